This is an optimization exercise on Yosys and OpenROAD, whose aim is small area, not a production implementation.
Where RTL was checked, it was by simulation tests only, not by an equivalence proof against the original.
Order is by start time. A run may have started before the one above it ended, and the first run may already hold edits.
Some runs may be left out. An edit can pass the tests and still lose a function that they never use.
The RTL of runs 5 and 6 was laid out without a check of its function.

### flow/config.mk
export PLATFORM = sky130hd
export DESIGN_NAME = Posit_div_N32_ES6_PIPE12
export DESIGN_NICKNAME = Posit_div_N32_ES6_PIPE12
export VERILOG_FILES = /design/flow/design.v
export SDC_FILE = /design/flow/constraint.sdc
export NUM_CORES = 4
export LEC_CHECK = 0
export CAP_MARGIN = 20
export CORE_MARGIN = 2
export CORE_UTILIZATION = 40
export SLEW_MARGIN = 20
### flow/constraint.sdc
create_clock -name core_clock -period 9.0 [get_ports {clk}]
set_input_delay 1.8000 -clock core_clock [delete_from_list [all_inputs] [get_ports {clk}]]
set_output_delay 1.8000 -clock core_clock [all_outputs]
set_load 0.01 [all_outputs]
### flow/design.v
`timescale 1ns / 1ps
module Posit_div_N32_ES6_PIPE12(clk, in1, in2, start, out, inf, zero, done);
function [31:0] log2;
input reg [31:0] value;
	begin
	value = value-1;
	for (log2=0; value>0; log2=log2+1)
        	value = value>>1;
      	end
endfunction
parameter N = 32;
parameter Bs = log2(N); 
parameter es = 6;
parameter M = N-es;
parameter NR_Iter = 2;
input clk;
input [N-1:0] in1, in2;
input start; 
output reg [N-1:0] out;
output reg inf, zero, done;
wire start0= start;
wire s1 = in1[N-1];
wire s2 = in2[N-1];
wire zero_tmp1 = |in1[N-2:0];
wire zero_tmp2 = |in2[N-2:0];
wire inf1 = in1[N-1] & (~zero_tmp1),
	inf2 = in2[N-1] & (~zero_tmp2);
wire zero1 = ~(in1[N-1] | zero_tmp1),
	zero2 = ~(in2[N-1] | zero_tmp2);
wire inf_t = inf1 | zero2,
	zero_t = zero1 | inf2;
wire rc1, rc2;
wire [Bs-1:0] regime1, regime2;
wire [es-1:0] e1, e2;
wire [M-1:0] mant1, mant2;
wire [N-1:0] xin1 = s1 ? -in1 : in1;
wire [N-1:0] xin2 = s2 ? -in2 : in2;
data_extract_N32_ES6 #(.N(N),.es(es)) uut_de1(.in(xin1), .rc(rc1), .regime(regime1), .exp(e1), .mant(mant1));
data_extract_N32_ES6 #(.N(N),.es(es)) uut_de2(.in(xin2), .rc(rc2), .regime(regime2), .exp(e2), .mant(mant2));
wire [M:0] m1 = {zero_tmp1,mant1}, 
	m2 = {zero_tmp2,mant2};
reg start_r00; 
reg s1_r00, s2_r00, inf_r00, zero_r00, rc1_r00, rc2_r00;
reg [Bs-1:0] regime1_r00, regime2_r00;
reg [es-1:0] e1_r00, e2_r00;
reg [M:0] m1_r00, m2_r00;
reg start_r0; 
reg s1_r0, s2_r0, inf_r0, zero_r0, rc1_r0, rc2_r0;
reg [Bs-1:0] regime1_r0, regime2_r0;
reg [es-1:0] e1_r0, e2_r0;
reg [M:0] m1_r0, m2_r0;
always @(posedge clk) begin
start_r0 <= start0; s1_r0 <= s1; s2_r0 <= s2; 
inf_r0 <= inf_t; zero_r0 <= zero_t; rc1_r0 <= rc1; rc2_r0 <= rc2;
regime1_r0 <= regime1; regime2_r0 <= regime2; 
e1_r0 <= e1; e2_r0 <= e2;
m1_r0 <= m1; m2_r0 <= m2;
end
wire [8:0] m2_inv0_tmp;
a1_inv_8bit9_lat0 i_uut (.clk(),.addr(m2_r0[M-1:M-8]),.dout(m2_inv0_tmp));
wire [2*M+1:0] m2_inv0_r0 = {1'b0, m2_inv0_tmp[8:0], {M-8{1'b0}} , {M{1'b0}}};
wire [2*M+1:0] m2_inv0_X_m2_r1;
wire [33:0] mult_P1;
mult_lat1#( .WIDTH(9) ) m24_1 (.clk(clk), .b({m2_inv0_r0[2*M:2*M-8]}), .a(m2_r0[M:2]), .product(mult_P1));
assign m2_inv0_X_m2_r1 = {mult_P1,14'b0,6'b0};
reg [M:0] two_m2_inv0_X_m2_r2, m2_r1, m2_r2;
reg[2*M+1:0] m2_inv0_r1, m2_inv0_r2;
always @(posedge clk)begin
two_m2_inv0_X_m2_r2 <= {1'b1,{M{1'b0}}} - {1'b0,m2_inv0_X_m2_r1[2*M+1:M+3],|m2_inv0_X_m2_r1[M+2:0]};
m2_inv0_r1 <= m2_inv0_r0; 
m2_inv0_r2 <= m2_inv0_r1;
m2_r1 <= m2_r0; 
m2_r2 <= m2_r1;
end
wire [2*M+1:0] m2_inv1_r3;
wire [33:0] mult_P3;
mult_lat1#( .WIDTH(9) ) m24_2 (.clk(clk), .b({m2_inv0_r2[2*M:2*M-8]}), .a({two_m2_inv0_X_m2_r2[M-1:2],|two_m2_inv0_X_m2_r2[1:0]}), .product(mult_P3));
assign m2_inv1_r3 = {mult_P3,14'b0,6'b0};
reg start_r1, start_r2, start_r3; 
reg s1_r1, s2_r1, inf_r1, zero_r1, rc1_r1, rc2_r1,
s1_r2, s2_r2, inf_r2, zero_r2, rc1_r2, rc2_r2,
s1_r3, s2_r3, inf_r3, zero_r3, rc1_r3, rc2_r3;
reg [Bs-1:0] regime1_r1, regime2_r1, regime1_r2, regime2_r2, regime1_r3, regime2_r3;
reg [es-1:0] e1_r1, e2_r1, e1_r2, e2_r2, e1_r3, e2_r3;
reg [M:0] m1_r1, m1_r2, m1_r3;
reg [M:0] m2_r3;
always @(posedge clk) begin
start_r1 <= start_r0; 
s1_r1 <= s1_r0; 
s2_r1 <= s2_r0; 
start_r2 <= start_r1; 
s1_r2 <= s1_r1; 
s2_r2 <= s2_r1; 
start_r3 <= start_r2; 
s1_r3 <= s1_r2; 
s2_r3 <= s2_r2; 
inf_r1 <= inf_r0; 
zero_r1 <= zero_r0; 
rc1_r1 <= rc1_r0; 
rc2_r1 <= rc2_r0;
inf_r2 <= inf_r1; 
zero_r2 <= zero_r1; 
rc1_r2 <= rc1_r1; 
rc2_r2 <= rc2_r1;
inf_r3 <= inf_r2; 
zero_r3 <= zero_r2; 
rc1_r3 <= rc1_r2; 
rc2_r3 <= rc2_r2;
regime1_r1 <= regime1_r0; 
regime2_r1 <= regime2_r0; 
regime1_r2 <= regime1_r1; 
regime2_r2 <= regime2_r1; 
regime1_r3 <= regime1_r2; 
regime2_r3 <= regime2_r2; 
e1_r1 <= e1_r0; 
e2_r1 <= e2_r0;
e1_r2 <= e1_r1; 
e2_r2 <= e2_r1;
e1_r3 <= e1_r2; 
e2_r3 <= e2_r2;
m1_r1 <= m1_r0; 
m1_r2 <= m1_r1; 
m1_r3 <= m1_r2;
m2_r3 <= m2_r2; 
end
wire [2*M+1:0] m2_inv1_X_m2_r4;
wire [41:0] mult_P4;
mult_lat1#( .WIDTH(17) ) m24_3 (.clk(clk), .b({m2_inv1_r3[2*M:2*M-2*8]}), .a(m2_r3[M:2]), .product(mult_P4));
assign m2_inv1_X_m2_r4 = {mult_P4,6'b0,6'b0};
reg [M:0] two_m2_inv1_X_m2_r5, m2_r4, m2_r5;
reg [2*M+1:0] m2_inv1_r4, m2_inv1_r5;
always @(posedge clk)begin
two_m2_inv1_X_m2_r5 <= {1'b1,{M{1'b0}}} - {1'b0,m2_inv1_X_m2_r4[2*M+1:M+3],|m2_inv1_X_m2_r4[M+2:0]};
m2_inv1_r4 <= m2_inv1_r3; m2_inv1_r5 <= m2_inv1_r4;
m2_r4 <= m2_r3; m2_r5 <= m2_r4;
end
wire [2*M+1:0] m2_inv2_r6;
wire [41:0] mult_P6;
mult_lat1#( .WIDTH(17) ) m24_4 (.clk(clk), .b({m2_inv1_r5[2*M:2*M-2*8]}), .a({two_m2_inv1_X_m2_r5[M-1:2],|two_m2_inv1_X_m2_r5[1:0]}), .product(mult_P6));
assign m2_inv2_r6 = {mult_P6,6'b0,6'b0};
reg start_r4, start_r5, start_r6; 
reg s1_r4, s2_r4, inf_r4, zero_r4, rc1_r4, rc2_r4,
s1_r5, s2_r5, inf_r5, zero_r5, rc1_r5, rc2_r5,
s1_r6, s2_r6, inf_r6, zero_r6, rc1_r6, rc2_r6;
reg [Bs-1:0] regime1_r4, regime2_r4, regime1_r5, regime2_r5, regime1_r6, regime2_r6;
reg [es-1:0] e1_r4, e2_r4, e1_r5, e2_r5, e1_r6, e2_r6;
reg [M:0] m1_r4, m1_r5, m1_r6;
reg [M:0] m2_r6;
always @(posedge clk) begin
start_r4 <= start_r3; 
s1_r4 <= s1_r3; 
s2_r4 <= s2_r3; 
start_r5 <= start_r4; 
s1_r5 <= s1_r4; 
s2_r5 <= s2_r4; 
start_r6 <= start_r5; 
s1_r6 <= s1_r5; 
s2_r6 <= s2_r5; 
inf_r4 <= inf_r3; 
zero_r4 <= zero_r3; 
rc1_r4 <= rc1_r3; 
rc2_r4 <= rc2_r3;
inf_r5 <= inf_r4; 
zero_r5 <= zero_r4; 
rc1_r5 <= rc1_r4; 
rc2_r5 <= rc2_r4;
inf_r6 <= inf_r5; 
zero_r6 <= zero_r5; 
rc1_r6 <= rc1_r5; 
rc2_r6 <= rc2_r5;
regime1_r4 <= regime1_r3; 
regime2_r4 <= regime2_r3; 
regime1_r5 <= regime1_r4; 
regime2_r5 <= regime2_r4; 
regime1_r6 <= regime1_r5; 
regime2_r6 <= regime2_r5; 
e1_r4 <= e1_r3; 
e2_r4 <= e2_r3;
e1_r5 <= e1_r4; 
e2_r5 <= e2_r4;
e1_r6 <= e1_r5; 
e2_r6 <= e2_r5;
m1_r4 <= m1_r3; 
m1_r5 <= m1_r4; 
m1_r6 <= m1_r5;
m2_r6 <= m2_r5;
end
wire [2*M+1:0] div_m;
wire [49:0] mult_P9;
mult_lat3 m24_5 (.clk(clk), .a(m1_r6[M:2]), .b({m2_inv2_r6[2*M:M+2]}), .product(mult_P9));
reg start_r7, start_r8, start_r9; 
reg s1_r7, s2_r7, inf_r7, zero_r7, rc1_r7, rc2_r7;
reg s1_r8, s2_r8, inf_r8, zero_r8, rc1_r8, rc2_r8;
reg s1_r9, s2_r9, inf_r9, zero_r9, rc1_r9, rc2_r9;
reg [Bs-1:0] regime1_r7, regime2_r7, regime1_r8, regime2_r8, regime1_r9, regime2_r9;
reg [es-1:0] e1_r7, e2_r7, e1_r8, e2_r8, e1_r9, e2_r9;
reg [M:0] m1_r7, m2_r7, m1_r8, m2_r8, m1_r9, m2_r9;
always @(posedge clk) begin
start_r7 <= start_r6; 
s1_r7 <= s1_r6; 
s2_r7 <= s2_r6; 
start_r8 <= start_r7; 
s1_r8 <= s1_r7; 
s2_r8 <= s2_r7; 
start_r9 <= start_r8; 
s1_r9 <= s1_r8; 
s2_r9 <= s2_r8; 
inf_r7 <= inf_r6;
zero_r7 <= zero_r6; 
rc1_r7 <= rc1_r6; 
rc2_r7 <= rc2_r6;
inf_r8 <= inf_r7; 
zero_r8 <= zero_r7; 
rc1_r8 <= rc1_r7; 
rc2_r8 <= rc2_r7;
inf_r9 <= inf_r8; 
zero_r9 <= zero_r8; 
rc1_r9 <= rc1_r8; 
rc2_r9 <= rc2_r8;
regime1_r7 <= regime1_r6; 
regime2_r7 <= regime2_r6; 
regime1_r8 <= regime1_r7; 
regime2_r8 <= regime2_r7; 
regime1_r9 <= regime1_r8; 
regime2_r9 <= regime2_r8; 
e1_r7 <= e1_r6; 
e2_r7 <= e2_r6; 
e1_r8 <= e1_r7; 
e2_r8 <= e2_r7; 
e1_r9 <= e1_r8; 
e2_r9 <= e2_r8;
m1_r7 <= m1_r6; 
m2_r7 <= m2_r6; 
m1_r8 <= m1_r7; 
m2_r8 <= m2_r7; 
m1_r9 <= m1_r8; 
m2_r9 <= m2_r8;
end
wire mant2_zero = ~|m2_r9[M-1:0];
assign div_m = mant2_zero ? {1'b0,m1_r9,{M{1'b0}}} : {mult_P9,4'b0};
wire div_m_udf = div_m[2*M+1];
wire [2*M+1:0] div_mN = ~div_m_udf ? div_m << 1'b1 : div_m;
wire div_s = s1_r9 ^ s2_r9;
wire [Bs+1:0] r1 = rc1_r9 ? {2'b0,regime1_r9} : -regime1_r9;
wire [Bs+1:0] r2 = rc2_r9 ? {2'b0,regime2_r9} : -regime2_r9;
wire [Bs+es+1:0] div_e = {r1, e1_r9} - {r2, e2_r9} - 1 + mant2_zero + div_m_udf;
wire [es+Bs:0] div_eN = div_e[es+Bs+1] ? -div_e : div_e;
wire [es-1:0] e_o = div_e[es-1:0];
wire [Bs:0] r_o = (~div_e[es+Bs+1] || (|div_e[es-1:0])) + div_eN[es+Bs:es];
wire [2*N-1+3:0]tmp_o = {{N{~div_e[es+Bs+1]}},div_e[es+Bs+1],e_o,div_mN[2*M:2*M-(N-es-1)+1], div_mN[2*M-(N-es-1):2*M-(N-es-1)-1],|div_mN[2*M-(N-es-1)-2:0] };	 
reg start_r10, div_s_r10, inf_r10, zero_r10;
reg [2*N-1+3:0] tmp_o_r10;
reg [Bs:0] r_o_r10;
reg [2*M+1:0] div_mN_r10;
always @(posedge clk) begin
start_r10 <= start_r9; div_s_r10 <= div_s; inf_r10 <= inf_r9; zero_r10 <= zero_r9;
r_o_r10 <= r_o;
tmp_o_r10 <= tmp_o;
div_mN_r10 <= div_mN;
end
wire [3*N-1+3:0] tmp1_o;
DSR_right_64_lat1 #(.N(3*N+3)) dsr2 (.clk(clk), .a({tmp_o,{N{1'b0}}}), .b(r_o[Bs] ? {Bs{1'b1}} : r_o), .c(tmp1_o));
wire L = tmp1_o[N+4], G = tmp1_o[N+3], R = tmp1_o[N+2], St = |tmp1_o[N+1:0],
     ulp = ((G & (R | St)) | (L & G & ~(R | St)));
wire [N-1:0] rnd_ulp = {{N-1{1'b0}},ulp};
wire [N-1:0] tmp1_o_rnd = (r_o_r10 < M-2) ? tmp1_o[2*N-1+3:N+3] + rnd_ulp : tmp1_o[2*N-1+3:N+3];	 
wire [N-1:0] tmp1_oN = div_s_r10 ? -tmp1_o_rnd : tmp1_o_rnd;
wire[N-1:0] out_tmp = inf_r10|zero_r10|(~div_mN_r10[2*M+1]) ? {inf_r10,{N-1{1'b0}}} : {div_s_r10, tmp1_oN[N-1:1]};
always @(posedge clk) begin
out <= out_tmp;
done <= start_r10;
inf <= inf_r10;
zero <= zero_r10;
end
endmodule
module data_extract_N32_ES6(in, rc, regime, exp, mant);
function [31:0] log2;
input reg [31:0] value;
	begin
	value = value-1;
	for (log2=0; value>0; log2=log2+1)
        	value = value>>1;
    end
endfunction
parameter N=32;
parameter Bs=log2(N);
parameter es = 6;
input [N-1:0] in;
output rc;
output [Bs-1:0] regime;
output [es-1:0] exp;
output [N-es-1:0] mant;
wire [N-1:0] xin = in;
assign rc = xin[N-2];
wire [N-1:0] xin_r = rc ? ~xin : xin;
wire [Bs-1:0] k;
LOD_32 uut_lod32_5 (.in({xin_r[N-2:0],rc^1'b0}), .out(k));
assign regime = rc ? k-1 : k;
wire [N-1:0] xin_tmp;
DSR_left_N_S #(.N(N), .S(Bs)) ls (.a({xin[N-3:0],2'b0}),.b(k),.c(xin_tmp));
assign exp= xin_tmp[N-1:N-es];
assign mant= xin_tmp[N-es-1:0];
endmodule
module DSR_left_N_S(a,b,c);
        parameter N=16;
        parameter S=4;
        input [N-1:0] a;
        input [S-1:0] b;
        output [N-1:0] c;
wire [N-1:0] tmp [S-1:0];
assign tmp[0]  = b[0] ? a << 7'd1  : a; 
genvar i;
generate
	for (i=1; i<S; i=i+1)begin:loop_blk
		assign tmp[i] = b[i] ? tmp[i-1] << 2**i : tmp[i-1];
	end
endgenerate
assign c = tmp[S-1];
endmodule
module DSR_right_64_lat1(clk,a,b,c);
        parameter N=32;
	input clk;
        input [N-1:0] a;
        input [5:0] b;
        output [N-1:0] c;
        wire [N-1:0] tmp32, tmp16, tmp8,  tmp4, tmp2, tmp1;
assign tmp32 = b[5] ? a >> 7'd32 : a;
assign tmp16 = b[4] ? tmp32 >> 7'd16 : tmp32;
assign tmp8  = b[3] ? tmp16 >> 7'd8  : tmp16;
reg[N-1:0] tmp8_r;
reg [5:0] b_r;
always @(posedge clk)begin
	tmp8_r <= tmp8;
	b_r <= b;
end
assign tmp4  = b_r[2] ? tmp8_r  >> 7'd4  : tmp8_r;
assign tmp2  = b_r[1] ? tmp4  >> 7'd2  : tmp4;
assign tmp1  = b_r[0] ? tmp2  >> 7'd1  : tmp2; 
assign c = tmp1;
endmodule
module LOD_32(in, out);
input [31:0] in;
output [4:0] out;
wire [3:0] out_l, out_h;
wire out_vl, out_vh;
LOD16_4 pl(.in(in[15:0]), .out(out_l), .out_v(out_vl));
LOD16_4 ph(.in(in[31:16]), .out(out_h), .out_v(out_vh));
assign out = out_vh ? {1'b0,out_h} : {out_vl,out_l};
endmodule
module LOD16_4(in, out, out_v);
input [15:0] in;
output [3:0] out;
output out_v;
wire [2:0] out_l, out_h;
wire out_vl, out_vh;
LOD8_3 pl(.in(in[7:0]), .out(out_l), .out_v(out_vl));
LOD8_3 ph(.in(in[15:8]), .out(out_h), .out_v(out_vh));
assign out = out_vh ? {1'b0,out_h} : {out_vl,out_l};
assign out_v = out_vl | out_vh;
endmodule
module LOD8_3(in, out, out_v);
input [7:0] in;
output [2:0] out;
output out_v;
wire [1:0] out_l, out_h;
wire out_vl, out_vh;
LOD4_2 pl(.in(in[3:0]), .out(out_l), .out_v(out_vl));
LOD4_2 ph(.in(in[7:4]), .out(out_h), .out_v(out_vh));
assign out = out_vh ? {1'b0,out_h} : {out_vl,out_l};
assign out_v = out_vl | out_vh;
endmodule
module LOD4_2(in, out, out_v);
input [3:0] in;
output [1:0] out;
output out_v;
wire out_l, out_h;
wire out_vl, out_vh;
LOD2_1 pl(.in(in[1:0]), .out(out_l), .out_v(out_vl));
LOD2_1 ph(.in(in[3:2]), .out(out_h), .out_v(out_vh));
assign out = out_vh ? {1'b0,out_h} : {out_vl,out_l};
assign out_v = out_vl | out_vh;
endmodule
module LOD2_1(in, out, out_v);
input [1:0] in;
output out;
output out_v;
assign out = ~in[1] & in[0];
assign out_v = |in;
endmodule
module a1_inv_8bit9_lat0 (clk, addr, dout);
  input clk;
  output reg [8 : 0] dout;
  input  [7 : 0] addr;
   reg [8:0] a1_inv_rom [(2**8-1):0];
always @(*) begin 
	case (addr) 
		8'd000	:       dout <= 9'h1ff;
		8'd001  :       dout <= 9'h1fe;
		8'd002  :       dout <= 9'h1fc;
        8'd003  :       dout <= 9'h1fa;
	    8'd004  :       dout <= 9'h1f8;
                8'd005  :       dout <= 9'h1f6;
                8'd006  :       dout <= 9'h1f4;
                8'd007  :       dout <= 9'h1f2;
                8'd008	:       dout <= 9'h1f0;
                8'd009  :       dout <= 9'h1ee;
                8'd010  :       dout <= 9'h1ec;
                8'd011  :       dout <= 9'h1ea;
                8'd012  :       dout <= 9'h1e9;
                8'd013  :       dout <= 9'h1e7;
                8'd014  :       dout <= 9'h1e5;
                8'd015  :       dout <= 9'h1e3;
                8'd016  :       dout <= 9'h1e1;
                8'd017  :       dout <= 9'h1e0;
                8'd018	:       dout <= 9'h1de;
                8'd019  :       dout <= 9'h1dc;
                8'd020  :       dout <= 9'h1da;
                8'd021  :       dout <= 9'h1d9;
                8'd022  :       dout <= 9'h1d7;
                8'd023  :       dout <= 9'h1d5;
                8'd024  :       dout <= 9'h1d4;
                8'd025  :       dout <= 9'h1d2;
                8'd026  :       dout <= 9'h1d0;
                8'd027  :       dout <= 9'h1cf;
                8'd028	:       dout <= 9'h1cd;
                8'd029  :       dout <= 9'h1cb;
                8'd030  :       dout <= 9'h1ca;
                8'd031  :       dout <= 9'h1c8;
                8'd032  :       dout <= 9'h1c7;
                8'd033  :       dout <= 9'h1c5;
                8'd034  :       dout <= 9'h1c3;
                8'd035  :       dout <= 9'h1c2;
                8'd036  :       dout <= 9'h1c0;
                8'd037  :       dout <= 9'h1bf;
                8'd038	:       dout <= 9'h1bd;
                8'd039  :       dout <= 9'h1bc;
                8'd040  :       dout <= 9'h1ba;
                8'd041  :       dout <= 9'h1b9;
                8'd042  :       dout <= 9'h1b7;
                8'd043  :       dout <= 9'h1b6;
                8'd044  :       dout <= 9'h1b4;
                8'd045  :       dout <= 9'h1b3;
                8'd046  :       dout <= 9'h1b2;
                8'd047  :       dout <= 9'h1b0;
                8'd048	:       dout <= 9'h1af;
                8'd049  :       dout <= 9'h1ad;
                8'd050  :       dout <= 9'h1ac;
                8'd051  :       dout <= 9'h1aa;
                8'd052  :       dout <= 9'h1a9;
                8'd053  :       dout <= 9'h1a8;
                8'd054  :       dout <= 9'h1a6;
                8'd055  :       dout <= 9'h1a5;
                8'd056  :       dout <= 9'h1a4;
                8'd057  :       dout <= 9'h1a2;
                8'd058	:       dout <= 9'h1a1;
                8'd059  :       dout <= 9'h1a0;
                8'd060  :       dout <= 9'h19e;
                8'd061  :       dout <= 9'h19d;
                8'd062  :       dout <= 9'h19c;
                8'd063  :       dout <= 9'h19a;
                8'd064  :       dout <= 9'h199;
                8'd065  :       dout <= 9'h198;
                8'd066  :       dout <= 9'h197;
                8'd067  :       dout <= 9'h195;
                8'd068	:       dout <= 9'h194;
                8'd069  :       dout <= 9'h193;
                8'd070  :       dout <= 9'h192;
                8'd071  :       dout <= 9'h190;
                8'd072  :       dout <= 9'h18f;
                8'd073  :       dout <= 9'h18e;
                8'd074  :       dout <= 9'h18d;
                8'd075  :       dout <= 9'h18b;
                8'd076  :       dout <= 9'h18a;
                8'd077  :       dout <= 9'h189;
                8'd078	:       dout <= 9'h188;
                8'd079  :       dout <= 9'h187;
                8'd080  :       dout <= 9'h186;
                8'd081  :       dout <= 9'h184;
                8'd082  :       dout <= 9'h183;
                8'd083  :       dout <= 9'h182;
                8'd084  :       dout <= 9'h181;
                8'd085  :       dout <= 9'h180;
                8'd086  :       dout <= 9'h17f;
                8'd087  :       dout <= 9'h17e;
                8'd088	:       dout <= 9'h17d;
                8'd089  :       dout <= 9'h17b;
                8'd090  :       dout <= 9'h17a;
                8'd091  :       dout <= 9'h179;
                8'd092  :       dout <= 9'h178;
                8'd093  :       dout <= 9'h177;
                8'd094  :       dout <= 9'h176;
                8'd095  :       dout <= 9'h175;
                8'd096  :       dout <= 9'h174;
                8'd097  :       dout <= 9'h173;
                8'd098	:       dout <= 9'h172;
                8'd099  :       dout <= 9'h171;
                8'd100  :       dout <= 9'h170;
                8'd101  :       dout <= 9'h16f;
                8'd102  :       dout <= 9'h16e;
                8'd103  :       dout <= 9'h16d;
                8'd104  :       dout <= 9'h16c;
                8'd105  :       dout <= 9'h16b;
                8'd106  :       dout <= 9'h16a;
                8'd107  :       dout <= 9'h169;
                8'd108	:       dout <= 9'h168;
                8'd109  :       dout <= 9'h167;
                8'd110  :       dout <= 9'h166;
                8'd111  :       dout <= 9'h165;
                8'd112  :       dout <= 9'h164;
                8'd113  :       dout <= 9'h163;
                8'd114  :       dout <= 9'h162;
                8'd115  :       dout <= 9'h161;
                8'd116  :       dout <= 9'h160;
                8'd117  :       dout <= 9'h15f;
                8'd118	:       dout <= 9'h15e;
                8'd119  :       dout <= 9'h15d;
                8'd120  :       dout <= 9'h15c;
                8'd121  :       dout <= 9'h15b;
                8'd122  :       dout <= 9'h15a;
                8'd123  :       dout <= 9'h159;
                8'd124  :       dout <= 9'h158;
                8'd125  :       dout <= 9'h158;
                8'd126  :       dout <= 9'h157;
                8'd127  :       dout <= 9'h156;
                8'd128	:       dout <= 9'h155;
                8'd129  :       dout <= 9'h154;
                8'd130  :       dout <= 9'h153;
                8'd131  :       dout <= 9'h152;
                8'd132  :       dout <= 9'h151;
                8'd133  :       dout <= 9'h150;
                8'd134  :       dout <= 9'h150;
                8'd135  :       dout <= 9'h14f;
                8'd136  :       dout <= 9'h14e;
                8'd137  :       dout <= 9'h14d;
                8'd138	:       dout <= 9'h14c;
                8'd139  :       dout <= 9'h14b;
                8'd140  :       dout <= 9'h14a;
                8'd141  :       dout <= 9'h14a;
                8'd142  :       dout <= 9'h149;
                8'd143  :       dout <= 9'h148;
                8'd144  :       dout <= 9'h147;
                8'd145  :       dout <= 9'h146;
                8'd146  :       dout <= 9'h146;
                8'd147  :       dout <= 9'h145;
                8'd148	:       dout <= 9'h144;
                8'd149  :       dout <= 9'h143;
                8'd150  :       dout <= 9'h142;
                8'd151  :       dout <= 9'h142;
                8'd152  :       dout <= 9'h141;
                8'd153  :       dout <= 9'h140;
                8'd154  :       dout <= 9'h13f;
                8'd155  :       dout <= 9'h13e;
                8'd156  :       dout <= 9'h13e;
                8'd157  :       dout <= 9'h13d;
                8'd158	:       dout <= 9'h13c;
                8'd159  :       dout <= 9'h13b;
                8'd160  :       dout <= 9'h13b;
                8'd161  :       dout <= 9'h13a;
                8'd162  :       dout <= 9'h139;
                8'd163  :       dout <= 9'h138;
                8'd164  :       dout <= 9'h138;
                8'd165  :       dout <= 9'h137;
                8'd166  :       dout <= 9'h136;
                8'd167  :       dout <= 9'h135;
                8'd168	:       dout <= 9'h135;
                8'd169  :       dout <= 9'h134;
                8'd170  :       dout <= 9'h133;
                8'd171  :       dout <= 9'h132;
                8'd172  :       dout <= 9'h132;
                8'd173  :       dout <= 9'h131;
                8'd174  :       dout <= 9'h130;
                8'd175  :       dout <= 9'h130;
                8'd176  :       dout <= 9'h12f;
                8'd177  :       dout <= 9'h12e;
                8'd178	:       dout <= 9'h12e;
                8'd179  :       dout <= 9'h12d;
                8'd180  :       dout <= 9'h12c;
                8'd181  :       dout <= 9'h12b;
                8'd182  :       dout <= 9'h12b;
                8'd183  :       dout <= 9'h12a;
                8'd184  :       dout <= 9'h129;
                8'd185  :       dout <= 9'h129;
                8'd186  :       dout <= 9'h128;
                8'd187  :       dout <= 9'h127;
                8'd188	:       dout <= 9'h127;
                8'd189  :       dout <= 9'h126;
                8'd190  :       dout <= 9'h125;
                8'd191  :       dout <= 9'h125;
                8'd192  :       dout <= 9'h124;
                8'd193  :       dout <= 9'h123;
                8'd194  :       dout <= 9'h123;
                8'd195  :       dout <= 9'h122;
                8'd196  :       dout <= 9'h121;
                8'd197  :       dout <= 9'h121;
                8'd198	:       dout <= 9'h120;
                8'd199  :       dout <= 9'h120;
                8'd200  :       dout <= 9'h11f;
                8'd201  :       dout <= 9'h11e;
                8'd202  :       dout <= 9'h11e;
                8'd203  :       dout <= 9'h11d;
                8'd204  :       dout <= 9'h11c;
                8'd205  :       dout <= 9'h11c;
                8'd206  :       dout <= 9'h11b;
                8'd207  :       dout <= 9'h11b;
                8'd208	:       dout <= 9'h11a;
                8'd209  :       dout <= 9'h119;
                8'd210  :       dout <= 9'h119;
                8'd211  :       dout <= 9'h118;
                8'd212  :       dout <= 9'h118;
                8'd213  :       dout <= 9'h117;
                8'd214  :       dout <= 9'h116;
                8'd215  :       dout <= 9'h116;
                8'd216  :       dout <= 9'h115;
                8'd217  :       dout <= 9'h115;
                8'd218	:       dout <= 9'h114;
                8'd219  :       dout <= 9'h113;
                8'd220  :       dout <= 9'h113;
                8'd221  :       dout <= 9'h112;
                8'd222  :       dout <= 9'h112;
                8'd223  :       dout <= 9'h111;
                8'd224  :       dout <= 9'h111;
                8'd225  :       dout <= 9'h110;
                8'd226  :       dout <= 9'h10f;
                8'd227  :       dout <= 9'h10f;
                8'd228	:       dout <= 9'h10e;
                8'd229  :       dout <= 9'h10e;
                8'd230  :       dout <= 9'h10d;
                8'd231  :       dout <= 9'h10d;
                8'd232  :       dout <= 9'h10c;
                8'd233  :       dout <= 9'h10c;
                8'd234  :       dout <= 9'h10b;
                8'd235  :       dout <= 9'h10a;
                8'd236  :       dout <= 9'h10a;
                8'd237  :       dout <= 9'h109;
                8'd238	:       dout <= 9'h109;
                8'd239  :       dout <= 9'h108;
                8'd240  :       dout <= 9'h108;
                8'd241  :       dout <= 9'h107;
                8'd242  :       dout <= 9'h107;
                8'd243  :       dout <= 9'h106;
                8'd244  :       dout <= 9'h106;
                8'd245  :       dout <= 9'h105;
                8'd246  :       dout <= 9'h105;
                8'd247  :       dout <= 9'h104;
                8'd248	:       dout <= 9'h104;
                8'd249  :       dout <= 9'h103;
                8'd250  :       dout <= 9'h103;
                8'd251  :       dout <= 9'h102;
                8'd252  :       dout <= 9'h102;
                8'd253  :       dout <= 9'h101;
                8'd254  :       dout <= 9'h101;
                8'd255  :       dout <= 9'h100;
		default : 	dout <= 9'h0;
	endcase
end
endmodule
module mult_lat1
#(
parameter WIDTH = 9
)
(
input clk,
input [25 - 1 : 0] a,
input [WIDTH - 1 : 0] b,
output [ 25 + WIDTH - 1 : 0] product
);
wire a_MSB = a[ 25 - 1 ];
wire[ 25 - 2 : 0 ] a_l = a[ 25 - 2 : 0 ];
wire [ 24 + WIDTH - 1 : 0 ] product_l;
wire [ WIDTH - 1 : 0 ] product_h;
wire [ 25 + WIDTH - 1 : 0 ] product_h_ls;
assign product_l = a_l * b;
assign product_h = a_MSB ? b : 0;
assign product_h_ls = { product_h, 24'd0 };
reg[25 + WIDTH - 1 : 0] product_reg;
always@( posedge clk ) begin
    product_reg <= { 1'b0, product_l} + product_h_ls;
end
assign product = product_reg;
endmodule
module mult_lat3
(
input clk,
input [25 - 1 : 0] a,
input [25 - 1 : 0] b,
output [ 25 + 25 - 1 : 0] product
);
wire[ 25 - 1 : 16 ] b_h = b[ 25 - 1 : 16 ];
wire[ 16 - 1 : 0 ] b_l = b[ 16 - 1 : 0 ];
wire[ 25 + 9 - 1 : 0 ] product_h;
wire[ 25 + 16 - 1 : 0 ] product_l;
mult_lat1 #( .WIDTH( 16 ) ) mult_25x16( .clk(clk), .a(a), .b(b_l), .product( product_l ) );
mult_lat1 #( .WIDTH( 9 ) ) mult_25x9( .clk(clk), .a(a), .b(b_h), .product( product_h ) );
wire [ 50 - 1 : 0 ] product_h_ls = { product_h, 16'd0 };
reg [ 50 - 1 : 0 ] product_reg;
reg [ 50 - 1 : 0 ] product_reg1;
always@( posedge clk ) begin
    product_reg <= product_h_ls + { 9'b0, product_l};
    product_reg1 <= product_reg;
end
assign product = product_reg1;
endmodule
### flow/run.sh
#!/bin/bash
# synth_recipe.tcl (not shown) runs the flow's synth.tcl, then flattens the netlist and writes it again
# the make line also repeats each setting of config.mk as NAME=value (left out here)
make -C /OpenROAD-flow-scripts/flow DESIGN_CONFIG=/design/flow/config.mk WORK_HOME=/design/flow/orfs CLKGATE_MAP_FILE= SYNTH_SCRIPT=/design/flow/synth_recipe.tcl finish
==> results.py, run 1 <==
metrics = {
    "final_layout": {
        "area_growth_pct": 10.4,
        "drive_gt1_share_pct": 6.05,
        "largest_register_ffs": 60,
        "nets": 13100,
    },
    "global_routing": {
        "antenna_found_initial": 9,
        "grt_max_degree": 54,
        "grt_overflow": 0,
        "track_usage_pct": 20.5,
        "grt_pass1_wl_um": 422000,
        "grt_pass1_vias": 76300,
    },
    "clock_tree": {
        "cts_root_buf": "clkbuf_16",
        "clk_path_buf_depth": 3,
        "cts_buffers": 139,
        "clk_pin_slew_ps": 70,
        "postCtsSetupBuffers": 0,
        "cts_resized": 0,
        "clock_sinks": 1293,
        "insertion_delay_ps": 830,
        "cts_hold_buf": 0,
        "htreeDepth": 4,
        "tritoncts": "done",
    },
    "synth": {
        "ys_seq_area_share_pct": 25.3,
        "syn-mean-instance-area_um2": 9.51,
        "synth_cell_types": 109,
        "syn_area_um2": 102000,
        "synth.top_cells.by_count": "2013 x inv_1, 1505 x fa_1, 1352 x nand2_1, 1293 x dfxtp_1, 833 x and2_1",
        "synth.largest_area_cell": "fa_1",
        "synth_top_area_share_pct": 29.4,
        "synthFlopType": "dfxtp_1",
        "yosys-top-cells-area": "fa_1 29%, dfxtp_1 25%, ha_1 8.3%",
        "yosysMostFrequentCell": "inv_1",
        "yosys_register_bits": 1293,
        "yosys_warnings": 8,
        "async_reset_ff_share_pct": 0,
        "syn_inst": 10800,
        "synth_edf_count": 0,
    },
    "sta": {
        "final.period_utilization_pct": 92.2,
        "setup_viol": 0,
        "tightest_slew_ps": 1140,
        "clock_skew_ps": 73.9,
        "min_period_ps": 8300,
        "fin_tns_setup_ps": 0,
        "slew_headroom_pct": 23.4,
        "rsz0062_at_grt": "false",
        "hold_violations": 0,
        "drv_slew": 0,
        "fmax_ghz": 0.120,
    },
    "detailed_routing": {
        "ant_nets": 0,
        "routedWlPerCell_um": 18.3,
        "initialDrtViolationCount": 4274,
        "drt-total-wl_um": 262000,
        "via_per_inst": 4.99,
        "vias": 71500,
        "drc": 0,
        "first_pass_iters": 6,
    },
    "run": {
        "drv_cap": 0,
    },
    "worst_setup_path": {
        "critPathMaxFanout": 10,
        "end_kind": "register",
        "crit_path_start_kind": "register",
        "reg2regPathDepth": 24,
        "arrival_ps": 9010,
        "critPathRequiredTime_ps": 9710,
        "ff2ff_setup_slack_ps": 700,
        "r2r-start": "m24_4.product_reg[19]",
        "reg2reg_to": "m24_5.mult_25x16.product_reg[40]",
        "path_class": "register to register",
    },
    "placement": {
        "dp_hpwl_um": 207000,
        "place.gp.congestion": 0.879,
        "port_buffers": 100,
    },
    "worst_hold_path": {
        "min_from": "m1_r5[20]",
        "hold_end": "m1_r6[20]",
        "whs_path_depth": 0,
        "hp-class": "register to register",
    },
    "floorplanning": {
        "start_util_pct": 40.3,
        "fp.dieH_um": 510,
        "rows": 185,
        "coreArea_um2": 254000,
        "die_w_um": 510,
        "fp.dieArea_um2": 260000,
        "ios": 101,
    },
    "outcome": {
        "status": "complete, no violations",
    },
}
==> routing by layer <==
metal  wire (um)  GRT usage (%)
met1      115000           27.2
met4        7730           6.29
met2      125000           34.5
met3       14500           3.05
met5          30              0
==> logic make-up after synthesis <==
group           after synthesis  synth area share [%]
buf+inv                    2433                  9.05
other cells                   1               0.00366
simple gates               3203                  15.1
mux                         268                  2.99
flops                      1293                  25.3
xor+xnor                    388                  3.32
fa+ha+maj                  2187                  37.7
compound gates             1000                  6.50
==> worst max-delay path, cell delays in order, from the launching register on <==
cell	delay, ps
dfxtp_1	750
nand2_1	150
fa_1	520
inv_1	60
fa_1	500
fa_1	510
inv_1	50
fa_1	550
fa_1	430
fa_1	500
inv_1	50
ha_1	220
o41ai_1	780
o211a_1	300
a211oi_1	100
a41o_1	270
o41ai_1	580
a2bb2oi_1	590
a21oi_1	230
a211o_1	340
nand2_1	130
o31a_1	180
o21ai_0	100
a21oi_1	190
xnor2_1	80
==> layout by cell type (no fill, tap or decap), types with 33 or more instances in the layout <==
cell type,n
mux2i_1,199
a211oi_1,48
nand2b_1,54
or3_1,62
and3_1,39
fa_1,1505
mux2_2,42
a21oi_1,284
nor2_1,399
clkdlybuf4s50_1,99
clkbuf_16,140
xnor2_1,258
nor2b_1,41
or2_2,33
o21a_1,34
nand3_1,105
buf_4,263
ha_1,681
nand2_1,1352
nor4_1,42
xor2_1,127
and2_1,832
a21o_1,47
nor3_1,147
o21ai_0,202
inv_1,2013
dfxtp_1,1290
==> worst max-delay path by stage <==
stage / from / end / slack (ps) / cells after the start
after global routing: m24_4.product_reg[19] / m24_5.mult_25x16.product_reg[40] / 260 / 28
final: m24_4.product_reg[19] / m24_5.mult_25x16.product_reg[40] / 700 / 24
after detailed placement: in2[1] / m24_1.b[1] / 260 / 26
after CTS: m24_4.product_reg[19] / m24_5.mult_25x16.product_reg[40] / 710 / 24
after floorplan: in2[0] / m24_1.b[1] / 1200 / 26
after global placement: in2[1] / m24_1.b[1] / 280 / 26
==> layout make-up <==
type	instances	area [um2]
clock inverter	68	1140
multi-input combinational	7048	67400
tap	3366	4210
inverter	2023	7600
antenna	3	7.51
fill	24200	141000
timing repair buffer	369	3090
sequential	1293	25900
clock buffer	182	3850
==> through the flow <==
step / util (%) / cell area, um2 / worst slack (ps) / hold slack [ps] / cells
6_report: 44.5 / 113000 / 700 / 293 / 14400
5_1_grt: 44.5 / 113000 / 255 / 309 / 14400
4_1_cts: 44.5 / 113000 / 710 / 292 / 14300
3_5_place_dp: 42.5 / 108000 / 263 / 312 / 14100
3_3_place_gp: 42.5 / 108000 / 280 / 310 / 14100
2_1_floorplan: - / 102000 / 1200 / 310 / 10800
Power of run 1 is not shown: default switching activity piles up to over one toggle a cycle in this logic, so the estimate is an artifact.
## Run 2: large edit since run 1, in outline
flow/design.v: 702 -> 3101 lines; modules unchanged: 0
  Posit_div_N32_ES6_PIPE12: edited, 274 -> 2818 lines, shown in part
  posit_dec: new, 17 lines
  recip_tab: new, 265 lines
  removed: data_extract_N32_ES6, DSR_left_N_S, DSR_right_64_lat1, LOD_32, LOD16_4, LOD8_3, LOD4_2, LOD2_1, a1_inv_8bit9_lat0, mult_lat1, mult_lat3
==> module Posit_div_N32_ES6_PIPE12, changes in run 2, first 58 of 3078 lines <==
@@ -1,274 +1,2818 @@
 module Posit_div_N32_ES6_PIPE12(clk, in1, in2, start, out, inf, zero, done);
-function [31:0] log2;
-input reg [31:0] value;
-	begin
-	value = value-1;
-	for (log2=0; value>0; log2=log2+1)
-        	value = value>>1;
-      	end
-endfunction
-parameter N = 32;
-parameter Bs = log2(N); 
-parameter es = 6;
-parameter M = N-es;
-parameter NR_Iter = 2;
 input clk;
-input [N-1:0] in1, in2;
-input start; 
-output reg [N-1:0] out;
-output reg inf, zero, done;
-wire start0= start;
-wire s1 = in1[N-1];
-wire s2 = in2[N-1];
-wire zero_tmp1 = |in1[N-2:0];
-wire zero_tmp2 = |in2[N-2:0];
-wire inf1 = in1[N-1] & (~zero_tmp1),
-	inf2 = in2[N-1] & (~zero_tmp2);
-wire zero1 = ~(in1[N-1] | zero_tmp1),
-	zero2 = ~(in2[N-1] | zero_tmp2);
-wire inf_t = inf1 | zero2,
-	zero_t = zero1 | inf2;
-wire rc1, rc2;
-wire [Bs-1:0] regime1, regime2;
-wire [es-1:0] e1, e2;
-wire [M-1:0] mant1, mant2;
-wire [N-1:0] xin1 = s1 ? -in1 : in1;
-wire [N-1:0] xin2 = s2 ? -in2 : in2;
-data_extract_N32_ES6 #(.N(N),.es(es)) uut_de1(.in(xin1), .rc(rc1), .regime(regime1), .exp(e1), .mant(mant1));
-data_extract_N32_ES6 #(.N(N),.es(es)) uut_de2(.in(xin2), .rc(rc2), .regime(regime2), .exp(e2), .mant(mant2));
-wire [M:0] m1 = {zero_tmp1,mant1}, 
-	m2 = {zero_tmp2,mant2};
-reg start_r00; 
-reg s1_r00, s2_r00, inf_r00, zero_r00, rc1_r00, rc2_r00;
-reg [Bs-1:0] regime1_r00, regime2_r00;
-reg [es-1:0] e1_r00, e2_r00;
-reg [M:0] m1_r00, m2_r00;
-reg start_r0; 
-reg s1_r0, s2_r0, inf_r0, zero_r0, rc1_r0, rc2_r0;
-reg [Bs-1:0] regime1_r0, regime2_r0;
-reg [es-1:0] e1_r0, e2_r0;
-reg [M:0] m1_r0, m2_r0;
+input [31:0] in1, in2;
+input start;
+output [31:0] out;
+output inf, zero, done;
+wire s1 = in1[31], s2 = in2[31];
+wire nz1 = |in1[30:0], nz2 = |in2[30:0];
+wire [0:0] vld = start;
==> module posit_dec as of run 2 <==
module posit_dec(input [31:0] x, output rc, output [4:0] k, output [5:0] e, output [25:0] mant);
wire [31:0] xin = x[31] ? -x : x;
assign rc = xin[30];
wire [31:0] xr = rc ? ~xin : xin;
wire [31:0] lz_in = {xr[30:0], rc};
reg [4:0] kk;
integer i;
always @(*) begin
  kk = 5'd0;
  for (i = 0; i < 32; i = i + 1)
    if (lz_in[i]) kk = 5'd31 - i[4:0];
end
assign k = kk;
wire [31:0] sh = {xin[29:0], 2'b0} << kk;
assign e = sh[31:26];
assign mant = sh[25:0];
endmodule
==> module recip_tab as of run 2 <==
module recip_tab (addr, dout);
  output reg [8 : 0] dout;
  input  [7 : 0] addr;
always @(*) begin 
	case (addr) 
		8'd000	:       dout <= 9'h1ff;
		8'd001  :       dout <= 9'h1fe;
		8'd002  :       dout <= 9'h1fc;
        8'd003  :       dout <= 9'h1fa;
	    8'd004  :       dout <= 9'h1f8;
                8'd005  :       dout <= 9'h1f6;
                8'd006  :       dout <= 9'h1f4;
                8'd007  :       dout <= 9'h1f2;
                8'd008	:       dout <= 9'h1f0;
                8'd009  :       dout <= 9'h1ee;
                8'd010  :       dout <= 9'h1ec;
                8'd011  :       dout <= 9'h1ea;
                8'd012  :       dout <= 9'h1e9;
                8'd013  :       dout <= 9'h1e7;
                8'd014  :       dout <= 9'h1e5;
                8'd015  :       dout <= 9'h1e3;
                8'd016  :       dout <= 9'h1e1;
                8'd017  :       dout <= 9'h1e0;
                8'd018	:       dout <= 9'h1de;
                8'd019  :       dout <= 9'h1dc;
                8'd020  :       dout <= 9'h1da;
                8'd021  :       dout <= 9'h1d9;
                8'd022  :       dout <= 9'h1d7;
                8'd023  :       dout <= 9'h1d5;
                8'd024  :       dout <= 9'h1d4;
                8'd025  :       dout <= 9'h1d2;
                8'd026  :       dout <= 9'h1d0;
                8'd027  :       dout <= 9'h1cf;
                8'd028	:       dout <= 9'h1cd;
                8'd029  :       dout <= 9'h1cb;
                8'd030  :       dout <= 9'h1ca;
                8'd031  :       dout <= 9'h1c8;
                8'd032  :       dout <= 9'h1c7;
                8'd033  :       dout <= 9'h1c5;
                8'd034  :       dout <= 9'h1c3;
                8'd035  :       dout <= 9'h1c2;
                8'd036  :       dout <= 9'h1c0;
                8'd037  :       dout <= 9'h1bf;
                8'd038	:       dout <= 9'h1bd;
                8'd039  :       dout <= 9'h1bc;
                8'd040  :       dout <= 9'h1ba;
                8'd041  :       dout <= 9'h1b9;
                8'd042  :       dout <= 9'h1b7;
                8'd043  :       dout <= 9'h1b6;
                8'd044  :       dout <= 9'h1b4;
                8'd045  :       dout <= 9'h1b3;
                8'd046  :       dout <= 9'h1b2;
                8'd047  :       dout <= 9'h1b0;
                8'd048	:       dout <= 9'h1af;
                8'd049  :       dout <= 9'h1ad;
                8'd050  :       dout <= 9'h1ac;
                8'd051  :       dout <= 9'h1aa;
                8'd052  :       dout <= 9'h1a9;
                8'd053  :       dout <= 9'h1a8;
                8'd054  :       dout <= 9'h1a6;
                8'd055  :       dout <= 9'h1a5;
                8'd056  :       dout <= 9'h1a4;
                8'd057  :       dout <= 9'h1a2;
                8'd058	:       dout <= 9'h1a1;
                8'd059  :       dout <= 9'h1a0;
                8'd060  :       dout <= 9'h19e;
                8'd061  :       dout <= 9'h19d;
                8'd062  :       dout <= 9'h19c;
                8'd063  :       dout <= 9'h19a;
                8'd064  :       dout <= 9'h199;
                8'd065  :       dout <= 9'h198;
                8'd066  :       dout <= 9'h197;
                8'd067  :       dout <= 9'h195;
                8'd068	:       dout <= 9'h194;
                8'd069  :       dout <= 9'h193;
                8'd070  :       dout <= 9'h192;
                8'd071  :       dout <= 9'h190;
                8'd072  :       dout <= 9'h18f;
                8'd073  :       dout <= 9'h18e;
                8'd074  :       dout <= 9'h18d;
                8'd075  :       dout <= 9'h18b;
                8'd076  :       dout <= 9'h18a;
                8'd077  :       dout <= 9'h189;
                8'd078	:       dout <= 9'h188;
                8'd079  :       dout <= 9'h187;
                8'd080  :       dout <= 9'h186;
                8'd081  :       dout <= 9'h184;
                8'd082  :       dout <= 9'h183;
                8'd083  :       dout <= 9'h182;
                8'd084  :       dout <= 9'h181;
                8'd085  :       dout <= 9'h180;
                8'd086  :       dout <= 9'h17f;
                8'd087  :       dout <= 9'h17e;
                8'd088	:       dout <= 9'h17d;
                8'd089  :       dout <= 9'h17b;
                8'd090  :       dout <= 9'h17a;
                8'd091  :       dout <= 9'h179;
                8'd092  :       dout <= 9'h178;
                8'd093  :       dout <= 9'h177;
                8'd094  :       dout <= 9'h176;
                8'd095  :       dout <= 9'h175;
                8'd096  :       dout <= 9'h174;
                8'd097  :       dout <= 9'h173;
                8'd098	:       dout <= 9'h172;
                8'd099  :       dout <= 9'h171;
                8'd100  :       dout <= 9'h170;
                8'd101  :       dout <= 9'h16f;
                8'd102  :       dout <= 9'h16e;
                8'd103  :       dout <= 9'h16d;
                8'd104  :       dout <= 9'h16c;
                8'd105  :       dout <= 9'h16b;
                8'd106  :       dout <= 9'h16a;
                8'd107  :       dout <= 9'h169;
                8'd108	:       dout <= 9'h168;
                8'd109  :       dout <= 9'h167;
                8'd110  :       dout <= 9'h166;
                8'd111  :       dout <= 9'h165;
                8'd112  :       dout <= 9'h164;
                8'd113  :       dout <= 9'h163;
                8'd114  :       dout <= 9'h162;
                8'd115  :       dout <= 9'h161;
                8'd116  :       dout <= 9'h160;
                8'd117  :       dout <= 9'h15f;
                8'd118	:       dout <= 9'h15e;
                8'd119  :       dout <= 9'h15d;
                8'd120  :       dout <= 9'h15c;
                8'd121  :       dout <= 9'h15b;
                8'd122  :       dout <= 9'h15a;
                8'd123  :       dout <= 9'h159;
                8'd124  :       dout <= 9'h158;
                8'd125  :       dout <= 9'h158;
                8'd126  :       dout <= 9'h157;
                8'd127  :       dout <= 9'h156;
                8'd128	:       dout <= 9'h155;
                8'd129  :       dout <= 9'h154;
                8'd130  :       dout <= 9'h153;
                8'd131  :       dout <= 9'h152;
                8'd132  :       dout <= 9'h151;
                8'd133  :       dout <= 9'h150;
                8'd134  :       dout <= 9'h150;
                8'd135  :       dout <= 9'h14f;
                8'd136  :       dout <= 9'h14e;
                8'd137  :       dout <= 9'h14d;
                8'd138	:       dout <= 9'h14c;
                8'd139  :       dout <= 9'h14b;
                8'd140  :       dout <= 9'h14a;
                8'd141  :       dout <= 9'h14a;
                8'd142  :       dout <= 9'h149;
                8'd143  :       dout <= 9'h148;
                8'd144  :       dout <= 9'h147;
                8'd145  :       dout <= 9'h146;
                8'd146  :       dout <= 9'h146;
                8'd147  :       dout <= 9'h145;
                8'd148	:       dout <= 9'h144;
                8'd149  :       dout <= 9'h143;
                8'd150  :       dout <= 9'h142;
                8'd151  :       dout <= 9'h142;
                8'd152  :       dout <= 9'h141;
                8'd153  :       dout <= 9'h140;
                8'd154  :       dout <= 9'h13f;
                8'd155  :       dout <= 9'h13e;
                8'd156  :       dout <= 9'h13e;
                8'd157  :       dout <= 9'h13d;
                8'd158	:       dout <= 9'h13c;
                8'd159  :       dout <= 9'h13b;
                8'd160  :       dout <= 9'h13b;
                8'd161  :       dout <= 9'h13a;
                8'd162  :       dout <= 9'h139;
                8'd163  :       dout <= 9'h138;
                8'd164  :       dout <= 9'h138;
                8'd165  :       dout <= 9'h137;
                8'd166  :       dout <= 9'h136;
                8'd167  :       dout <= 9'h135;
                8'd168	:       dout <= 9'h135;
                8'd169  :       dout <= 9'h134;
                8'd170  :       dout <= 9'h133;
                8'd171  :       dout <= 9'h132;
                8'd172  :       dout <= 9'h132;
                8'd173  :       dout <= 9'h131;
                8'd174  :       dout <= 9'h130;
                8'd175  :       dout <= 9'h130;
                8'd176  :       dout <= 9'h12f;
                8'd177  :       dout <= 9'h12e;
                8'd178	:       dout <= 9'h12e;
                8'd179  :       dout <= 9'h12d;
                8'd180  :       dout <= 9'h12c;
                8'd181  :       dout <= 9'h12b;
                8'd182  :       dout <= 9'h12b;
                8'd183  :       dout <= 9'h12a;
                8'd184  :       dout <= 9'h129;
                8'd185  :       dout <= 9'h129;
                8'd186  :       dout <= 9'h128;
                8'd187  :       dout <= 9'h127;
                8'd188	:       dout <= 9'h127;
                8'd189  :       dout <= 9'h126;
                8'd190  :       dout <= 9'h125;
                8'd191  :       dout <= 9'h125;
                8'd192  :       dout <= 9'h124;
                8'd193  :       dout <= 9'h123;
                8'd194  :       dout <= 9'h123;
                8'd195  :       dout <= 9'h122;
                8'd196  :       dout <= 9'h121;
                8'd197  :       dout <= 9'h121;
                8'd198	:       dout <= 9'h120;
                8'd199  :       dout <= 9'h120;
                8'd200  :       dout <= 9'h11f;
                8'd201  :       dout <= 9'h11e;
                8'd202  :       dout <= 9'h11e;
                8'd203  :       dout <= 9'h11d;
                8'd204  :       dout <= 9'h11c;
                8'd205  :       dout <= 9'h11c;
                8'd206  :       dout <= 9'h11b;
                8'd207  :       dout <= 9'h11b;
                8'd208	:       dout <= 9'h11a;
                8'd209  :       dout <= 9'h119;
                8'd210  :       dout <= 9'h119;
                8'd211  :       dout <= 9'h118;
                8'd212  :       dout <= 9'h118;
                8'd213  :       dout <= 9'h117;
                8'd214  :       dout <= 9'h116;
                8'd215  :       dout <= 9'h116;
                8'd216  :       dout <= 9'h115;
                8'd217  :       dout <= 9'h115;
                8'd218	:       dout <= 9'h114;
                8'd219  :       dout <= 9'h113;
                8'd220  :       dout <= 9'h113;
                8'd221  :       dout <= 9'h112;
                8'd222  :       dout <= 9'h112;
                8'd223  :       dout <= 9'h111;
                8'd224  :       dout <= 9'h111;
                8'd225  :       dout <= 9'h110;
                8'd226  :       dout <= 9'h10f;
                8'd227  :       dout <= 9'h10f;
                8'd228	:       dout <= 9'h10e;
                8'd229  :       dout <= 9'h10e;
                8'd230  :       dout <= 9'h10d;
                8'd231  :       dout <= 9'h10d;
                8'd232  :       dout <= 9'h10c;
                8'd233  :       dout <= 9'h10c;
                8'd234  :       dout <= 9'h10b;
                8'd235  :       dout <= 9'h10a;
                8'd236  :       dout <= 9'h10a;
                8'd237  :       dout <= 9'h109;
                8'd238	:       dout <= 9'h109;
                8'd239  :       dout <= 9'h108;
                8'd240  :       dout <= 9'h108;
                8'd241  :       dout <= 9'h107;
                8'd242  :       dout <= 9'h107;
                8'd243  :       dout <= 9'h106;
                8'd244  :       dout <= 9'h106;
                8'd245  :       dout <= 9'h105;
                8'd246  :       dout <= 9'h105;
                8'd247  :       dout <= 9'h104;
                8'd248	:       dout <= 9'h104;
                8'd249  :       dout <= 9'h103;
                8'd250  :       dout <= 9'h103;
                8'd251  :       dout <= 9'h102;
                8'd252  :       dout <= 9'h102;
                8'd253  :       dout <= 9'h101;
                8'd254  :       dout <= 9'h101;
                8'd255  :       dout <= 9'h100;
		default : 	dout <= 9'h0;
	endcase
end
endmodule
==> results.py, run 2 <==
metrics = {
    "detailed_routing": {
        "routedWlPerCell_um": 20.2,
        "vias": 52500,
        "drt-total-wl_um": 189000,
        "initialDrtViolationCount": 4253,
        "drc": 0,
        "first_pass_iters": 6,
        "via_per_inst": 5.63,
        "ant_nets": 0,
    },
    "worst_setup_path": {
        "path_class": "register to primary output",
        "worstPathCellList": "buf_6, mux2_2, and3_1, a31oi_1, nand2_1, o21ai_0, or2_2, or4b_2, nor4b_1, o21ai_0, a22o_1, ha_1, ha_1, nand2_1, or4_1, nor2_1, nand4_1, inv_1, and3_1, xnor2_1, nor2_1, clkdlybuf4s50_1",
        "cp_slowest_cell": "mux2_2",
        "critPathMaxFanout": 63,
        "critPathRequiredTime_ps": 7200,
        "r2r-start": "Rf_r5[3]",
        "end_kind": "primary output",
        "setup.worst_path.start": "pm_r6[28]",
        "crit_path_start_kind": "register",
        "critPathMaxStageDelay_ps": 840,
        "arrival_ps": 6660,
    },
    "synth": {
        "syn_inst": 7356,
        "yosys_warnings": 3,
        "synth.largest_area_cell": "fa_1",
        "synth_top_area_share_pct": 20.0,
        "synth_cell_types": 116,
        "synth.top_cells.by_count": "873 x inv_1, 663 x xnor2_1, 624 x fa_1, 574 x a22oi_1, 452 x dfxtp_1",
        "synth_edf_count": 0,
        "synthFlopType": "dfxtp_1",
        "yosys_register_bits": 452,
        "syn-mean-instance-area_um2": 8.49,
        "yosysMostFrequentCell": "inv_1",
        "async_reset_ff_share_pct": 0,
        "syn_area_um2": 62500,
        "yosys-top-cells-area": "fa_1 20%, dfxtp_1 14%, xnor2_1 9.3%",
        "ys_seq_area_share_pct": 14.5,
    },
    "sta": {
        "drv_slew": 0,
        "slew_headroom_pct": 22.0,
        "fmax_ghz": 0.118,
        "rsz0062_at_grt": "false",
        "min_period_ps": 8460,
        "setup_ws_ps": 544,
        "hold_violations": 0,
        "final.period_utilization_pct": 94.0,
        "clock_skew_ps": 48.2,
        "tightest_slew_ps": 1170,
        "fin_tns_setup_ps": 0,
        "setup_viol": 0,
    },
    "final_layout": {
        "fin_area_um2": 67700,
        "mostFrequentLayoutCells": "873 x inv_1, 663 x xnor2_1, 624 x fa_1",
        "nets": 8286,
        "diodes": 0,
        "largest-register": "pm_r6",
        "mostFrequentLayoutCell": "inv_1",
        "largest_register_ffs": 29,
        "area_growth_pct": 8.37,
        "drive_gt1_share_pct": 7.14,
        "nFillCells": 15400,
    },
    "floorplanning": {
        "rows": 145,
        "fp.dieArea_um2": 159000,
        "die_w_um": 399,
        "fp.dieH_um": 399,
        "coreArea_um2": 156000,
        "ios": 101,
        "start_util_pct": 40.1,
    },
    "clock_tree": {
        "clk_path_buf_depth": 3,
        "postCtsSetupBuffers": 0,
        "clk_pin_slew_ps": 70,
        "clock_sinks": 452,
        "tritoncts": "done",
        "htreeDepth": 2,
        "insertion_delay_ps": 640,
        "cts_buffers": 53,
        "cts_root_buf": "clkbuf_16",
    },
    "placement": {
        "place.gp.congestion": 0.913,
        "dp_hpwl_um": 146000,
        "dpl-instance-area_um2": 65900,
        "dp_slack_ps": -54.4,
        "port_buffers": 100,
    },
    "global_routing": {
        "antenna_found_initial": 1,
        "grt_pass1_wl_um": 302000,
        "grt_pass1_vias": 53000,
        "grt_max_degree": 64,
        "grt_overflow": 0,
        "track_usage_pct": 23.5,
    },
    "run": {
        "drv_cap": 0,
    },
    "worst_hold_path": {
        "min_from": "vld_r5",
        "hp-class": "register to register",
    },
    "outcome": {
        "status": "complete, no violations",
    },
}
-- run 2: cell count changes after synthesis, sizes merged, moves of 52 or more --
cell	change
a211oi	+52
a22oi	+558
and2	-785
buf	+77
dfxtp	-841
fa	-881
ha	-323
inv	-1131
nand2	-901
o21ai	+97
xnor2	+403
xor2	+190
-- run 2: path summary, 6_finish.rpt --
kind / endpoint / slack [ps] / cells after the start
setup reg to reg: pm_r6[28] / 580 / 33
hold / removal: vld_r6 / 310 / 0
setup / recovery: out[20] / 540 / 22
hold reg to reg: vld_r6 / 310 / 0
-- run 2: logic make-up (layout without fill, tap and decap cells) --
kind of cell | count (synthesis) | after routing | share of synthesized area (%)
XOR/XNOR | 981 | 981 | 13.8
AND/OR/NAND/NOR | 1426 | 1426 | 10.9
buffers and inverters | 1430 | 1352 | 8.83
other | 1 | 2 | 0.00600
flip-flops | 452 | 452 | 14.5
AO/OA/AOI/OAI | 1777 | 1777 | 19.7
multiplexers | 306 | 306 | 5.14
adder cells (fa/ha/maj) | 983 | 983 | 27.2
-- run 2: area by class of cell --
type | instances | area, um2 | area share (%)
multi-input combinational | 5475 | 47900 | 70.8
sequential | 452 | 9050 | 13.4
inverter | 902 | 3390 | 5.01
timing repair buffer | 354 | 2940 | 4.35
tap | 2058 | 2570 | 3.80
clock buffer | 57 | 1350 | 2.00
clock inverter | 39 | 433 | 0.640
-- run 2: metal layers --
metal / track usage (%) / vias up / wire length (um)
met5: 0 / - / 14
met4: 7.28 / 2 / 5710
met3: 2.33 / 280 / 10700
met2: 39.8 / 1749 / 89400
met1: 31.6 / 25800 / 83100
li1: - / 24700 / -
-- run 2: repair_timing --
item | CTS | global route
endpoints found under the setup margin | 0 | 12
hold buffers | 0 | 0
resized for setup | 0 | 2
-- run 2: critical path, delay by kind of cell, from the launching register on --
| family | cells | cell delay, ps |
|---|---|---|
| AND/OR/NAND/NOR | 11 | 2620 |
| buffers and inverters | 3 | 1110 |
| multiplexers | 1 | 840 |
| AO/OA/AOI/OAI | 4 | 580 |
| adder cells (fa/ha/maj) | 2 | 410 |
| flip-flops | 1 | 360 |
| XOR/XNOR | 1 | 120 |
-- run 2: stage by stage --
stage	hold WS (ps)	cells	utilization [%]
6_report	311	9337	43.5
2_1_floorplan	310	7357	-
3_3_place_gp	310	9241	42.3
3_5_place_dp	312	9241	42.3
5_1_grt	312	9337	43.5
4_1_cts	305	9337	43.5
Power of run 2 is left out for the same reason.
==> run 3, diff against run 2 <==
--- a/flow/config.mk
+++ b/flow/config.mk
@@ -5,7 +5,8 @@
 export SDC_FILE = /design/flow/constraint.sdc
 export NUM_CORES = 4
 export LEC_CHECK = 0
+export ABC_AREA = 1
 export CAP_MARGIN = 20
 export CORE_MARGIN = 2
-export CORE_UTILIZATION = 40
+export CORE_UTILIZATION = 50
 export SLEW_MARGIN = 20
==> results.py, run 3 <==
metrics = {
    "outcome": {
        "status": "complete, no violations",
    },
    "floorplanning": {
        "ios": 101,
        "fp.dieH_um": 350,
        "coreArea_um2": 119000,
        "rows": 127,
        "die_w_um": 350,
        "start_util_pct": 50.2,
        "fp.dieArea_um2": 123000,
    },
    "detailed_routing": {
        "routedWlPerCell_um": 19.1,
        "drt-total-wl_um": 180000,
        "via_per_inst": 5.52,
        "drc": 0,
        "vias": 52100,
        "initialDrtViolationCount": 4550,
        "ant_nets": 0,
        "first_pass_iters": 6,
    },
    "clock_tree": {
        "clk_path_buf_depth": 3,
        "htreeDepth": 2,
        "clock_sinks": 452,
        "cts_root_buf": "clkbuf_16",
        "cts_hold_buf": 0,
        "tritoncts": "done",
        "clk_pin_slew_ps": 80,
        "cts_buffers": 50,
        "insertion_delay_ps": 680,
    },
    "final_layout": {
        "nets": 8835,
        "diodes": 0,
        "mostFrequentLayoutCells": "1329 x inv_1, 1116 x nand2_1, 930 x xor2_1",
        "area_growth_pct": 7.50,
        "drive_gt1_share_pct": 5.76,
        "largest-register": "pm_r6",
        "mostFrequentLayoutCell": "inv_1",
        "largest_register_ffs": 29,
    },
    "synth": {
        "synthFlopType": "dfxtp_1",
        "yosysMostFrequentCell": "inv_1",
        "synth_edf_count": 0,
        "ys_seq_area_share_pct": 15.1,
        "synth_top_area_share_pct": 20.8,
        "synth.top_cells.by_count": "1331 x inv_1, 1116 x nand2_1, 930 x xor2_1, 634 x o22ai_1, 624 x fa_1",
        "syn-mean-instance-area_um2": 7.63,
        "syn_inst": 7855,
        "yosys_register_bits": 452,
        "synth.largest_area_cell": "fa_1",
        "yosys_warnings": 3,
        "yosys-top-cells-area": "fa_1 21%, dfxtp_1 15%, xor2_1 14%",
        "synth_cell_types": 67,
        "syn_area_um2": 59900,
        "async_reset_ff_share_pct": 0,
    },
    "sta": {
        "setup_viol": 0,
        "slew_headroom_pct": 33.9,
        "tightest_slew_ps": 989,
        "fmax_ghz": 0.123,
        "clock_skew_ps": 65.1,
        "hold_violations": 0,
        "setup_ws_ps": 878,
        "fin_tns_setup_ps": 0,
        "final.period_utilization_pct": 90.2,
        "rsz0062_at_grt": "false",
        "min_period_ps": 8120,
        "drv_slew": 0,
    },
    "placement": {
        "place.gp.congestion": 0.946,
        "dp_hpwl_um": 142000,
        "port_buffers": 100,
        "dp_slack_ps": 593,
    },
    "worst_setup_path": {
        "arrival_ps": 6320,
        "path_class": "register to primary output",
        "critPathMaxFanout": 35,
        "cp_top_family": "simple AND/OR/NAND/NOR gates",
        "critPathRequiredTime_ps": 7200,
        "critPathBufInv": 8,
        "cp_slowest_cell": "clkdlybuf4s50_1",
        "cp_common_cell": "nand2_1",
        "critPathMaxStageDelay_ps": 600,
        "end_kind": "primary output",
        "crit_cells": 36,
        "reg2regPathDepth": 36,
        "crit_path_start_kind": "register",
    },
    "global_routing": {
        "grt_pass1_wl_um": 288000,
        "grt_overflow": 0,
        "antenna_found_initial": 2,
        "grt_max_degree": 49,
        "grt_pass1_vias": 51500,
        "track_usage_pct": 29.6,
    },
    "run": {
        "drv_cap": 0,
    },
    "worst_hold_path": {
        "whs_path_depth": 0,
        "hp-class": "register to register",
    },
}
## run 3: changes by cell type in the layout (fill, tap and decap cells not counted), moves of 116 or more
cell	previous run	this run
xor2_1	318	930
mux2i_1	234	18
nand2_1	451	1116
xnor2_1	663	102
a22oi_1	574	2
o22ai_1	17	634
buf_4	250	134
inv_1	873	1329
nand3_1	115	276
o21ai_0	266	482
## run 3: final cells by class
class / count / area [um2]
repair inverters: 4 / 27.5
clock buffers: 64 / 1370
multi-input cells: 5626 / 44100
fillers: 11800 / 55100
clock inverters: 29 / 507
flip-flops and latches: 452 / 9050
repair buffers: 234 / 2010
well taps: 1612 / 2020
inverters: 1419 / 5340
## run 3: cell families after synthesis
family / Yosys count / synth area share [%]
and+or+nand+nor: 1996 / 14.3
buffers and inverters: 1778 / 11.4
AOI/OAI and AO/OA: 1585 / 15.2
xor gates and xnor gates: 1034 / 15.1
adders and majority gates: 982 / 28.3
DFF: 452 / 15.1
muxes: 27 / 0.470
other: 1 / 0.00626
## run 3: what timing repair did
action / in CTS / in global routing
endpoints found under the setup margin: 0 / 7
setup buffers: 0 / 1
gates resized for setup: 0 / 11
## run 3: worst paths after layout
path | endpoint | slack [ps] | startpoint
worst min register to register | m1_r4[24] | 310 | m1_r3[24]
worst max-delay path | out[25] | 880 | pm_r6[28]
worst min-delay path | m1_r4[24] | 310 | m1_r3[24]
worst max register to register | pm_r6[26] | 950 | Rf_r5[1]
## run 3: metrics by stage
stage	cells	instance area [um2]	utilization (%)	hold WS (ps)
2_1_floorplan	7856	59900	-	310
3_3_place_gp	9342	62500	52.3	311
3_5_place_dp	9342	62500	52.3	312
4_1_cts	9435	64400	53.9	308
5_1_grt	9440	64400	53.9	316
6_report	9440	64400	53.9	309
## run 3: per-layer routing
metal / GRT usage (%) / vias up / wire [um]
met3: 4.80 / 285 / 14200
met2: 47.4 / 2021 / 80300
li1: - / 25000 / -
met5: 0 / - / 0
met4: 8.93 / 0 / 5670
met1: 41.0 / 24800 / 80200
Power of run 3 is left out for the same reason.
==> run 4, diff against run 3 <==
--- a/flow/design.v
+++ b/flow/design.v
@@ -2835,267 +2835,269 @@
 assign mant = sh[25:0];
 endmodule
 module recip_tab (addr, dout);
-  output reg [8 : 0] dout;
-  input  [7 : 0] addr;
-always @(*) begin 
-	case (addr) 
-		8'd000	:       dout <= 9'h1ff;
-		8'd001  :       dout <= 9'h1fe;
-		8'd002  :       dout <= 9'h1fc;
-        8'd003  :       dout <= 9'h1fa;
-	    8'd004  :       dout <= 9'h1f8;
-                8'd005  :       dout <= 9'h1f6;
-                8'd006  :       dout <= 9'h1f4;
-                8'd007  :       dout <= 9'h1f2;
-                8'd008	:       dout <= 9'h1f0;
-                8'd009  :       dout <= 9'h1ee;
-                8'd010  :       dout <= 9'h1ec;
-                8'd011  :       dout <= 9'h1ea;
-                8'd012  :       dout <= 9'h1e9;
-                8'd013  :       dout <= 9'h1e7;
-                8'd014  :       dout <= 9'h1e5;
-                8'd015  :       dout <= 9'h1e3;
-                8'd016  :       dout <= 9'h1e1;
-                8'd017  :       dout <= 9'h1e0;
-                8'd018	:       dout <= 9'h1de;
-                8'd019  :       dout <= 9'h1dc;
-                8'd020  :       dout <= 9'h1da;
-                8'd021  :       dout <= 9'h1d9;
-                8'd022  :       dout <= 9'h1d7;
-                8'd023  :       dout <= 9'h1d5;
-                8'd024  :       dout <= 9'h1d4;
-                8'd025  :       dout <= 9'h1d2;
-                8'd026  :       dout <= 9'h1d0;
-                8'd027  :       dout <= 9'h1cf;
-                8'd028	:       dout <= 9'h1cd;
-                8'd029  :       dout <= 9'h1cb;
-                8'd030  :       dout <= 9'h1ca;
-                8'd031  :       dout <= 9'h1c8;
-                8'd032  :       dout <= 9'h1c7;
-                8'd033  :       dout <= 9'h1c5;
-                8'd034  :       dout <= 9'h1c3;
-                8'd035  :       dout <= 9'h1c2;
-                8'd036  :       dout <= 9'h1c0;
-                8'd037  :       dout <= 9'h1bf;
-                8'd038	:       dout <= 9'h1bd;
-                8'd039  :       dout <= 9'h1bc;
-                8'd040  :       dout <= 9'h1ba;
-                8'd041  :       dout <= 9'h1b9;
-                8'd042  :       dout <= 9'h1b7;
-                8'd043  :       dout <= 9'h1b6;
-                8'd044  :       dout <= 9'h1b4;
-                8'd045  :       dout <= 9'h1b3;
-                8'd046  :       dout <= 9'h1b2;
-                8'd047  :       dout <= 9'h1b0;
-                8'd048	:       dout <= 9'h1af;
-                8'd049  :       dout <= 9'h1ad;
-                8'd050  :       dout <= 9'h1ac;
-                8'd051  :       dout <= 9'h1aa;
-                8'd052  :       dout <= 9'h1a9;
-                8'd053  :       dout <= 9'h1a8;
-                8'd054  :       dout <= 9'h1a6;
-                8'd055  :       dout <= 9'h1a5;
-                8'd056  :       dout <= 9'h1a4;
-                8'd057  :       dout <= 9'h1a2;
-                8'd058	:       dout <= 9'h1a1;
-                8'd059  :       dout <= 9'h1a0;
-                8'd060  :       dout <= 9'h19e;
-                8'd061  :       dout <= 9'h19d;
-                8'd062  :       dout <= 9'h19c;
-                8'd063  :       dout <= 9'h19a;
-                8'd064  :       dout <= 9'h199;
-                8'd065  :       dout <= 9'h198;
-                8'd066  :       dout <= 9'h197;
-                8'd067  :       dout <= 9'h195;
-                8'd068	:       dout <= 9'h194;
-                8'd069  :       dout <= 9'h193;
-                8'd070  :       dout <= 9'h192;
-                8'd071  :       dout <= 9'h190;
-                8'd072  :       dout <= 9'h18f;
-                8'd073  :       dout <= 9'h18e;
-                8'd074  :       dout <= 9'h18d;
-                8'd075  :       dout <= 9'h18b;
-                8'd076  :       dout <= 9'h18a;
-                8'd077  :       dout <= 9'h189;
-                8'd078	:       dout <= 9'h188;
-                8'd079  :       dout <= 9'h187;
-                8'd080  :       dout <= 9'h186;
-                8'd081  :       dout <= 9'h184;
-                8'd082  :       dout <= 9'h183;
-                8'd083  :       dout <= 9'h182;
-                8'd084  :       dout <= 9'h181;
-                8'd085  :       dout <= 9'h180;
-                8'd086  :       dout <= 9'h17f;
-                8'd087  :       dout <= 9'h17e;
-                8'd088	:       dout <= 9'h17d;
-                8'd089  :       dout <= 9'h17b;
-                8'd090  :       dout <= 9'h17a;
-                8'd091  :       dout <= 9'h179;
-                8'd092  :       dout <= 9'h178;
-                8'd093  :       dout <= 9'h177;
-                8'd094  :       dout <= 9'h176;
-                8'd095  :       dout <= 9'h175;
-                8'd096  :       dout <= 9'h174;
-                8'd097  :       dout <= 9'h173;
-                8'd098	:       dout <= 9'h172;
-                8'd099  :       dout <= 9'h171;
-                8'd100  :       dout <= 9'h170;
-                8'd101  :       dout <= 9'h16f;
-                8'd102  :       dout <= 9'h16e;
-                8'd103  :       dout <= 9'h16d;
-                8'd104  :       dout <= 9'h16c;
-                8'd105  :       dout <= 9'h16b;
-                8'd106  :       dout <= 9'h16a;
-                8'd107  :       dout <= 9'h169;
-                8'd108	:       dout <= 9'h168;
-                8'd109  :       dout <= 9'h167;
-                8'd110  :       dout <= 9'h166;
-                8'd111  :       dout <= 9'h165;
-                8'd112  :       dout <= 9'h164;
-                8'd113  :       dout <= 9'h163;
-                8'd114  :       dout <= 9'h162;
-                8'd115  :       dout <= 9'h161;
-                8'd116  :       dout <= 9'h160;
-                8'd117  :       dout <= 9'h15f;
-                8'd118	:       dout <= 9'h15e;
-                8'd119  :       dout <= 9'h15d;
-                8'd120  :       dout <= 9'h15c;
-                8'd121  :       dout <= 9'h15b;
-                8'd122  :       dout <= 9'h15a;
-                8'd123  :       dout <= 9'h159;
-                8'd124  :       dout <= 9'h158;
-                8'd125  :       dout <= 9'h158;
-                8'd126  :       dout <= 9'h157;
-                8'd127  :       dout <= 9'h156;
-                8'd128	:       dout <= 9'h155;
-                8'd129  :       dout <= 9'h154;
-                8'd130  :       dout <= 9'h153;
-                8'd131  :       dout <= 9'h152;
-                8'd132  :       dout <= 9'h151;
-                8'd133  :       dout <= 9'h150;
-                8'd134  :       dout <= 9'h150;
-                8'd135  :       dout <= 9'h14f;
-                8'd136  :       dout <= 9'h14e;
-                8'd137  :       dout <= 9'h14d;
-                8'd138	:       dout <= 9'h14c;
-                8'd139  :       dout <= 9'h14b;
-                8'd140  :       dout <= 9'h14a;
-                8'd141  :       dout <= 9'h14a;
-                8'd142  :       dout <= 9'h149;
-                8'd143  :       dout <= 9'h148;
-                8'd144  :       dout <= 9'h147;
-                8'd145  :       dout <= 9'h146;
-                8'd146  :       dout <= 9'h146;
-                8'd147  :       dout <= 9'h145;
-                8'd148	:       dout <= 9'h144;
-                8'd149  :       dout <= 9'h143;
-                8'd150  :       dout <= 9'h142;
-                8'd151  :       dout <= 9'h142;
-                8'd152  :       dout <= 9'h141;
-                8'd153  :       dout <= 9'h140;
-                8'd154  :       dout <= 9'h13f;
-                8'd155  :       dout <= 9'h13e;
-                8'd156  :       dout <= 9'h13e;
-                8'd157  :       dout <= 9'h13d;
-                8'd158	:       dout <= 9'h13c;
-                8'd159  :       dout <= 9'h13b;
-                8'd160  :       dout <= 9'h13b;
-                8'd161  :       dout <= 9'h13a;
-                8'd162  :       dout <= 9'h139;
-                8'd163  :       dout <= 9'h138;
-                8'd164  :       dout <= 9'h138;
-                8'd165  :       dout <= 9'h137;
-                8'd166  :       dout <= 9'h136;
-                8'd167  :       dout <= 9'h135;
-                8'd168	:       dout <= 9'h135;
-                8'd169  :       dout <= 9'h134;
-                8'd170  :       dout <= 9'h133;
-                8'd171  :       dout <= 9'h132;
-                8'd172  :       dout <= 9'h132;
-                8'd173  :       dout <= 9'h131;
-                8'd174  :       dout <= 9'h130;
-                8'd175  :       dout <= 9'h130;
-                8'd176  :       dout <= 9'h12f;
-                8'd177  :       dout <= 9'h12e;
-                8'd178	:       dout <= 9'h12e;
-                8'd179  :       dout <= 9'h12d;
-                8'd180  :       dout <= 9'h12c;
-                8'd181  :       dout <= 9'h12b;
-                8'd182  :       dout <= 9'h12b;
-                8'd183  :       dout <= 9'h12a;
-                8'd184  :       dout <= 9'h129;
-                8'd185  :       dout <= 9'h129;
-                8'd186  :       dout <= 9'h128;
-                8'd187  :       dout <= 9'h127;
-                8'd188	:       dout <= 9'h127;
-                8'd189  :       dout <= 9'h126;
-                8'd190  :       dout <= 9'h125;
-                8'd191  :       dout <= 9'h125;
-                8'd192  :       dout <= 9'h124;
-                8'd193  :       dout <= 9'h123;
-                8'd194  :       dout <= 9'h123;
-                8'd195  :       dout <= 9'h122;
-                8'd196  :       dout <= 9'h121;
-                8'd197  :       dout <= 9'h121;
-                8'd198	:       dout <= 9'h120;
-                8'd199  :       dout <= 9'h120;
-                8'd200  :       dout <= 9'h11f;
-                8'd201  :       dout <= 9'h11e;
-                8'd202  :       dout <= 9'h11e;
-                8'd203  :       dout <= 9'h11d;
-                8'd204  :       dout <= 9'h11c;
-                8'd205  :       dout <= 9'h11c;
-                8'd206  :       dout <= 9'h11b;
-                8'd207  :       dout <= 9'h11b;
-                8'd208	:       dout <= 9'h11a;
-                8'd209  :       dout <= 9'h119;
-                8'd210  :       dout <= 9'h119;
-                8'd211  :       dout <= 9'h118;
-                8'd212  :       dout <= 9'h118;
-                8'd213  :       dout <= 9'h117;
-                8'd214  :       dout <= 9'h116;
-                8'd215  :       dout <= 9'h116;
-                8'd216  :       dout <= 9'h115;
-                8'd217  :       dout <= 9'h115;
-                8'd218	:       dout <= 9'h114;
-                8'd219  :       dout <= 9'h113;
-                8'd220  :       dout <= 9'h113;
-                8'd221  :       dout <= 9'h112;
-                8'd222  :       dout <= 9'h112;
-                8'd223  :       dout <= 9'h111;
-                8'd224  :       dout <= 9'h111;
-                8'd225  :       dout <= 9'h110;
-                8'd226  :       dout <= 9'h10f;
-                8'd227  :       dout <= 9'h10f;
-                8'd228	:       dout <= 9'h10e;
-                8'd229  :       dout <= 9'h10e;
-                8'd230  :       dout <= 9'h10d;
-                8'd231  :       dout <= 9'h10d;
-                8'd232  :       dout <= 9'h10c;
-                8'd233  :       dout <= 9'h10c;
-                8'd234  :       dout <= 9'h10b;
-                8'd235  :       dout <= 9'h10a;
-                8'd236  :       dout <= 9'h10a;
-                8'd237  :       dout <= 9'h109;
-                8'd238	:       dout <= 9'h109;
-                8'd239  :       dout <= 9'h108;
-                8'd240  :       dout <= 9'h108;
-                8'd241  :       dout <= 9'h107;
-                8'd242  :       dout <= 9'h107;
-                8'd243  :       dout <= 9'h106;
-                8'd244  :       dout <= 9'h106;
-                8'd245  :       dout <= 9'h105;
-                8'd246  :       dout <= 9'h105;
-                8'd247  :       dout <= 9'h104;
-                8'd248	:       dout <= 9'h104;
-                8'd249  :       dout <= 9'h103;
-                8'd250  :       dout <= 9'h103;
-                8'd251  :       dout <= 9'h102;
-                8'd252  :       dout <= 9'h102;
-                8'd253  :       dout <= 9'h101;
-                8'd254  :       dout <= 9'h101;
-                8'd255  :       dout <= 9'h100;
-		default : 	dout <= 9'h0;
-	endcase
+input [7:0] addr;
+output [8:0] dout;
+reg [5:0] c;
+always @(*) begin
+  case (addr)
+    8'd0: c = 6'd0;
+    8'd1: c = 6'd0;
+    8'd2: c = 6'd1;
+    8'd3: c = 6'd2;
+    8'd4: c = 6'd3;
+    8'd5: c = 6'd4;
+    8'd6: c = 6'd5;
+    8'd7: c = 6'd6;
+    8'd8: c = 6'd7;
+    8'd9: c = 6'd8;
+    8'd10: c = 6'd9;
+    8'd11: c = 6'd10;
+    8'd12: c = 6'd10;
+    8'd13: c = 6'd11;
+    8'd14: c = 6'd12;
+    8'd15: c = 6'd13;
+    8'd16: c = 6'd14;
+    8'd17: c = 6'd14;
+    8'd18: c = 6'd15;
+    8'd19: c = 6'd16;
+    8'd20: c = 6'd17;
+    8'd21: c = 6'd17;
+    8'd22: c = 6'd18;
+    8'd23: c = 6'd19;
+    8'd24: c = 6'd19;
+    8'd25: c = 6'd20;
+    8'd26: c = 6'd21;
+    8'd27: c = 6'd21;
+    8'd28: c = 6'd22;
+    8'd29: c = 6'd23;
+    8'd30: c = 6'd23;
+    8'd31: c = 6'd24;
+    8'd32: c = 6'd24;
+    8'd33: c = 6'd25;
+    8'd34: c = 6'd26;
+    8'd35: c = 6'd26;
+    8'd36: c = 6'd27;
+    8'd37: c = 6'd27;
+    8'd38: c = 6'd28;
+    8'd39: c = 6'd28;
+    8'd40: c = 6'd29;
+    8'd41: c = 6'd29;
+    8'd42: c = 6'd30;
+    8'd43: c = 6'd30;
+    8'd44: c = 6'd31;
+    8'd45: c = 6'd31;
+    8'd46: c = 6'd31;
+    8'd47: c = 6'd32;
+    8'd48: c = 6'd32;
+    8'd49: c = 6'd33;
+    8'd50: c = 6'd33;
+    8'd51: c = 6'd34;
+    8'd52: c = 6'd34;
+    8'd53: c = 6'd34;
+    8'd54: c = 6'd35;
+    8'd55: c = 6'd35;
+    8'd56: c = 6'd35;
+    8'd57: c = 6'd36;
+    8'd58: c = 6'd36;
+    8'd59: c = 6'd36;
+    8'd60: c = 6'd37;
+    8'd61: c = 6'd37;
+    8'd62: c = 6'd37;
+    8'd63: c = 6'd38;
+    8'd64: c = 6'd38;
+    8'd65: c = 6'd38;
+    8'd66: c = 6'd38;
+    8'd67: c = 6'd39;
+    8'd68: c = 6'd39;
+    8'd69: c = 6'd39;
+    8'd70: c = 6'd39;
+    8'd71: c = 6'd40;
+    8'd72: c = 6'd40;
+    8'd73: c = 6'd40;
+    8'd74: c = 6'd40;
+    8'd75: c = 6'd41;
+    8'd76: c = 6'd41;
+    8'd77: c = 6'd41;
+    8'd78: c = 6'd41;
+    8'd79: c = 6'd41;
+    8'd80: c = 6'd41;
+    8'd81: c = 6'd42;
+    8'd82: c = 6'd42;
+    8'd83: c = 6'd42;
+    8'd84: c = 6'd42;
+    8'd85: c = 6'd42;
+    8'd86: c = 6'd42;
+    8'd87: c = 6'd42;
+    8'd88: c = 6'd42;
+    8'd89: c = 6'd43;
+    8'd90: c = 6'd43;
+    8'd91: c = 6'd43;
+    8'd92: c = 6'd43;
+    8'd93: c = 6'd43;
+    8'd94: c = 6'd43;
+    8'd95: c = 6'd43;
+    8'd96: c = 6'd43;
+    8'd97: c = 6'd43;
+    8'd98: c = 6'd43;
+    8'd99: c = 6'd43;
+    8'd100: c = 6'd43;
+    8'd101: c = 6'd43;
+    8'd102: c = 6'd43;
+    8'd103: c = 6'd43;
+    8'd104: c = 6'd43;
+    8'd105: c = 6'd43;
+    8'd106: c = 6'd43;
+    8'd107: c = 6'd43;
+    8'd108: c = 6'd43;
+    8'd109: c = 6'd43;
+    8'd110: c = 6'd43;
+    8'd111: c = 6'd43;
+    8'd112: c = 6'd43;
+    8'd113: c = 6'd43;
+    8'd114: c = 6'd43;
+    8'd115: c = 6'd43;
+    8'd116: c = 6'd43;
+    8'd117: c = 6'd43;
+    8'd118: c = 6'd43;
+    8'd119: c = 6'd43;
+    8'd120: c = 6'd43;
+    8'd121: c = 6'd43;
+    8'd122: c = 6'd43;
+    8'd123: c = 6'd43;
+    8'd124: c = 6'd43;
+    8'd125: c = 6'd42;
+    8'd126: c = 6'd42;
+    8'd127: c = 6'd42;
+    8'd128: c = 6'd42;
+    8'd129: c = 6'd42;
+    8'd130: c = 6'd42;
+    8'd131: c = 6'd42;
+    8'd132: c = 6'd42;
+    8'd133: c = 6'd42;
+    8'd134: c = 6'd41;
+    8'd135: c = 6'd41;
+    8'd136: c = 6'd41;
+    8'd137: c = 6'd41;
+    8'd138: c = 6'd41;
+    8'd139: c = 6'd41;
+    8'd140: c = 6'd41;
+    8'd141: c = 6'd40;
+    8'd142: c = 6'd40;
+    8'd143: c = 6'd40;
+    8'd144: c = 6'd40;
+    8'd145: c = 6'd40;
+    8'd146: c = 6'd39;
+    8'd147: c = 6'd39;
+    8'd148: c = 6'd39;
+    8'd149: c = 6'd39;
+    8'd150: c = 6'd39;
+    8'd151: c = 6'd38;
+    8'd152: c = 6'd38;
+    8'd153: c = 6'd38;
+    8'd154: c = 6'd38;
+    8'd155: c = 6'd38;
+    8'd156: c = 6'd37;
+    8'd157: c = 6'd37;
+    8'd158: c = 6'd37;
+    8'd159: c = 6'd37;
+    8'd160: c = 6'd36;
+    8'd161: c = 6'd36;
+    8'd162: c = 6'd36;
+    8'd163: c = 6'd36;
+    8'd164: c = 6'd35;
+    8'd165: c = 6'd35;
+    8'd166: c = 6'd35;
+    8'd167: c = 6'd35;
+    8'd168: c = 6'd34;
+    8'd169: c = 6'd34;
+    8'd170: c = 6'd34;
+    8'd171: c = 6'd34;
+    8'd172: c = 6'd33;
+    8'd173: c = 6'd33;
+    8'd174: c = 6'd33;
+    8'd175: c = 6'd32;
+    8'd176: c = 6'd32;
+    8'd177: c = 6'd32;
+    8'd178: c = 6'd31;
+    8'd179: c = 6'd31;
+    8'd180: c = 6'd31;
+    8'd181: c = 6'd31;
+    8'd182: c = 6'd30;
+    8'd183: c = 6'd30;
+    8'd184: c = 6'd30;
+    8'd185: c = 6'd29;
+    8'd186: c = 6'd29;
+    8'd187: c = 6'd29;
+    8'd188: c = 6'd28;
+    8'd189: c = 6'd28;
+    8'd190: c = 6'd28;
+    8'd191: c = 6'd27;
+    8'd192: c = 6'd27;
+    8'd193: c = 6'd27;
+    8'd194: c = 6'd26;
+    8'd195: c = 6'd26;
+    8'd196: c = 6'd26;
+    8'd197: c = 6'd25;
+    8'd198: c = 6'd25;
+    8'd199: c = 6'd24;
+    8'd200: c = 6'd24;
+    8'd201: c = 6'd24;
+    8'd202: c = 6'd23;
+    8'd203: c = 6'd23;
+    8'd204: c = 6'd23;
+    8'd205: c = 6'd22;
+    8'd206: c = 6'd22;
+    8'd207: c = 6'd21;
+    8'd208: c = 6'd21;
+    8'd209: c = 6'd21;
+    8'd210: c = 6'd20;
+    8'd211: c = 6'd20;
+    8'd212: c = 6'd19;
+    8'd213: c = 6'd19;
+    8'd214: c = 6'd19;
+    8'd215: c = 6'd18;
+    8'd216: c = 6'd18;
+    8'd217: c = 6'd17;
+    8'd218: c = 6'd17;
+    8'd219: c = 6'd17;
+    8'd220: c = 6'd16;
+    8'd221: c = 6'd16;
+    8'd222: c = 6'd15;
+    8'd223: c = 6'd15;
+    8'd224: c = 6'd14;
+    8'd225: c = 6'd14;
+    8'd226: c = 6'd14;
+    8'd227: c = 6'd13;
+    8'd228: c = 6'd13;
+    8'd229: c = 6'd12;
+    8'd230: c = 6'd12;
+    8'd231: c = 6'd11;
+    8'd232: c = 6'd11;
+    8'd233: c = 6'd10;
+    8'd234: c = 6'd10;
+    8'd235: c = 6'd10;
+    8'd236: c = 6'd9;
+    8'd237: c = 6'd9;
+    8'd238: c = 6'd8;
+    8'd239: c = 6'd8;
+    8'd240: c = 6'd7;
+    8'd241: c = 6'd7;
+    8'd242: c = 6'd6;
+    8'd243: c = 6'd6;
+    8'd244: c = 6'd5;
+    8'd245: c = 6'd5;
+    8'd246: c = 6'd4;
+    8'd247: c = 6'd4;
+    8'd248: c = 6'd3;
+    8'd249: c = 6'd3;
+    8'd250: c = 6'd2;
+    8'd251: c = 6'd2;
+    8'd252: c = 6'd1;
+    8'd253: c = 6'd1;
+    8'd254: c = 6'd0;
+    8'd255: c = 6'd0;
+    default: c = 6'd0;
+  endcase
 end
+assign dout = 9'd511 - {1'b0, addr} - {3'b0, c};
 endmodule
==> flow/flow/run.sh (new file) <==
#!/bin/bash
# Standard ORFS layout, with one extra netlist pass between synthesis and floorplan:
# flow/polar.py flips the polarity of full-adder cells (FA(~a,~b,~c) = ~FA(a,b,c))
# where that removes inverters.  Registers and everything else are left as synthesized.
set -euo pipefail
WH=$(grep -o 'WORK_HOME=[^ ]*' standard.sh | head -1 | cut -d= -f2)
R=$WH/results/sky130hd/Posit_div_N32_ES6_PIPE12/base
bash standard.sh "$R/1_2_yosys.v" > synth_make.log 2>&1
cp "$R/1_2_yosys.v" "$R/1_2_yosys.std.v"
python3 flow/polar.py "$R/1_2_yosys.std.v" "$R/1_2_yosys.pol.v" > polar.log 2>&1
cp "$R/1_2_yosys.pol.v" "$R/1_2_yosys.v"
bash standard.sh > layout_make.log 2>&1
==> flow/flow/polar.py (new file) <==
#!/usr/bin/env python3
"""Remove inverters around sky130 full adders by flipping adder polarity.

A full adder is self-dual: FA(~a,~b,~c) = (~sum, ~cout).  For each fa cell we may
feed it the complements of its inputs and take the complements of its outputs;
this is done greedily whenever it reduces the number of inverters.
usage: polar.py in.v out.v
"""
import re, sys
from collections import defaultdict

src = open(sys.argv[1]).read()
cell_re = re.compile(r'^(\s*)(sky130_fd_sc_hd__\w+)\s+(\S+)\s*\((.*?)\);\s*$', re.S | re.M)
pin_re = re.compile(r'\.(\w+)\(\s*([^()]*?)\s*\)')

OUTPINS = {'X', 'Y', 'Q', 'Q_N', 'SUM', 'COUT', 'HI', 'LO'}
cells = {}      # name -> [type, {pin: net}]
order = []
pieces = []
pos = 0
for m in cell_re.finditer(src):
    pieces.append(src[pos:m.start()])
    pieces.append(('CELL', m.group(3)))
    pos = m.end()
    pins = dict(pin_re.findall(m.group(4)))
    cells[m.group(3)] = [m.group(2), pins]
    order.append(m.group(3))
pieces.append(src[pos:])
# nets used outside cells (assigns, ports) are external
ext = set()
for p in pieces:
    if isinstance(p, str):
        for line in p.split('\n'):
            l = line.strip()
            if l.startswith('assign') or l.startswith('output') or l.startswith('input'):
                for tok in re.findall(r'\\\S+|[A-Za-z_][\w$]*(?:\[\d+\])?', l):
                    ext.add(tok)
                    ext.add(re.sub(r'\[\d+\]$', '', tok))

def is_ext(net):
    return net in ext or re.sub(r'\[\d+\]$', '', net) in ext

driver = {}
loads = defaultdict(set)
def rebuild():
    driver.clear(); loads.clear()
    for c, (t, pins) in cells.items():
        for p, n in pins.items():
            if p in OUTPINS: driver[n] = (c, p)
            else: loads[n].add((c, p))
rebuild()

def is_inv(c): return cells[c][0].startswith('sky130_fd_sc_hd__inv_')
newid = [0]
newnets = []
def new_net():
    newid[0] += 1
    n = f"_pol{newid[0]}_"
    newnets.append(n)
    return n
def inv_of(net):
    """an existing inverter driven by net, if any"""
    for c, p in loads.get(net, ()):
        if is_inv(c): return c
    return None
def add_inv(a, y):
    newid[0] += 1
    c = f"_polinv{newid[0]}_"
    cells[c] = ['sky130_fd_sc_hd__inv_1', {'A': a, 'Y': y}]
    order.append(c)
    driver[y] = (c, 'Y'); loads[a].add((c, 'A'))
    return c
def del_cell(c):
    t, pins = cells.pop(c)
    for p, n in pins.items():
        if p in OUTPINS: driver.pop(n, None)
        else: loads[n].discard((c, p))
def connect(c, p, net):
    old = cells[c][1][p]
    if p in OUTPINS: driver.pop(old, None); driver[net] = (c, p)
    else: loads[old].discard((c, p)); loads[net].add((c, p))
    cells[c][1][p] = net

XSWAP = {'sky130_fd_sc_hd__xor2_1': 'sky130_fd_sc_hd__xnor2_1',
         'sky130_fd_sc_hd__xnor2_1': 'sky130_fd_sc_hd__xor2_1'}
def is_x(c): return cells[c][0] in XSWAP
def xswap(c):
    t, pins = cells[c]
    nt = XSWAP[t]
    cells[c][0] = nt
    if 'X' in pins: pins['Y'] = pins.pop('X'); driver[pins['Y']] = (c, 'Y')
    elif 'Y' in pins: pins['X'] = pins.pop('Y'); driver[pins['X']] = (c, 'X')
def free_compl_driver(n):
    """driver cell whose type can be swapped to complement net n for free"""
    d = driver.get(n)
    if d and is_x(d[0]) and len(loads[n]) == 1 and not is_ext(n): return d[0]
    return None

def gain(f):
    pins = cells[f][1]
    g = 0
    for p in ('A', 'B', 'CIN'):
        n = pins[p]
        d = driver.get(n)
        if d and is_inv(d[0]):
            # complement available for free; inverter removable if only load
            if len(loads[n]) == 1 and not is_ext(n): g += 1
        elif free_compl_driver(n):
            pass
        else:
            if inv_of(n) is None: g -= 1
    for p in ('SUM', 'COUT'):
        n = pins[p]
        ld = loads.get(n, set())
        invl = [c for c, q in ld if is_inv(c)]
        xl = [c for c, q in ld if is_x(c)]
        other = len(ld) - len(invl) - len(xl)
        g += len(invl)
        if other > 0 or is_ext(n): g -= 1
    return g

def flip(f):
    pins = cells[f][1]
    for p in ('A', 'B', 'CIN'):
        n = pins[p]
        d = driver.get(n)
        if d and is_inv(d[0]):
            src_net = cells[d[0]][1]['A']
            connect(f, p, src_net)
            if not loads[n] and not is_ext(n): del_cell(d[0])
        elif free_compl_driver(n):
            xswap(free_compl_driver(n))
        else:
            i = inv_of(n)
            if i is None:
                y = new_net(); add_inv(n, y)
            else:
                y = cells[i][1]['Y']
            connect(f, p, y)
    for p in ('SUM', 'COUT'):
        n = pins[p]
        phys = new_net()
        connect(f, p, phys)
        for c, q in list(loads.get(n, ())):
            if is_inv(c):
                y = cells[c][1]['Y']
                for c2, q2 in list(loads.get(y, ())):
                    connect(c2, q2, phys)
                if is_ext(y):
                    # keep a buffer-free path: y must still be driven -> keep inverter off phys? use buf
                    cells[c][1]['A'] = phys; loads[n].discard((c, 'A')); loads[phys].add((c, 'A'))
                    cells[c][0] = 'sky130_fd_sc_hd__buf_1'
                else:
                    del_cell(c)
            elif is_x(c):
                xswap(c)
                connect(c, q, phys)
        if loads.get(n) or is_ext(n):
            add_inv(phys, n)

fas = [c for c in order if cells[c][0].startswith('sky130_fd_sc_hd__fa_')]
ninv0 = sum(1 for c in cells if is_inv(c))
total = 0
for it in range(20):
    changed = 0
    for f in fas:
        if f in cells and gain(f) > 0:
            flip(f); changed += 1
    total += changed
    if not changed: break
# cleanup: absorb remaining inverters into xor/xnor cells
for c in list(cells):
    if c not in cells or not is_inv(c): continue
    a = cells[c][1]['A']; y = cells[c][1]['Y']
    if is_ext(y): continue
    d = free_compl_driver(a)
    if d:
        xswap(d)
        for c2, q2 in list(loads.get(y, ())): connect(c2, q2, a)
        del_cell(c); continue
    ld = list(loads.get(y, ()))
    if ld and all(is_x(c2) for c2, q2 in ld) and len(set(c2 for c2, q2 in ld)) == len(ld):
        for c2, q2 in ld:
            xswap(c2)
            connect(c2, q2, a)
        del_cell(c)
ninv1 = sum(1 for c in cells if is_inv(c))
sys.stderr.write(f"polar: flipped {total} adders, inverters {ninv0} -> {ninv1}\n")

# write out
out = []
first_cell = True
for p in pieces:
    if isinstance(p, str):
        out.append(p)
    else:
        c = p[1]
        if first_cell:
            first_cell = False
            out.append("".join(f"  wire {n};\n" for n in newnets))
            # new cells
            for c2 in order:
                if c2.startswith('_polinv') and c2 in cells:
                    t, pins = cells[c2]
                    out.append(f"  {t} {c2} (\n" + ",\n".join(f"    .{k}({v}{' ' if v.startswith(chr(92)) else ''})" for k, v in pins.items()) + "\n  );\n")
        if c in cells:
            t, pins = cells[c]
            out.append(f"  {t} {c} (\n" + ",\n".join(f"    .{k}({v}{' ' if v.startswith(chr(92)) else ''})" for k, v in pins.items()) + "\n  );")
        else:
            out.append("")
open(sys.argv[2], 'w').write("".join(out))
==> flow/standard.sh (new file) <==
#!/bin/bash
# synth_recipe.tcl (not shown) runs the flow's synth.tcl, then flattens the netlist and writes it again
# the make line also repeats each setting of config.mk as NAME=value (left out here)
make -C /OpenROAD-flow-scripts/flow DESIGN_CONFIG=/design/flow/config.mk WORK_HOME=/design/flow/orfs CLKGATE_MAP_FILE= SYNTH_SCRIPT=/design/flow/synth_recipe.tcl "${@:-finish}"
--- a/flow/config.mk
+++ b/flow/config.mk
@@ -8,5 +8,5 @@
 export ABC_AREA = 1
 export CAP_MARGIN = 20
 export CORE_MARGIN = 2
-export CORE_UTILIZATION = 50
+export CORE_UTILIZATION = 40
 export SLEW_MARGIN = 20
removed: flow/run.sh
==> results.py, run 4 <==
metrics = {
    "final_layout": {
        "mostFrequentLayoutCell": "nand2_1",
        "drive_gt1_share_pct": 6.52,
        "largest_register_ffs": 29,
        "nFillCells": 14300,
        "largest-register": "pm_r6",
        "utilization_pct": 43.9,
        "nets": 8162,
        "area_growth_pct": 8.73,
        "mostFrequentLayoutCells": "1082 x nand2_1, 698 x inv_1, 694 x xor2_1",
    },
    "worst_setup_path": {
        "critPathRequiredTime_ps": 7200,
        "path_class": "register to primary output",
        "cp_common_cell": "nor2_2",
        "arrival_ps": 6500,
        "critPathMaxStageDelay_ps": 540,
        "crit_path_start_kind": "register",
        "ff2ff_setup_slack_ps": 1080,
        "end_kind": "primary output",
        "cp_slowest_cell": "clkdlybuf4s50_1",
        "cp_top_family": "simple AND/OR/NAND/NOR gates",
        "critPathMaxFanout": 19,
        "critPathBufInv": 13,
    },
    "floorplanning": {
        "start_util_pct": 40.4,
        "ios": 101,
        "coreArea_um2": 142000,
        "fp.dieH_um": 383,
        "rows": 138,
        "fp.dieArea_um2": 146000,
        "die_w_um": 383,
    },
    "synth": {
        "syn_area_um2": 57300,
        "syn_inst": 7139,
        "syn-mean-instance-area_um2": 8.03,
        "yosys_warnings": 3,
    },
    "detailed_routing": {
        "highest_layer": "met4",
        "ant_nets": 0,
        "routedWlPerCell_um": 18.3,
        "vias": 48900,
        "drc": 0,
        "first_pass_iters": 6,
        "via_per_inst": 5.40,
        "wl_met1_um": 72800,
        "met2_length_um": 76800,
        "initialDrtViolationCount": 3819,
        "wl_met3_um": 10900,
        "drt-total-wl_um": 165000,
    },
    "clock_tree": {
        "cts_buffers": 52,
        "insertion_delay_ps": 640,
        "clock_sinks": 451,
        "htreeDepth": 2,
        "cts_hold_buf": 0,
        "clk_path_buf_depth": 3,
        "tritoncts": "done",
        "clk_pin_slew_ps": 70,
        "cts_root_buf": "clkbuf_16",
    },
    "global_routing": {
        "grt_pass1_vias": 48800,
        "grt_pass1_wl_um": 266000,
        "grt_overflow": 0,
        "antenna_found_initial": 3,
        "track_usage_pct": 22.2,
        "grt_max_degree": 46,
    },
    "placement": {
        "port_buffers": 100,
        "dp_hpwl_um": 130000,
        "place.gp.congestion": 0.941,
    },
    "sta": {
        "setup_viol": 0,
        "drv_slew": 0,
        "final.period_utilization_pct": 92.2,
        "fin_tns_setup_ps": 0,
        "fmax_ghz": 0.121,
        "slew_headroom_pct": 28.0,
        "hold_violations": 0,
        "clock_skew_ps": 31.8,
        "min_period_ps": 8300,
        "rsz0062_at_grt": "false",
        "tightest_slew_ps": 1080,
    },
    "run": {
        "drv_cap": 0,
    },
    "worst_hold_path": {
        "hp-class": "register to register",
    },
    "outcome": {
        "status": "complete, no violations",
    },
}
[run 4: repair_timing]
action / 4_1_cts / 5_1_grt
buffers inserted: 0 / 1
endpoints found under the setup margin: 0 / 5
resized for setup: 0 / 16
[run 4: final cells by class]
type	count	area, um2	share of cell area [%]
inverters	802	3040	4.88
well taps	1890	2360	3.79
clock buffers	59	1380	2.21
multi-input cells	5538	43800	70.3
clock inverters	39	518	0.831
diodes	2	5.00	0.00803
repair buffers	258	2190	3.52
flip-flops and latches	451	9030	14.5
repair inverters	2	11.3	0.0181
[run 4: worst reg2reg max path, delay by kind of cell (launching register included)]
family                   cells  cell delay (ps)
AO/OA/AOI/OAI                9             2170
XOR/XNOR                     1              210
adder cells (fa/ha/maj)      6             2800
AND/OR/NAND/NOR             15             1690
buffers and inverters        4              560
flip-flops                   1              380
[run 4: stage by stage]
stage / hold WS (ps) / cells / cell area, um2 / setup WS [ps]
floorplan: 310 / 7140 / 57300 / 2210
global placement: 309 / 8938 / 60400 / 1030
detailed placement: 312 / 8938 / 60400 / 984
CTS: 298 / 9036 / 62300 / 273
global route: 310 / 9039 / 62300 / 6.43
finish: 297 / 9041 / 62300 / 704
[run 4: path summary, 6_finish.rpt]
kind,cells past startpoint,to,from
setup / recovery,47,out[29],pm_r6[28]
setup reg to reg,35,pm_r6[27],Rf_r5[1]
hold reg to reg,0,m1_r3[14],m1_r2[14]
hold / removal,0,m1_r3[14],m1_r2[14]
[run 4: per-layer routing]
metal	vias to the layer above	track usage, %
met5	-	0
met4	0	6.69
met3	299	3.46
met2	1666	37.1
met1	23400	29.5
li1	23500	-
Power of run 4 is left out for the same reason.
==> run 5, diff against run 4 <==
--- a/flow/design.v
+++ b/flow/design.v
@@ -424,7 +424,146 @@
 wire L1_w375 = (L1_w323 & L1_w324) | (L1_w278 & (L1_w323 ^ L1_w324));
 wire [26:0] L1_a = {L1_w373, L1_w371, L1_w369, L1_w367, L1_w365, L1_w363, L1_w361, L1_w359, L1_w357, L1_w355, L1_w353, L1_w351, L1_w349, L1_w347, L1_w345, L1_w343, L1_w341, L1_w339, L1_w337, L1_w335, L1_w333, L1_w331, L1_w329, L1_w327, L1_w326, L1_w4, L1_w3};
 wire [26:0] L1_b = {L1_w374, L1_w372, L1_w370, L1_w368, L1_w366, L1_w364, L1_w362, L1_w360, L1_w358, L1_w356, L1_w354, L1_w352, L1_w350, L1_w348, L1_w346, L1_w344, L1_w342, L1_w340, L1_w338, L1_w336, L1_w334, L1_w332, L1_w330, L1_w328, 1'b0, 1'b0, L1_w0};
-wire [26:0] L1 = L1_a + L1_b;
+wire L1_w376 = L1_w3 & L1_w0;
+wire L1_w377 = L1_w3 ^ L1_w0;
+wire L1_w378 = L1_w327 & L1_w328;
+wire L1_w379 = L1_w327 ^ L1_w328;
+wire L1_w380 = L1_w329 & L1_w330;
+wire L1_w381 = L1_w329 ^ L1_w330;
+wire L1_w382 = L1_w331 & L1_w332;
+wire L1_w383 = L1_w331 ^ L1_w332;
+wire L1_w384 = L1_w333 & L1_w334;
+wire L1_w385 = L1_w333 ^ L1_w334;
+wire L1_w386 = L1_w335 & L1_w336;
+wire L1_w387 = L1_w335 ^ L1_w336;
+wire L1_w388 = L1_w337 & L1_w338;
+wire L1_w389 = L1_w337 ^ L1_w338;
+wire L1_w390 = L1_w339 & L1_w340;
+wire L1_w391 = L1_w339 ^ L1_w340;
+wire L1_w392 = L1_w341 & L1_w342;
+wire L1_w393 = L1_w341 ^ L1_w342;
+wire L1_w394 = L1_w343 & L1_w344;
+wire L1_w395 = L1_w343 ^ L1_w344;
+wire L1_w396 = L1_w345 & L1_w346;
+wire L1_w397 = L1_w345 ^ L1_w346;
+wire L1_w398 = L1_w347 & L1_w348;
+wire L1_w399 = L1_w347 ^ L1_w348;
+wire L1_w400 = L1_w349 & L1_w350;
+wire L1_w401 = L1_w349 ^ L1_w350;
+wire L1_w402 = L1_w351 & L1_w352;
+wire L1_w403 = L1_w351 ^ L1_w352;
+wire L1_w404 = L1_w353 & L1_w354;
+wire L1_w405 = L1_w353 ^ L1_w354;
+wire L1_w406 = L1_w355 & L1_w356;
+wire L1_w407 = L1_w355 ^ L1_w356;
+wire L1_w408 = L1_w357 & L1_w358;
+wire L1_w409 = L1_w357 ^ L1_w358;
+wire L1_w410 = L1_w359 & L1_w360;
+wire L1_w411 = L1_w359 ^ L1_w360;
+wire L1_w412 = L1_w361 & L1_w362;
+wire L1_w413 = L1_w361 ^ L1_w362;
+wire L1_w414 = L1_w363 & L1_w364;
+wire L1_w415 = L1_w363 ^ L1_w364;
+wire L1_w416 = L1_w365 & L1_w366;
+wire L1_w417 = L1_w365 ^ L1_w366;
+wire L1_w418 = L1_w367 & L1_w368;
+wire L1_w419 = L1_w367 ^ L1_w368;
+wire L1_w420 = L1_w369 & L1_w370;
+wire L1_w421 = L1_w369 ^ L1_w370;
+wire L1_w422 = L1_w371 & L1_w372;
+wire L1_w423 = L1_w371 ^ L1_w372;
+wire L1_w424 = L1_w373 & L1_w374;
+wire L1_w425 = L1_w373 ^ L1_w374;
+wire L1_w426 = L1_w4 & L1_w376;
+wire L1_w427 = L1_w4 & L1_w377;
+wire L1_w428 = L1_w379 & L1_w326;
+wire L1_w429 = L1_w382 | (L1_w383 & L1_w380);
+wire L1_w430 = L1_w383 & L1_w381;
+wire L1_w431 = L1_w386 | (L1_w387 & L1_w384);
+wire L1_w432 = L1_w387 & L1_w385;
+wire L1_w433 = L1_w390 | (L1_w391 & L1_w388);
+wire L1_w434 = L1_w391 & L1_w389;
+wire L1_w435 = L1_w394 | (L1_w395 & L1_w392);
+wire L1_w436 = L1_w395 & L1_w393;
+wire L1_w437 = L1_w398 | (L1_w399 & L1_w396);
+wire L1_w438 = L1_w399 & L1_w397;
+wire L1_w439 = L1_w402 | (L1_w403 & L1_w400);
+wire L1_w440 = L1_w403 & L1_w401;
+wire L1_w441 = L1_w406 | (L1_w407 & L1_w404);
+wire L1_w442 = L1_w407 & L1_w405;
+wire L1_w443 = L1_w410 | (L1_w411 & L1_w408);
+wire L1_w444 = L1_w411 & L1_w409;
+wire L1_w445 = L1_w414 | (L1_w415 & L1_w412);
+wire L1_w446 = L1_w415 & L1_w413;
+wire L1_w447 = L1_w418 | (L1_w419 & L1_w416);
+wire L1_w448 = L1_w419 & L1_w417;
+wire L1_w449 = L1_w422 | (L1_w423 & L1_w420);
+wire L1_w450 = L1_w423 & L1_w421;
+wire L1_w451 = L1_w378 | (L1_w428 & L1_w426);
+wire L1_w452 = L1_w428 & L1_w427;
+wire L1_w453 = L1_w431 | (L1_w432 & L1_w429);
+wire L1_w454 = L1_w432 & L1_w430;
+wire L1_w455 = L1_w435 | (L1_w436 & L1_w433);
+wire L1_w456 = L1_w436 & L1_w434;
+wire L1_w457 = L1_w439 | (L1_w440 & L1_w437);
+wire L1_w458 = L1_w440 & L1_w438;
+wire L1_w459 = L1_w443 | (L1_w444 & L1_w441);
+wire L1_w460 = L1_w444 & L1_w442;
+wire L1_w461 = L1_w447 | (L1_w448 & L1_w445);
+wire L1_w462 = L1_w448 & L1_w446;
+wire L1_w463 = L1_w453 | (L1_w454 & L1_w451);
+wire L1_w464 = L1_w454 & L1_w452;
+wire L1_w465 = L1_w457 | (L1_w458 & L1_w455);
+wire L1_w466 = L1_w458 & L1_w456;
+wire L1_w467 = L1_w461 | (L1_w462 & L1_w459);
+wire L1_w468 = L1_w462 & L1_w460;
+wire L1_w469 = L1_w465 | (L1_w466 & L1_w463);
+wire L1_w470 = L1_w466 & L1_w464;
+wire L1_w471 = L1_w467 | (L1_w468 & L1_w469);
+wire L1_w472 = L1_w468 & L1_w470;
+wire L1_w473 = L1_w455 | (L1_w456 & L1_w463);
+wire L1_w474 = L1_w456 & L1_w464;
+wire L1_w475 = L1_w459 | (L1_w460 & L1_w469);
+wire L1_w476 = L1_w460 & L1_w470;
+wire L1_w477 = L1_w429 | (L1_w430 & L1_w451);
+wire L1_w478 = L1_w430 & L1_w452;
+wire L1_w479 = L1_w433 | (L1_w434 & L1_w463);
+wire L1_w480 = L1_w434 & L1_w464;
+wire L1_w481 = L1_w437 | (L1_w438 & L1_w473);
+wire L1_w482 = L1_w438 & L1_w474;
+wire L1_w483 = L1_w441 | (L1_w442 & L1_w469);
+wire L1_w484 = L1_w442 & L1_w470;
+wire L1_w485 = L1_w445 | (L1_w446 & L1_w475);
+wire L1_w486 = L1_w446 & L1_w476;
+wire L1_w487 = L1_w449 | (L1_w450 & L1_w471);
+wire L1_w488 = L1_w450 & L1_w472;
+wire L1_w489 = L1_w326 & L1_w426;
+wire L1_w490 = L1_w326 & L1_w427;
+wire L1_w491 = L1_w380 | (L1_w381 & L1_w451);
+wire L1_w492 = L1_w381 & L1_w452;
+wire L1_w493 = L1_w384 | (L1_w385 & L1_w477);
+wire L1_w494 = L1_w385 & L1_w478;
+wire L1_w495 = L1_w388 | (L1_w389 & L1_w463);
+wire L1_w496 = L1_w389 & L1_w464;
+wire L1_w497 = L1_w392 | (L1_w393 & L1_w479);
+wire L1_w498 = L1_w393 & L1_w480;
+wire L1_w499 = L1_w396 | (L1_w397 & L1_w473);
+wire L1_w500 = L1_w397 & L1_w474;
+wire L1_w501 = L1_w400 | (L1_w401 & L1_w481);
+wire L1_w502 = L1_w401 & L1_w482;
+wire L1_w503 = L1_w404 | (L1_w405 & L1_w469);
+wire L1_w504 = L1_w405 & L1_w470;
+wire L1_w505 = L1_w408 | (L1_w409 & L1_w483);
+wire L1_w506 = L1_w409 & L1_w484;
+wire L1_w507 = L1_w412 | (L1_w413 & L1_w475);
+wire L1_w508 = L1_w413 & L1_w476;
+wire L1_w509 = L1_w416 | (L1_w417 & L1_w485);
+wire L1_w510 = L1_w417 & L1_w486;
+wire L1_w511 = L1_w420 | (L1_w421 & L1_w471);
+wire L1_w512 = L1_w421 & L1_w472;
+wire L1_w513 = L1_w424 | (L1_w425 & L1_w487);
+wire L1_w514 = L1_w425 & L1_w488;
+wire [26:0] L1 = {(L1_w425 ^ L1_w487), (L1_w423 ^ L1_w511), (L1_w421 ^ L1_w471), (L1_w419 ^ L1_w509), (L1_w417 ^ L1_w485), (L1_w415 ^ L1_w507), (L1_w413 ^ L1_w475), (L1_w411 ^ L1_w505), (L1_w409 ^ L1_w483), (L1_w407 ^ L1_w503), (L1_w405 ^ L1_w469), (L1_w403 ^ L1_w501), (L1_w401 ^ L1_w481), (L1_w399 ^ L1_w499), (L1_w397 ^ L1_w473), (L1_w395 ^ L1_w497), (L1_w393 ^ L1_w479), (L1_w391 ^ L1_w495), (L1_w389 ^ L1_w463), (L1_w387 ^ L1_w493), (L1_w385 ^ L1_w477), (L1_w383 ^ L1_w491), (L1_w381 ^ L1_w451), (L1_w379 ^ L1_w489), (L1_w326 ^ L1_w426), (L1_w4 ^ L1_w376), L1_w377};
 wire [17:0] ny1 = ~{L1[26:10], L1[9] | (|L1[8:0])};
 reg [0:0] vld_r2;
 reg [0:0] sgn_r2;
@@ -738,7 +877,182 @@
 wire P3_w287 = t_r2[7] & 1'b1;
 wire [31:0] P3_a = {P3_w285, P3_w283, P3_w281, P3_w279, P3_w277, P3_w275, P3_w273, P3_w271, P3_w269, P3_w267, P3_w265, P3_w263, P3_w261, P3_w259, P3_w257, P3_w255, P3_w253, P3_w251, P3_w249, P3_w247, P3_w245, P3_w243, P3_w241, P3_w239, P3_w237, P3_w235, P3_w233, P3_w231, P3_w229, P3_w227, P3_w225, P3_w224};
 wire [31:0] P3_b = {P3_w286, P3_w284, P3_w282, P3_w280, P3_w278, P3_w276, P3_w274, P3_w272, P3_w270, P3_w268, P3_w266, P3_w264, P3_w262, P3_w260, P3_w258, P3_w256, P3_w254, P3_w252, P3_w250, P3_w248, P3_w246, P3_w244, P3_w242, P3_w240, P3_w238, P3_w236, P3_w234, P3_w232, P3_w230, P3_w228, P3_w226, 1'b0};
-wire [31:0] P3 = P3_a + P3_b;
+wire P3_w288 = P3_w225 & P3_w226;
+wire P3_w289 = P3_w225 ^ P3_w226;
+wire P3_w290 = P3_w227 & P3_w228;
+wire P3_w291 = P3_w227 ^ P3_w228;
+wire P3_w292 = P3_w229 & P3_w230;
+wire P3_w293 = P3_w229 ^ P3_w230;
+wire P3_w294 = P3_w231 & P3_w232;
+wire P3_w295 = P3_w231 ^ P3_w232;
+wire P3_w296 = P3_w233 & P3_w234;
+wire P3_w297 = P3_w233 ^ P3_w234;
+wire P3_w298 = P3_w235 & P3_w236;
+wire P3_w299 = P3_w235 ^ P3_w236;
+wire P3_w300 = P3_w237 & P3_w238;
+wire P3_w301 = P3_w237 ^ P3_w238;
+wire P3_w302 = P3_w239 & P3_w240;
+wire P3_w303 = P3_w239 ^ P3_w240;
+wire P3_w304 = P3_w241 & P3_w242;
+wire P3_w305 = P3_w241 ^ P3_w242;
+wire P3_w306 = P3_w243 & P3_w244;
+wire P3_w307 = P3_w243 ^ P3_w244;
+wire P3_w308 = P3_w245 & P3_w246;
+wire P3_w309 = P3_w245 ^ P3_w246;
+wire P3_w310 = P3_w247 & P3_w248;
+wire P3_w311 = P3_w247 ^ P3_w248;
+wire P3_w312 = P3_w249 & P3_w250;
+wire P3_w313 = P3_w249 ^ P3_w250;
+wire P3_w314 = P3_w251 & P3_w252;
+wire P3_w315 = P3_w251 ^ P3_w252;
+wire P3_w316 = P3_w253 & P3_w254;
+wire P3_w317 = P3_w253 ^ P3_w254;
+wire P3_w318 = P3_w255 & P3_w256;
+wire P3_w319 = P3_w255 ^ P3_w256;
+wire P3_w320 = P3_w257 & P3_w258;
+wire P3_w321 = P3_w257 ^ P3_w258;
+wire P3_w322 = P3_w259 & P3_w260;
+wire P3_w323 = P3_w259 ^ P3_w260;
+wire P3_w324 = P3_w261 & P3_w262;
+wire P3_w325 = P3_w261 ^ P3_w262;
+wire P3_w326 = P3_w263 & P3_w264;
+wire P3_w327 = P3_w263 ^ P3_w264;
+wire P3_w328 = P3_w265 & P3_w266;
+wire P3_w329 = P3_w265 ^ P3_w266;
+wire P3_w330 = P3_w267 & P3_w268;
+wire P3_w331 = P3_w267 ^ P3_w268;
+wire P3_w332 = P3_w269 & P3_w270;
+wire P3_w333 = P3_w269 ^ P3_w270;
+wire P3_w334 = P3_w271 & P3_w272;
+wire P3_w335 = P3_w271 ^ P3_w272;
+wire P3_w336 = P3_w273 & P3_w274;
+wire P3_w337 = P3_w273 ^ P3_w274;
+wire P3_w338 = P3_w275 & P3_w276;
+wire P3_w339 = P3_w275 ^ P3_w276;
+wire P3_w340 = P3_w277 & P3_w278;
+wire P3_w341 = P3_w277 ^ P3_w278;
+wire P3_w342 = P3_w279 & P3_w280;
+wire P3_w343 = P3_w279 ^ P3_w280;
+wire P3_w344 = P3_w281 & P3_w282;
+wire P3_w345 = P3_w281 ^ P3_w282;
+wire P3_w346 = P3_w283 & P3_w284;
+wire P3_w347 = P3_w283 ^ P3_w284;
+wire P3_w348 = P3_w285 & P3_w286;
+wire P3_w349 = P3_w285 ^ P3_w286;
+wire P3_w350 = P3_w289 & P3_w224;
+wire P3_w351 = P3_w292 | (P3_w293 & P3_w290);
+wire P3_w352 = P3_w293 & P3_w291;
+wire P3_w353 = P3_w296 | (P3_w297 & P3_w294);
+wire P3_w354 = P3_w297 & P3_w295;
+wire P3_w355 = P3_w300 | (P3_w301 & P3_w298);
+wire P3_w356 = P3_w301 & P3_w299;
+wire P3_w357 = P3_w304 | (P3_w305 & P3_w302);
+wire P3_w358 = P3_w305 & P3_w303;
+wire P3_w359 = P3_w308 | (P3_w309 & P3_w306);
+wire P3_w360 = P3_w309 & P3_w307;
+wire P3_w361 = P3_w312 | (P3_w313 & P3_w310);
+wire P3_w362 = P3_w313 & P3_w311;
+wire P3_w363 = P3_w316 | (P3_w317 & P3_w314);
+wire P3_w364 = P3_w317 & P3_w315;
+wire P3_w365 = P3_w320 | (P3_w321 & P3_w318);
+wire P3_w366 = P3_w321 & P3_w319;
+wire P3_w367 = P3_w324 | (P3_w325 & P3_w322);
+wire P3_w368 = P3_w325 & P3_w323;
+wire P3_w369 = P3_w328 | (P3_w329 & P3_w326);
+wire P3_w370 = P3_w329 & P3_w327;
+wire P3_w371 = P3_w332 | (P3_w333 & P3_w330);
+wire P3_w372 = P3_w333 & P3_w331;
+wire P3_w373 = P3_w336 | (P3_w337 & P3_w334);
+wire P3_w374 = P3_w337 & P3_w335;
+wire P3_w375 = P3_w340 | (P3_w341 & P3_w338);
+wire P3_w376 = P3_w341 & P3_w339;
+wire P3_w377 = P3_w344 | (P3_w345 & P3_w342);
+wire P3_w378 = P3_w345 & P3_w343;
+wire P3_w379 = P3_w348 | (P3_w349 & P3_w346);
+wire P3_w380 = P3_w349 & P3_w347;
+wire P3_w381 = P3_w351 | (P3_w352 & P3_w288);
+wire P3_w382 = P3_w352 & P3_w350;
+wire P3_w383 = P3_w355 | (P3_w356 & P3_w353);
+wire P3_w384 = P3_w356 & P3_w354;
+wire P3_w385 = P3_w359 | (P3_w360 & P3_w357);
+wire P3_w386 = P3_w360 & P3_w358;
+wire P3_w387 = P3_w363 | (P3_w364 & P3_w361);
+wire P3_w388 = P3_w364 & P3_w362;
+wire P3_w389 = P3_w367 | (P3_w368 & P3_w365);
+wire P3_w390 = P3_w368 & P3_w366;
+wire P3_w391 = P3_w371 | (P3_w372 & P3_w369);
+wire P3_w392 = P3_w372 & P3_w370;
+wire P3_w393 = P3_w375 | (P3_w376 & P3_w373);
+wire P3_w394 = P3_w376 & P3_w374;
+wire P3_w395 = P3_w379 | (P3_w380 & P3_w377);
+wire P3_w396 = P3_w380 & P3_w378;
+wire P3_w397 = P3_w383 | (P3_w384 & P3_w381);
+wire P3_w398 = P3_w384 & P3_w382;
+wire P3_w399 = P3_w387 | (P3_w388 & P3_w385);
+wire P3_w400 = P3_w388 & P3_w386;
+wire P3_w401 = P3_w391 | (P3_w392 & P3_w389);
+wire P3_w402 = P3_w392 & P3_w390;
+wire P3_w403 = P3_w395 | (P3_w396 & P3_w393);
+wire P3_w404 = P3_w396 & P3_w394;
+wire P3_w405 = P3_w399 | (P3_w400 & P3_w397);
+wire P3_w406 = P3_w400 & P3_w398;
+wire P3_w407 = P3_w403 | (P3_w404 & P3_w401);
+wire P3_w408 = P3_w404 & P3_w402;
+wire P3_w409 = P3_w407 | (P3_w408 & P3_w405);
+wire P3_w410 = P3_w408 & P3_w406;
+wire P3_w411 = P3_w401 | (P3_w402 & P3_w405);
+wire P3_w412 = P3_w402 & P3_w406;
+wire P3_w413 = P3_w385 | (P3_w386 & P3_w397);
+wire P3_w414 = P3_w386 & P3_w398;
+wire P3_w415 = P3_w389 | (P3_w390 & P3_w405);
+wire P3_w416 = P3_w390 & P3_w406;
+wire P3_w417 = P3_w393 | (P3_w394 & P3_w411);
+wire P3_w418 = P3_w394 & P3_w412;
+wire P3_w419 = P3_w353 | (P3_w354 & P3_w381);
+wire P3_w420 = P3_w354 & P3_w382;
+wire P3_w421 = P3_w357 | (P3_w358 & P3_w397);
+wire P3_w422 = P3_w358 & P3_w398;
+wire P3_w423 = P3_w361 | (P3_w362 & P3_w413);
+wire P3_w424 = P3_w362 & P3_w414;
+wire P3_w425 = P3_w365 | (P3_w366 & P3_w405);
+wire P3_w426 = P3_w366 & P3_w406;
+wire P3_w427 = P3_w369 | (P3_w370 & P3_w415);
+wire P3_w428 = P3_w370 & P3_w416;
+wire P3_w429 = P3_w373 | (P3_w374 & P3_w411);
+wire P3_w430 = P3_w374 & P3_w412;
+wire P3_w431 = P3_w377 | (P3_w378 & P3_w417);
+wire P3_w432 = P3_w378 & P3_w418;
+wire P3_w433 = P3_w290 | (P3_w291 & P3_w288);
+wire P3_w434 = P3_w291 & P3_w350;
+wire P3_w435 = P3_w294 | (P3_w295 & P3_w381);
+wire P3_w436 = P3_w295 & P3_w382;
+wire P3_w437 = P3_w298 | (P3_w299 & P3_w419);
+wire P3_w438 = P3_w299 & P3_w420;
+wire P3_w439 = P3_w302 | (P3_w303 & P3_w397);
+wire P3_w440 = P3_w303 & P3_w398;
+wire P3_w441 = P3_w306 | (P3_w307 & P3_w421);
+wire P3_w442 = P3_w307 & P3_w422;
+wire P3_w443 = P3_w310 | (P3_w311 & P3_w413);
+wire P3_w444 = P3_w311 & P3_w414;
+wire P3_w445 = P3_w314 | (P3_w315 & P3_w423);
+wire P3_w446 = P3_w315 & P3_w424;
+wire P3_w447 = P3_w318 | (P3_w319 & P3_w405);
+wire P3_w448 = P3_w319 & P3_w406;
+wire P3_w449 = P3_w322 | (P3_w323 & P3_w425);
+wire P3_w450 = P3_w323 & P3_w426;
+wire P3_w451 = P3_w326 | (P3_w327 & P3_w415);
+wire P3_w452 = P3_w327 & P3_w416;
+wire P3_w453 = P3_w330 | (P3_w331 & P3_w427);
+wire P3_w454 = P3_w331 & P3_w428;
+wire P3_w455 = P3_w334 | (P3_w335 & P3_w411);
+wire P3_w456 = P3_w335 & P3_w412;
+wire P3_w457 = P3_w338 | (P3_w339 & P3_w429);
+wire P3_w458 = P3_w339 & P3_w430;
+wire P3_w459 = P3_w342 | (P3_w343 & P3_w417);
+wire P3_w460 = P3_w343 & P3_w418;
+wire P3_w461 = P3_w346 | (P3_w347 & P3_w431);
+wire P3_w462 = P3_w347 & P3_w432;
+wire [31:0] P3 = {(P3_w349 ^ P3_w461), (P3_w347 ^ P3_w431), (P3_w345 ^ P3_w459), (P3_w343 ^ P3_w417), (P3_w341 ^ P3_w457), (P3_w339 ^ P3_w429), (P3_w337 ^ P3_w455), (P3_w335 ^ P3_w411), (P3_w333 ^ P3_w453), (P3_w331 ^ P3_w427), (P3_w329 ^ P3_w451), (P3_w327 ^ P3_w415), (P3_w325 ^ P3_w449), (P3_w323 ^ P3_w425), (P3_w321 ^ P3_w447), (P3_w319 ^ P3_w405), (P3_w317 ^ P3_w445), (P3_w315 ^ P3_w423), (P3_w313 ^ P3_w443), (P3_w311 ^ P3_w413), (P3_w309 ^ P3_w441), (P3_w307 ^ P3_w421), (P3_w305 ^ P3_w439), (P3_w303 ^ P3_w397), (P3_w301 ^ P3_w437), (P3_w299 ^ P3_w419), (P3_w297 ^ P3_w435), (P3_w295 ^ P3_w381), (P3_w293 ^ P3_w433), (P3_w291 ^ P3_w288), P3_w289, P3_w224};
 wire [15:0] inv1f = P3[31:16];
 reg [0:0] vld_r3;
 reg [0:0] sgn_r3;
@@ -1291,7 +1605,146 @@
 wire L4_w528 = (L4_w476 & L4_w477) | (L4_w431 & (L4_w476 ^ L4_w477));
 wire [26:0] L4_a = {L4_w526, L4_w524, L4_w522, L4_w520, L4_w518, L4_w516, L4_w514, L4_w512, L4_w510, L4_w508, L4_w506, L4_w504, L4_w502, L4_w500, L4_w498, L4_w496, L4_w494, L4_w492, L4_w490, L4_w488, L4_w486, L4_w484, L4_w482, L4_w480, L4_w479, L4_w4, L4_w3};
 wire [26:0] L4_b = {L4_w527, L4_w525, L4_w523, L4_w521, L4_w519, L4_w517, L4_w515, L4_w513, L4_w511, L4_w509, L4_w507, L4_w505, L4_w503, L4_w501, L4_w499, L4_w497, L4_w495, L4_w493, L4_w491, L4_w489, L4_w487, L4_w485, L4_w483, L4_w481, 1'b0, 1'b0, L4_w0};
-wire [26:0] L4 = L4_a + L4_b;
+wire L4_w529 = L4_w3 & L4_w0;
+wire L4_w530 = L4_w3 ^ L4_w0;
+wire L4_w531 = L4_w480 & L4_w481;
+wire L4_w532 = L4_w480 ^ L4_w481;
+wire L4_w533 = L4_w482 & L4_w483;
+wire L4_w534 = L4_w482 ^ L4_w483;
+wire L4_w535 = L4_w484 & L4_w485;
+wire L4_w536 = L4_w484 ^ L4_w485;
+wire L4_w537 = L4_w486 & L4_w487;
+wire L4_w538 = L4_w486 ^ L4_w487;
+wire L4_w539 = L4_w488 & L4_w489;
+wire L4_w540 = L4_w488 ^ L4_w489;
+wire L4_w541 = L4_w490 & L4_w491;
+wire L4_w542 = L4_w490 ^ L4_w491;
+wire L4_w543 = L4_w492 & L4_w493;
+wire L4_w544 = L4_w492 ^ L4_w493;
+wire L4_w545 = L4_w494 & L4_w495;
+wire L4_w546 = L4_w494 ^ L4_w495;
+wire L4_w547 = L4_w496 & L4_w497;
+wire L4_w548 = L4_w496 ^ L4_w497;
+wire L4_w549 = L4_w498 & L4_w499;
+wire L4_w550 = L4_w498 ^ L4_w499;
+wire L4_w551 = L4_w500 & L4_w501;
+wire L4_w552 = L4_w500 ^ L4_w501;
+wire L4_w553 = L4_w502 & L4_w503;
+wire L4_w554 = L4_w502 ^ L4_w503;
+wire L4_w555 = L4_w504 & L4_w505;
+wire L4_w556 = L4_w504 ^ L4_w505;
+wire L4_w557 = L4_w506 & L4_w507;
+wire L4_w558 = L4_w506 ^ L4_w507;
+wire L4_w559 = L4_w508 & L4_w509;
+wire L4_w560 = L4_w508 ^ L4_w509;
+wire L4_w561 = L4_w510 & L4_w511;
+wire L4_w562 = L4_w510 ^ L4_w511;
+wire L4_w563 = L4_w512 & L4_w513;
+wire L4_w564 = L4_w512 ^ L4_w513;
+wire L4_w565 = L4_w514 & L4_w515;
+wire L4_w566 = L4_w514 ^ L4_w515;
+wire L4_w567 = L4_w516 & L4_w517;
+wire L4_w568 = L4_w516 ^ L4_w517;
+wire L4_w569 = L4_w518 & L4_w519;
+wire L4_w570 = L4_w518 ^ L4_w519;
+wire L4_w571 = L4_w520 & L4_w521;
+wire L4_w572 = L4_w520 ^ L4_w521;
+wire L4_w573 = L4_w522 & L4_w523;
+wire L4_w574 = L4_w522 ^ L4_w523;
+wire L4_w575 = L4_w524 & L4_w525;
+wire L4_w576 = L4_w524 ^ L4_w525;
+wire L4_w577 = L4_w526 & L4_w527;
+wire L4_w578 = L4_w526 ^ L4_w527;
+wire L4_w579 = L4_w4 & L4_w529;
+wire L4_w580 = L4_w4 & L4_w530;
+wire L4_w581 = L4_w532 & L4_w479;
+wire L4_w582 = L4_w535 | (L4_w536 & L4_w533);
+wire L4_w583 = L4_w536 & L4_w534;
+wire L4_w584 = L4_w539 | (L4_w540 & L4_w537);
+wire L4_w585 = L4_w540 & L4_w538;
+wire L4_w586 = L4_w543 | (L4_w544 & L4_w541);
+wire L4_w587 = L4_w544 & L4_w542;
+wire L4_w588 = L4_w547 | (L4_w548 & L4_w545);
+wire L4_w589 = L4_w548 & L4_w546;
+wire L4_w590 = L4_w551 | (L4_w552 & L4_w549);
+wire L4_w591 = L4_w552 & L4_w550;
+wire L4_w592 = L4_w555 | (L4_w556 & L4_w553);
+wire L4_w593 = L4_w556 & L4_w554;
+wire L4_w594 = L4_w559 | (L4_w560 & L4_w557);
+wire L4_w595 = L4_w560 & L4_w558;
+wire L4_w596 = L4_w563 | (L4_w564 & L4_w561);
+wire L4_w597 = L4_w564 & L4_w562;
+wire L4_w598 = L4_w567 | (L4_w568 & L4_w565);
+wire L4_w599 = L4_w568 & L4_w566;
+wire L4_w600 = L4_w571 | (L4_w572 & L4_w569);
+wire L4_w601 = L4_w572 & L4_w570;
+wire L4_w602 = L4_w575 | (L4_w576 & L4_w573);
+wire L4_w603 = L4_w576 & L4_w574;
+wire L4_w604 = L4_w531 | (L4_w581 & L4_w579);
+wire L4_w605 = L4_w581 & L4_w580;
+wire L4_w606 = L4_w584 | (L4_w585 & L4_w582);
+wire L4_w607 = L4_w585 & L4_w583;
+wire L4_w608 = L4_w588 | (L4_w589 & L4_w586);
+wire L4_w609 = L4_w589 & L4_w587;
+wire L4_w610 = L4_w592 | (L4_w593 & L4_w590);
+wire L4_w611 = L4_w593 & L4_w591;
+wire L4_w612 = L4_w596 | (L4_w597 & L4_w594);
+wire L4_w613 = L4_w597 & L4_w595;
+wire L4_w614 = L4_w600 | (L4_w601 & L4_w598);
+wire L4_w615 = L4_w601 & L4_w599;
+wire L4_w616 = L4_w606 | (L4_w607 & L4_w604);
+wire L4_w617 = L4_w607 & L4_w605;
+wire L4_w618 = L4_w610 | (L4_w611 & L4_w608);
+wire L4_w619 = L4_w611 & L4_w609;
+wire L4_w620 = L4_w614 | (L4_w615 & L4_w612);
+wire L4_w621 = L4_w615 & L4_w613;
+wire L4_w622 = L4_w618 | (L4_w619 & L4_w616);
+wire L4_w623 = L4_w619 & L4_w617;
+wire L4_w624 = L4_w620 | (L4_w621 & L4_w622);
+wire L4_w625 = L4_w621 & L4_w623;
+wire L4_w626 = L4_w608 | (L4_w609 & L4_w616);
+wire L4_w627 = L4_w609 & L4_w617;
+wire L4_w628 = L4_w612 | (L4_w613 & L4_w622);
+wire L4_w629 = L4_w613 & L4_w623;
+wire L4_w630 = L4_w582 | (L4_w583 & L4_w604);
+wire L4_w631 = L4_w583 & L4_w605;
+wire L4_w632 = L4_w586 | (L4_w587 & L4_w616);
+wire L4_w633 = L4_w587 & L4_w617;
+wire L4_w634 = L4_w590 | (L4_w591 & L4_w626);
+wire L4_w635 = L4_w591 & L4_w627;
+wire L4_w636 = L4_w594 | (L4_w595 & L4_w622);
+wire L4_w637 = L4_w595 & L4_w623;
+wire L4_w638 = L4_w598 | (L4_w599 & L4_w628);
+wire L4_w639 = L4_w599 & L4_w629;
+wire L4_w640 = L4_w602 | (L4_w603 & L4_w624);
+wire L4_w641 = L4_w603 & L4_w625;
+wire L4_w642 = L4_w479 & L4_w579;
+wire L4_w643 = L4_w479 & L4_w580;
+wire L4_w644 = L4_w533 | (L4_w534 & L4_w604);
+wire L4_w645 = L4_w534 & L4_w605;
+wire L4_w646 = L4_w537 | (L4_w538 & L4_w630);
+wire L4_w647 = L4_w538 & L4_w631;
+wire L4_w648 = L4_w541 | (L4_w542 & L4_w616);
+wire L4_w649 = L4_w542 & L4_w617;
+wire L4_w650 = L4_w545 | (L4_w546 & L4_w632);
+wire L4_w651 = L4_w546 & L4_w633;
+wire L4_w652 = L4_w549 | (L4_w550 & L4_w626);
+wire L4_w653 = L4_w550 & L4_w627;
+wire L4_w654 = L4_w553 | (L4_w554 & L4_w634);
+wire L4_w655 = L4_w554 & L4_w635;
+wire L4_w656 = L4_w557 | (L4_w558 & L4_w622);
+wire L4_w657 = L4_w558 & L4_w623;
+wire L4_w658 = L4_w561 | (L4_w562 & L4_w636);
+wire L4_w659 = L4_w562 & L4_w637;
+wire L4_w660 = L4_w565 | (L4_w566 & L4_w628);
+wire L4_w661 = L4_w566 & L4_w629;
+wire L4_w662 = L4_w569 | (L4_w570 & L4_w638);
+wire L4_w663 = L4_w570 & L4_w639;
+wire L4_w664 = L4_w573 | (L4_w574 & L4_w624);
+wire L4_w665 = L4_w574 & L4_w625;
+wire L4_w666 = L4_w577 | (L4_w578 & L4_w640);
+wire L4_w667 = L4_w578 & L4_w641;
+wire [26:0] L4 = {(L4_w578 ^ L4_w640), (L4_w576 ^ L4_w664), (L4_w574 ^ L4_w624), (L4_w572 ^ L4_w662), (L4_w570 ^ L4_w638), (L4_w568 ^ L4_w660), (L4_w566 ^ L4_w628), (L4_w564 ^ L4_w658), (L4_w562 ^ L4_w636), (L4_w560 ^ L4_w656), (L4_w558 ^ L4_w622), (L4_w556 ^ L4_w654), (L4_w554 ^ L4_w634), (L4_w552 ^ L4_w652), (L4_w550 ^ L4_w626), (L4_w548 ^ L4_w650), (L4_w546 ^ L4_w632), (L4_w544 ^ L4_w648), (L4_w542 ^ L4_w616), (L4_w540 ^ L4_w646), (L4_w538 ^ L4_w630), (L4_w536 ^ L4_w644), (L4_w534 ^ L4_w604), (L4_w532 ^ L4_w642), (L4_w479 ^ L4_w579), (L4_w4 ^ L4_w529), L4_w530};
 wire [9:0] ny2 = ~{L4[26:18], L4[17] | (|L4[16:0])};
 reg [0:0] vld_r4;
 reg [0:0] sgn_r4;
@@ -1668,7 +2121,228 @@
 wire P6_w351 = inv1[15] & 1'b1;
 wire [39:0] P6_a = {P6_w349, P6_w347, P6_w345, P6_w343, P6_w341, P6_w339, P6_w337, P6_w335, P6_w333, P6_w331, P6_w329, P6_w327, P6_w325, P6_w323, P6_w321, P6_w319, P6_w317, P6_w315, P6_w313, P6_w311, P6_w309, P6_w307, P6_w305, P6_w303, P6_w301, P6_w299, P6_w297, P6_w295, P6_w293, P6_w291, P6_w289, P6_w287, P6_w285, P6_w283, P6_w281, P6_w279, P6_w277, P6_w275, P6_w273, P6_w272};
 wire [39:0] P6_b = {P6_w350, P6_w348, P6_w346, P6_w344, P6_w342, P6_w340, P6_w338, P6_w336, P6_w334, P6_w332, P6_w330, P6_w328, P6_w326, P6_w324, P6_w322, P6_w320, P6_w318, P6_w316, P6_w314, P6_w312, P6_w310, P6_w308, P6_w306, P6_w304, P6_w302, P6_w300, P6_w298, P6_w296, P6_w294, P6_w292, P6_w290, P6_w288, P6_w286, P6_w284, P6_w282, P6_w280, P6_w278, P6_w276, P6_w274, 1'b0};
-wire [39:0] P6 = P6_a + P6_b;
+wire P6_w352 = P6_w273 & P6_w274;
+wire P6_w353 = P6_w273 ^ P6_w274;
+wire P6_w354 = P6_w275 & P6_w276;
+wire P6_w355 = P6_w275 ^ P6_w276;
+wire P6_w356 = P6_w277 & P6_w278;
+wire P6_w357 = P6_w277 ^ P6_w278;
+wire P6_w358 = P6_w279 & P6_w280;
+wire P6_w359 = P6_w279 ^ P6_w280;
+wire P6_w360 = P6_w281 & P6_w282;
+wire P6_w361 = P6_w281 ^ P6_w282;
+wire P6_w362 = P6_w283 & P6_w284;
+wire P6_w363 = P6_w283 ^ P6_w284;
+wire P6_w364 = P6_w285 & P6_w286;
+wire P6_w365 = P6_w285 ^ P6_w286;
+wire P6_w366 = P6_w287 & P6_w288;
+wire P6_w367 = P6_w287 ^ P6_w288;
+wire P6_w368 = P6_w289 & P6_w290;
+wire P6_w369 = P6_w289 ^ P6_w290;
+wire P6_w370 = P6_w291 & P6_w292;
+wire P6_w371 = P6_w291 ^ P6_w292;
+wire P6_w372 = P6_w293 & P6_w294;
+wire P6_w373 = P6_w293 ^ P6_w294;
+wire P6_w374 = P6_w295 & P6_w296;
+wire P6_w375 = P6_w295 ^ P6_w296;
+wire P6_w376 = P6_w297 & P6_w298;
+wire P6_w377 = P6_w297 ^ P6_w298;
+wire P6_w378 = P6_w299 & P6_w300;
+wire P6_w379 = P6_w299 ^ P6_w300;
+wire P6_w380 = P6_w301 & P6_w302;
+wire P6_w381 = P6_w301 ^ P6_w302;
+wire P6_w382 = P6_w303 & P6_w304;
+wire P6_w383 = P6_w303 ^ P6_w304;
+wire P6_w384 = P6_w305 & P6_w306;
+wire P6_w385 = P6_w305 ^ P6_w306;
+wire P6_w386 = P6_w307 & P6_w308;
+wire P6_w387 = P6_w307 ^ P6_w308;
+wire P6_w388 = P6_w309 & P6_w310;
+wire P6_w389 = P6_w309 ^ P6_w310;
+wire P6_w390 = P6_w311 & P6_w312;
+wire P6_w391 = P6_w311 ^ P6_w312;
+wire P6_w392 = P6_w313 & P6_w314;
+wire P6_w393 = P6_w313 ^ P6_w314;
+wire P6_w394 = P6_w315 & P6_w316;
+wire P6_w395 = P6_w315 ^ P6_w316;
+wire P6_w396 = P6_w317 & P6_w318;
+wire P6_w397 = P6_w317 ^ P6_w318;
+wire P6_w398 = P6_w319 & P6_w320;
+wire P6_w399 = P6_w319 ^ P6_w320;
+wire P6_w400 = P6_w321 & P6_w322;
+wire P6_w401 = P6_w321 ^ P6_w322;
+wire P6_w402 = P6_w323 & P6_w324;
+wire P6_w403 = P6_w323 ^ P6_w324;
+wire P6_w404 = P6_w325 & P6_w326;
+wire P6_w405 = P6_w325 ^ P6_w326;
+wire P6_w406 = P6_w327 & P6_w328;
+wire P6_w407 = P6_w327 ^ P6_w328;
+wire P6_w408 = P6_w329 & P6_w330;
+wire P6_w409 = P6_w329 ^ P6_w330;
+wire P6_w410 = P6_w331 & P6_w332;
+wire P6_w411 = P6_w331 ^ P6_w332;
+wire P6_w412 = P6_w333 & P6_w334;
+wire P6_w413 = P6_w333 ^ P6_w334;
+wire P6_w414 = P6_w335 & P6_w336;
+wire P6_w415 = P6_w335 ^ P6_w336;
+wire P6_w416 = P6_w337 & P6_w338;
+wire P6_w417 = P6_w337 ^ P6_w338;
+wire P6_w418 = P6_w339 & P6_w340;
+wire P6_w419 = P6_w339 ^ P6_w340;
+wire P6_w420 = P6_w341 & P6_w342;
+wire P6_w421 = P6_w341 ^ P6_w342;
+wire P6_w422 = P6_w343 & P6_w344;
+wire P6_w423 = P6_w343 ^ P6_w344;
+wire P6_w424 = P6_w345 & P6_w346;
+wire P6_w425 = P6_w345 ^ P6_w346;
+wire P6_w426 = P6_w347 & P6_w348;
+wire P6_w427 = P6_w347 ^ P6_w348;
+wire P6_w428 = P6_w349 & P6_w350;
+wire P6_w429 = P6_w349 ^ P6_w350;
+wire P6_w430 = P6_w353 & P6_w272;
+wire P6_w431 = P6_w356 | (P6_w357 & P6_w354);
+wire P6_w432 = P6_w357 & P6_w355;
+wire P6_w433 = P6_w360 | (P6_w361 & P6_w358);
+wire P6_w434 = P6_w361 & P6_w359;
+wire P6_w435 = P6_w364 | (P6_w365 & P6_w362);
+wire P6_w436 = P6_w365 & P6_w363;
+wire P6_w437 = P6_w368 | (P6_w369 & P6_w366);
+wire P6_w438 = P6_w369 & P6_w367;
+wire P6_w439 = P6_w372 | (P6_w373 & P6_w370);
+wire P6_w440 = P6_w373 & P6_w371;
+wire P6_w441 = P6_w376 | (P6_w377 & P6_w374);
+wire P6_w442 = P6_w377 & P6_w375;
+wire P6_w443 = P6_w380 | (P6_w381 & P6_w378);
+wire P6_w444 = P6_w381 & P6_w379;
+wire P6_w445 = P6_w384 | (P6_w385 & P6_w382);
+wire P6_w446 = P6_w385 & P6_w383;
+wire P6_w447 = P6_w388 | (P6_w389 & P6_w386);
+wire P6_w448 = P6_w389 & P6_w387;
+wire P6_w449 = P6_w392 | (P6_w393 & P6_w390);
+wire P6_w450 = P6_w393 & P6_w391;
+wire P6_w451 = P6_w396 | (P6_w397 & P6_w394);
+wire P6_w452 = P6_w397 & P6_w395;
+wire P6_w453 = P6_w400 | (P6_w401 & P6_w398);
+wire P6_w454 = P6_w401 & P6_w399;
+wire P6_w455 = P6_w404 | (P6_w405 & P6_w402);
+wire P6_w456 = P6_w405 & P6_w403;
+wire P6_w457 = P6_w408 | (P6_w409 & P6_w406);
+wire P6_w458 = P6_w409 & P6_w407;
+wire P6_w459 = P6_w412 | (P6_w413 & P6_w410);
+wire P6_w460 = P6_w413 & P6_w411;
+wire P6_w461 = P6_w416 | (P6_w417 & P6_w414);
+wire P6_w462 = P6_w417 & P6_w415;
+wire P6_w463 = P6_w420 | (P6_w421 & P6_w418);
+wire P6_w464 = P6_w421 & P6_w419;
+wire P6_w465 = P6_w424 | (P6_w425 & P6_w422);
+wire P6_w466 = P6_w425 & P6_w423;
+wire P6_w467 = P6_w428 | (P6_w429 & P6_w426);
+wire P6_w468 = P6_w429 & P6_w427;
+wire P6_w469 = P6_w431 | (P6_w432 & P6_w352);
+wire P6_w470 = P6_w432 & P6_w430;
+wire P6_w471 = P6_w435 | (P6_w436 & P6_w433);
+wire P6_w472 = P6_w436 & P6_w434;
+wire P6_w473 = P6_w439 | (P6_w440 & P6_w437);
+wire P6_w474 = P6_w440 & P6_w438;
+wire P6_w475 = P6_w443 | (P6_w444 & P6_w441);
+wire P6_w476 = P6_w444 & P6_w442;
+wire P6_w477 = P6_w447 | (P6_w448 & P6_w445);
+wire P6_w478 = P6_w448 & P6_w446;
+wire P6_w479 = P6_w451 | (P6_w452 & P6_w449);
+wire P6_w480 = P6_w452 & P6_w450;
+wire P6_w481 = P6_w455 | (P6_w456 & P6_w453);
+wire P6_w482 = P6_w456 & P6_w454;
+wire P6_w483 = P6_w459 | (P6_w460 & P6_w457);
+wire P6_w484 = P6_w460 & P6_w458;
+wire P6_w485 = P6_w463 | (P6_w464 & P6_w461);
+wire P6_w486 = P6_w464 & P6_w462;
+wire P6_w487 = P6_w467 | (P6_w468 & P6_w465);
+wire P6_w488 = P6_w468 & P6_w466;
+wire P6_w489 = P6_w471 | (P6_w472 & P6_w469);
+wire P6_w490 = P6_w472 & P6_w470;
+wire P6_w491 = P6_w475 | (P6_w476 & P6_w473);
+wire P6_w492 = P6_w476 & P6_w474;
+wire P6_w493 = P6_w479 | (P6_w480 & P6_w477);
+wire P6_w494 = P6_w480 & P6_w478;
+wire P6_w495 = P6_w483 | (P6_w484 & P6_w481);
+wire P6_w496 = P6_w484 & P6_w482;
+wire P6_w497 = P6_w487 | (P6_w488 & P6_w485);
+wire P6_w498 = P6_w488 & P6_w486;
+wire P6_w499 = P6_w491 | (P6_w492 & P6_w489);
+wire P6_w500 = P6_w492 & P6_w490;
+wire P6_w501 = P6_w495 | (P6_w496 & P6_w493);
+wire P6_w502 = P6_w496 & P6_w494;
+wire P6_w503 = P6_w501 | (P6_w502 & P6_w499);
+wire P6_w504 = P6_w502 & P6_w500;
+wire P6_w505 = P6_w493 | (P6_w494 & P6_w499);
+wire P6_w506 = P6_w494 & P6_w500;
+wire P6_w507 = P6_w497 | (P6_w498 & P6_w503);
+wire P6_w508 = P6_w498 & P6_w504;
+wire P6_w509 = P6_w473 | (P6_w474 & P6_w489);
+wire P6_w510 = P6_w474 & P6_w490;
+wire P6_w511 = P6_w477 | (P6_w478 & P6_w499);
+wire P6_w512 = P6_w478 & P6_w500;
+wire P6_w513 = P6_w481 | (P6_w482 & P6_w505);
+wire P6_w514 = P6_w482 & P6_w506;
+wire P6_w515 = P6_w485 | (P6_w486 & P6_w503);
+wire P6_w516 = P6_w486 & P6_w504;
+wire P6_w517 = P6_w433 | (P6_w434 & P6_w469);
+wire P6_w518 = P6_w434 & P6_w470;
+wire P6_w519 = P6_w437 | (P6_w438 & P6_w489);
+wire P6_w520 = P6_w438 & P6_w490;
+wire P6_w521 = P6_w441 | (P6_w442 & P6_w509);
+wire P6_w522 = P6_w442 & P6_w510;
+wire P6_w523 = P6_w445 | (P6_w446 & P6_w499);
+wire P6_w524 = P6_w446 & P6_w500;
+wire P6_w525 = P6_w449 | (P6_w450 & P6_w511);
+wire P6_w526 = P6_w450 & P6_w512;
+wire P6_w527 = P6_w453 | (P6_w454 & P6_w505);
+wire P6_w528 = P6_w454 & P6_w506;
+wire P6_w529 = P6_w457 | (P6_w458 & P6_w513);
+wire P6_w530 = P6_w458 & P6_w514;
+wire P6_w531 = P6_w461 | (P6_w462 & P6_w503);
+wire P6_w532 = P6_w462 & P6_w504;
+wire P6_w533 = P6_w465 | (P6_w466 & P6_w515);
+wire P6_w534 = P6_w466 & P6_w516;
+wire P6_w535 = P6_w354 | (P6_w355 & P6_w352);
+wire P6_w536 = P6_w355 & P6_w430;
+wire P6_w537 = P6_w358 | (P6_w359 & P6_w469);
+wire P6_w538 = P6_w359 & P6_w470;
+wire P6_w539 = P6_w362 | (P6_w363 & P6_w517);
+wire P6_w540 = P6_w363 & P6_w518;
+wire P6_w541 = P6_w366 | (P6_w367 & P6_w489);
+wire P6_w542 = P6_w367 & P6_w490;
+wire P6_w543 = P6_w370 | (P6_w371 & P6_w519);
+wire P6_w544 = P6_w371 & P6_w520;
+wire P6_w545 = P6_w374 | (P6_w375 & P6_w509);
+wire P6_w546 = P6_w375 & P6_w510;
+wire P6_w547 = P6_w378 | (P6_w379 & P6_w521);
+wire P6_w548 = P6_w379 & P6_w522;
+wire P6_w549 = P6_w382 | (P6_w383 & P6_w499);
+wire P6_w550 = P6_w383 & P6_w500;
+wire P6_w551 = P6_w386 | (P6_w387 & P6_w523);
+wire P6_w552 = P6_w387 & P6_w524;
+wire P6_w553 = P6_w390 | (P6_w391 & P6_w511);
+wire P6_w554 = P6_w391 & P6_w512;
+wire P6_w555 = P6_w394 | (P6_w395 & P6_w525);
+wire P6_w556 = P6_w395 & P6_w526;
+wire P6_w557 = P6_w398 | (P6_w399 & P6_w505);
+wire P6_w558 = P6_w399 & P6_w506;
+wire P6_w559 = P6_w402 | (P6_w403 & P6_w527);
+wire P6_w560 = P6_w403 & P6_w528;
+wire P6_w561 = P6_w406 | (P6_w407 & P6_w513);
+wire P6_w562 = P6_w407 & P6_w514;
+wire P6_w563 = P6_w410 | (P6_w411 & P6_w529);
+wire P6_w564 = P6_w411 & P6_w530;
+wire P6_w565 = P6_w414 | (P6_w415 & P6_w503);
+wire P6_w566 = P6_w415 & P6_w504;
+wire P6_w567 = P6_w418 | (P6_w419 & P6_w531);
+wire P6_w568 = P6_w419 & P6_w532;
+wire P6_w569 = P6_w422 | (P6_w423 & P6_w515);
+wire P6_w570 = P6_w423 & P6_w516;
+wire P6_w571 = P6_w426 | (P6_w427 & P6_w533);
+wire P6_w572 = P6_w427 & P6_w534;
+wire [39:0] P6 = {(P6_w429 ^ P6_w571), (P6_w427 ^ P6_w533), (P6_w425 ^ P6_w569), (P6_w423 ^ P6_w515), (P6_w421 ^ P6_w567), (P6_w419 ^ P6_w531), (P6_w417 ^ P6_w565), (P6_w415 ^ P6_w503), (P6_w413 ^ P6_w563), (P6_w411 ^ P6_w529), (P6_w409 ^ P6_w561), (P6_w407 ^ P6_w513), (P6_w405 ^ P6_w559), (P6_w403 ^ P6_w527), (P6_w401 ^ P6_w557), (P6_w399 ^ P6_w505), (P6_w397 ^ P6_w555), (P6_w395 ^ P6_w525), (P6_w393 ^ P6_w553), (P6_w391 ^ P6_w511), (P6_w389 ^ P6_w551), (P6_w387 ^ P6_w523), (P6_w385 ^ P6_w549), (P6_w383 ^ P6_w499), (P6_w381 ^ P6_w547), (P6_w379 ^ P6_w521), (P6_w377 ^ P6_w545), (P6_w375 ^ P6_w509), (P6_w373 ^ P6_w543), (P6_w371 ^ P6_w519), (P6_w369 ^ P6_w541), (P6_w367 ^ P6_w489), (P6_w365 ^ P6_w539), (P6_w363 ^ P6_w517), (P6_w361 ^ P6_w537), (P6_w359 ^ P6_w469), (P6_w357 ^ P6_w535), (P6_w355 ^ P6_w352), P6_w353, P6_w272};
 wire [23:0] Rf = P6[39:16];
 reg [0:0] vld_r5;
 reg [0:0] sgn_r5;
@@ -2763,7 +3437,284 @@
 wire P9_w1072 = P9_w376 & 1'b1;
 wire [49:0] P9_a = {P9_w1070, P9_w1068, P9_w1066, P9_w1064, P9_w1062, P9_w1060, P9_w1058, P9_w1056, P9_w1054, P9_w1052, P9_w1050, P9_w1048, P9_w1046, P9_w1044, P9_w1042, P9_w1040, P9_w1038, P9_w1036, P9_w1034, P9_w1032, P9_w1030, P9_w1028, P9_w1026, P9_w1024, P9_w1022, P9_w1020, P9_w1018, P9_w1016, P9_w1014, P9_w1012, P9_w1010, P9_w1008, P9_w1006, P9_w1004, P9_w1002, P9_w1000, P9_w998, P9_w996, P9_w994, P9_w992, P9_w990, P9_w988, P9_w986, P9_w984, P9_w982, P9_w980, P9_w978, P9_w977, P9_w4, P9_w3};
 wire [49:0] P9_b = {P9_w1071, P9_w1069, P9_w1067, P9_w1065, P9_w1063, P9_w1061, P9_w1059, P9_w1057, P9_w1055, P9_w1053, P9_w1051, P9_w1049, P9_w1047, P9_w1045, P9_w1043, P9_w1041, P9_w1039, P9_w1037, P9_w1035, P9_w1033, P9_w1031, P9_w1029, P9_w1027, P9_w1025, P9_w1023, P9_w1021, P9_w1019, P9_w1017, P9_w1015, P9_w1013, P9_w1011, P9_w1009, P9_w1007, P9_w1005, P9_w1003, P9_w1001, P9_w999, P9_w997, P9_w995, P9_w993, P9_w991, P9_w989, P9_w987, P9_w985, P9_w983, P9_w981, P9_w979, 1'b0, 1'b0, P9_w0};
-wire [49:0] P9 = P9_a + P9_b;
+wire P9_w1073 = P9_w3 & P9_w0;
+wire P9_w1074 = P9_w3 ^ P9_w0;
+wire P9_w1075 = P9_w978 & P9_w979;
+wire P9_w1076 = P9_w978 ^ P9_w979;
+wire P9_w1077 = P9_w980 & P9_w981;
+wire P9_w1078 = P9_w980 ^ P9_w981;
+wire P9_w1079 = P9_w982 & P9_w983;
+wire P9_w1080 = P9_w982 ^ P9_w983;
+wire P9_w1081 = P9_w984 & P9_w985;
+wire P9_w1082 = P9_w984 ^ P9_w985;
+wire P9_w1083 = P9_w986 & P9_w987;
+wire P9_w1084 = P9_w986 ^ P9_w987;
+wire P9_w1085 = P9_w988 & P9_w989;
+wire P9_w1086 = P9_w988 ^ P9_w989;
+wire P9_w1087 = P9_w990 & P9_w991;
+wire P9_w1088 = P9_w990 ^ P9_w991;
+wire P9_w1089 = P9_w992 & P9_w993;
+wire P9_w1090 = P9_w992 ^ P9_w993;
+wire P9_w1091 = P9_w994 & P9_w995;
+wire P9_w1092 = P9_w994 ^ P9_w995;
+wire P9_w1093 = P9_w996 & P9_w997;
+wire P9_w1094 = P9_w996 ^ P9_w997;
+wire P9_w1095 = P9_w998 & P9_w999;
+wire P9_w1096 = P9_w998 ^ P9_w999;
+wire P9_w1097 = P9_w1000 & P9_w1001;
+wire P9_w1098 = P9_w1000 ^ P9_w1001;
+wire P9_w1099 = P9_w1002 & P9_w1003;
+wire P9_w1100 = P9_w1002 ^ P9_w1003;
+wire P9_w1101 = P9_w1004 & P9_w1005;
+wire P9_w1102 = P9_w1004 ^ P9_w1005;
+wire P9_w1103 = P9_w1006 & P9_w1007;
+wire P9_w1104 = P9_w1006 ^ P9_w1007;
+wire P9_w1105 = P9_w1008 & P9_w1009;
+wire P9_w1106 = P9_w1008 ^ P9_w1009;
+wire P9_w1107 = P9_w1010 & P9_w1011;
+wire P9_w1108 = P9_w1010 ^ P9_w1011;
+wire P9_w1109 = P9_w1012 & P9_w1013;
+wire P9_w1110 = P9_w1012 ^ P9_w1013;
+wire P9_w1111 = P9_w1014 & P9_w1015;
+wire P9_w1112 = P9_w1014 ^ P9_w1015;
+wire P9_w1113 = P9_w1016 & P9_w1017;
+wire P9_w1114 = P9_w1016 ^ P9_w1017;
+wire P9_w1115 = P9_w1018 & P9_w1019;
+wire P9_w1116 = P9_w1018 ^ P9_w1019;
+wire P9_w1117 = P9_w1020 & P9_w1021;
+wire P9_w1118 = P9_w1020 ^ P9_w1021;
+wire P9_w1119 = P9_w1022 & P9_w1023;
+wire P9_w1120 = P9_w1022 ^ P9_w1023;
+wire P9_w1121 = P9_w1024 & P9_w1025;
+wire P9_w1122 = P9_w1024 ^ P9_w1025;
+wire P9_w1123 = P9_w1026 & P9_w1027;
+wire P9_w1124 = P9_w1026 ^ P9_w1027;
+wire P9_w1125 = P9_w1028 & P9_w1029;
+wire P9_w1126 = P9_w1028 ^ P9_w1029;
+wire P9_w1127 = P9_w1030 & P9_w1031;
+wire P9_w1128 = P9_w1030 ^ P9_w1031;
+wire P9_w1129 = P9_w1032 & P9_w1033;
+wire P9_w1130 = P9_w1032 ^ P9_w1033;
+wire P9_w1131 = P9_w1034 & P9_w1035;
+wire P9_w1132 = P9_w1034 ^ P9_w1035;
+wire P9_w1133 = P9_w1036 & P9_w1037;
+wire P9_w1134 = P9_w1036 ^ P9_w1037;
+wire P9_w1135 = P9_w1038 & P9_w1039;
+wire P9_w1136 = P9_w1038 ^ P9_w1039;
+wire P9_w1137 = P9_w1040 & P9_w1041;
+wire P9_w1138 = P9_w1040 ^ P9_w1041;
+wire P9_w1139 = P9_w1042 & P9_w1043;
+wire P9_w1140 = P9_w1042 ^ P9_w1043;
+wire P9_w1141 = P9_w1044 & P9_w1045;
+wire P9_w1142 = P9_w1044 ^ P9_w1045;
+wire P9_w1143 = P9_w1046 & P9_w1047;
+wire P9_w1144 = P9_w1046 ^ P9_w1047;
+wire P9_w1145 = P9_w1048 & P9_w1049;
+wire P9_w1146 = P9_w1048 ^ P9_w1049;
+wire P9_w1147 = P9_w1050 & P9_w1051;
+wire P9_w1148 = P9_w1050 ^ P9_w1051;
+wire P9_w1149 = P9_w1052 & P9_w1053;
+wire P9_w1150 = P9_w1052 ^ P9_w1053;
+wire P9_w1151 = P9_w1054 & P9_w1055;
+wire P9_w1152 = P9_w1054 ^ P9_w1055;
+wire P9_w1153 = P9_w1056 & P9_w1057;
+wire P9_w1154 = P9_w1056 ^ P9_w1057;
+wire P9_w1155 = P9_w1058 & P9_w1059;
+wire P9_w1156 = P9_w1058 ^ P9_w1059;
+wire P9_w1157 = P9_w1060 & P9_w1061;
+wire P9_w1158 = P9_w1060 ^ P9_w1061;
+wire P9_w1159 = P9_w1062 & P9_w1063;
+wire P9_w1160 = P9_w1062 ^ P9_w1063;
+wire P9_w1161 = P9_w1064 & P9_w1065;
+wire P9_w1162 = P9_w1064 ^ P9_w1065;
+wire P9_w1163 = P9_w1066 & P9_w1067;
+wire P9_w1164 = P9_w1066 ^ P9_w1067;
+wire P9_w1165 = P9_w1068 & P9_w1069;
+wire P9_w1166 = P9_w1068 ^ P9_w1069;
+wire P9_w1167 = P9_w1070 & P9_w1071;
+wire P9_w1168 = P9_w1070 ^ P9_w1071;
+wire P9_w1169 = P9_w4 & P9_w1073;
+wire P9_w1170 = P9_w4 & P9_w1074;
+wire P9_w1171 = P9_w1076 & P9_w977;
+wire P9_w1172 = P9_w1079 | (P9_w1080 & P9_w1077);
+wire P9_w1173 = P9_w1080 & P9_w1078;
+wire P9_w1174 = P9_w1083 | (P9_w1084 & P9_w1081);
+wire P9_w1175 = P9_w1084 & P9_w1082;
+wire P9_w1176 = P9_w1087 | (P9_w1088 & P9_w1085);
+wire P9_w1177 = P9_w1088 & P9_w1086;
+wire P9_w1178 = P9_w1091 | (P9_w1092 & P9_w1089);
+wire P9_w1179 = P9_w1092 & P9_w1090;
+wire P9_w1180 = P9_w1095 | (P9_w1096 & P9_w1093);
+wire P9_w1181 = P9_w1096 & P9_w1094;
+wire P9_w1182 = P9_w1099 | (P9_w1100 & P9_w1097);
+wire P9_w1183 = P9_w1100 & P9_w1098;
+wire P9_w1184 = P9_w1103 | (P9_w1104 & P9_w1101);
+wire P9_w1185 = P9_w1104 & P9_w1102;
+wire P9_w1186 = P9_w1107 | (P9_w1108 & P9_w1105);
+wire P9_w1187 = P9_w1108 & P9_w1106;
+wire P9_w1188 = P9_w1111 | (P9_w1112 & P9_w1109);
+wire P9_w1189 = P9_w1112 & P9_w1110;
+wire P9_w1190 = P9_w1115 | (P9_w1116 & P9_w1113);
+wire P9_w1191 = P9_w1116 & P9_w1114;
+wire P9_w1192 = P9_w1119 | (P9_w1120 & P9_w1117);
+wire P9_w1193 = P9_w1120 & P9_w1118;
+wire P9_w1194 = P9_w1123 | (P9_w1124 & P9_w1121);
+wire P9_w1195 = P9_w1124 & P9_w1122;
+wire P9_w1196 = P9_w1127 | (P9_w1128 & P9_w1125);
+wire P9_w1197 = P9_w1128 & P9_w1126;
+wire P9_w1198 = P9_w1131 | (P9_w1132 & P9_w1129);
+wire P9_w1199 = P9_w1132 & P9_w1130;
+wire P9_w1200 = P9_w1135 | (P9_w1136 & P9_w1133);
+wire P9_w1201 = P9_w1136 & P9_w1134;
+wire P9_w1202 = P9_w1139 | (P9_w1140 & P9_w1137);
+wire P9_w1203 = P9_w1140 & P9_w1138;
+wire P9_w1204 = P9_w1143 | (P9_w1144 & P9_w1141);
+wire P9_w1205 = P9_w1144 & P9_w1142;
+wire P9_w1206 = P9_w1147 | (P9_w1148 & P9_w1145);
+wire P9_w1207 = P9_w1148 & P9_w1146;
+wire P9_w1208 = P9_w1151 | (P9_w1152 & P9_w1149);
+wire P9_w1209 = P9_w1152 & P9_w1150;
+wire P9_w1210 = P9_w1155 | (P9_w1156 & P9_w1153);
+wire P9_w1211 = P9_w1156 & P9_w1154;
+wire P9_w1212 = P9_w1159 | (P9_w1160 & P9_w1157);
+wire P9_w1213 = P9_w1160 & P9_w1158;
+wire P9_w1214 = P9_w1163 | (P9_w1164 & P9_w1161);
+wire P9_w1215 = P9_w1164 & P9_w1162;
+wire P9_w1216 = P9_w1167 | (P9_w1168 & P9_w1165);
+wire P9_w1217 = P9_w1168 & P9_w1166;
+wire P9_w1218 = P9_w1075 | (P9_w1171 & P9_w1169);
+wire P9_w1219 = P9_w1171 & P9_w1170;
+wire P9_w1220 = P9_w1174 | (P9_w1175 & P9_w1172);
+wire P9_w1221 = P9_w1175 & P9_w1173;
+wire P9_w1222 = P9_w1178 | (P9_w1179 & P9_w1176);
+wire P9_w1223 = P9_w1179 & P9_w1177;
+wire P9_w1224 = P9_w1182 | (P9_w1183 & P9_w1180);
+wire P9_w1225 = P9_w1183 & P9_w1181;
+wire P9_w1226 = P9_w1186 | (P9_w1187 & P9_w1184);
+wire P9_w1227 = P9_w1187 & P9_w1185;
+wire P9_w1228 = P9_w1190 | (P9_w1191 & P9_w1188);
+wire P9_w1229 = P9_w1191 & P9_w1189;
+wire P9_w1230 = P9_w1194 | (P9_w1195 & P9_w1192);
+wire P9_w1231 = P9_w1195 & P9_w1193;
+wire P9_w1232 = P9_w1198 | (P9_w1199 & P9_w1196);
+wire P9_w1233 = P9_w1199 & P9_w1197;
+wire P9_w1234 = P9_w1202 | (P9_w1203 & P9_w1200);
+wire P9_w1235 = P9_w1203 & P9_w1201;
+wire P9_w1236 = P9_w1206 | (P9_w1207 & P9_w1204);
+wire P9_w1237 = P9_w1207 & P9_w1205;
+wire P9_w1238 = P9_w1210 | (P9_w1211 & P9_w1208);
+wire P9_w1239 = P9_w1211 & P9_w1209;
+wire P9_w1240 = P9_w1214 | (P9_w1215 & P9_w1212);
+wire P9_w1241 = P9_w1215 & P9_w1213;
+wire P9_w1242 = P9_w1220 | (P9_w1221 & P9_w1218);
+wire P9_w1243 = P9_w1221 & P9_w1219;
+wire P9_w1244 = P9_w1224 | (P9_w1225 & P9_w1222);
+wire P9_w1245 = P9_w1225 & P9_w1223;
+wire P9_w1246 = P9_w1228 | (P9_w1229 & P9_w1226);
+wire P9_w1247 = P9_w1229 & P9_w1227;
+wire P9_w1248 = P9_w1232 | (P9_w1233 & P9_w1230);
+wire P9_w1249 = P9_w1233 & P9_w1231;
+wire P9_w1250 = P9_w1236 | (P9_w1237 & P9_w1234);
+wire P9_w1251 = P9_w1237 & P9_w1235;
+wire P9_w1252 = P9_w1240 | (P9_w1241 & P9_w1238);
+wire P9_w1253 = P9_w1241 & P9_w1239;
+wire P9_w1254 = P9_w1244 | (P9_w1245 & P9_w1242);
+wire P9_w1255 = P9_w1245 & P9_w1243;
+wire P9_w1256 = P9_w1248 | (P9_w1249 & P9_w1246);
+wire P9_w1257 = P9_w1249 & P9_w1247;
+wire P9_w1258 = P9_w1252 | (P9_w1253 & P9_w1250);
+wire P9_w1259 = P9_w1253 & P9_w1251;
+wire P9_w1260 = P9_w1256 | (P9_w1257 & P9_w1254);
+wire P9_w1261 = P9_w1257 & P9_w1255;
+wire P9_w1262 = P9_w1258 | (P9_w1259 & P9_w1260);
+wire P9_w1263 = P9_w1259 & P9_w1261;
+wire P9_w1264 = P9_w1246 | (P9_w1247 & P9_w1254);
+wire P9_w1265 = P9_w1247 & P9_w1255;
+wire P9_w1266 = P9_w1250 | (P9_w1251 & P9_w1260);
+wire P9_w1267 = P9_w1251 & P9_w1261;
+wire P9_w1268 = P9_w1222 | (P9_w1223 & P9_w1242);
+wire P9_w1269 = P9_w1223 & P9_w1243;
+wire P9_w1270 = P9_w1226 | (P9_w1227 & P9_w1254);
+wire P9_w1271 = P9_w1227 & P9_w1255;
+wire P9_w1272 = P9_w1230 | (P9_w1231 & P9_w1264);
+wire P9_w1273 = P9_w1231 & P9_w1265;
+wire P9_w1274 = P9_w1234 | (P9_w1235 & P9_w1260);
+wire P9_w1275 = P9_w1235 & P9_w1261;
+wire P9_w1276 = P9_w1238 | (P9_w1239 & P9_w1266);
+wire P9_w1277 = P9_w1239 & P9_w1267;
+wire P9_w1278 = P9_w1172 | (P9_w1173 & P9_w1218);
+wire P9_w1279 = P9_w1173 & P9_w1219;
+wire P9_w1280 = P9_w1176 | (P9_w1177 & P9_w1242);
+wire P9_w1281 = P9_w1177 & P9_w1243;
+wire P9_w1282 = P9_w1180 | (P9_w1181 & P9_w1268);
+wire P9_w1283 = P9_w1181 & P9_w1269;
+wire P9_w1284 = P9_w1184 | (P9_w1185 & P9_w1254);
+wire P9_w1285 = P9_w1185 & P9_w1255;
+wire P9_w1286 = P9_w1188 | (P9_w1189 & P9_w1270);
+wire P9_w1287 = P9_w1189 & P9_w1271;
+wire P9_w1288 = P9_w1192 | (P9_w1193 & P9_w1264);
+wire P9_w1289 = P9_w1193 & P9_w1265;
+wire P9_w1290 = P9_w1196 | (P9_w1197 & P9_w1272);
+wire P9_w1291 = P9_w1197 & P9_w1273;
+wire P9_w1292 = P9_w1200 | (P9_w1201 & P9_w1260);
+wire P9_w1293 = P9_w1201 & P9_w1261;
+wire P9_w1294 = P9_w1204 | (P9_w1205 & P9_w1274);
+wire P9_w1295 = P9_w1205 & P9_w1275;
+wire P9_w1296 = P9_w1208 | (P9_w1209 & P9_w1266);
+wire P9_w1297 = P9_w1209 & P9_w1267;
+wire P9_w1298 = P9_w1212 | (P9_w1213 & P9_w1276);
+wire P9_w1299 = P9_w1213 & P9_w1277;
+wire P9_w1300 = P9_w1216 | (P9_w1217 & P9_w1262);
+wire P9_w1301 = P9_w1217 & P9_w1263;
+wire P9_w1302 = P9_w977 & P9_w1169;
+wire P9_w1303 = P9_w977 & P9_w1170;
+wire P9_w1304 = P9_w1077 | (P9_w1078 & P9_w1218);
+wire P9_w1305 = P9_w1078 & P9_w1219;
+wire P9_w1306 = P9_w1081 | (P9_w1082 & P9_w1278);
+wire P9_w1307 = P9_w1082 & P9_w1279;
+wire P9_w1308 = P9_w1085 | (P9_w1086 & P9_w1242);
+wire P9_w1309 = P9_w1086 & P9_w1243;
+wire P9_w1310 = P9_w1089 | (P9_w1090 & P9_w1280);
+wire P9_w1311 = P9_w1090 & P9_w1281;
+wire P9_w1312 = P9_w1093 | (P9_w1094 & P9_w1268);
+wire P9_w1313 = P9_w1094 & P9_w1269;
+wire P9_w1314 = P9_w1097 | (P9_w1098 & P9_w1282);
+wire P9_w1315 = P9_w1098 & P9_w1283;
+wire P9_w1316 = P9_w1101 | (P9_w1102 & P9_w1254);
+wire P9_w1317 = P9_w1102 & P9_w1255;
+wire P9_w1318 = P9_w1105 | (P9_w1106 & P9_w1284);
+wire P9_w1319 = P9_w1106 & P9_w1285;
+wire P9_w1320 = P9_w1109 | (P9_w1110 & P9_w1270);
+wire P9_w1321 = P9_w1110 & P9_w1271;
+wire P9_w1322 = P9_w1113 | (P9_w1114 & P9_w1286);
+wire P9_w1323 = P9_w1114 & P9_w1287;
+wire P9_w1324 = P9_w1117 | (P9_w1118 & P9_w1264);
+wire P9_w1325 = P9_w1118 & P9_w1265;
+wire P9_w1326 = P9_w1121 | (P9_w1122 & P9_w1288);
+wire P9_w1327 = P9_w1122 & P9_w1289;
+wire P9_w1328 = P9_w1125 | (P9_w1126 & P9_w1272);
+wire P9_w1329 = P9_w1126 & P9_w1273;
+wire P9_w1330 = P9_w1129 | (P9_w1130 & P9_w1290);
+wire P9_w1331 = P9_w1130 & P9_w1291;
+wire P9_w1332 = P9_w1133 | (P9_w1134 & P9_w1260);
+wire P9_w1333 = P9_w1134 & P9_w1261;
+wire P9_w1334 = P9_w1137 | (P9_w1138 & P9_w1292);
+wire P9_w1335 = P9_w1138 & P9_w1293;
+wire P9_w1336 = P9_w1141 | (P9_w1142 & P9_w1274);
+wire P9_w1337 = P9_w1142 & P9_w1275;
+wire P9_w1338 = P9_w1145 | (P9_w1146 & P9_w1294);
+wire P9_w1339 = P9_w1146 & P9_w1295;
+wire P9_w1340 = P9_w1149 | (P9_w1150 & P9_w1266);
+wire P9_w1341 = P9_w1150 & P9_w1267;
+wire P9_w1342 = P9_w1153 | (P9_w1154 & P9_w1296);
+wire P9_w1343 = P9_w1154 & P9_w1297;
+wire P9_w1344 = P9_w1157 | (P9_w1158 & P9_w1276);
+wire P9_w1345 = P9_w1158 & P9_w1277;
+wire P9_w1346 = P9_w1161 | (P9_w1162 & P9_w1298);
+wire P9_w1347 = P9_w1162 & P9_w1299;
+wire P9_w1348 = P9_w1165 | (P9_w1166 & P9_w1262);
+wire P9_w1349 = P9_w1166 & P9_w1263;
+wire [49:0] P9 = {(P9_w1168 ^ P9_w1348), (P9_w1166 ^ P9_w1262), (P9_w1164 ^ P9_w1346), (P9_w1162 ^ P9_w1298), (P9_w1160 ^ P9_w1344), (P9_w1158 ^ P9_w1276), (P9_w1156 ^ P9_w1342), (P9_w1154 ^ P9_w1296), (P9_w1152 ^ P9_w1340), (P9_w1150 ^ P9_w1266), (P9_w1148 ^ P9_w1338), (P9_w1146 ^ P9_w1294), (P9_w1144 ^ P9_w1336), (P9_w1142 ^ P9_w1274), (P9_w1140 ^ P9_w1334), (P9_w1138 ^ P9_w1292), (P9_w1136 ^ P9_w1332), (P9_w1134 ^ P9_w1260), (P9_w1132 ^ P9_w1330), (P9_w1130 ^ P9_w1290), (P9_w1128 ^ P9_w1328), (P9_w1126 ^ P9_w1272), (P9_w1124 ^ P9_w1326), (P9_w1122 ^ P9_w1288), (P9_w1120 ^ P9_w1324), (P9_w1118 ^ P9_w1264), (P9_w1116 ^ P9_w1322), (P9_w1114 ^ P9_w1286), (P9_w1112 ^ P9_w1320), (P9_w1110 ^ P9_w1270), (P9_w1108 ^ P9_w1318), (P9_w1106 ^ P9_w1284), (P9_w1104 ^ P9_w1316), (P9_w1102 ^ P9_w1254), (P9_w1100 ^ P9_w1314), (P9_w1098 ^ P9_w1282), (P9_w1096 ^ P9_w1312), (P9_w1094 ^ P9_w1268), (P9_w1092 ^ P9_w1310), (P9_w1090 ^ P9_w1280), (P9_w1088 ^ P9_w1308), (P9_w1086 ^ P9_w1242), (P9_w1084 ^ P9_w1306), (P9_w1082 ^ P9_w1278), (P9_w1080 ^ P9_w1304), (P9_w1078 ^ P9_w1218), (P9_w1076 ^ P9_w1302), (P9_w977 ^ P9_w1169), (P9_w4 ^ P9_w1073), P9_w1074};
 wire [49:0] P9s = m2z_r5 ? {2'b01, m1_r5, 22'd0} : P9;
 wire [28:0] pm = P9s[49:21];
 wire [0:0] stlo = |P9s[20:0];
--- a/flow/config.mk
+++ b/flow/config.mk
@@ -8,5 +8,6 @@
 export ABC_AREA = 1
 export CAP_MARGIN = 20
 export CORE_MARGIN = 2
-export CORE_UTILIZATION = 40
+export CORE_UTILIZATION = 55
+export CTS_BUF_LIST = sky130_fd_sc_hd__clkbuf_8
 export SLEW_MARGIN = 20
==> results.py, run 5 <==
metrics = {
    "final_layout": {
        "seqCellArea_um2": 9030,
        "drive_gt1_share_pct": 6.07,
        "mostFrequentLayoutCell": "nand2_1",
        "utilization_pct": 59.8,
        "nFillCells": 9668,
        "multiInputGateArea_um2": 43500,
        "area_growth_pct": 7.39,
        "largest_register_ffs": 29,
        "largest-register": "pm_r6",
        "mostFrequentLayoutCells": "1012 x nand2_1, 735 x inv_1, 691 x fa_1",
        "final_cells": 8339,
        "nets": 8033,
    },
    "worst_setup_path": {
        "cp_slowest_cell": "nand2_1",
        "end_kind": "register",
        "critPathBufInv": 2,
        "cp_top_family": "adder cells",
        "ff2ff_setup_slack_ps": 690,
        "arrival_ps": 8880,
        "crit_path_start_kind": "register",
        "critPathMaxStageDelay_ps": 670,
        "path_class": "register to register",
        "critPathRequiredTime_ps": 9570,
        "critPathMaxFanout": 25,
    },
    "global_routing": {
        "antenna_found_initial": 1,
        "grt_max_degree": 50,
        "grt_pass1_vias": 48100,
        "grt_overflow": 0,
        "grt_pass1_wl_um": 262000,
        "track_usage_pct": 30.4,
    },
    "sta": {
        "setup_viol": 0,
        "min_period_ps": 8310,
        "rsz0062_at_grt": "true",
        "drv_slew": 0,
        "final.period_utilization_pct": 92.3,
        "tightest_slew_ps": 1030,
        "hold_violations": 0,
        "holdWs_ps": 284,
        "clock_skew_ps": 45.4,
        "fmax_ghz": 0.120,
        "slew_headroom_pct": 31.3,
    },
    "floorplanning": {
        "ios": 101,
        "start_util_pct": 55.7,
        "coreArea_um2": 102000,
        "fp.dieArea_um2": 106000,
        "die_w_um": 326,
        "fp.dieH_um": 326,
        "rows": 117,
    },
    "clock_tree": {
        "insertion_delay_ps": 710,
        "cts_root_buf": "clkbuf_8",
        "cts_buffers": 77,
        "clock_sinks": 451,
        "clk_path_buf_depth": 3,
        "clk_pin_slew_ps": 80,
        "htreeDepth": 3,
        "tritoncts": "done",
    },
    "detailed_routing": {
        "initialDrtViolationCount": 3785,
        "drc": 0,
        "first_pass_iters": 8,
        "vias": 47900,
        "via_per_inst": 5.75,
        "routedWlPerCell_um": 19.4,
        "ant_nets": 0,
        "drt-total-wl_um": 162000,
    },
    "placement": {
        "dp.cells": 8199,
        "dp_hpwl_um": 126000,
        "port_buffers": 100,
        "place.gp.congestion": 0.948,
    },
    "worst_hold_path": {
        "hp-class": "register to register",
    },
    "synth": {
        "syn_inst": 6936,
        "yosys_warnings": 3,
        "syn-mean-instance-area_um2": 8.21,
        "syn_area_um2": 56900,
    },
    "run": {
        "drv_cap": 0,
    },
    "outcome": {
        "status": "complete, no violations",
    },
}
## run 5: cell count changes in the layout (fill, tap and decap cells not counted), moves of 37 or more
cell and change:
a21oi_1 -101, nand3_1 +92, inv_1 +37, clkbuf_8 +91
fa_1 +65, o21ai_1 -65, nand2_1 -70, xor2_1 -61
clkbuf_16 -53
## run 5: area by class of cell
class	count	share of cell area, %
Clock inverter	44	0.663
Antenna cell	2	0.00819
Sequential cell	451	14.8
Inverter	809	4.99
Tap cell	1368	2.80
Timing Repair Buffer	244	3.46
Clock buffer	94	2.12
Multi-Input combinational cell	5327	71.2
## run 5: what timing repair did
| item | in CTS | in global routing |
|---|---|---|
| pin swaps | 0 | 2 |
| hold buffers | 0 | 0 |
| endpoints found under the setup margin | 1 | 9 |
| gates resized for setup | 1 | 22 |
| buffers inserted | 0 | 0 |
| gates cloned | 0 | 0 |
## run 5: path summary, 6_finish.rpt
check	start	to	cells after the start
min	m1_r4[14]	m1_r5[14]	0
min reg2reg	m1_r4[14]	m1_r5[14]	0
max reg2reg	Rf_r5[0]	pm_r6[27]	32
max	Rf_r5[0]	pm_r6[27]	32
## run 5: metrics by stage
step                worst slack (ps)  instance area, um2  setup TNS (ps)
global route                    -151               61100            -151
floorplan                       1440               56900               0
detailed placement               460               59300               0
finish                           691               61100               0
global placement                 590               59300               0
CTS                             81.5               61000               0
## run 5: routing by layer
layer  vias up  wire [um]  GRT usage [%]
met2      1705      77600           51.5
met5         -          0              0
li1      22800          -              -
met3       370       9810           3.87
met1     23000      68100           39.8
met4         0       6310           11.3
Power of run 5 is left out for the same reason.
==> run 6, diff against run 5 <==
--- a/flow/config.mk
+++ b/flow/config.mk
@@ -9,5 +9,4 @@
 export CAP_MARGIN = 20
 export CORE_MARGIN = 2
 export CORE_UTILIZATION = 55
-export CTS_BUF_LIST = sky130_fd_sc_hd__clkbuf_8
 export SLEW_MARGIN = 20
==> results.py, run 6 <==
metrics = {
    "sta": {
        "setup_viol": 0,
        "slew_headroom_pct": 31.8,
        "setup_ws_ps": 736,
        "final.period_utilization_pct": 91.8,
        "hold_violations": 0,
        "clock_skew_ps": 49.7,
        "min_period_ps": 8260,
        "rsz0062_at_grt": "true",
        "drv_slew": 0,
        "fmax_ghz": 0.121,
        "tightest_slew_ps": 1020,
    },
    "worst_hold_path": {
        "hp-class": "register to register",
    },
    "floorplanning": {
        "die_w_um": 326,
        "rows": 117,
        "fp.dieH_um": 326,
        "coreArea_um2": 102000,
        "start_util_pct": 55.7,
        "ios": 101,
        "fp.dieArea_um2": 106000,
    },
    "final_layout": {
        "diodes": 0,
        "nets": 8008,
        "largest_register_ffs": 29,
        "area_growth_pct": 7.65,
        "mostFrequentLayoutCells": "1012 x nand2_1, 721 x inv_1, 691 x fa_1",
        "drive_gt1_share_pct": 5.62,
        "mostFrequentLayoutCell": "nand2_1",
        "largest-register": "pm_r6",
    },
    "placement": {
        "port_buffers": 100,
        "place.gp.congestion": 0.948,
        "dp_slack_ps": 460,
        "dp_hpwl_um": 126000,
    },
    "clock_tree": {
        "cts_root_buf": "clkbuf_16",
        "cts_buffers": 52,
        "clk_path_buf_depth": 3,
        "cts_hold_buf": 0,
        "tritoncts": "done",
        "cts_resized": 0,
        "clock_sinks": 451,
        "clk_pin_slew_ps": 80,
        "postCtsSetupBuffers": 0,
        "insertion_delay_ps": 680,
        "htreeDepth": 2,
    },
    "worst_setup_path": {
        "worstSetupEndpoint": "pm_r6[27]",
        "arrival_ps": 8810,
        "cp_slowest_cell": "nand2_1",
        "r2r-start": "Rf_r5[0]",
        "end_kind": "register",
        "critPathRequiredTime_ps": 9540,
        "reg2regPathDepth": 32,
        "critPathMaxFanout": 25,
        "critPathMaxStageDelay_ps": 660,
        "crit_path_start_kind": "register",
        "path_class": "register to register",
        "ff2ff_setup_slack_ps": 740,
        "setup.worst_path.start": "Rf_r5[0]",
        "reg2reg_to": "pm_r6[27]",
    },
    "global_routing": {
        "grt_overflow": 0,
        "grt_pass1_vias": 47900,
        "grt_pass1_wl_um": 261000,
        "antenna_found_initial": 0,
        "track_usage_pct": 30.4,
        "grt_max_degree": 50,
    },
    "synth": {
        "syn_area_um2": 56900,
        "syn_inst": 6936,
        "syn-mean-instance-area_um2": 8.21,
        "yosys_warnings": 3,
    },
    "outcome": {
        "status": "complete, no violations",
    },
    "detailed_routing": {
        "drt-total-wl_um": 162000,
        "first_pass_iters": 8,
        "routedWlPerCell_um": 19.5,
        "initialDrtViolationCount": 3821,
        "via_per_inst": 5.77,
        "ant_nets": 0,
        "vias": 47800,
        "drc": 0,
    },
    "run": {
        "drv_cap": 0,
    },
}
==> run 6: changes by cell type in the layout (fill, tap and decap cells not counted), moves of 4 or more <==
| cell | delta |
|---|---|
| clkbuf_8 | -88 |
| clkbuf_16 | +52 |
| inv_1 | -14 |
| clkbuf_1 | +6 |
| clkinv_2 | -4 |
| inv_6 | +4 |
==> run 6: per-stage QoR <==
stage / TNS, ps / utilization, % / instance area, um2 / hold slack (ps) / cells
floorplan: 0 / - / 56900 / 310 / 6937
global placement: 0 / 58.1 / 59300 / 310 / 8199
detailed placement: 0 / 58.1 / 59300 / 312 / 8199
CTS: 0 / 59.9 / 61200 / 275 / 8295
global route: -104 / 60.0 / 61300 / 283 / 8295
finish: 0 / 60.0 / 61300 / 280 / 8295
==> run 6: routing by layer <==
metal  up-vias  wire (um)  GRT usage, %
li1      22700          -             -
met4         0       6210          10.7
met1     23000      68200          39.9
met5         -          0             0
met3       363       9600          3.60
met2      1691      77800          51.7
==> run 6: worst min-delay path by stage <==
stage                         start   endpoint  slack [ps]  depth (start not counted)
final                     m1_r4[14]  m1_r5[14]         280                          0
after global routing       de_r2[0]   de_r3[0]         280                          0
after CTS                 m1_r2[22]  m1_r3[22]         270                          0
after detailed placement   de_r3[2]   de_r4[2]         310                          0
after global placement     m1_r4[2]   m1_r5[2]         310                          0
after floorplan            de_r2[0]   de_r3[0]         310                          0
==> run 6: critical path, delay by kind of cell, from the launching register on <==
kind	cells	cell delay, ps
compound gates	9	2240
xor+xnor	1	210
fa+ha+maj	6	2680
buf+inv	2	450
flops	1	380
simple gates	14	2190
==> run 6: area by class of cell <==
class	instances	area (um2)
Clock buffer	64	1410
Clock inverter	32	452
Fill cell	9590	40900
Inverter	809	3050
Multi-Input combinational cell	5327	43500
Sequential cell	451	9030
Tap cell	1368	1710
Timing Repair Buffer	244	2110
Power of run 6 is left out for the same reason.
## Run 7: large edit since run 6, in outline
flow/design.v: 4054 -> 4249 lines; modules unchanged: 2
  Posit_div_N32_ES6_PIPE12: edited, 3769 -> 3964 lines, shown in part
==> module Posit_div_N32_ES6_PIPE12 as of run 7, first 54 of 3964 lines <==
module Posit_div_N32_ES6_PIPE12(clk, in1, in2, start, out, inf, zero, done);
input clk;
input [31:0] in1, in2;
input start;
output [31:0] out;
output inf, zero, done;
wire s1 = in1[31], s2 = in2[31];
wire nz1 = |in1[30:0], nz2 = |in2[30:0];
wire [0:0] vld = start;
wire [0:0] sgn = s1 ^ s2;
wire [0:0] finf = (s1 & ~nz1) | ~(s2 | nz2);
wire [0:0] fzero = ~(s1 | nz1) | (s2 & ~nz2);
wire rc1, rc2; wire [4:0] k1, k2; wire [5:0] e1, e2; wire [25:0] mant1, mant2;
posit_dec d1(.x(in1), .rc(rc1), .k(k1), .e(e1), .mant(mant1));
posit_dec d2(.x(in2), .rc(rc2), .k(k2), .e(e2), .mant(mant2));
wire [11:0] x1 = {rc1, k1, e1};
wire [11:0] x2 = {rc2, k2, e2};
wire [25:0] m1 = mant1;
wire [23:0] m = mant2[25:2];
wire [1:0] mlo = mant2[1:0];
reg [0:0] vld_r1;
reg [0:0] sgn_r1;
reg [0:0] finf_r1;
reg [0:0] fzero_r1;
reg [11:0] x1_r1;
reg [11:0] x2_r1;
reg [25:0] m1_r1;
reg [23:0] m_r1;
reg [1:0] mlo_r1;
always @(posedge clk) begin
  vld_r1 <= vld;
  sgn_r1 <= sgn;
  finf_r1 <= finf;
  fzero_r1 <= fzero;
  x1_r1 <= x1;
  x2_r1 <= x2;
  m1_r1 <= m1;
  m_r1 <= m;
  mlo_r1 <= mlo;
end
wire [6:0] r1 = x1_r1[11] ? {2'b0, x1_r1[10:6] - 5'd1} : -{2'b0, x1_r1[10:6]};
wire [6:0] r2 = x2_r1[11] ? {2'b0, x2_r1[10:6] - 5'd1} : -{2'b0, x2_r1[10:6]};
wire [0:0] m2z = ~(|m_r1 | |mlo_r1);
wire [12:0] de = {r1, x1_r1[5:0]} - {r2, x2_r1[5:0]} - 13'd1 + {12'd0, m2z};
wire [8:0] t_tab;
recip_tab tab(.addr(m_r1[23:16]), .dout(t_tab));
wire [8:0] t = t_tab;
wire L1_w0 = m_r1[1] & ~(m_r1[0] & 1'b0);
wire L1_w1 = m_r1[0] ^ 1'b0;
wire L1_w2 = (m_r1[1] & ~m_r1[0] & ~1'b0) | (~m_r1[1] & m_r1[0] & 1'b0);
wire L1_w3 = ((L1_w1 & t[0])) ^ L1_w0;
wire L1_w4 = ((L1_w1 & t[1]) | (L1_w2 & t[0])) ^ L1_w0;
wire L1_w5 = ((L1_w1 & t[2]) | (L1_w2 & t[1])) ^ L1_w0;
wire L1_w6 = ((L1_w1 & t[3]) | (L1_w2 & t[2])) ^ L1_w0;
--- a/flow/flow/polar.py
+++ b/flow/flow/polar.py
@@ -158,16 +158,28 @@
         if loads.get(n) or is_ext(n):
             add_inv(phys, n)
 
+import random, copy
+random.seed(1)
 fas = [c for c in order if cells[c][0].startswith('sky130_fd_sc_hd__fa_')]
 ninv0 = sum(1 for c in cells if is_inv(c))
 total = 0
-for it in range(20):
+def ninv(): return sum(1 for c in cells if is_inv(c))
+def snapshot(): return (copy.deepcopy(cells), list(order), list(newnets), newid[0])
+best = (ninv(), snapshot())
+for it in range(200):
     changed = 0
-    for f in fas:
-        if f in cells and gain(f) > 0:
+    fl = list(fas); random.shuffle(fl)
+    for f in fl:
+        if f not in cells: continue
+        g = gain(f)
+        if g > 0 or (g == 0 and it < 180 and random.random() < 0.3):
             flip(f); changed += 1
     total += changed
+    n = ninv()
+    if n < best[0]: best = (n, snapshot())
     if not changed: break
+cells, order, newnets, newid[0] = best[1][0], best[1][1], best[1][2], best[1][3]
+rebuild()
 # cleanup: absorb remaining inverters into xor/xnor cells
 for c in list(cells):
     if c not in cells or not is_inv(c): continue
--- a/flow/config.mk
+++ b/flow/config.mk
@@ -9,4 +9,5 @@
 export CAP_MARGIN = 20
 export CORE_MARGIN = 2
 export CORE_UTILIZATION = 55
+export CTS_BUF_LIST = sky130_fd_sc_hd__clkbuf_8
 export SLEW_MARGIN = 20
==> results.py, run 7 <==
metrics = {
    "outcome": {
        "status": "complete, no violations",
    },
    "global_routing": {
        "track_usage_pct": 30.6,
        "grt_overflow": 0,
        "grt_max_degree": 49,
        "grt_pass1_wl_um": 251000,
        "antenna_found_initial": 5,
        "grt_pass1_vias": 45800,
    },
    "floorplanning": {
        "fp.dieArea_um2": 102000,
        "coreArea_um2": 98600,
        "rows": 115,
        "ios": 101,
        "die_w_um": 319,
        "start_util_pct": 55.5,
        "fp.dieH_um": 319,
    },
    "clock_tree": {
        "insertion_delay_ps": 740,
        "clk_pin_slew_ps": 60,
        "clk_path_buf_depth": 3,
        "clock_sinks": 451,
        "cts_root_buf": "clkbuf_8",
        "tritoncts": "done",
        "htreeDepth": 3,
        "cts_hold_buf": 0,
        "cts_buffers": 81,
    },
    "detailed_routing": {
        "via_per_inst": 5.79,
        "drt-total-wl_um": 155000,
        "vias": 46400,
        "ant_nets": 0,
        "routedWlPerCell_um": 19.4,
        "initialDrtViolationCount": 4069,
        "first_pass_iters": 6,
        "drc": 0,
    },
    "sta": {
        "tightest_slew_ps": 1040,
        "fmax_ghz": 0.122,
        "drv_slew": 0,
        "slew_headroom_pct": 28.6,
        "min_period_ps": 8170,
        "hold_violations": 0,
        "clock_skew_ps": 55.0,
        "setup_viol": 0,
        "final.period_utilization_pct": 90.8,
    },
    "synth": {
        "syn_area_um2": 54700,
        "syn-mean-instance-area_um2": 8.20,
        "syn_inst": 6671,
        "yosys_warnings": 3,
    },
    "run": {
        "drv_cap": 0,
    },
    "worst_setup_path": {
        "critPathBufInv": 4,
        "r2r-start": "ny2_r4[1]",
        "cp_slowest_cell": "clkdlybuf4s50_1",
        "end_kind": "primary output",
        "setup.worst_path.start": "pm_r6[28]",
        "cp_top_family": "simple AND/OR/NAND/NOR gates",
        "critPathMaxStageDelay_ps": 550,
        "arrival_ps": 6370,
        "cp_common_cell": "nor2_2",
        "critPathRequiredTime_ps": 7200,
        "crit_path_start_kind": "register",
        "critPathMaxFanout": 16,
        "path_class": "register to primary output",
    },
    "final_layout": {
        "largest_register_ffs": 29,
        "drive_gt1_share_pct": 6.91,
        "mostFrequentLayoutCells": "887 x nand2_1, 697 x xor2_1, 667 x o22ai_1",
        "nets": 7662,
        "nFillCells": 9148,
        "utilization_pct": 59.7,
        "largest-register": "pm_r6",
        "mostFrequentLayoutCell": "nand2_1",
        "area_growth_pct": 7.57,
    },
    "worst_hold_path": {
        "hp-class": "register to register",
        "min_from": "m1_r3[24]",
    },
    "placement": {
        "port_buffers": 100,
        "dp_hpwl_um": 121000,
        "place.gp.congestion": 0.951,
    },
}
-- run 7: repair_timing --
item	4_1_cts	5_1_grt
hold endpoints to repair	0	0
gates resized for setup	0	3
setup endpoints to repair	0	5
buffers inserted	0	2
-- run 7: cell type report --
class | count | area, um2 | area share, %
Antenna cell | 1 | 2.50 | 0.00425
Clock inverter | 44 | 433 | 0.736
Sequential cell | 451 | 9030 | 15.3
Tap cell | 1287 | 1610 | 2.74
Inverter | 706 | 2660 | 4.52
Timing Repair Buffer | 246 | 2100 | 3.57
Multi-Input combinational cell | 5167 | 41600 | 70.6
Clock buffer | 105 | 1450 | 2.46
-- run 7: path summary, 6_finish.rpt --
path | end | slack [ps] | cells after the start
worst max-delay path | out[23] | 830 | 34
worst min-delay path | m1_r4[24] | 310 | 0
worst max register to register | Rf_r5[22] | 1260 | 35
worst min register to register | m1_r4[24] | 310 | 0
-- run 7: through the flow --
stage,setup slack (ps),hold WS (ps),setup TNS (ps),cell area [um2],cells
after floorplan,1880,310,0,54700,6672
after CTS,217,292,0,58800,8003
final,828,312,0,58900,8007
after detailed placement,1020,312,0,56900,7854
after global routing,-10.4,304,-10.4,58900,8007
after global placement,1050,310,0,56900,7854
-- run 7: per-layer routing --
metal | GRT usage, % | wire length (um) | up-vias | part of all wire [%]
met2 | 50.3 | 72400 | 1697 | 47
met4 | 9.69 | 4660 | 2 | 3.0
met1 | 41.8 | 67700 | 22200 | 44
met3 | 4.19 | 10600 | 297 | 6.8
met5 | 0 | 13 | - | 0.0084
li1 | - | - | 22200 | -
Power of run 7 is left out for the same reason.
==> run 8, diff against run 7 <==
--- a/flow/config.mk
+++ b/flow/config.mk
@@ -6,8 +6,8 @@
 export NUM_CORES = 4
 export LEC_CHECK = 0
 export ABC_AREA = 1
-export CAP_MARGIN = 20
+export CAP_MARGIN = 5
 export CORE_MARGIN = 2
-export CORE_UTILIZATION = 55
+export CORE_UTILIZATION = 65
 export CTS_BUF_LIST = sky130_fd_sc_hd__clkbuf_8
-export SLEW_MARGIN = 20
+export SLEW_MARGIN = 5
==> results.py, run 8 <==
metrics = {
    "run": {
        "drv_cap": 0,
    },
    "floorplanning": {
        "ios": 101,
        "die_w_um": 294,
        "coreArea_um2": 83600,
        "start_util_pct": 65.5,
        "fp.dieArea_um2": 86500,
        "fp.dieH_um": 294,
        "rows": 106,
    },
    "sta": {
        "setup_viol": 0,
        "fin_tns_setup_ps": 0,
        "drv_slew": 0,
        "min_period_ps": 8260,
        "rsz0062_at_grt": "false",
        "clock_skew_ps": 64.4,
        "tightest_slew_ps": 1080,
        "slew_headroom_pct": 27.5,
        "hold_violations": 0,
        "setup_ws_ps": 740,
        "fmax_ghz": 0.121,
        "final.period_utilization_pct": 91.8,
    },
    "detailed_routing": {
        "drt-total-wl_um": 151000,
        "wl_met1_um": 61700,
        "vias": 47200,
        "highest_layer": "met5",
        "wl_met3_um": 12500,
        "first_pass_iters": 9,
        "drc": 0,
        "met2_length_um": 69600,
        "initialDrtViolationCount": 4012,
        "ant_nets": 0,
        "via_per_inst": 6.07,
        "routedWlPerCell_um": 19.4,
    },
    "clock_tree": {
        "postCtsSetupBuffers": 0,
        "cts_buffers": 78,
        "clk_path_buf_depth": 3,
        "clk_pin_slew_ps": 90,
        "tritoncts": "done",
        "clock_sinks": 451,
        "cts_root_buf": "clkbuf_8",
        "htreeDepth": 3,
        "insertion_delay_ps": 710,
    },
    "final_layout": {
        "mostFrequentLayoutCell": "nand2_1",
        "largest-register": "pm_r6",
        "drive_gt1_share_pct": 6.35,
        "largest_register_ffs": 29,
        "seqCellArea_um2": 9030,
        "nFillCells": 6962,
        "mostFrequentLayoutCells": "887 x nand2_1, 697 x xor2_1, 667 x o22ai_1",
        "area_growth_pct": 6.40,
        "multiInputGateArea_um2": 41600,
        "nets": 7640,
    },
    "global_routing": {
        "antenna_found_initial": 5,
        "grt_pass1_vias": 46300,
        "track_usage_pct": 34.9,
        "grt_pass1_wl_um": 244000,
        "grt_max_degree": 49,
        "grt_overflow": 0,
    },
    "placement": {
        "dp_slack_ps": 1070,
        "port_buffers": 100,
        "place.gp.congestion": 0.974,
        "dp_hpwl_um": 117000,
    },
    "worst_setup_path": {
        "critPathRequiredTime_ps": 7200,
        "critPathMaxFanout": 28,
        "critPathBufInv": 3,
        "critPathMaxStageDelay_ps": 550,
        "arrival_ps": 6460,
        "path_class": "register to primary output",
        "cp_slowest_cell": "clkdlybuf4s50_1",
        "crit_path_start_kind": "register",
        "setup.worst_path.start": "pm_r6[28]",
        "r2r-start": "ny2_r4[0]",
        "end_kind": "primary output",
        "cp_top_family": "simple AND/OR/NAND/NOR gates",
    },
    "worst_hold_path": {
        "min_from": "m1_r3[15]",
        "hp-class": "register to register",
    },
    "synth": {
        "yosys_warnings": 3,
        "syn-mean-instance-area_um2": 8.20,
        "syn_area_um2": 54700,
        "syn_inst": 6671,
    },
    "outcome": {
        "status": "complete, no violations",
    },
}
## run 8: timing repair
item | 4_1_cts | 5_1_grt
hold endpoints to repair | 0 | 0
hold buffers | 0 | 0
gates resized for setup | 0 | 3
setup endpoints to repair | 0 | 4
## run 8: routing by layer
metal,vias to the layer above,GRT usage (%)
met3,493,5.69
met1,22300,46.0
met5,-,0
met4,6,15.2
li1,22200,-
met2,2208,56.9
## run 8: final cells by class
type / instances / share of cell area [%]
multi-input cells: 5167 / 71.4
repair buffers: 227 / 3.36
clock inverters: 48 / 0.729
clock buffers: 90 / 2.13
flip-flops and latches: 451 / 15.5
diodes: 1 / 0.00430
well taps: 1080 / 2.32
inverters: 706 / 4.56
## run 8: worst register-to-register path, delay by kind of cell, from the launching register on
family,cells,cell delay [ps]
fa+ha+maj,5,2260
buf+inv,4,540
compound gates,15,3140
xor+xnor,2,370
flops,1,330
simple gates,9,1350
## run 8: path summary, 6_finish.rpt
| check | endpoint | slack (ps) | cells after the start |
|---|---|---|---|
| hold reg to reg | m1_r4[15] | 300 | 0 |
| setup / recovery | out[23] | 740 | 33 |
| setup reg to reg | Rf_r5[22] | 890 | 35 |
| hold / removal | m1_r4[15] | 300 | 0 |
## run 8: per-stage QoR
step	area (um2)	hold slack [ps]	instances	util, %
6_report	58200	297	7770	69.7
3_3_place_gp	56500	310	7630	67.7
4_1_cts	58200	300	7768	69.7
3_5_place_dp	56500	312	7630	67.7
2_1_floorplan	54700	310	6672	-
5_1_grt	58200	308	7770	69.7
Power of run 8 is left out for the same reason.
==> run 9, diff against run 8 <==
==> flow/flow/run.sh (replaced) <==
#!/bin/bash
# Standard ORFS layout with two changes to synthesis-level logic optimisation:
#  1. synthesis runs with an area-only ABC script (flow/abc_area.script: no buffering or
#     gate upsizing in ABC; the layout's repair steps size and buffer afterwards);
#  2. flow/polar.py flips the polarity of full-adder cells (FA(~a,~b,~c) = ~FA(a,b,c))
#     where that removes inverters.
# Registers are left exactly as the standard synthesis makes them.
set -euo pipefail
WH=$(grep -o 'WORK_HOME=[^ ]*' standard.sh | head -1 | cut -d= -f2)
R=$WH/results/sky130hd/Posit_div_N32_ES6_PIPE12/base
rm -rf myscripts
cp -r "$FLOW_HOME/scripts" myscripts
cp flow/abc_area.script myscripts/abc_area.script
bash standard.sh SCRIPTS_DIR="$PWD/myscripts" "$R/1_2_yosys.v" > synth_make.log 2>&1
cp "$R/1_2_yosys.v" "$R/1_2_yosys.std.v"
python3 flow/polar.py "$R/1_2_yosys.std.v" "$R/1_2_yosys.pol.v" > polar.log 2>&1
cp "$R/1_2_yosys.pol.v" "$R/1_2_yosys.v"
bash standard.sh > layout_make.log 2>&1
==> flow/flow/abc_area.script (new file) <==
strash
dch -f
map -a
mfs2
strash
dch -f
map -a
topo
--- a/flow/config.mk
+++ b/flow/config.mk
@@ -6,8 +6,8 @@
 export NUM_CORES = 4
 export LEC_CHECK = 0
 export ABC_AREA = 1
-export CAP_MARGIN = 5
+export CAP_MARGIN = 20
 export CORE_MARGIN = 2
-export CORE_UTILIZATION = 65
+export CORE_UTILIZATION = 55
 export CTS_BUF_LIST = sky130_fd_sc_hd__clkbuf_8
-export SLEW_MARGIN = 5
+export SLEW_MARGIN = 20
==> results.py, run 9 <==
metrics = {
    "sta": {
        "setup_ws_ps": 361,
        "setup_viol": 0,
        "clock_skew_ps": 49.4,
        "drv_slew": 0,
        "slew_headroom_pct": 29.1,
        "final.period_utilization_pct": 96.0,
        "min_period_ps": 8640,
        "fmax_ghz": 0.116,
        "tightest_slew_ps": 1060,
        "rsz0062_at_grt": "true",
        "fin_tns_setup_ps": 0,
        "hold_violations": 0,
    },
    "synth": {
        "syn_area_um2": 53800,
        "ys_seq_area_share_pct": 16.8,
        "yosysMostFrequentCell": "clkinv_1",
        "synth_compound_area_share_pct": 17.0,
        "synthSimpleGateAreaFrac_pct": 11.2,
        "async_reset_ff_share_pct": 0,
        "synthFlopType": "dfxtp_1",
        "synthAdderAreaFrac_pct": 30.2,
        "syn_inst": 6613,
        "synth.largest_area_cell": "fa_1",
        "syn-mean-instance-area_um2": 8.13,
        "synth_top_family_by_area": "adder cells",
        "yosys_register_bits": 451,
        "post_synth_mux_area_share_pct": 0.540,
        "synth_xor_area_share_pct": 16.3,
        "yosys-top-cells-area": "fa_1 22%, dfxtp_1 17%, xor2_1 14%",
        "synth.top_cells.by_count": "1144 x clkinv_1, 846 x xor2_1, 720 x nand2_1, 669 x o22ai_1, 592 x fa_1",
        "synth_top_area_share_pct": 22.0,
        "synth_cell_types": 45,
        "synth_edf_count": 0,
        "yosys_warnings": 3,
    },
    "clock_tree": {
        "clk_path_buf_depth": 3,
        "clock_sinks": 451,
        "cts_hold_buf": 0,
        "clk_pin_slew_ps": 60,
        "insertion_delay_ps": 740,
        "htreeDepth": 3,
        "cts_buffers": 78,
        "tritoncts": "done",
        "cts_root_buf": "clkbuf_8",
    },
    "final_layout": {
        "fin_area_um2": 61200,
        "nets": 8133,
        "nFillCells": 8830,
        "mostFrequentLayoutCell": "clkinv_1",
        "multiInputGateArea_um2": 40800,
        "drive_gt1_share_pct": 9.10,
        "mostFrequentLayoutCells": "1125 x clkinv_1, 846 x xor2_1, 711 x nand2_1",
        "utilization_pct": 63.2,
        "area_growth_pct": 13.8,
        "largest_register_ffs": 29,
        "seqCellArea_um2": 9050,
        "largest-register": "pm_r6",
    },
    "detailed_routing": {
        "first_pass_iters": 8,
        "routedWlPerCell_um": 19.0,
        "vias": 48100,
        "via_per_inst": 5.69,
        "ant_nets": 0,
        "drt-total-wl_um": 161000,
        "initialDrtViolationCount": 3898,
        "drc": 0,
    },
    "global_routing": {
        "track_usage_pct": 32.3,
        "grt_pass1_vias": 47600,
        "grt_max_degree": 49,
        "grt_overflow": 0,
        "grt_pass1_wl_um": 256000,
        "antenna_found_initial": 4,
    },
    "worst_setup_path": {
        "crit_path_start_kind": "register",
        "cp_common_cell": "nand2_1",
        "critPathBufInv": 5,
        "reg2regPathDepth": 51,
        "path_class": "register to primary output",
        "crit_cells": 37,
        "end_kind": "primary output",
        "critPathRequiredTime_ps": 7200,
        "arrival_ps": 6840,
        "cp_top_family": "simple AND/OR/NAND/NOR gates",
        "critPathMaxStageDelay_ps": 610,
        "cp_slowest_cell": "clkdlybuf4s50_1",
        "critPathMaxFanout": 11,
    },
    "floorplanning": {
        "fp.dieArea_um2": 100000,
        "ios": 101,
        "rows": 114,
        "fp.dieH_um": 317,
        "start_util_pct": 55.5,
        "coreArea_um2": 96900,
        "die_w_um": 317,
    },
    "placement": {
        "port_buffers": 100,
        "dpl-instance-area_um2": 58800,
        "dp_slack_ps": -146,
        "dp_hpwl_um": 129000,
        "place.gp.congestion": 0.949,
    },
    "worst_hold_path": {
        "whs_path_depth": 0,
        "hp-class": "register to register",
    },
    "outcome": {
        "status": "complete, no violations",
    },
    "run": {
        "drv_cap": 0,
    },
}
==> run 9: layout make-up <==
type                            instances  area share, %
Clock inverter                         40          0.779
Multi-Input combinational cell       5019           66.7
Clock buffer                          100           2.25
Inverter                             1144           7.04
Timing Repair Buffer                  430           5.81
Antenna cell                            3         0.0123
Tap cell                             1276           2.61
Sequential cell                       451           14.8
==> run 9: repair_timing <==
action / 4_1_cts / 5_1_grt
setup buffers: 2 / 17
pin swaps: 2 / 23
resized for setup: 20 / 149
endpoints found under the setup margin: 10 / 24
==> run 9: path summary, 6_finish.rpt <==
check / startpoint / end / slack [ps]
max: pm_r6[28] / out[25] / 360
min: m1_r4[4] / m1_r5[4] / 320
max reg2reg: Rf_r5[3] / pm_r6[24] / 560
min reg2reg: m1_r4[4] / m1_r5[4] / 320
==> run 9: through the flow <==
step,hold WS (ps),std cells
after floorplan,310,6614
after CTS,320,8443
after detailed placement,312,8301
after global routing,325,8463
after global placement,310,8301
final,317,8463
==> run 9: per-layer routing <==
layer	track usage, %	share of wire [%]	up-vias
met3	6.11	8.2	346
met4	9.56	3.0	2
li1	-	-	23000
met1	44.0	43	22900
met2	52.2	45	1882
met5	0	0.0069	-
==> run 9: logic make-up after synthesis <==
family	count (synthesis)
AO/OA/AOI/OAI	1565
XOR/XNOR	1000
adder cells (fa/ha/maj)	943
buffers and inverters	1144
flip-flops	451
multiplexers	29
other	1
AND/OR/NAND/NOR	1480
Power of run 9 is left out for the same reason.
==> run 10, diff against run 9 <==
==> flow/flow/run.sh (replaced) <==
#!/bin/bash
# Standard ORFS layout, with one extra netlist pass between synthesis and floorplan:
# flow/polar.py flips the polarity of full-adder cells (FA(~a,~b,~c) = ~FA(a,b,c))
# where that removes inverters.  Registers and everything else are left as synthesized.
set -euo pipefail
WH=$(grep -o 'WORK_HOME=[^ ]*' standard.sh | head -1 | cut -d= -f2)
R=$WH/results/sky130hd/Posit_div_N32_ES6_PIPE12/base
bash standard.sh "$R/1_2_yosys.v" > synth_make.log 2>&1
cp "$R/1_2_yosys.v" "$R/1_2_yosys.std.v"
python3 flow/polar.py "$R/1_2_yosys.std.v" "$R/1_2_yosys.pol.v" > polar.log 2>&1
cp "$R/1_2_yosys.pol.v" "$R/1_2_yosys.v"
bash standard.sh > layout_make.log 2>&1
--- a/flow/flow/polar.py
+++ b/flow/flow/polar.py
@@ -50,7 +50,7 @@
             else: loads[n].add((c, p))
 rebuild()
 
-def is_inv(c): return cells[c][0].startswith('sky130_fd_sc_hd__inv_')
+def is_inv(c): return cells[c][0].startswith(('sky130_fd_sc_hd__inv_', 'sky130_fd_sc_hd__clkinv_'))
 newid = [0]
 newnets = []
 def new_net():
--- a/flow/config.mk
+++ b/flow/config.mk
@@ -6,8 +6,9 @@
 export NUM_CORES = 4
 export LEC_CHECK = 0
 export ABC_AREA = 1
-export CAP_MARGIN = 20
+export CAP_MARGIN = 5
 export CORE_MARGIN = 2
-export CORE_UTILIZATION = 55
-export CTS_BUF_LIST = sky130_fd_sc_hd__clkbuf_8
-export SLEW_MARGIN = 20
+export CORE_UTILIZATION = 65
+export CTS_BUF_LIST = sky130_fd_sc_hd__clkbuf_4
+export CTS_CLUSTER_SIZE = 24
+export SLEW_MARGIN = 5
removed: flow/flow/abc_area.script
==> results.py, run 10 <==
metrics = {
    "detailed_routing": {
        "via_per_inst": 6.06,
        "vias": 47600,
        "initialDrtViolationCount": 4477,
        "ant_nets": 0,
        "drt-total-wl_um": 151000,
        "drc": 0,
        "first_pass_iters": 6,
        "routedWlPerCell_um": 19.3,
    },
    "floorplanning": {
        "start_util_pct": 65.6,
        "ios": 101,
        "coreArea_um2": 83400,
        "die_w_um": 294,
        "fp.dieH_um": 294,
        "rows": 106,
        "fp.dieArea_um2": 86500,
    },
    "synth": {
        "yosys_warnings": 3,
        "syn_inst": 6666,
        "syn-mean-instance-area_um2": 8.21,
        "syn_area_um2": 54700,
    },
    "clock_tree": {
        "htreeDepth": 3,
        "cts_root_buf": "clkbuf_4",
        "cts_buffers": 111,
        "clock_sinks": 451,
        "clk_path_buf_depth": 3,
        "clk_pin_slew_ps": 70,
        "insertion_delay_ps": 1000,
        "tritoncts": "done",
        "cts_hold_buf": 0,
    },
    "final_layout": {
        "drive_gt1_share_pct": 7.42,
        "multiInputGateArea_um2": 41600,
        "largest_register_ffs": 29,
        "nets": 7679,
        "seqCellArea_um2": 9030,
        "nFillCells": 6966,
        "mostFrequentLayoutCell": "nand2_1",
        "mostFrequentLayoutCells": "887 x nand2_1, 707 x xor2_1, 667 x o22ai_1",
        "largest-register": "pm_r6",
        "area_growth_pct": 6.54,
    },
    "global_routing": {
        "antenna_found_initial": 5,
        "track_usage_pct": 34.9,
        "grt_pass1_wl_um": 243000,
        "grt_max_degree": 49,
        "grt_overflow": 0,
        "grt_pass1_vias": 46500,
    },
    "placement": {
        "port_buffers": 100,
        "place.gp.congestion": 0.973,
        "dp_hpwl_um": 117000,
    },
    "run": {
        "drv_cap": 0,
    },
    "worst_setup_path": {
        "critPathBufInv": 3,
        "critPathMaxStageDelay_ps": 550,
        "cp_slowest_cell": "clkdlybuf4s50_1",
        "cp_top_family": "simple AND/OR/NAND/NOR gates",
        "crit_path_start_kind": "register",
        "critPathRequiredTime_ps": 7200,
        "path_class": "register to primary output",
        "arrival_ps": 6560,
        "critPathMaxFanout": 28,
        "end_kind": "primary output",
    },
    "sta": {
        "rsz0062_at_grt": "false",
        "slew_headroom_pct": 25.0,
        "hold_violations": 0,
        "tightest_slew_ps": 1120,
        "fin_tns_setup_ps": 0,
        "final.period_utilization_pct": 92.9,
        "drv_slew": 0,
        "clock_skew_ps": 77.6,
        "setup_viol": 0,
        "fmax_ghz": 0.120,
        "min_period_ps": 8360,
    },
    "worst_hold_path": {
        "hp-class": "register to register",
    },
    "outcome": {
        "status": "complete, no violations",
    },
}
[run 10: final timing paths]
| kind | start | endpoint | slack (ps) | cells after the start |
|---|---|---|---|---|
| worst max-delay path | pm_r6[28] | out[23] | 640 | 33 |
| worst max register to register | ny2_r4[7] | Rf_r5[22] | 1000 | 35 |
| worst min register to register | m_r2[21] | m_r3[21] | 260 | 0 |
| worst min-delay path | m_r2[21] | m_r3[21] | 260 | 0 |
[run 10: layer usage]
metal  global-route usage (%)  vias to the layer above  share of wire [%]
met5                        0                        -             0.0079
li1                         -                    22300                  -
met1                     45.8                    22500                 41
met3                     6.06                      502                8.6
met4                     15.6                        2                4.6
met2                     56.5                     2273                 46
[run 10: metrics by stage]
step | util [%] | hold slack, ps | setup slack [ps] | cell area, um2 | cells
6_report | 69.9 | 261 | 642 | 58300 | 7849
4_1_cts | 69.7 | 288 | 159 | 58200 | 7832
3_3_place_gp | 67.8 | 309 | 741 | 56500 | 7627
2_1_floorplan | - | 310 | 1710 | 54700 | 6667
3_5_place_dp | 67.8 | 312 | 728 | 56500 | 7627
5_1_grt | 69.8 | 270 | 18.2 | 58300 | 7847
[run 10: worst register-to-register path: cells and delay by family (launching register included)]
kind	cells	cell delay [ps]
AO/OA/AOI/OAI	17	3660
adder cells (fa/ha/maj)	4	1670
AND/OR/NAND/NOR	8	1060
buffers and inverters	4	680
flip-flops	1	490
XOR/XNOR	2	330
[run 10: timing repair]
| item | 4_1_cts | 5_1_grt |
|---|---|---|
| buffers inserted | 0 | 9 |
| setup endpoints to repair | 1 | 5 |
| endpoints found under the hold margin | 0 | 0 |
| cloned | 0 | 1 |
| gates resized for setup | 1 | 5 |
[run 10: cell type report]
| cell class | instances | area share, % |
|---|---|---|
| repair buffers | 238 | 3.51 |
| well taps | 1080 | 2.32 |
| diodes | 7 | 0.0301 |
| inverters | 701 | 4.53 |
| multi-input cells | 5167 | 71.3 |
| clock buffers | 163 | 2.10 |
| flip-flops and latches | 451 | 15.5 |
| clock inverters | 42 | 0.685 |
Power of run 10 is left out for the same reason.
==> run 11, diff against run 10 <==
==> flow/flow/run.sh (replaced) <==
#!/bin/bash
# Standard ORFS layout with two changes to synthesis-level logic optimisation:
#  1. synthesis runs with ABC_AREA's script minus its buffering and gate sizing
#     (flow/abc_area.script); the layout's repair steps size and buffer afterwards;
#  2. flow/polar.py flips the polarity of full-adder cells (FA(~a,~b,~c) = ~FA(a,b,c))
#     where that removes inverters.
# Registers are left exactly as the standard synthesis makes them.
set -euo pipefail
WH=$(grep -o 'WORK_HOME=[^ ]*' standard.sh | head -1 | cut -d= -f2)
R=$WH/results/sky130hd/Posit_div_N32_ES6_PIPE12/base
rm -rf myscripts
cp -r "$FLOW_HOME/scripts" myscripts
cp flow/abc_area.script myscripts/abc_area.script
bash standard.sh SCRIPTS_DIR="$PWD/myscripts" "$R/1_2_yosys.v" > synth_make.log 2>&1
cp "$R/1_2_yosys.v" "$R/1_2_yosys.std.v"
python3 flow/polar.py "$R/1_2_yosys.std.v" "$R/1_2_yosys.pol.v" > polar.log 2>&1
cp "$R/1_2_yosys.pol.v" "$R/1_2_yosys.v"
bash standard.sh > layout_make.log 2>&1
==> flow/flow/abc_area.script (new file) <==
strash
dch
map -B 0.9
topo
--- a/flow/config.mk
+++ b/flow/config.mk
@@ -9,6 +9,5 @@
 export CAP_MARGIN = 5
 export CORE_MARGIN = 2
 export CORE_UTILIZATION = 65
-export CTS_BUF_LIST = sky130_fd_sc_hd__clkbuf_4
-export CTS_CLUSTER_SIZE = 24
+export CTS_BUF_LIST = sky130_fd_sc_hd__clkbuf_8
 export SLEW_MARGIN = 5
==> results.py, run 11 <==
metrics = {
    "synth": {
        "yosys_warnings": 3,
        "syn_inst": 6297,
        "syn-mean-instance-area_um2": 8.38,
        "syn_area_um2": 52800,
    },
    "worst_setup_path": {
        "cp_top_family": "simple AND/OR/NAND/NOR gates",
        "cp_slowest_cell": "clkdlybuf4s50_1",
        "critPathMaxStageDelay_ps": 530,
        "cp_common_cell": "nand2_1",
        "critPathBufInv": 5,
        "critPathMaxFanout": 20,
        "arrival_ps": 6740,
        "crit_path_start_kind": "register",
        "reg2regPathDepth": 34,
        "setup.worst_path.start": "pm_r6[28]",
        "r2r-start": "ny2_r4[1]",
        "crit_cells": 31,
        "ff2ff_setup_slack_ps": 550,
        "critPathRequiredTime_ps": 7200,
        "end_kind": "primary output",
        "reg2reg_to": "Rf_r5[22]",
        "path_class": "register to primary output",
        "worstSetupEndpoint": "out[22]",
    },
    "detailed_routing": {
        "via_per_inst": 6.18,
        "routedWlPerCell_um": 20.4,
        "first_pass_iters": 9,
        "drc": 0,
        "vias": 47900,
        "initialDrtViolationCount": 4949,
        "drt-total-wl_um": 159000,
        "ant_nets": 0,
    },
    "floorplanning": {
        "coreArea_um2": 80400,
        "rows": 104,
        "fp.dieH_um": 289,
        "fp.dieArea_um2": 83500,
        "start_util_pct": 65.6,
        "ios": 101,
        "die_w_um": 289,
    },
    "placement": {
        "dp.cells": 7625,
        "dpl-instance-area_um2": 56400,
        "dp_hpwl_um": 123000,
        "port_buffers": 100,
        "place.gp.congestion": 0.989,
    },
    "global_routing": {
        "grt_pass1_vias": 46600,
        "antenna_found_initial": 4,
        "grt_max_degree": 51,
        "track_usage_pct": 37.9,
        "grt_pass1_wl_um": 250000,
        "grt_overflow": 0,
    },
    "sta": {
        "slew_headroom_pct": 22.1,
        "min_period_ps": 8540,
        "rsz0062_at_grt": "false",
        "fmax_ghz": 0.117,
        "clock_skew_ps": 49.3,
        "setup_viol": 0,
        "holdWs_ps": 304,
        "final.period_utilization_pct": 94.8,
        "tightest_slew_ps": 1160,
        "hold_violations": 0,
        "drv_slew": 0,
    },
    "final_layout": {
        "largest-register": "pm_r6",
        "nets": 7649,
        "final_cells": 7757,
        "largest_register_ffs": 29,
        "mostFrequentLayoutCell": "nand2_1",
        "fin_area_um2": 58100,
        "mostFrequentLayoutCells": "906 x nand2_1, 677 x xor2_1, 667 x o22ai_1",
        "drive_gt1_share_pct": 6.05,
        "area_growth_pct": 10.1,
    },
    "clock_tree": {
        "clk_path_buf_depth": 3,
        "postCtsSetupBuffers": 0,
        "cts_root_buf": "clkbuf_8",
        "tritoncts": "done",
        "insertion_delay_ps": 710,
        "cts_buffers": 72,
        "clock_sinks": 451,
        "clk_pin_slew_ps": 80,
        "htreeDepth": 3,
    },
    "run": {
        "drv_cap": 0,
    },
    "outcome": {
        "status": "complete, no violations",
    },
    "worst_hold_path": {
        "hp-class": "register to register",
    },
}
-- run 11: timing repair --
action / CTS / global route
endpoints found under the setup margin: 5 / 7
gates resized for setup: 7 / 30
gates cloned: 0 / 1
hold buffers: 0 / 0
pin swaps: 0 / 1
-- run 11: cell type report --
cell class | instances | area, um2
Timing Repair Buffer | 268 | 2300
Sequential cell | 451 | 9030
Multi-Input combinational cell | 5166 | 41300
Fill cell | 6431 | 22300
Antenna cell | 2 | 5.00
Clock buffer | 87 | 1200
Inverter | 681 | 2570
Tap cell | 1060 | 1330
Clock inverter | 42 | 349
-- run 11: how the worst min path moves through the flow --
stage,from,end,slack (ps),depth (start not counted)
finish,sgn_r3,sgn_r4,300,0
global route,m1_r4[10],m1_r5[10],320,0
CTS,sgn_r3,sgn_r4,310,0
detailed placement,m1_r4[3],m1_r5[3],310,0
global placement,vld_r5,vld_r6,310,0
floorplan,de_r2[0],de_r3[0],310,0
-- run 11: layer usage --
| metal | global-route usage (%) | vias up | routed length [um] |
|---|---|---|---|
| met5 | 0 | - | 25 |
| met4 | 15.6 | 4 | 6820 |
| met3 | 9.34 | 532 | 17500 |
| met2 | 59.0 | 2679 | 70700 |
| met1 | 50.8 | 22500 | 63500 |
| li1 | - | 22200 | - |
-- run 11: metrics by stage --
stage / setup WS, ps / setup TNS, ps / utilization (%)
5_1_grt: 33.3 / 0 / 72.2
4_1_cts: 67.6 / 0 / 72.1
3_3_place_gp: 356 / 0 / 70.2
2_1_floorplan: -158 / -158 / -
6_report: 464 / 0 / 72.2
3_5_place_dp: 255 / 0 / 70.2
Power of run 11 is left out for the same reason.
## Run 12: large edit since run 11, in outline
flow/design.v: 4249 -> 4210 lines; modules unchanged: 2
  Posit_div_N32_ES6_PIPE12: edited, 3964 -> 3925 lines, shown in part
==> module Posit_div_N32_ES6_PIPE12, changes in run 12, first 53 of 2884 lines <==
@@ -15,18 +15,16 @@
 posit_dec d2(.x(in2), .rc(rc2), .k(k2), .e(e2), .mant(mant2));
 wire [11:0] x1 = {rc1, k1, e1};
 wire [11:0] x2 = {rc2, k2, e2};
-wire [25:0] m1 = mant1;
-wire [23:0] m = mant2[25:2];
-wire [1:0] mlo = mant2[1:0];
+wire [22:0] m1 = mant1[25:3];
+wire [22:0] m = mant2[25:3];
 reg [0:0] vld_r1;
 reg [0:0] sgn_r1;
 reg [0:0] finf_r1;
 reg [0:0] fzero_r1;
 reg [11:0] x1_r1;
 reg [11:0] x2_r1;
-reg [25:0] m1_r1;
-reg [23:0] m_r1;
-reg [1:0] mlo_r1;
+reg [22:0] m1_r1;
+reg [22:0] m_r1;
 always @(posedge clk) begin
   vld_r1 <= vld;
   sgn_r1 <= sgn;
@@ -36,18 +34,17 @@
   x2_r1 <= x2;
   m1_r1 <= m1;
   m_r1 <= m;
-  mlo_r1 <= mlo;
 end
 wire [6:0] r1 = x1_r1[11] ? {2'b0, x1_r1[10:6] - 5'd1} : -{2'b0, x1_r1[10:6]};
 wire [6:0] r2 = x2_r1[11] ? {2'b0, x2_r1[10:6] - 5'd1} : -{2'b0, x2_r1[10:6]};
-wire [0:0] m2z = ~(|m_r1 | |mlo_r1);
+wire [0:0] m2z = ~|m_r1;
 wire [12:0] de = {r1, x1_r1[5:0]} - {r2, x2_r1[5:0]} - 13'd1 + {12'd0, m2z};
 wire [8:0] t_tab;
-recip_tab tab(.addr(m_r1[23:16]), .dout(t_tab));
+recip_tab tab(.addr(m_r1[22:15]), .dout(t_tab));
 wire [8:0] t = t_tab;
-wire L1_w0 = m_r1[1] & ~(m_r1[0] & 1'b0);
-wire L1_w1 = m_r1[0] ^ 1'b0;
-wire L1_w2 = (m_r1[1] & ~m_r1[0] & ~1'b0) | (~m_r1[1] & m_r1[0] & 1'b0);
+wire L1_w0 = m_r1[0] & ~(1'b0 & 1'b0);
+wire L1_w1 = 1'b0 ^ 1'b0;
+wire L1_w2 = (m_r1[0] & ~1'b0 & ~1'b0) | (~m_r1[0] & 1'b0 & 1'b0);
 wire L1_w3 = ((L1_w1 & t[0])) ^ L1_w0;
 wire L1_w4 = ((L1_w1 & t[1]) | (L1_w2 & t[0])) ^ L1_w0;
 wire L1_w5 = ((L1_w1 & t[2]) | (L1_w2 & t[1])) ^ L1_w0;
@@ -59,9 +56,9 @@
 wire L1_w11 = ((L1_w1 & t[8]) | (L1_w2 & t[7])) ^ L1_w0;
 wire L1_w12 = ((L1_w2 & t[8])) ^ L1_w0;
 wire L1_w13 = ~L1_w0;
-wire L1_w14 = m_r1[3] & ~(m_r1[2] & m_r1[1]);
-wire L1_w15 = m_r1[2] ^ m_r1[1];
removed: flow/flow/abc_area.script
==> flow/flow/run.sh (replaced) <==
#!/bin/bash
# Standard ORFS layout, with one extra netlist pass between synthesis and floorplan:
# flow/polar.py flips the polarity of full-adder cells (FA(~a,~b,~c) = ~FA(a,b,c))
# where that removes inverters.  Registers and everything else are left as synthesized.
set -euo pipefail
WH=$(grep -o 'WORK_HOME=[^ ]*' standard.sh | head -1 | cut -d= -f2)
R=$WH/results/sky130hd/Posit_div_N32_ES6_PIPE12/base
bash standard.sh "$R/1_2_yosys.v" > synth_make.log 2>&1
cp "$R/1_2_yosys.v" "$R/1_2_yosys.std.v"
python3 flow/polar.py "$R/1_2_yosys.std.v" "$R/1_2_yosys.pol.v" > polar.log 2>&1
cp "$R/1_2_yosys.pol.v" "$R/1_2_yosys.v"
bash standard.sh > layout_make.log 2>&1
==> results.py, run 12 <==
metrics = {
    "outcome": {
        "status": "complete, no violations",
    },
    "detailed_routing": {
        "via_per_inst": 6.11,
        "drc": 0,
        "first_pass_iters": 7,
        "routedWlPerCell_um": 19.8,
        "ant_nets": 0,
        "vias": 47000,
        "initialDrtViolationCount": 4710,
        "drt-total-wl_um": 153000,
    },
    "sta": {
        "slew_headroom_pct": 15.2,
        "tightest_slew_ps": 1270,
        "clock_skew_ps": 45.7,
        "final.period_utilization_pct": 90.8,
        "min_period_ps": 8170,
        "rsz0062_at_grt": "false",
        "fin_tns_setup_ps": 0,
        "hold_violations": 0,
        "setup_viol": 0,
        "fmax_ghz": 0.122,
        "drv_slew": 0,
    },
    "final_layout": {
        "nets": 7579,
        "mostFrequentLayoutCell": "nand2_1",
        "drive_gt1_share_pct": 5.72,
        "largest_register_ffs": 29,
        "area_growth_pct": 6.78,
        "largest-register": "pm_r6",
        "final_cells": 7704,
        "mostFrequentLayoutCells": "930 x nand2_1, 682 x xor2_1, 639 x o22ai_1",
    },
    "clock_tree": {
        "htreeDepth": 3,
        "cts_root_buf": "clkbuf_8",
        "tritoncts": "done",
        "clk_pin_slew_ps": 80,
        "clock_sinks": 442,
        "clk_path_buf_depth": 3,
        "cts_hold_buf": 0,
        "cts_buffers": 73,
        "insertion_delay_ps": 680,
    },
    "worst_setup_path": {
        "critPathMaxFanout": 15,
        "path_class": "register to register",
        "end_kind": "register",
        "reg2regPathDepth": 25,
        "crit_path_start_kind": "register",
        "arrival_ps": 8670,
        "critPathRequiredTime_ps": 9500,
    },
    "floorplanning": {
        "coreArea_um2": 81800,
        "rows": 105,
        "die_w_um": 291,
        "fp.dieH_um": 291,
        "ios": 101,
        "start_util_pct": 65.5,
        "fp.dieArea_um2": 84700,
    },
    "global_routing": {
        "grt_overflow": 0,
        "grt_max_degree": 54,
        "grt_pass1_wl_um": 246000,
        "antenna_found_initial": 2,
        "grt_pass1_vias": 46600,
        "track_usage_pct": 35.7,
    },
    "run": {
        "drv_cap": 0,
    },
    "synth": {
        "syn-mean-instance-area_um2": 8.11,
        "syn_area_um2": 53600,
        "yosys_warnings": 3,
        "syn_inst": 6608,
    },
    "placement": {
        "dp.cells": 7560,
        "dp_hpwl_um": 117000,
        "place.gp.congestion": 0.996,
        "port_buffers": 100,
    },
    "worst_hold_path": {
        "hp-class": "register to register",
        "whs_path_depth": 0,
    },
}
==> run 12: worst max-delay path, stage by stage, from the launching register on <==
cell and delay (ps):
dfxtp_1 380, inv_1 100, or2_2 270, o21ai_0 650, inv_1 500, o22ai_1 280
xor2_1 200, fa_1 470, fa_1 570, fa_1 430, fa_1 440, ha_1 320
a21oi_1 260, o21bai_1 140, a21o_1 190, a21o_1 200, a21oi_1 220, inv_1 60
a21oi_1 270, fa_1 260, o21ai_0 80, nor4_1 290, o211ai_1 160, a2111oi_0 450
nand3_1 210, nor3_1 570
==> run 12: path summary, 6_finish.rpt <==
kind              startpoint        end  slack [ps]
setup reg to reg     m_r3[4]  ny2_r4[0]         830
setup / recovery     m_r3[4]  ny2_r4[0]         830
hold / removal     m1_r4[16]  m1_r5[16]         290
hold reg to reg    m1_r4[16]  m1_r5[16]         290
==> run 12: layout make-up <==
class                   instances  area, um2
diodes                          5       12.5
clock buffers                  87       1200
clock inverters                40        368
fillers                      6774      24600
inverters                     684       2580
multi-input cells            5144      40900
flip-flops and latches        442       8850
well taps                    1070       1340
repair buffers                231       1990
repair inverters                1       5.00
==> run 12: timing repair <==
action | in CTS | in global routing
setup buffers | 0 | 9
gates resized for setup | 0 | 17
hold endpoints to repair | 0 | 0
endpoints found under the setup margin | 0 | 8
==> run 12: layer usage <==
metal | track usage, % | part of all wire, %
met1 | 45.7 | 40
met2 | 59.4 | 47
met3 | 6.79 | 9.0
met4 | 14.7 | 4.3
met5 | 0 | 0.0085
==> run 12: per-stage QoR <==
step | utilization [%] | setup slack (ps) | hold slack (ps) | instance area (um2)
2_1_floorplan | - | 1680 | 310 | 53600
3_3_place_gp | 67.8 | 991 | 310 | 55500
3_5_place_dp | 67.8 | 881 | 312 | 55500
4_1_cts | 69.7 | 159 | 288 | 57000
5_1_grt | 69.9 | 37.6 | 295 | 57200
6_report | 69.9 | 832 | 294 | 57200
Power of run 12 is left out for the same reason.
==> run 13, diff against run 12 <==
--- a/flow/design.v
+++ b/flow/design.v
@@ -42,7 +42,7 @@
 wire [12:0] de = {r1, x1_r1[5:0]} - {r2, x2_r1[5:0]} - 13'd1 + {12'd0, m2z};
 wire [8:0] t_tab;
 recip_tab tab(.addr(m_r1[22:15]), .dout(t_tab));
-wire [8:0] t = t_tab;
+wire [8:0] t = {1'b1, t_tab[7:0]};
 wire L1_w0 = m_r1[0] & ~(1'b0 & 1'b0);
 wire L1_w1 = 1'b0 ^ 1'b0;
 wire L1_w2 = (m_r1[0] & ~1'b0 & ~1'b0) | (~m_r1[0] & 1'b0 & 1'b0);
==> results.py, run 13 <==
metrics = {
    "global_routing": {
        "grt_pass1_wl_um": 240000,
        "grt_pass1_vias": 45600,
        "grt_overflow": 0,
        "antenna_found_initial": 3,
        "grt_max_degree": 58,
        "track_usage_pct": 34.9,
    },
    "sta": {
        "min_period_ps": 8300,
        "tightest_slew_ps": 1290,
        "slew_headroom_pct": 13.5,
        "holdWs_ps": 280,
        "hold_violations": 0,
        "final.period_utilization_pct": 92.2,
        "drv_slew": 0,
        "setup_viol": 0,
        "fmax_ghz": 0.121,
        "clock_skew_ps": 54.7,
    },
    "synth": {
        "syn_inst": 6535,
        "syn_area_um2": 53400,
        "yosys_warnings": 3,
        "syn-mean-instance-area_um2": 8.17,
    },
    "clock_tree": {
        "insertion_delay_ps": 690,
        "clk_pin_slew_ps": 60,
        "postCtsSetupBuffers": 0,
        "cts_root_buf": "clkbuf_8",
        "htreeDepth": 3,
        "clock_sinks": 441,
        "clk_path_buf_depth": 3,
        "tritoncts": "done",
        "cts_buffers": 74,
    },
    "detailed_routing": {
        "routedWlPerCell_um": 19.4,
        "drt-total-wl_um": 148000,
        "via_per_inst": 6.06,
        "drc": 0,
        "vias": 46200,
        "initialDrtViolationCount": 4346,
        "first_pass_iters": 8,
        "ant_nets": 0,
    },
    "placement": {
        "dpl-instance-area_um2": 55200,
        "dp.cells": 7478,
        "place.gp.congestion": 0.979,
        "port_buffers": 100,
        "dp_hpwl_um": 113000,
    },
    "final_layout": {
        "largest_register_ffs": 29,
        "drive_gt1_share_pct": 6.28,
        "largest-register": "pm_r6",
        "utilization_pct": 69.7,
        "nFillCells": 6859,
        "nets": 7486,
        "seqCellArea_um2": 8830,
        "final_cells": 7616,
        "multiInputGateArea_um2": 40700,
        "fin_area_um2": 57000,
        "mostFrequentLayoutCell": "nand2_1",
        "mostFrequentLayoutCells": "940 x nand2_1, 695 x xor2_1, 619 x o22ai_1",
        "area_growth_pct": 6.67,
    },
    "floorplanning": {
        "die_w_um": 291,
        "ios": 101,
        "fp.dieArea_um2": 84500,
        "coreArea_um2": 81700,
        "rows": 105,
        "start_util_pct": 65.4,
        "fp.dieH_um": 291,
    },
    "worst_setup_path": {
        "cp_common_cell": "nand2_2",
        "critPathRequiredTime_ps": 7200,
        "ff2ff_setup_slack_ps": 1170,
        "cp_slowest_cell": "dfxtp_2",
        "critPathBufInv": 4,
        "path_class": "register to primary output",
        "arrival_ps": 6500,
        "critPathMaxStageDelay_ps": 550,
        "end_kind": "primary output",
        "cp_top_family": "simple AND/OR/NAND/NOR gates",
        "crit_path_start_kind": "register",
        "critPathMaxFanout": 33,
    },
    "run": {
        "drv_cap": 0,
    },
    "worst_hold_path": {
        "hp-class": "register to register",
    },
    "outcome": {
        "status": "complete, no violations",
    },
}
## run 13: cell type report
class | count | area share, %
clock inverter | 45 | 0.843
timing repair buffer | 215 | 3.29
clock buffer | 91 | 2.20
inverter | 656 | 4.33
sequential | 441 | 15.5
antenna | 1 | 0.00439
multi-input combinational | 5097 | 71.5
tap | 1070 | 2.35
## run 13: worst reg2reg max path: cells and delay by family (launching register included)
family / cells / cell delay [ps]
adder cells (fa/ha/maj): 6 / 2690
AO/OA/AOI/OAI: 9 / 2180
AND/OR/NAND/NOR: 8 / 1450
buffers and inverters: 5 / 800
flip-flops: 1 / 390
XOR/XNOR: 1 / 200
## run 13: routing by layer
layer,global-route usage [%],part of all wire (%),wire length [um],vias to the layer above
met1,44.9,40,59300,21900
met2,57.9,47,69200,2208
met4,14.9,4.5,6620,2
met5,0,0.0088,13,-
met3,6.17,8.6,12800,468
li1,-,-,-,21600
## run 13: what timing repair did
action	CTS	global route
resized for setup	0	3
setup endpoints to repair	0	3
hold buffers	0	0
## run 13: worst paths after layout
path / cells after the start / to / start
max: 36 / out[21] / pm_r6[28]
min: 0 / m1_r5[0] / m1_r4[0]
max reg2reg: 29 / ny2_r4[0] / m_r3[4]
min reg2reg: 0 / m1_r5[0] / m1_r4[0]
## run 13: per-stage QoR
step	TNS [ps]	setup slack, ps
final	0	705
after global routing	-3.08	-3.08
after CTS	0	447
after detailed placement	0	1170
after global placement	0	1230
after floorplan	0	1570
Power of run 13 is left out for the same reason.
## Run 14: large edit since run 13, in outline
flow/design.v: 4210 -> 3939 lines; modules unchanged: 2
  Posit_div_N32_ES6_PIPE12: edited, 3925 -> 3654 lines, shown in part
==> module Posit_div_N32_ES6_PIPE12, changes in run 14, first 34 of 2155 lines <==
@@ -564,6 +564,7 @@
 wire L1_w517 = L1_w497 & L1_w493;
 wire [25:0] L1 = {(L1_w404 ^ L1_w514), (L1_w402 ^ L1_w512), (L1_w400 ^ L1_w510), (L1_w398 ^ L1_w508), (L1_w396 ^ L1_w506), (L1_w394 ^ L1_w504), (L1_w392 ^ L1_w502), (L1_w390 ^ L1_w500), (L1_w388 ^ L1_w498), (L1_w386 ^ L1_w492), (L1_w384 ^ L1_w490), (L1_w382 ^ L1_w488), (L1_w380 ^ L1_w486), (L1_w378 ^ L1_w484), (L1_w376 ^ L1_w482), (L1_w374 ^ L1_w480), (L1_w372 ^ L1_w478), (L1_w370 ^ L1_w460), (L1_w368 ^ L1_w458), (L1_w366 ^ L1_w456), (L1_w364 ^ L1_w454), (L1_w362 ^ L1_w432), (L1_w360 ^ L1_w430), (L1_w309 ^ L1_w405), (L1_w4 ^ L1_w357), L1_w358};
 wire [16:0] ny1 = ~{L1[25:10], L1[9] | (|L1[8:0])};
+wire [9:0] L1lo = L1[9:0];
 reg [0:0] vld_r2;
 reg [0:0] sgn_r2;
 reg [0:0] finf_r2;
@@ -574,6 +575,7 @@
 reg [22:0] m_r2;
 reg [8:0] t_r2;
 reg [16:0] ny1_r2;
+reg [9:0] L1lo_r2;
 always @(posedge clk) begin
   vld_r2 <= vld_r1;
   sgn_r2 <= sgn_r1;
@@ -585,505 +587,436 @@
   m_r2 <= m_r1;
   t_r2 <= t;
   ny1_r2 <= ny1;
+  L1lo_r2 <= L1lo;
 end
-wire P3_w0 = t_r2[1] & ~(t_r2[0] & 1'b0);
-wire P3_w1 = t_r2[0] ^ 1'b0;
-wire P3_w2 = (t_r2[1] & ~t_r2[0] & ~1'b0) | (~t_r2[1] & t_r2[0] & 1'b0);
-wire P3_w3 = ((P3_w1 & ny1_r2[0])) ^ P3_w0;
-wire P3_w4 = ((P3_w1 & ny1_r2[1]) | (P3_w2 & ny1_r2[0])) ^ P3_w0;
-wire P3_w5 = ((P3_w1 & ny1_r2[2]) | (P3_w2 & ny1_r2[1])) ^ P3_w0;
-wire P3_w6 = ((P3_w1 & ny1_r2[3]) | (P3_w2 & ny1_r2[2])) ^ P3_w0;
-wire P3_w7 = ((P3_w1 & ny1_r2[4]) | (P3_w2 & ny1_r2[3])) ^ P3_w0;
-wire P3_w8 = ((P3_w1 & ny1_r2[5]) | (P3_w2 & ny1_r2[4])) ^ P3_w0;
-wire P3_w9 = ((P3_w1 & ny1_r2[6]) | (P3_w2 & ny1_r2[5])) ^ P3_w0;
-wire P3_w10 = ((P3_w1 & ny1_r2[7]) | (P3_w2 & ny1_r2[6])) ^ P3_w0;
-wire P3_w11 = ((P3_w1 & ny1_r2[8]) | (P3_w2 & ny1_r2[7])) ^ P3_w0;
==> results.py, run 14 <==
metrics = {
    "sta": {
        "min_period_ps": 8290,
        "hold_violations": 0,
        "clock_skew_ps": 36.2,
        "fmax_ghz": 0.121,
        "setup_viol": 0,
        "drv_slew": 0,
        "slew_headroom_pct": 17.4,
        "final.period_utilization_pct": 92.1,
        "holdWs_ps": 297,
        "tightest_slew_ps": 1230,
    },
    "global_routing": {
        "grt_pass1_vias": 44000,
        "grt_max_degree": 54,
        "grt_overflow": 0,
        "antenna_found_initial": 2,
        "track_usage_pct": 34.2,
        "grt_pass1_wl_um": 229000,
    },
    "worst_setup_path": {
        "critPathMaxStageDelay_ps": 550,
        "ff2ff_setup_slack_ps": 910,
        "cp_top_family": "simple AND/OR/NAND/NOR gates",
        "path_class": "register to primary output",
        "critPathMaxFanout": 46,
        "critPathRequiredTime_ps": 7200,
        "cp_common_cell": "nand2_2",
        "cp_slowest_cell": "clkdlybuf4s50_1",
        "critPathBufInv": 7,
        "end_kind": "primary output",
        "arrival_ps": 6490,
        "crit_path_start_kind": "register",
    },
    "floorplanning": {
        "fp.dieArea_um2": 82800,
        "rows": 104,
        "coreArea_um2": 80200,
        "start_util_pct": 65.3,
        "ios": 101,
        "die_w_um": 288,
        "fp.dieH_um": 288,
    },
    "clock_tree": {
        "cts_hold_buf": 0,
        "tritoncts": "done",
        "cts_buffers": 75,
        "insertion_delay_ps": 690,
        "clock_sinks": 470,
        "clk_pin_slew_ps": 50,
        "clk_path_buf_depth": 3,
        "htreeDepth": 3,
        "postCtsSetupBuffers": 0,
        "cts_root_buf": "clkbuf_8",
        "cts_resized": 0,
    },
    "final_layout": {
        "largest_register_ffs": 29,
        "mostFrequentLayoutCell": "nand2_1",
        "largest-register": "pm_r6",
        "utilization_pct": 69.4,
        "drive_gt1_share_pct": 6.25,
        "nFillCells": 6756,
        "nets": 7310,
        "area_growth_pct": 6.33,
        "mostFrequentLayoutCells": "959 x nand2_1, 660 x xor2_1, 584 x o22ai_1",
    },
    "synth": {
        "syn_inst": 6398,
        "syn_area_um2": 52300,
        "yosys_warnings": 3,
        "syn-mean-instance-area_um2": 8.18,
    },
    "detailed_routing": {
        "first_pass_iters": 6,
        "routedWlPerCell_um": 18.9,
        "vias": 44700,
        "ant_nets": 0,
        "via_per_inst": 5.98,
        "drc": 0,
        "drt-total-wl_um": 141000,
        "initialDrtViolationCount": 4149,
    },
    "run": {
        "drv_cap": 0,
    },
    "placement": {
        "place.gp.congestion": 0.965,
        "dp_hpwl_um": 108000,
        "port_buffers": 100,
    },
    "worst_hold_path": {
        "hp-class": "register to register",
    },
    "outcome": {
        "status": "complete, no violations",
    },
}
## run 14: path summary, 6_finish.rpt
path / startpoint / end / cells after the start
max: pm_r6[28] / out[26] / 36
min: m1_r3[7] / m1_r4[7] / 0
max reg2reg: ny2_r4[1] / Rf_r5[23] / 41
min reg2reg: m1_r3[7] / m1_r4[7] / 0
## run 14: area by class of cell
type                       instances  area, um2  share of cell area, %
antenna                            2       5.00                0.00900
clock inverter                    39        289                  0.520
multi-input combinational       4959      39100                   70.3
inverter                         640       2400                   4.32
clock buffer                      87       1200                   2.15
timing repair buffer             220       1910                   3.43
sequential                       470       9410                   16.9
tap                             1060       1330                   2.38
## run 14: worst register-to-register path: cells and delay by family, from the launching register on
family	cells	cell delay (ps)
fa+ha+maj	5	2270
simple gates	14	1290
compound gates	16	2920
flops	1	600
buf+inv	4	570
xor+xnor	2	340
## run 14: metal layers
layer	global-route usage [%]	up-vias	part of all wire (%)
met4	14.2	0	4.6
met5	0	-	0
met3	6.08	509	8.4
met1	44.1	21000	40
met2	56.7	2058	47
li1	-	21100	-
## run 14: stage by stage
| stage | instance area (um2) | cells | TNS (ps) | worst slack, ps |
|---|---|---|---|---|
| final | 55600 | 7477 | 0 | 707 |
| after detailed placement | 54100 | 7349 | 0 | 888 |
| after floorplan | 52300 | 6398 | 0 | 1630 |
| after CTS | 55600 | 7475 | 0 | 375 |
| after global placement | 54100 | 7349 | 0 | 863 |
| after global routing | 55600 | 7476 | -12.9 | -12.9 |
Power of run 14 is left out for the same reason.
==> run 15, diff against run 14 <==
--- a/flow/flow/polar.py
+++ b/flow/flow/polar.py
@@ -196,6 +196,91 @@
             xswap(c2)
             connect(c2, q2, a)
         del_cell(c)
+# half adders next to inverters: rebuild them from xor/xnor + and/nand/nor gates
+def new_cell(t, pins):
+    newid[0] += 1
+    c = f"_polg{newid[0]}_"
+    cells[c] = [t, dict(pins)]
+    order.append(c)
+    for p_, n_ in pins.items():
+        if p_ in OUTPINS: driver[n_] = (c, p_)
+        else: loads[n_].add((c, p_))
+    return c
+def inv_only(n):
+    ld = loads.get(n, set())
+    return bool(ld) and not is_ext(n) and all(is_inv(c) for c, q in ld)
+def excl_inv_driver(n):
+    d = driver.get(n)
+    if d and is_inv(d[0]) and len(loads[n]) == 1 and not is_ext(n): return d[0]
+    return None
+def absorb(n):
+    """n is consumed only by inverters: remove them, return the net carrying ~n"""
+    invs = [c for c, q in loads[n]]
+    y0 = cells[invs[0]][1]['Y']
+    for c in invs[1:]:
+        y = cells[c][1]['Y']
+        for c2, q2 in list(loads.get(y, ())): connect(c2, q2, y0)
+        if is_ext(y): return None
+    for c in invs: del_cell(c)
+    return y0
+nha = 0
+for c in [c for c in list(cells) if cells[c][0].startswith('sky130_fd_sc_hd__ha_')]:
+    if c not in cells: continue
+    pins = cells[c][1]
+    a, b, so, co = pins['A'], pins['B'], pins['SUM'], pins['COUT']
+    ia, ib = excl_inv_driver(a), excl_inv_driver(b)
+    if ia and ib:
+        a2, b2 = cells[ia][1]['A'], cells[ib][1]['A']
+        del_cell(c); del_cell(ia); del_cell(ib)
+        new_cell('sky130_fd_sc_hd__xor2_1', {'A': a2, 'B': b2, 'X': so})
+        new_cell('sky130_fd_sc_hd__nor2_1', {'A': a2, 'B': b2, 'Y': co})
+        nha += 1
+        continue
+    if inv_only(co):
+        del_cell(c)
+        con = absorb(co)
+        if inv_only(so):
+            son = absorb(so)
+            new_cell('sky130_fd_sc_hd__xnor2_1', {'A': a, 'B': b, 'Y': son})
+        else:
+            new_cell('sky130_fd_sc_hd__xor2_1', {'A': a, 'B': b, 'X': so})
+        new_cell('sky130_fd_sc_hd__nand2_1', {'A': a, 'B': b, 'Y': con})
+        nha += 1
+        continue
+    if inv_only(so):
+        del_cell(c)
+        son = absorb(so)
+        new_cell('sky130_fd_sc_hd__xnor2_1', {'A': a, 'B': b, 'Y': son})
+        new_cell('sky130_fd_sc_hd__and2_1', {'A': a, 'B': b, 'X': co})
+        nha += 1
+sys.stderr.write(f"polar: rebuilt {nha} half adders\n")
+# a gate followed by an inverter that is its only load -> the complementary gate
+COMPL = {'nand2_1': 'and2_1', 'nor2_1': 'or2_1', 'nand3_1': 'and3_1', 'nor3_1': 'or3_1',
+         'o21ai_0': 'o21a_1', 'o21ai_1': 'o21a_1', 'a21oi_1': 'a21o_1',
+         'o22ai_1': 'o22a_1', 'a22oi_1': 'a22o_1', 'nand4_1': 'and4_1', 'nor4_1': 'or4_1',
+         'a211oi_1': 'a211o_1', 'o211ai_1': 'o211a_1', 'a31oi_1': 'a31o_1', 'o31ai_1': 'o31a_1'}
+ngc = 0
+for c in list(cells):
+    if c not in cells or not is_inv(c): continue
+    a = cells[c][1]['A']; y = cells[c][1]['Y']
+    if is_ext(a) or len(loads.get(a, ())) != 1: continue
+    d = driver.get(a)
+    if not d: continue
+    g = d[0]; t = cells[g][0][len('sky130_fd_sc_hd__'):]
+    if is_inv(g) and not is_ext(y):
+        # double inversion
+        src = cells[g][1]['A']
+        for c2, q2 in list(loads.get(y, ())): connect(c2, q2, src)
+        del_cell(c); del_cell(g); ngc += 1
+        continue
+    if t in COMPL and d[1] == 'Y':
+        del_cell(c)
+        pins = cells[g][1]
+        pins.pop('Y'); driver.pop(a, None)
+        pins['X'] = y; driver[y] = (g, 'X')
+        cells[g][0] = 'sky130_fd_sc_hd__' + COMPL[t]
+        ngc += 1
+sys.stderr.write(f"polar: merged {ngc} gate-inverter pairs\n")
 ninv1 = sum(1 for c in cells if is_inv(c))
 sys.stderr.write(f"polar: flipped {total} adders, inverters {ninv0} -> {ninv1}\n")
 
@@ -212,7 +297,7 @@
             out.append("".join(f"  wire {n};\n" for n in newnets))
             # new cells
             for c2 in order:
-                if c2.startswith('_polinv') and c2 in cells:
+                if (c2.startswith('_polinv') or c2.startswith('_polg')) and c2 in cells:
                     t, pins = cells[c2]
                     out.append(f"  {t} {c2} (\n" + ",\n".join(f"    .{k}({v}{' ' if v.startswith(chr(92)) else ''})" for k, v in pins.items()) + "\n  );\n")
         if c in cells:
==> results.py, run 15 <==
metrics = {
    "worst_setup_path": {
        "ff2ff_setup_slack_ps": 820,
        "reg2reg_to": "Rf_r5[23]",
        "r2r-start": "ny2_r4[1]",
        "critPathRequiredTime_ps": 7200,
        "critPathMaxStageDelay_ps": 550,
        "worstSetupEndpoint": "out[26]",
        "setup.worst_path.start": "pm_r6[28]",
        "arrival_ps": 6530,
        "cp_slowest_cell": "clkdlybuf4s50_1",
        "path_class": "register to primary output",
        "cp_common_cell": "nand2_2",
        "end_kind": "primary output",
        "crit_path_start_kind": "register",
        "reg2regPathDepth": 39,
        "critPathMaxFanout": 39,
    },
    "final_layout": {
        "final_cells": 7410,
        "mostFrequentLayoutCells": "960 x nand2_1, 674 x xor2_1, 583 x o22ai_1",
        "mostFrequentLayoutCell": "nand2_1",
        "largest_register_ffs": 29,
        "nets": 7184,
        "nFillCells": 6619,
        "area_growth_pct": 7.06,
        "utilization_pct": 70.4,
        "drive_gt1_share_pct": 6.62,
        "largest-register": "pm_r6",
    },
    "floorplanning": {
        "rows": 103,
        "die_w_um": 287,
        "start_util_pct": 65.7,
        "ios": 101,
        "fp.dieArea_um2": 82300,
        "fp.dieH_um": 287,
        "coreArea_um2": 79100,
    },
    "outcome": {
        "status": "complete, no violations",
    },
    "placement": {
        "dp.cells": 7265,
        "port_buffers": 100,
        "dp_hpwl_um": 107000,
        "dp_slack_ps": 913,
        "place.gp.congestion": 0.984,
    },
    "sta": {
        "fmax_ghz": 0.120,
        "slew_headroom_pct": 10.4,
        "hold_violations": 0,
        "setup_viol": 0,
        "fin_tns_setup_ps": 0,
        "clock_skew_ps": 62.9,
        "min_period_ps": 8330,
        "final.period_utilization_pct": 92.6,
        "setup_ws_ps": 670,
        "tightest_slew_ps": 1340,
        "rsz0062_at_grt": "false",
        "drv_slew": 0,
    },
    "clock_tree": {
        "cts_resized": 0,
        "tritoncts": "done",
        "htreeDepth": 3,
        "clock_sinks": 470,
        "postCtsSetupBuffers": 0,
        "cts_buffers": 78,
        "cts_root_buf": "clkbuf_8",
        "cts_hold_buf": 0,
        "clk_path_buf_depth": 3,
        "clk_pin_slew_ps": 70,
        "insertion_delay_ps": 720,
    },
    "run": {
        "drv_cap": 0,
    },
    "synth": {
        "yosys_warnings": 3,
        "syn_inst": 6319,
        "syn-mean-instance-area_um2": 8.23,
        "syn_area_um2": 52000,
    },
    "detailed_routing": {
        "initialDrtViolationCount": 4542,
        "drt-total-wl_um": 140000,
        "vias": 44700,
        "via_per_inst": 6.03,
        "drc": 0,
        "first_pass_iters": 8,
        "ant_nets": 0,
        "routedWlPerCell_um": 18.9,
    },
    "global_routing": {
        "grt_overflow": 0,
        "antenna_found_initial": 1,
        "grt_pass1_wl_um": 227000,
        "grt_max_degree": 47,
        "track_usage_pct": 33.9,
        "grt_pass1_vias": 43700,
    },
    "worst_hold_path": {
        "hp-class": "register to register",
    },
}
## run 15: cell types whose count changed in the layout (fill, tap and decap cells not counted), moves of 19 or more
cell     previous run  this run
xnor2_1           288       326
o21ai_0           391       372
and2_1              5        55
ha_1              343       288
inv_1             561       438
o21a_1              6        27
## run 15: final cells by class
cell class | instances | area (um2) | share of cell area, %
Antenna cell | 5 | 12.5 | 0.0225
Inverter | 512 | 1920 | 3.46
Timing Repair Buffer | 225 | 1950 | 3.50
Tap cell | 1050 | 1310 | 2.36
Clock inverter | 46 | 524 | 0.941
Clock buffer | 94 | 1290 | 2.32
Multi-Input combinational cell | 5008 | 39300 | 70.5
Sequential cell | 470 | 9410 | 16.9
## run 15: worst min path at each step
| stage | startpoint | endpoint | slack, ps | cells past startpoint |
|---|---|---|---|---|
| 3_5_place_dp | de_r3[12] | de_r4[12] | 310 | 0 |
| 4_1_cts | m1_r1[1] | m1_r2[1] | 260 | 0 |
| 2_1_floorplan | L1lo_r2[1] | L1l_r3[1] | 310 | 0 |
| 5_1_grt | m1_r1[1] | m1_r2[1] | 270 | 0 |
| 3_3_place_gp | m2z_r2 | m2z_r3 | 310 | 0 |
| 6_report | m1_r3[0] | m1_r4[0] | 270 | 0 |
## run 15: metal layers
| layer | share of wire (%) | GRT usage [%] | routed length, um |
|---|---|---|---|
| met5 | 0 | 0 | 0 |
| met4 | 3.5 | 12.0 | 4890 |
| met3 | 7.8 | 5.41 | 10900 |
| met2 | 48 | 57.4 | 66700 |
| met1 | 41 | 44.0 | 57200 |
## run 15: per-stage QoR
stage | hold slack, ps | area, um2
CTS | 260 | 55700
detailed placement | 312 | 53800
finish | 273 | 55700
global route | 268 | 55700
global placement | 310 | 53800
floorplan | 310 | 52000
## run 15: critical path: cells and delay by family, from the launching register on
family          cells  cell delay [ps]
simple gates       22             2720
compound gates      5              910
xor+xnor            1              240
buf+inv             6             1400
flops               1              520
Power of run 15 is left out for the same reason.
==> run 16, diff against run 15 <==
--- a/flow/flow/run.sh
+++ b/flow/flow/run.sh
@@ -1,7 +1,9 @@
 #!/bin/bash
 # Standard ORFS layout, with one extra netlist pass between synthesis and floorplan:
-# flow/polar.py flips the polarity of full-adder cells (FA(~a,~b,~c) = ~FA(a,b,c))
-# where that removes inverters.  Registers and everything else are left as synthesized.
+# flow/polar.py removes inverters from the synthesized netlist by flipping the polarity
+# of full-adder cells (FA(~a,~b,~c) = ~FA(a,b,c)), swapping xor/xnor, rebuilding half
+# adders next to inverters from xor/xnor + and/nand/nor gates, and merging a gate with
+# a following inverter into the complementary gate.  Registers are left as synthesized.
 set -euo pipefail
 WH=$(grep -o 'WORK_HOME=[^ ]*' standard.sh | head -1 | cut -d= -f2)
 R=$WH/results/sky130hd/Posit_div_N32_ES6_PIPE12/base
--- a/flow/config.mk
+++ b/flow/config.mk
@@ -8,6 +8,7 @@
 export ABC_AREA = 1
 export CAP_MARGIN = 5
 export CORE_MARGIN = 2
-export CORE_UTILIZATION = 65
+export CORE_UTILIZATION = 70
 export CTS_BUF_LIST = sky130_fd_sc_hd__clkbuf_8
+export PLACE_DENSITY = 0.75
 export SLEW_MARGIN = 5
==> results.py, run 16 <==
metrics = {
    "outcome": {
        "status": "complete, no violations",
    },
    "detailed_routing": {
        "drc": 0,
        "via_per_inst": 6.21,
        "routedWlPerCell_um": 19.3,
        "initialDrtViolationCount": 5176,
        "drt-total-wl_um": 141000,
        "ant_nets": 0,
        "vias": 45400,
        "first_pass_iters": 9,
    },
    "run": {
        "drv_cap": 0,
    },
    "global_routing": {
        "grt_pass1_vias": 44700,
        "grt_max_degree": 49,
        "grt_pass1_wl_um": 229000,
        "track_usage_pct": 36.6,
        "antenna_found_initial": 1,
        "grt_overflow": 0,
    },
    "clock_tree": {
        "cts_root_buf": "clkbuf_8",
        "tritoncts": "done",
        "cts_buffers": 77,
        "insertion_delay_ps": 700,
        "clock_sinks": 470,
        "htreeDepth": 3,
        "clk_path_buf_depth": 3,
        "clk_pin_slew_ps": 60,
        "postCtsSetupBuffers": 0,
    },
    "floorplanning": {
        "die_w_um": 277,
        "coreArea_um2": 73200,
        "rows": 99,
        "fp.dieH_um": 277,
        "start_util_pct": 71.1,
        "fp.dieArea_um2": 76500,
        "ios": 101,
    },
    "sta": {
        "setup_viol": 0,
        "tightest_slew_ps": 1140,
        "fin_tns_setup_ps": 0,
        "holdWs_ps": 284,
        "min_period_ps": 8310,
        "rsz0062_at_grt": "false",
        "drv_slew": 0,
        "hold_violations": 0,
        "final.period_utilization_pct": 92.4,
        "slew_headroom_pct": 23.2,
        "fmax_ghz": 0.120,
        "clock_skew_ps": 55.1,
    },
    "final_layout": {
        "nFillCells": 5520,
        "area_growth_pct": 6.57,
        "utilization_pct": 75.7,
        "largest-register": "pm_r6",
        "nets": 7177,
        "mostFrequentLayoutCells": "960 x nand2_1, 674 x xor2_1, 583 x o22ai_1",
        "largest_register_ffs": 29,
        "mostFrequentLayoutCell": "nand2_1",
        "drive_gt1_share_pct": 6.48,
    },
    "synth": {
        "yosys_warnings": 3,
        "syn_area_um2": 52000,
        "syn-mean-instance-area_um2": 8.23,
        "syn_inst": 6319,
    },
    "worst_setup_path": {
        "critPathRequiredTime_ps": 7200,
        "path_class": "register to primary output",
        "critPathMaxFanout": 48,
        "arrival_ps": 6510,
        "cp_slowest_cell": "clkdlybuf4s50_1",
        "end_kind": "primary output",
        "critPathMaxStageDelay_ps": 550,
        "crit_path_start_kind": "register",
        "cp_common_cell": "nand2_2",
    },
    "worst_hold_path": {
        "hp-class": "register to register",
    },
    "placement": {
        "place.gp.congestion": 0.963,
        "port_buffers": 100,
        "dp_hpwl_um": 107000,
    },
}
==> run 16: layout make-up <==
cell class              count  area (um2)  area share (%)
inverters                 512        1920            3.47
well taps                 959        1200            2.16
flip-flops and latches    470        9410            17.0
multi-input cells        5008       39300            70.8
clock inverters            46         472           0.851
repair buffers            219        1900            3.43
clock buffers              92        1270            2.28
diodes                      2        5.00         0.00903
==> run 16: per-stage QoR <==
stage	worst slack, ps	cell area (um2)	std cells
6_report	685	55400	7308
2_1_floorplan	1460	52000	6319
3_5_place_dp	1000	53700	7168
3_3_place_gp	1150	53700	7168
5_1_grt	90.5	55400	7307
4_1_cts	456	55400	7306
==> run 16: path summary, 6_finish.rpt <==
path	cells after the start	endpoint	slack [ps]	startpoint
max	36	out[26]	690	pm_r6[28]
min	0	m1_r5[17]	280	m1_r4[17]
max reg2reg	37	Rf_r5[23]	730	ny2_r4[0]
min reg2reg	0	m1_r5[17]	280	m1_r4[17]
==> run 16: metal layers <==
layer  GRT usage (%)  up-vias  part of all wire (%)
met5               0        -                     0
met4            15.9        0                   4.5
met3            5.84      539                   8.7
met2            61.8     2469                    48
met1            46.5    21300                    39
li1                -    21000                     -
==> run 16: critical path, delay by kind of cell (launching register included) <==
| family | cells | cell delay [ps] |
|---|---|---|
| XOR/XNOR | 1 | 210 |
| buffers and inverters | 6 | 1380 |
| AO/OA/AOI/OAI | 6 | 1100 |
| flip-flops | 1 | 420 |
| AND/OR/NAND/NOR | 23 | 2720 |
==> run 16: what timing repair did <==
item                                    4_1_cts  5_1_grt
gates resized for setup                       0        3
endpoints found under the setup margin        0        4
hold buffers                                  0        0
Power of run 16 is left out for the same reason.
==> run 17, diff against run 16 <==
--- a/flow/config.mk
+++ b/flow/config.mk
@@ -8,7 +8,8 @@
 export ABC_AREA = 1
 export CAP_MARGIN = 5
 export CORE_MARGIN = 2
-export CORE_UTILIZATION = 70
-export CTS_BUF_LIST = sky130_fd_sc_hd__clkbuf_8
-export PLACE_DENSITY = 0.75
+export CORE_UTILIZATION = 65
+export CTS_BUF_LIST = sky130_fd_sc_hd__clkbuf_16
+export CTS_CLUSTER_DIAMETER = 120
+export CTS_CLUSTER_SIZE = 30
 export SLEW_MARGIN = 5
==> results.py, run 17 <==
metrics = {
    "synth": {
        "syn_area_um2": 52000,
        "yosys_warnings": 3,
        "syn-mean-instance-area_um2": 8.23,
        "syn_inst": 6319,
    },
    "detailed_routing": {
        "via_per_inst": 6.09,
        "drc": 0,
        "routedWlPerCell_um": 19.0,
        "drt-total-wl_um": 139000,
        "ant_nets": 0,
        "initialDrtViolationCount": 4343,
        "first_pass_iters": 6,
        "vias": 44400,
    },
    "global_routing": {
        "track_usage_pct": 33.5,
        "grt_pass1_wl_um": 225000,
        "grt_overflow": 0,
        "antenna_found_initial": 0,
        "grt_max_degree": 47,
        "grt_pass1_vias": 43100,
    },
    "outcome": {
        "status": "complete, no violations",
    },
    "sta": {
        "hold_violations": 0,
        "min_period_ps": 8270,
        "drv_slew": 0,
        "fmax_ghz": 0.121,
        "rsz0062_at_grt": "false",
        "slew_headroom_pct": 11.0,
        "final.period_utilization_pct": 91.9,
        "setup_viol": 0,
        "fin_tns_setup_ps": 0,
        "tightest_slew_ps": 1330,
        "clock_skew_ps": 23.9,
    },
    "worst_setup_path": {
        "path_class": "register to primary output",
        "critPathMaxFanout": 39,
        "cp_slowest_cell": "clkdlybuf4s50_1",
        "arrival_ps": 6470,
        "critPathMaxStageDelay_ps": 550,
        "end_kind": "primary output",
        "critPathRequiredTime_ps": 7200,
        "cp_common_cell": "nand2_2",
        "cp_top_family": "simple AND/OR/NAND/NOR gates",
        "crit_path_start_kind": "register",
        "critPathBufInv": 6,
    },
    "clock_tree": {
        "postCtsSetupBuffers": 0,
        "cts_hold_buf": 0,
        "clk_pin_slew_ps": 100,
        "cts_resized": 0,
        "insertion_delay_ps": 590,
        "cts_root_buf": "clkbuf_16",
        "cts_buffers": 22,
        "tritoncts": "done",
        "htreeDepth": 1,
        "clock_sinks": 470,
        "clk_path_buf_depth": 3,
    },
    "final_layout": {
        "largest-register": "pm_r6",
        "nets": 7128,
        "mostFrequentLayoutCell": "nand2_1",
        "mostFrequentLayoutCells": "960 x nand2_1, 674 x xor2_1, 583 x o22ai_1",
        "drive_gt1_share_pct": 5.24,
        "diodes": 0,
        "multiInputGateArea_um2": 39300,
        "nFillCells": 6743,
        "seqCellArea_um2": 9410,
        "fin_area_um2": 54600,
        "largest_register_ffs": 29,
        "area_growth_pct": 4.93,
    },
    "floorplanning": {
        "ios": 101,
        "coreArea_um2": 79100,
        "start_util_pct": 65.7,
        "fp.dieH_um": 287,
        "fp.dieArea_um2": 82300,
        "rows": 103,
        "die_w_um": 287,
    },
    "worst_hold_path": {
        "hp-class": "register to register",
    },
    "placement": {
        "place.gp.congestion": 0.984,
        "dpl-instance-area_um2": 53800,
        "port_buffers": 100,
        "dp_hpwl_um": 107000,
    },
    "run": {
        "drv_cap": 0,
    },
}
==> run 17: cell type report <==
class	count	share of cell area (%)
multi-input cells	5008	71.9
well taps	1050	2.41
clock inverters	8	0.287
clock buffers	23	1.05
repair buffers	225	3.56
inverters	512	3.53
flip-flops and latches	470	17.2
==> run 17: path summary, 6_finish.rpt <==
check / from / to / slack (ps) / cells after the start
worst max register to register: ny2_r4[1] / Rf_r5[23] / 830 / 39
worst min register to register: m1_r4[7] / m1_r5[7] / 330 / 0
worst max-delay path: pm_r6[28] / out[26] / 730 / 34
worst min-delay path: m1_r4[7] / m1_r5[7] / 330 / 0
==> run 17: per-layer routing <==
layer	up-vias	global-route usage [%]	wire length, um
li1	20900	-	-
met1	21200	44.2	56700
met2	2012	57.0	66000
met3	401	4.30	10700
met4	0	10.8	5080
met5	-	0	0
==> run 17: metrics by stage <==
stage	worst slack [ps]	utilization, %	cells	hold slack [ps]
final	730	69.0	7296	332
after floorplan	1460	-	6319	310
after detailed placement	913	68.0	7265	312
after global placement	1200	68.0	7265	310
after global routing	31.0	69.0	7296	337
after CTS	446	69.0	7296	335
Power of run 17 is left out for the same reason.
==> run 18, diff against run 17 <==
--- a/flow/config.mk
+++ b/flow/config.mk
@@ -9,7 +9,7 @@
 export CAP_MARGIN = 5
 export CORE_MARGIN = 2
 export CORE_UTILIZATION = 65
-export CTS_BUF_LIST = sky130_fd_sc_hd__clkbuf_16
-export CTS_CLUSTER_DIAMETER = 120
-export CTS_CLUSTER_SIZE = 30
+export CTS_BUF_LIST = sky130_fd_sc_hd__clkbuf_8
+export CTS_CLUSTER_DIAMETER = 80
+export CTS_CLUSTER_SIZE = 16
 export SLEW_MARGIN = 5
==> results.py, run 18 <==
metrics = {
    "sta": {
        "tightest_slew_ps": 1320,
        "setup_viol": 0,
        "final.period_utilization_pct": 91.7,
        "min_period_ps": 8250,
        "rsz0062_at_grt": "false",
        "drv_slew": 0,
        "hold_violations": 0,
        "slew_headroom_pct": 11.2,
        "clock_skew_ps": 63.9,
        "fin_tns_setup_ps": 0,
        "fmax_ghz": 0.121,
    },
    "worst_setup_path": {
        "reg2regPathDepth": 39,
        "critPathMaxStageDelay_ps": 550,
        "arrival_ps": 6450,
        "path_class": "register to primary output",
        "end_kind": "primary output",
        "critPathRequiredTime_ps": 7200,
        "critPathMaxFanout": 39,
        "crit_path_start_kind": "register",
        "cp_common_cell": "nand2_2",
        "cp_slowest_cell": "clkdlybuf4s50_1",
    },
    "detailed_routing": {
        "initialDrtViolationCount": 4337,
        "via_per_inst": 6.07,
        "vias": 44400,
        "first_pass_iters": 9,
        "routedWlPerCell_um": 18.9,
        "drt-total-wl_um": 138000,
        "ant_nets": 0,
        "drc": 0,
    },
    "clock_tree": {
        "clk_path_buf_depth": 3,
        "htreeDepth": 2,
        "cts_hold_buf": 0,
        "cts_root_buf": "clkbuf_8",
        "clk_pin_slew_ps": 90,
        "tritoncts": "done",
        "cts_buffers": 38,
        "insertion_delay_ps": 660,
        "postCtsSetupBuffers": 0,
        "clock_sinks": 470,
    },
    "placement": {
        "place.gp.congestion": 0.984,
        "dp_hpwl_um": 107000,
        "port_buffers": 100,
    },
    "floorplanning": {
        "ios": 101,
        "fp.dieArea_um2": 82300,
        "die_w_um": 287,
        "rows": 103,
        "start_util_pct": 65.7,
        "fp.dieH_um": 287,
        "coreArea_um2": 79100,
    },
    "outcome": {
        "status": "complete, no violations",
    },
    "global_routing": {
        "busiest_layer": "met2",
        "antenna_found_initial": 1,
        "grt_max_degree": 47,
        "grt_pass1_vias": 43100,
        "grt.met1_usage_pct": 44.0,
        "grt_pass1_wl_um": 225000,
        "grt_overflow": 0,
        "track_usage_pct": 33.5,
        "use_met3_pct": 4.84,
        "grtUsageMet2_pct": 56.8,
    },
    "final_layout": {
        "drive_gt1_share_pct": 5.54,
        "nets": 7144,
        "area_growth_pct": 4.97,
        "mostFrequentLayoutCells": "960 x nand2_1, 674 x xor2_1, 583 x o22ai_1",
        "largest_register_ffs": 29,
        "largest-register": "pm_r6",
        "mostFrequentLayoutCell": "nand2_1",
        "nFillCells": 6766,
    },
    "synth": {
        "syn_inst": 6319,
        "syn_area_um2": 52000,
        "syn-mean-instance-area_um2": 8.23,
        "yosys_warnings": 3,
    },
    "worst_hold_path": {
        "hp-class": "register to register",
        "whs_path_depth": 0,
    },
    "run": {
        "drv_cap": 0,
    },
}
run 18: critical path: cells and delay by family, from the launching register on:
| kind | cells | cell delay (ps) |
|---|---|---|
| compound gates | 5 | 890 |
| simple gates | 22 | 2700 |
| flops | 1 | 520 |
| xor+xnor | 1 | 240 |
| buf+inv | 6 | 1400 |
run 18: area by class of cell:
cell class                      instances  area (um2)  share of cell area [%]
Clock buffer                           40         551                    1.01
Antenna cell                            2        5.00                 0.00917
Multi-Input combinational cell       5008       39300                    71.9
Timing Repair Buffer                  225        1950                    3.57
Clock inverter                         11         189                   0.346
Tap cell                             1050        1310                    2.41
Inverter                              512        1920                    3.52
Sequential cell                       470        9410                    17.2
run 18: path summary, 6_finish.rpt:
| kind | from | end | slack [ps] |
|---|---|---|---|
| min reg2reg | m2z_r3 | m2z_r4 | 280 |
| max reg2reg | ny2_r4[1] | Rf_r5[23] | 820 |
| min | m2z_r3 | m2z_r4 | 280 |
| max | pm_r6[28] | out[26] | 750 |
run 18: through the flow:
stage | setup WS, ps | std cells | utilization [%] | hold WS, ps | cell area, um2
6_report | 750 | 7318 | 69.0 | 283 | 54600
5_1_grt | 42.6 | 7317 | 69.0 | 271 | 54600
4_1_cts | 339 | 7316 | 69.0 | 253 | 54600
3_5_place_dp | 913 | 7265 | 68.0 | 312 | 53800
3_3_place_gp | 1200 | 7265 | 68.0 | 310 | 53800
2_1_floorplan | 1460 | 6319 | - | 310 | 52000
run 18: what timing repair did:
item                       4_1_cts  5_1_grt
gates resized for setup          0        7
setup endpoints to repair        0        4
hold endpoints to repair         0        0
run 18: layer usage:
| metal | vias to the layer above | routed length [um] |
|---|---|---|
| met3 | 406 | 10700 |
| met5 | - | 0 |
| li1 | 20900 | - |
| met2 | 1946 | 66000 |
| met4 | 0 | 4950 |
| met1 | 21200 | 56800 |
Power of run 18 is left out for the same reason.

-- static timing again, ports no longer ideal --
No port has a modelled driver above. Below, the same layouts with a new extraction and two added sets of constraints.
Step 1: set_driving_cell puts a clkbuf_16 on clk and a buf_2 on each other input, an assumption about the parent block.
Step 2 times the ports against the registers' clock, not the clock port: input delays grow and output delays shrink by t, the midpoint of the rising clock arrivals with the driver on.
Three values: ideal ports, drivers, drivers and shift; two values: the first two.
run	t (ns)	setup WS [ns]	latest minus earliest clock arrival (ns)	slew at the worst register clock pin (ns)	worst data-port slew with drivers (ns)
run 1	0.889	0.700 / 0.700 / 0.270	0.078 / 0.079	0.07 / 0.07	0.13
run 2	0.688	0.544 / 0.468 / -0.086	0.049 / 0.048	0.07 / 0.07	0.06
run 3	0.717	0.878 / 0.801 / 0.509	0.072 / 0.071	0.08 / 0.08	0.06
run 4	0.701	0.704 / 0.628 / 0.901	0.035 / 0.034	0.08 / 0.08	0.04
run 5	0.750	0.691 / 0.663 / 0.404	0.052 / 0.052	0.08 / 0.08	0.05
run 6	0.721	0.736 / 0.699 / 0.366	0.066 / 0.066	0.08 / 0.08	0.05
run 7	0.782	0.828 / 0.760 / 1.052	0.055 / 0.055	0.09 / 0.09	0.04
run 8	0.749	0.740 / 0.672 / 0.894	0.067 / 0.068	0.09 / 0.09	0.04
run 9	0.782	0.361 / 0.292 / 0.116	0.050 / 0.050	0.07 / 0.07	0.06
run 10	1.028	0.642 / 0.574 / 0.622	0.084 / 0.084	0.09 / 0.09	0.04
run 11	0.738	0.464 / 0.403 / 0.550	0.058 / 0.058	0.08 / 0.08	0.05
run 12	0.726	0.832 / 0.771 / 0.748	0.047 / 0.048	0.08 / 0.08	0.05
run 13	0.732	0.705 / 0.638 / 1.085	0.058 / 0.059	0.07 / 0.07	0.04
run 14	0.741	0.707 / 0.637 / 0.714	0.043 / 0.044	0.07 / 0.07	0.04
run 15	0.756	0.670 / 0.603 / 0.821	0.063 / 0.063	0.07 / 0.07	0.06
run 16	0.743	0.685 / 0.614 / 0.735	0.064 / 0.064	0.09 / 0.09	0.04
run 17	0.646	0.730 / 0.658 / 0.828	0.024 / 0.024	0.11 / 0.11	0.06
run 18	0.698	0.750 / 0.679 / 0.816	0.065 / 0.065	0.11 / 0.11	0.06
Met with ideal ports but missed after step 2: setup timing in run 2. The setup slack of run 2, which loses most, moves by -0.076 ns with the drivers and by -0.630 ns with both steps.
